This is an optimization exercise on Yosys and OpenROAD, whose aim is small area and a short achievable clock period, not a production implementation.
RTL that was checked went through simulation tests only; none was proved equivalent to the original.
Runs are listed by start time; runs that overlapped did not see each other's results, and the first one shown may already differ from the original design.
Not every run is shown, and edits may drop behaviour that the tests do not exercise.
No functional check of the RTL was part of runs 7 to 10.
Power and IR drop assume default switching activity.

<file path="flow/config.mk">
export PLATFORM = sky130hd
export DESIGN_NAME = alu_top
export DESIGN_NICKNAME = alu_top
export VERILOG_FILES = /design/flow/design.v
export SDC_FILE = /design/flow/constraint.sdc
export NUM_CORES = 4
export LEC_CHECK = 0
export CAP_MARGIN = 20
export CORE_MARGIN = 2
export CORE_UTILIZATION = 40
export SLEW_MARGIN = 20
</file>
<file path="flow/constraint.sdc">
create_clock -name core_clock -period 25.0 [get_ports {clk}]
set_input_delay 5.0000 -clock core_clock [delete_from_list [all_inputs] [get_ports {clk}]]
set_output_delay 5.0000 -clock core_clock [all_outputs]
set_load 0.01 [all_outputs]
</file>
<file path="flow/design.v">
module alu_top (
    input             clk,
    input      [7:0]  a,
    input      [7:0]  b,
    input      [3:0]  command,
    input             en,
    output reg [15:0] out
);
    reg  [7:0]  a_q, b_q;
    reg  [3:0]  command_q;
    reg         en_q;
    wire [15:0] alu_out;
    always @(posedge clk) begin
        a_q       <= a;
        b_q       <= b;
        command_q <= command;
        en_q      <= en;
        out       <= alu_out;
    end
    alu u_alu (.a(a_q), .b(b_q), .command(command_q), .en(en_q), .out(alu_out));
endmodule

module alu (
	input [7:0]a,b, 
	input [3:0]command,
	input en,
	output reg [15:0] out
);
parameter 	 
    ADD  = 4'b0000,  
	INC  = 4'b0001,  
	SUB  = 4'b0010,  
	DEC  = 4'b0011,  
	MUL  = 4'b0100,  
	DIV  = 4'b0101,  
	SHL  = 4'b0110,  
	SHR  = 4'b0111,  
	AND  = 4'b1000,  
	OR   = 4'b1001,  
	INV  = 4'b1010,  
	NAND = 4'b1011,  
	NOR  = 4'b1100,  
	XOR  = 4'b1101,  
	XNOR = 4'b1110,  
	BUF  = 4'b1111;  
always @(*) begin
	if (en) begin
		case (command)
		ADD	: out= a+b;
		INC	: out= a+1;
		SUB	: out= b-a;
		DEC	: out= a-1;
		MUL	: out= a*b;
		DIV	: out= (b == 8'd0) ? 16'd0 : a/b;
		SHL	: out= a<<1;
		SHR	: out= a>>1;
		AND	: out= a&b;
		OR	: out= a|b;
		INV	: out= ~(a&b);
		NAND: out= ~(a|b);
		NOR	: out= ~(a^b);
		XOR	: out= a^b;
		XNOR: out= ~(a^b);
		BUF	: out= a;
	endcase
	end
	else begin
		out=16'd0;
	end
end
endmodule
</file>
<file path="flow/run.sh">
#!/bin/bash
# synth_recipe.tcl (not shown) runs the flow's synth.tcl, then flattens the netlist and writes it again
# the make line also repeats each setting of config.mk as NAME=value (left out here)
make -C /OpenROAD-flow-scripts/flow DESIGN_CONFIG=/design/flow/config.mk WORK_HOME=/design/flow/orfs CLKGATE_MAP_FILE= SYNTH_SCRIPT=/design/flow/synth_recipe.tcl finish
</file>
==> results.yml, run 1 <==
finish:
  nets: 1605
  seq_area_um2: 741
  drive_above_1_share_pct: 14.4
  final_common_cell: "ha_1"
  final_cells: 1697
  fin_util_pct: 47.5
  fill_cells: 2427
  area_growth_pct: 17.1
  multiInputGateArea_um2: 8910
  diodes: 0
  final_cell_mix: "165 x ha_1, 141 x nor2_1, 115 x nand2_1"
timing:
  hold_violations: 0
  hold_slack_ns: 0.639
  worst_pin_slew_ns: 0.980
  fmax_mhz: 42.1
  clock_skew_ns: 0.0146
  finalSetupViolCount: 0
  relSlewSlack_pct: 34.3
  setup_tns_ns: 0
  drv_slew: 0
  finalCritPeriodShare_pct: 95.1
  final.min_clock_period_ns: 23.77
place:
  port_buffers: 37
  hpwl_um: 22900
  gp_congestion: 0.911
  placed_cells: 1668
grt:
  antenna_found_initial: 0
  grt-ovfl-total: 0
  grt_max_degree: 47
  grt_use_total_pct: 23.1
  grt_pass1_vias: 9098
  grt_pass1_wl_um: 48000
job:
  cap_viol_max_count: 0
synth:
  yosysWarnings: 2
  synth-edff-count: 0
  netlist_area_um2: 9820
  synth-seq-cells: 37
  async_flop_share_pct: 0
  synthTopCellsByArea: "ha_1 22%, fa_1 7.7%, dfxtp_1 7.5%"
  synthCells: 1293
  synth_top_cell_area_share_pct: 22.0
  ys_seq_area_share_pct: 7.54
  synth-main-ff-cell: "dfxtp_1"
  synth_area_leader_cell: "ha_1"
  post_synth_num_cell_types: 87
  synth_area_per_cell_um2: 7.59
critical_path:
  end_kind: "flip-flop"
  critPathLaunchType: "flip-flop"
  crit_arrival_ns: 23.95
  crit_top_cell: "o21a_1"
  path_class: "flip-flop to flip-flop"
  crit_buf_inv: 6
  path_max_fanout: 9
  required_ns: 25.17
  slowest_delay_ns: 0.44
  critPathTopFamily: "compound AO/OA/AOI/OAI gates"
  cpMaxStageDelayCell: "o41a_1"
clocking:
  cts_max_level: 2
  cts_tree: "yes"
  cts_buffers: 5
  clk_latency_ns: 0.31
  cts_root_buf: "clkbuf_16"
  clkSinkCount: 37
  clockBufferDepth: 2
  cts.clk_slew.worst_paths_ns: 0.07
  postCtsHoldBufs: 0
die:
  die_w_um: 161
  ioPinCount: 38
  start_util_pct: 40.6
  row_count: 57
  design.core.area_um2: 24200
  die_h_um: 161
  die_area_um2: 25800
routing:
  routed_wl_um: 30600
  via_per_inst: 5.72
  drtPass1Iterations: 8
  num_vias: 9706
  wire_per_inst_um: 18.0
  drc_errors: 0
  ant_nets: 0
  drt-initial-drc-count: 728
power:
  total_leakage_power_uw: 0.00529
  vdd_drop_max_uv: 218
  power_uw: 1680
  p_per_area_nw_per_um2: 146
hold_path:
  hold_class: "flip-flop to flip-flop"
outcome:
  outcome: "finished clean"
==> final cells by class <==
type | instances | area share (%)
clock inverter | 3 | 0.381
multi-input combinational | 1122 | 77.5
sequential | 37 | 6.44
clock buffer | 5 | 1.09
tap | 324 | 3.53
inverter | 100 | 3.27
timing repair buffer | 106 | 7.76
==> per-layer routing <==
layer / vias up / track usage (%) / share of wire (%)
met5: - / 0 / 0
met4: 0 / 5.94 / 2.5
met3: 49 / 2.66 / 4.5
met2: 248 / 37.5 / 45
met1: 4575 / 32.6 / 48
li1: 4834 / - / -
==> what timing repair did <==
action | in CTS | in global routing
gates resized for setup | 3 | 71
pin swaps | 0 | 39
cloned | 0 | 1
endpoints found under the setup margin | 1 | 2
setup buffers | 1 | 19
==> power by group <==
| group | switching, uW | internal (uW) | leakage, uW |
|---|---|---|---|
| clock | 31.7 | 47.4 | 0.0000842 |
| combinational | 818 | 714 | 0.00489 |
| sequential | 5.92 | 64.2 | 0.000310 |
| total | 856 | 826 | 0.00529 |
==> sequential cells by signal, summed over array words and instances, names as in the netlist <==
register,cells
command_q,4
b_q,8
en_q,1
out,16
a_q,8
==> final timing paths <==
| check | start | cells past startpoint | end | slack, ns |
|---|---|---|---|---|
| hold reg to reg | en_q$_DFF_P_ | 1 | out[6]$_SDFF_PN0_ | 0.64 |
| setup / recovery | b_q[0]$_DFF_P_ | 123 | out[0]$_SDFF_PN0_ | 1.23 |
| setup reg to reg | b_q[0]$_DFF_P_ | 123 | out[0]$_SDFF_PN0_ | 1.23 |
| hold / removal | en_q$_DFF_P_ | 1 | out[6]$_SDFF_PN0_ | 0.64 |
==> metrics by stage <==
stage                     setup slack (ns)  instance area, um2
after floorplan                     0.0961                9850
after global placement               0.159               10800
after detailed placement            -0.335               10800
after CTS                           0.0168               11000
after global routing                -0.316               11500
final                                 1.23               11500
==> worst reg2reg max path: cells and delay by family, from the launching register on <==
family | cells | cell delay [ns]
AOI/OAI and AO/OA | 67 | 12.25
DFF | 1 | 0.34
buffers and inverters | 6 | 0.88
and+or+nand+nor | 29 | 4.03
muxes | 8 | 2.24
adders and majority gates | 13 | 3.89
==> synth_stat cells, types with 7 or more instances <==
cell      count
mux2i_1      14
o22ai_1       9
nand3_1      18
or2_2         8
o21ai_0      55
ha_1        173
o21a_1       38
or3_1        13
mux2_2       25
clkbuf_1     28
nand2b_1      9
xor2_1       26
o21bai_1     12
xnor2_1      52
nand2_1     117
a221oi_1     10
o31ai_1      17
nor2_1      149
nor3_1       52
o221ai_1      7
inv_1        96
nor2b_1      12
a211oi_1      9
a21o_1       22
a21oi_1      96
dfxtp_1      37
fa_1         38
a31oi_1      14
o211ai_1     13
==> logic make-up after synthesis <==
kind of cell	count (synthesis)	share of synthesized area (%)
AOI/OAI and AO/OA	364	25.5
xor gates and xnor gates	78	6.96
adders and majority gates	211	29.8
buffers and inverters	142	5.75
DFF	37	7.54
muxes	43	4.94
other	1	0.0382
and+or+nand+nor	417	19.5
==> inputs of run 2 (changes only) <==
==> flow/design.v (replaced) <==
module alu_top (
    input             clk,
    input      [7:0]  a,
    input      [7:0]  b,
    input      [3:0]  command,
    input             en,
    output reg [15:0] out
);
    reg  [7:0]  a_q, b_q;
    reg  [3:0]  command_q;
    reg         en_q;
    wire [15:0] alu_out;
    always @(posedge clk) begin
        a_q       <= a;
        b_q       <= b;
        command_q <= command;
        en_q      <= en;
        out       <= alu_out;
    end
    alu u_alu (.a(a_q), .b(b_q), .command(command_q), .en(en_q), .out(alu_out));
endmodule

module alu (
	input [7:0] a, b,
	input [3:0] command,
	input en,
	output [15:0] out
);
wire T0 = (command[2:0] == 3'd2) | (command[2:0] == 3'd3) | (command[2:0] == 3'd4) | (command[2:0] == 3'd6);
wire T1 = (command[2:0] == 3'd1) | (command[2:0] == 3'd2) | (command[2:0] == 3'd5);
wire T2 = (command[2:0] == 3'd1) | (command[2:0] == 3'd2) | (command[2:0] == 3'd5) | (command[2:0] == 3'd7);
wire T3 = (command[2:0] == 3'd0) | (command[2:0] == 3'd1) | (command[2:0] == 3'd4) | (command[2:0] == 3'd6) | (command[2:0] == 3'd7);
wire [7:0] r_log;
assign r_log[0] = a[0] ? (b[0] ? T3 : T2) : (b[0] ? T1 : T0);
assign r_log[1] = a[1] ? (b[1] ? T3 : T2) : (b[1] ? T1 : T0);
assign r_log[2] = a[2] ? (b[2] ? T3 : T2) : (b[2] ? T1 : T0);
assign r_log[3] = a[3] ? (b[3] ? T3 : T2) : (b[3] ? T1 : T0);
assign r_log[4] = a[4] ? (b[4] ? T3 : T2) : (b[4] ? T1 : T0);
assign r_log[5] = a[5] ? (b[5] ? T3 : T2) : (b[5] ? T1 : T0);
assign r_log[6] = a[6] ? (b[6] ? T3 : T2) : (b[6] ? T1 : T0);
assign r_log[7] = a[7] ? (b[7] ? T3 : T2) : (b[7] ? T1 : T0);
wire log_hi = (command[2:0] == 3'd2) | (command[2:0] == 3'd3) | (command[2:0] == 3'd4) | (command[2:0] == 3'd6);
wire [7:0] x = a ^ {8{command[1] & ~command[0]}};
wire [7:0] y = (b & {8{~command[0]}}) | {8{command[1] & command[0]}};
wire [8:0] s = x + y + (command[1] ^ command[0]);
wire [15:0] r_arith = {{7{command[1] & ~s[8]}}, s[8] ^ command[1], s[7:0]};
wire pp0_0 = a[0] & b[0];
wire pp0_1 = a[0] & b[1];
wire pp0_2 = a[0] & b[2];
wire pp0_3 = a[0] & b[3];
wire pp0_4 = a[0] & b[4];
wire pp0_5 = a[0] & b[5];
wire pp0_6 = a[0] & b[6];
wire pp0_7 = a[0] & b[7];
wire pp1_0 = a[1] & b[0];
wire pp1_1 = a[1] & b[1];
wire pp1_2 = a[1] & b[2];
wire pp1_3 = a[1] & b[3];
wire pp1_4 = a[1] & b[4];
wire pp1_5 = a[1] & b[5];
wire pp1_6 = a[1] & b[6];
wire pp1_7 = a[1] & b[7];
wire pp2_0 = a[2] & b[0];
wire pp2_1 = a[2] & b[1];
wire pp2_2 = a[2] & b[2];
wire pp2_3 = a[2] & b[3];
wire pp2_4 = a[2] & b[4];
wire pp2_5 = a[2] & b[5];
wire pp2_6 = a[2] & b[6];
wire pp2_7 = a[2] & b[7];
wire pp3_0 = a[3] & b[0];
wire pp3_1 = a[3] & b[1];
wire pp3_2 = a[3] & b[2];
wire pp3_3 = a[3] & b[3];
wire pp3_4 = a[3] & b[4];
wire pp3_5 = a[3] & b[5];
wire pp3_6 = a[3] & b[6];
wire pp3_7 = a[3] & b[7];
wire pp4_0 = a[4] & b[0];
wire pp4_1 = a[4] & b[1];
wire pp4_2 = a[4] & b[2];
wire pp4_3 = a[4] & b[3];
wire pp4_4 = a[4] & b[4];
wire pp4_5 = a[4] & b[5];
wire pp4_6 = a[4] & b[6];
wire pp4_7 = a[4] & b[7];
wire pp5_0 = a[5] & b[0];
wire pp5_1 = a[5] & b[1];
wire pp5_2 = a[5] & b[2];
wire pp5_3 = a[5] & b[3];
wire pp5_4 = a[5] & b[4];
wire pp5_5 = a[5] & b[5];
wire pp5_6 = a[5] & b[6];
wire pp5_7 = a[5] & b[7];
wire pp6_0 = a[6] & b[0];
wire pp6_1 = a[6] & b[1];
wire pp6_2 = a[6] & b[2];
wire pp6_3 = a[6] & b[3];
wire pp6_4 = a[6] & b[4];
wire pp6_5 = a[6] & b[5];
wire pp6_6 = a[6] & b[6];
wire pp6_7 = a[6] & b[7];
wire pp7_0 = a[7] & b[0];
wire pp7_1 = a[7] & b[1];
wire pp7_2 = a[7] & b[2];
wire pp7_3 = a[7] & b[3];
wire pp7_4 = a[7] & b[4];
wire pp7_5 = a[7] & b[5];
wire pp7_6 = a[7] & b[6];
wire pp7_7 = a[7] & b[7];
wire hs1 = pp0_6 ^ pp1_5;
wire hc2 = pp0_6 & pp1_5;
wire fs3 = pp0_7 ^ pp1_6 ^ pp2_5;
wire fc4 = (pp0_7 & pp1_6) | (pp0_7 & pp2_5) | (pp1_6 & pp2_5);
wire hs5 = pp3_4 ^ pp4_3;
wire hc6 = pp3_4 & pp4_3;
wire fs7 = pp1_7 ^ pp2_6 ^ pp3_5;
wire fc8 = (pp1_7 & pp2_6) | (pp1_7 & pp3_5) | (pp2_6 & pp3_5);
wire hs9 = pp4_4 ^ pp5_3;
wire hc10 = pp4_4 & pp5_3;
wire fs11 = pp2_7 ^ pp3_6 ^ pp4_5;
wire fc12 = (pp2_7 & pp3_6) | (pp2_7 & pp4_5) | (pp3_6 & pp4_5);
wire hs13 = pp0_4 ^ pp1_3;
wire hc14 = pp0_4 & pp1_3;
wire fs15 = pp0_5 ^ pp1_4 ^ pp2_3;
wire fc16 = (pp0_5 & pp1_4) | (pp0_5 & pp2_3) | (pp1_4 & pp2_3);
wire hs17 = pp3_2 ^ pp4_1;
wire hc18 = pp3_2 & pp4_1;
wire fs19 = hs1 ^ pp2_4 ^ pp3_3;
wire fc20 = (hs1 & pp2_4) | (hs1 & pp3_3) | (pp2_4 & pp3_3);
wire fs21 = pp4_2 ^ pp5_1 ^ pp6_0;
wire fc22 = (pp4_2 & pp5_1) | (pp4_2 & pp6_0) | (pp5_1 & pp6_0);
wire fs23 = fs3 ^ hs5 ^ pp5_2;
wire fc24 = (fs3 & hs5) | (fs3 & pp5_2) | (hs5 & pp5_2);
wire fs25 = pp6_1 ^ pp7_0 ^ hc2;
wire fc26 = (pp6_1 & pp7_0) | (pp6_1 & hc2) | (pp7_0 & hc2);
wire fs27 = fs7 ^ hs9 ^ pp6_2;
wire fc28 = (fs7 & hs9) | (fs7 & pp6_2) | (hs9 & pp6_2);
wire fs29 = pp7_1 ^ fc4 ^ hc6;
wire fc30 = (pp7_1 & fc4) | (pp7_1 & hc6) | (fc4 & hc6);
wire fs31 = fs11 ^ pp5_4 ^ pp6_3;
wire fc32 = (fs11 & pp5_4) | (fs11 & pp6_3) | (pp5_4 & pp6_3);
wire fs33 = pp7_2 ^ fc8 ^ hc10;
wire fc34 = (pp7_2 & fc8) | (pp7_2 & hc10) | (fc8 & hc10);
wire fs35 = pp3_7 ^ pp4_6 ^ pp5_5;
wire fc36 = (pp3_7 & pp4_6) | (pp3_7 & pp5_5) | (pp4_6 & pp5_5);
wire fs37 = pp6_4 ^ pp7_3 ^ fc12;
wire fc38 = (pp6_4 & pp7_3) | (pp6_4 & fc12) | (pp7_3 & fc12);
wire fs39 = pp4_7 ^ pp5_6 ^ pp6_5;
wire fc40 = (pp4_7 & pp5_6) | (pp4_7 & pp6_5) | (pp5_6 & pp6_5);
wire hs41 = pp0_3 ^ pp1_2;
wire hc42 = pp0_3 & pp1_2;
wire fs43 = hs13 ^ pp2_2 ^ pp3_1;
wire fc44 = (hs13 & pp2_2) | (hs13 & pp3_1) | (pp2_2 & pp3_1);
wire fs45 = fs15 ^ hs17 ^ pp5_0;
wire fc46 = (fs15 & hs17) | (fs15 & pp5_0) | (hs17 & pp5_0);
wire fs47 = fs19 ^ fs21 ^ fc16;
wire fc48 = (fs19 & fs21) | (fs19 & fc16) | (fs21 & fc16);
wire fs49 = fs23 ^ fs25 ^ fc20;
wire fc50 = (fs23 & fs25) | (fs23 & fc20) | (fs25 & fc20);
wire fs51 = fs27 ^ fs29 ^ fc24;
wire fc52 = (fs27 & fs29) | (fs27 & fc24) | (fs29 & fc24);
wire fs53 = fs31 ^ fs33 ^ fc28;
wire fc54 = (fs31 & fs33) | (fs31 & fc28) | (fs33 & fc28);
wire fs55 = fs35 ^ fs37 ^ fc32;
wire fc56 = (fs35 & fs37) | (fs35 & fc32) | (fs37 & fc32);
wire fs57 = fs39 ^ pp7_4 ^ fc36;
wire fc58 = (fs39 & pp7_4) | (fs39 & fc36) | (pp7_4 & fc36);
wire fs59 = pp5_7 ^ pp6_6 ^ pp7_5;
wire fc60 = (pp5_7 & pp6_6) | (pp5_7 & pp7_5) | (pp6_6 & pp7_5);
wire hs61 = pp0_2 ^ pp1_1;
wire hc62 = pp0_2 & pp1_1;
wire fs63 = hs41 ^ pp2_1 ^ pp3_0;
wire fc64 = (hs41 & pp2_1) | (hs41 & pp3_0) | (pp2_1 & pp3_0);
wire fs65 = fs43 ^ pp4_0 ^ hc42;
wire fc66 = (fs43 & pp4_0) | (fs43 & hc42) | (pp4_0 & hc42);
wire fs67 = fs45 ^ hc14 ^ fc44;
wire fc68 = (fs45 & hc14) | (fs45 & fc44) | (hc14 & fc44);
wire fs69 = fs47 ^ hc18 ^ fc46;
wire fc70 = (fs47 & hc18) | (fs47 & fc46) | (hc18 & fc46);
wire fs71 = fs49 ^ fc22 ^ fc48;
wire fc72 = (fs49 & fc22) | (fs49 & fc48) | (fc22 & fc48);
wire fs73 = fs51 ^ fc26 ^ fc50;
wire fc74 = (fs51 & fc26) | (fs51 & fc50) | (fc26 & fc50);
wire fs75 = fs53 ^ fc30 ^ fc52;
wire fc76 = (fs53 & fc30) | (fs53 & fc52) | (fc30 & fc52);
wire fs77 = fs55 ^ fc34 ^ fc54;
wire fc78 = (fs55 & fc34) | (fs55 & fc54) | (fc34 & fc54);
wire fs79 = fs57 ^ fc38 ^ fc56;
wire fc80 = (fs57 & fc38) | (fs57 & fc56) | (fc38 & fc56);
wire fs81 = fs59 ^ fc40 ^ fc58;
wire fc82 = (fs59 & fc40) | (fs59 & fc58) | (fc40 & fc58);
wire fs83 = pp6_7 ^ pp7_6 ^ fc60;
wire fc84 = (pp6_7 & pp7_6) | (pp6_7 & fc60) | (pp7_6 & fc60);
wire [15:0] m_x = {1'b0, pp7_7, fs83, fs81, fs79, fs77, fs75, fs73, fs71, fs69, fs67, fs65, fs63, hs61, pp0_1, pp0_0};
wire [15:0] m_y = {1'b0, fc84, fc82, fc80, fc78, fc76, fc74, fc72, fc70, fc68, fc66, fc64, hc62, pp2_0, pp1_0, 1'b0};
wire [15:0] r_mul = m_x + m_y;
wire bnz = |b;
wire e85 = a[6] ~^ b[0];
wire e86 = a[7] ~^ b[1];
wire E87 = e86 & e85;
wire V88 = e86 ? a[6] : a[7];
wire ge89 = E87 | V88;
wire d90 = ~e85;
wire d91 = e86 ^ (e85 | a[6]);
wire c92 = ge89 & (b <= 8'd3);
wire e93 = ~a[6];
wire e94 = a[7] ~^ b[0];
wire E95 = e94 & e93;
wire V96 = e94 ? a[6] : a[7];
wire ge97 = E95 | V96;
wire d98 = ~e93;
wire d99 = e94 ^ (e93 | a[6]);
wire c100 = ge97 & (b <= 8'd1);
wire [10:0] b3 = 3 * {3'b0, b};
wire e101 = a[6] ~^ b3[0];
wire e102 = a[7] ~^ b3[1];
wire E103 = e102 & e101;
wire V104 = e102 ? a[6] : a[7];
wire ge105 = E103 | V104;
wire d106 = ~e101;
wire d107 = e102 ^ (e101 | a[6]);
wire c108 = ge105 & (b <= 8'd1);
wire q7 = c100;
wire q6 = (c100 ? c108 : c92);
wire s109 = ~c92;
wire s110 = c92 & ~c100;
wire s111 = c100 & ~c108;
wire s112 = c108;
wire r113 = (s109 & a[6]) | (s110 & d90) | (s111 & d98) | (s112 & d106);
wire r114 = (s109 & a[7]) | (s110 & d91) | (s111 & d99) | (s112 & d107);
wire e115 = a[4] ~^ b[0];
wire e116 = a[5] ~^ b[1];
wire e117 = r113 ~^ b[2];
wire e118 = r114 ~^ b[3];
wire E119 = e116 & e115;
wire V120 = e116 ? a[4] : a[5];
wire E121 = e118 & e117;
wire V122 = e118 ? r113 : r114;
wire E123 = e117 & E119;
wire V124 = e117 ? V120 : r113;
wire E125 = E121 & E119;
wire V126 = E121 ? V120 : V122;
wire ge127 = E125 | V126;
wire d128 = ~e115;
wire d129 = e116 ^ (e115 | a[4]);
wire d130 = e117 ^ (E119 | V120);
wire d131 = e118 ^ (E123 | V124);
wire c132 = ge127 & (b <= 8'd15);
wire e133 = ~a[4];
wire e134 = a[5] ~^ b[0];
wire e135 = r113 ~^ b[1];
wire e136 = r114 ~^ b[2];
wire E137 = e134 & e133;
wire V138 = e134 ? a[4] : a[5];
wire E139 = e136 & e135;
wire V140 = e136 ? r113 : r114;
wire E141 = e135 & E137;
wire V142 = e135 ? V138 : r113;
wire E143 = E139 & E137;
wire V144 = E139 ? V138 : V140;
wire ge145 = E143 | V144;
wire d146 = ~e133;
wire d147 = e134 ^ (e133 | a[4]);
wire d148 = e135 ^ (E137 | V138);
wire d149 = e136 ^ (E141 | V142);
wire c150 = ge145 & (b <= 8'd7);
wire e151 = a[4] ~^ b3[0];
wire e152 = a[5] ~^ b3[1];
wire e153 = r113 ~^ b3[2];
wire e154 = r114 ~^ b3[3];
wire E155 = e152 & e151;
wire V156 = e152 ? a[4] : a[5];
wire E157 = e154 & e153;
wire V158 = e154 ? r113 : r114;
wire E159 = e153 & E155;
wire V160 = e153 ? V156 : r113;
wire E161 = E157 & E155;
wire V162 = E157 ? V156 : V158;
wire ge163 = E161 | V162;
wire d164 = ~e151;
wire d165 = e152 ^ (e151 | a[4]);
wire d166 = e153 ^ (E155 | V156);
wire d167 = e154 ^ (E159 | V160);
wire c168 = ge163 & (b <= 8'd5);
wire q5 = c150;
wire q4 = (c150 ? c168 : c132);
wire s169 = ~c132;
wire s170 = c132 & ~c150;
wire s171 = c150 & ~c168;
wire s172 = c168;
wire r173 = (s169 & a[4]) | (s170 & d128) | (s171 & d146) | (s172 & d164);
wire r174 = (s169 & a[5]) | (s170 & d129) | (s171 & d147) | (s172 & d165);
wire r175 = (s169 & r113) | (s170 & d130) | (s171 & d148) | (s172 & d166);
wire r176 = (s169 & r114) | (s170 & d131) | (s171 & d149) | (s172 & d167);
wire e177 = a[2] ~^ b[0];
wire e178 = a[3] ~^ b[1];
wire e179 = r173 ~^ b[2];
wire e180 = r174 ~^ b[3];
wire e181 = r175 ~^ b[4];
wire e182 = r176 ~^ b[5];
wire E183 = e178 & e177;
wire V184 = e178 ? a[2] : a[3];
wire E185 = e180 & e179;
wire V186 = e180 ? r173 : r174;
wire E187 = e182 & e181;
wire V188 = e182 ? r175 : r176;
wire E189 = e179 & E183;
wire V190 = e179 ? V184 : r173;
wire E191 = E185 & E183;
wire V192 = E185 ? V184 : V186;
wire E193 = e181 & E191;
wire V194 = e181 ? V192 : r175;
wire E195 = E187 & E191;
wire V196 = E187 ? V192 : V188;
wire ge197 = E195 | V196;
wire d198 = ~e177;
wire d199 = e178 ^ (e177 | a[2]);
wire d200 = e179 ^ (E183 | V184);
wire d201 = e180 ^ (E189 | V190);
wire d202 = e181 ^ (E191 | V192);
wire d203 = e182 ^ (E193 | V194);
wire c204 = ge197 & (b <= 8'd63);
wire e205 = ~a[2];
wire e206 = a[3] ~^ b[0];
wire e207 = r173 ~^ b[1];
wire e208 = r174 ~^ b[2];
wire e209 = r175 ~^ b[3];
wire e210 = r176 ~^ b[4];
wire E211 = e206 & e205;
wire V212 = e206 ? a[2] : a[3];
wire E213 = e208 & e207;
wire V214 = e208 ? r173 : r174;
wire E215 = e210 & e209;
wire V216 = e210 ? r175 : r176;
wire E217 = e207 & E211;
wire V218 = e207 ? V212 : r173;
wire E219 = E213 & E211;
wire V220 = E213 ? V212 : V214;
wire E221 = e209 & E219;
wire V222 = e209 ? V220 : r175;
wire E223 = E215 & E219;
wire V224 = E215 ? V220 : V216;
wire ge225 = E223 | V224;
wire d226 = ~e205;
wire d227 = e206 ^ (e205 | a[2]);
wire d228 = e207 ^ (E211 | V212);
wire d229 = e208 ^ (E217 | V218);
wire d230 = e209 ^ (E219 | V220);
wire d231 = e210 ^ (E221 | V222);
wire c232 = ge225 & (b <= 8'd31);
wire e233 = a[2] ~^ b3[0];
wire e234 = a[3] ~^ b3[1];
wire e235 = r173 ~^ b3[2];
wire e236 = r174 ~^ b3[3];
wire e237 = r175 ~^ b3[4];
wire e238 = r176 ~^ b3[5];
wire E239 = e234 & e233;
wire V240 = e234 ? a[2] : a[3];
wire E241 = e236 & e235;
wire V242 = e236 ? r173 : r174;
wire E243 = e238 & e237;
wire V244 = e238 ? r175 : r176;
wire E245 = e235 & E239;
wire V246 = e235 ? V240 : r173;
wire E247 = E241 & E239;
wire V248 = E241 ? V240 : V242;
wire E249 = e237 & E247;
wire V250 = e237 ? V248 : r175;
wire E251 = E243 & E247;
wire V252 = E243 ? V248 : V244;
wire ge253 = E251 | V252;
wire d254 = ~e233;
wire d255 = e234 ^ (e233 | a[2]);
wire d256 = e235 ^ (E239 | V240);
wire d257 = e236 ^ (E245 | V246);
wire d258 = e237 ^ (E247 | V248);
wire d259 = e238 ^ (E249 | V250);
wire c260 = ge253 & (b <= 8'd21);
wire q3 = c232;
wire q2 = (c232 ? c260 : c204);
wire s261 = ~c204;
wire s262 = c204 & ~c232;
wire s263 = c232 & ~c260;
wire s264 = c260;
wire r265 = (s261 & a[2]) | (s262 & d198) | (s263 & d226) | (s264 & d254);
wire r266 = (s261 & a[3]) | (s262 & d199) | (s263 & d227) | (s264 & d255);
wire r267 = (s261 & r173) | (s262 & d200) | (s263 & d228) | (s264 & d256);
wire r268 = (s261 & r174) | (s262 & d201) | (s263 & d229) | (s264 & d257);
wire r269 = (s261 & r175) | (s262 & d202) | (s263 & d230) | (s264 & d258);
wire r270 = (s261 & r176) | (s262 & d203) | (s263 & d231) | (s264 & d259);
wire e271 = a[0] ~^ b[0];
wire e272 = a[1] ~^ b[1];
wire e273 = r265 ~^ b[2];
wire e274 = r266 ~^ b[3];
wire e275 = r267 ~^ b[4];
wire e276 = r268 ~^ b[5];
wire e277 = r269 ~^ b[6];
wire e278 = r270 ~^ b[7];
wire E279 = e272 & e271;
wire V280 = e272 ? a[0] : a[1];
wire E281 = e274 & e273;
wire V282 = e274 ? r265 : r266;
wire E283 = e276 & e275;
wire V284 = e276 ? r267 : r268;
wire E285 = e278 & e277;
wire V286 = e278 ? r269 : r270;
wire E287 = e273 & E279;
wire V288 = e273 ? V280 : r265;
wire E289 = E281 & E279;
wire V290 = E281 ? V280 : V282;
wire E291 = e277 & E283;
wire V292 = e277 ? V284 : r269;
wire E293 = E285 & E283;
wire V294 = E285 ? V284 : V286;
wire E295 = e275 & E289;
wire V296 = e275 ? V290 : r267;
wire E297 = E283 & E289;
wire V298 = E283 ? V290 : V284;
wire E299 = E291 & E289;
wire V300 = E291 ? V290 : V292;
wire E301 = E293 & E289;
wire V302 = E293 ? V290 : V294;
wire ge303 = E301 | V302;
wire c304 = ge303;
wire e305 = ~a[0];
wire e306 = a[1] ~^ b[0];
wire e307 = r265 ~^ b[1];
wire e308 = r266 ~^ b[2];
wire e309 = r267 ~^ b[3];
wire e310 = r268 ~^ b[4];
wire e311 = r269 ~^ b[5];
wire e312 = r270 ~^ b[6];
wire E313 = e306 & e305;
wire V314 = e306 ? a[0] : a[1];
wire E315 = e308 & e307;
wire V316 = e308 ? r265 : r266;
wire E317 = e310 & e309;
wire V318 = e310 ? r267 : r268;
wire E319 = e312 & e311;
wire V320 = e312 ? r269 : r270;
wire E321 = e307 & E313;
wire V322 = e307 ? V314 : r265;
wire E323 = E315 & E313;
wire V324 = E315 ? V314 : V316;
wire E325 = e311 & E317;
wire V326 = e311 ? V318 : r269;
wire E327 = E319 & E317;
wire V328 = E319 ? V318 : V320;
wire E329 = e309 & E323;
wire V330 = e309 ? V324 : r267;
wire E331 = E317 & E323;
wire V332 = E317 ? V324 : V318;
wire E333 = E325 & E323;
wire V334 = E325 ? V324 : V326;
wire E335 = E327 & E323;
wire V336 = E327 ? V324 : V328;
wire ge337 = E335 | V336;
wire c338 = ge337 & (b <= 8'd127);
wire e339 = a[0] ~^ b3[0];
wire e340 = a[1] ~^ b3[1];
wire e341 = r265 ~^ b3[2];
wire e342 = r266 ~^ b3[3];
wire e343 = r267 ~^ b3[4];
wire e344 = r268 ~^ b3[5];
wire e345 = r269 ~^ b3[6];
wire e346 = r270 ~^ b3[7];
wire E347 = e340 & e339;
wire V348 = e340 ? a[0] : a[1];
wire E349 = e342 & e341;
wire V350 = e342 ? r265 : r266;
wire E351 = e344 & e343;
wire V352 = e344 ? r267 : r268;
wire E353 = e346 & e345;
wire V354 = e346 ? r269 : r270;
wire E355 = e341 & E347;
wire V356 = e341 ? V348 : r265;
wire E357 = E349 & E347;
wire V358 = E349 ? V348 : V350;
wire E359 = e345 & E351;
wire V360 = e345 ? V352 : r269;
wire E361 = E353 & E351;
wire V362 = E353 ? V352 : V354;
wire E363 = e343 & E357;
wire V364 = e343 ? V358 : r267;
wire E365 = E351 & E357;
wire V366 = E351 ? V358 : V352;
wire E367 = E359 & E357;
wire V368 = E359 ? V358 : V360;
wire E369 = E361 & E357;
wire V370 = E361 ? V358 : V362;
wire ge371 = E369 | V370;
wire c372 = ge371 & (b <= 8'd85);
wire q1 = c338;
wire q0 = (c338 ? c372 : c304);
wire [15:0] r_div = {8'd0, {q7,q6,q5,q4,q3,q2,q1,q0} & {8{bnz}}};
reg [15:0] o;
always @(*) begin
	case (command)
	4'd0, 4'd1, 4'd2, 4'd3: o = r_arith;
	4'd4: o = r_mul;
	4'd5: o = r_div;
	4'd6: o = {7'd0, a, 1'b0};
	4'd7: o = {9'd0, a[7:1]};
	default: o = {{8{log_hi}}, r_log};
	endcase
end
assign out = en ? o : 16'd0;
endmodule
==> results.yml, run 2 <==
die:
  ioPinCount: 38
  row_count: 46
  design.core.area_um2: 15900
  start_util_pct: 40.8
  die_h_um: 131
  die_w_um: 131
  die_area_um2: 17200
critical_path:
  r2r_slack_ns: 17.86
  crit_arrival_ns: 7.36
  crit_path_end: "out[1]$_SDFF_PN0_"
  reg2reg_depth: 21
  r2r_end: "out[1]$_SDFF_PN0_"
  critPathLaunchType: "flip-flop"
  path_class: "flip-flop to flip-flop"
  r2r_start: "b_q[1]$_DFF_P_"
  setup.worst_path.start: "b_q[1]$_DFF_P_"
  required_ns: 25.22
  path_max_fanout: 14
  end_kind: "flip-flop"
finish:
  final_cell_mix: "78 x inv_1, 68 x nor2_1, 63 x ha_1"
  largest_reg_flops: 16
  area_growth_pct: 10.4
  final_common_cell: "inv_1"
  regMostFlops: "out"
  fin_util_pct: 45.1
  drive_above_1_share_pct: 7.64
  diodes: 0
  nets: 935
  reg.largest.list: "out (16), a_q (8), b_q (8)"
synth:
  ys_seq_area_share_pct: 11.4
  netlist_area_um2: 6480
  yosysWarnings: 2
  synth_top_cell_area_share_pct: 12.2
  post_synth_num_cell_types: 90
  synth.most_common_cell: "inv_1"
  synth_area_leader_cell: "ha_1"
  synthCells: 800
  async_flop_share_pct: 0
  ys_top_cells_by_count: "78 x inv_1, 68 x nor2_1, 63 x ha_1"
  synth-edff-count: 0
  synth_area_per_cell_um2: 8.10
  synth-main-ff-cell: "dfxtp_1"
  synth-seq-cells: 37
  synthTopCellsByArea: "ha_1 12%, fa_1 12%, dfxtp_1 11%"
timing:
  finalCritPeriodShare_pct: 28.6
  rsz0062_at_grt: "false"
  relSlewSlack_pct: 21.4
  setup_tns_ns: 0
  final.min_clock_period_ns: 7.14
  fmax_mhz: 140
  finalSetupViolCount: 0
  hold_slack_ns: 0.496
  drv_slew: 0
  worst_pin_slew_ns: 1.16
  clock_skew_ns: 0.0110
  hold_violations: 0
power:
  combPwrFrac_pct: 64.0
  swShare_pct: 45.6
  total_leakage_power_uw: 0.00295
  p_clk_share_pct: 17.5
  p_switching_uw: 172
  p_per_area_nw_per_um2: 52.8
  intPower_uw: 206
  vdd_drop_max_uv: 28.8
  seqPwrFrac_pct: 18.5
clocking:
  clkSinkCount: 37
  cts.clk_slew.worst_paths_ns: 0.06
  cts_max_level: 2
  postCtsHoldBufs: 0
  cts_setup_buffers: 0
  cts_tree: "yes"
  cts_buffers: 5
  clk_latency_ns: 0.31
  clockBufferDepth: 2
  cts_resized: 0
  cts_root_buf: "clkbuf_16"
hold_path:
  min_path_cells: 2
  hold_class: "flip-flop to flip-flop"
routing:
  routed_wl_um: 20000
  drtPass1Iterations: 5
  ant_nets: 0
  via_per_inst: 5.83
  num_vias: 5997
  drc_errors: 0
  wire_per_inst_um: 19.4
  drt-initial-drc-count: 583
grt:
  grt-ovfl-total: 0
  grt_pass1_wl_um: 31900
  grt_max_degree: 26
  grt_use_total_pct: 23.4
  grt_pass1_vias: 5909
  antenna_found_initial: 0
job:
  cap_viol_max_count: 0
place:
  hpwl_um: 15300
  port_buffers: 37
  gp_congestion: 0.983
outcome:
  outcome: "finished clean"
==> run 2: area by class of cell <==
class,instances,area (um2)
inverter,85,319
multi-input combinational,640,5280
tap,216,270
timing repair buffer,42,408
fill,1620,8730
clock inverter,3,17.5
sequential,37,741
clock buffer,5,125
==> run 2: per-layer routing <==
metal  part of all wire [%]  track usage, %  vias up  wire [um]
met5                      0               0        -          0
met4                    4.1            11.4        0        826
met3                    6.7            4.09       58       1340
met2                     44            36.8      228       8860
met1                     45            30.9     2863       8940
li1                       -               -     2848          -
==> run 2: critical path: stages, from the launching register on <==
cell       delay (ns)
dfxtp_1          0.68
clkinv_1         0.54
ha_1             0.62
inv_1            0.15
a211oi_2         0.24
o31ai_4          0.11
a221oi_4         0.49
nor2_1           0.10
o31ai_2          0.69
o21a_2           0.32
o22ai_1          0.19
o221a_2          0.40
o311ai_4         0.34
and2_1           0.29
a2bb2oi_1        0.11
o311a_2          0.20
maj3_2           0.32
maj3_2           0.31
maj3_2           0.31
nor3_2           0.29
a21oi_1          0.11
a211oi_1         0.24
==> run 2: stage by stage <==
stage          cells  total power, uW  worst slack [ns]  area (um2)
2_1_floorplan    800              255             18.97        6480
3_3_place_gp    1020              309             17.84        7000
3_5_place_dp    1020              309             17.65        7000
4_1_cts         1028              377             17.65        7140
5_1_grt         1028              411             17.35        7160
6_report        1028              378             17.86        7160
==> run 2: kinds of logic after synthesis <==
| family | Yosys count | share of synthesized area, % |
|---|---|---|
| AO/OA/AOI/OAI | 235 | 26.9 |
| XOR/XNOR | 67 | 9.05 |
| adder cells (fa/ha/maj) | 120 | 27.1 |
| buffers and inverters | 123 | 7.43 |
| flip-flops | 37 | 11.4 |
| multiplexers | 12 | 2.86 |
| AND/OR/NAND/NOR | 206 | 15.3 |
==> run 2: worst min-delay path by stage <==
stage | startpoint | endpoint | slack, ns
detailed placement | en_q$_DFF_P_ | out[2]$_SDFF_PN0_ | 0.48
floorplan | en_q$_DFF_P_ | out[2]$_SDFF_PN0_ | 0.44
global route | en_q$_DFF_P_ | out[2]$_SDFF_PN0_ | 0.53
CTS | en_q$_DFF_P_ | out[2]$_SDFF_PN0_ | 0.50
global placement | en_q$_DFF_P_ | out[2]$_SDFF_PN0_ | 0.48
finish | en_q$_DFF_P_ | out[2]$_SDFF_PN0_ | 0.50
==> run 2: power groups by stage <==
| stage | clock [uW] | combinational, uW | sequential, uW |
|---|---|---|---|
| after detailed placement | 0 | 238 | 71.0 |
| after floorplan | 0 | 186 | 69.1 |
| after global placement | 0 | 238 | 70.9 |
| after global routing | 70.1 | 270 | 70.6 |
| final | 66.2 | 242 | 69.8 |
| after CTS | 67.5 | 240 | 69.7 |
==> inputs of run 3 (changes only) <==
==> flow/design.v (replaced) <==
module alu_top (
    input             clk,
    input      [7:0]  a,
    input      [7:0]  b,
    input      [3:0]  command,
    input             en,
    output reg [15:0] out
);
    reg  [7:0]  a_q, b_q;
    reg  [3:0]  command_q;
    reg         en_q;
    wire [15:0] alu_out;
    always @(posedge clk) begin
        a_q       <= a;
        b_q       <= b;
        command_q <= command;
        en_q      <= en;
        out       <= alu_out;
    end
    alu u_alu (.a(a_q), .b(b_q), .command(command_q), .en(en_q), .out(alu_out));
endmodule

module alu (
	input [7:0] a, b,
	input [3:0] command,
	input en,
	output [15:0] out
);
wire T0 = (command[2:0] == 3'd2) | (command[2:0] == 3'd3) | (command[2:0] == 3'd4) | (command[2:0] == 3'd6);
wire T1 = (command[2:0] == 3'd1) | (command[2:0] == 3'd2) | (command[2:0] == 3'd5);
wire T2 = (command[2:0] == 3'd1) | (command[2:0] == 3'd2) | (command[2:0] == 3'd5) | (command[2:0] == 3'd7);
wire T3 = (command[2:0] == 3'd0) | (command[2:0] == 3'd1) | (command[2:0] == 3'd4) | (command[2:0] == 3'd6) | (command[2:0] == 3'd7);
wire [7:0] r_log;
assign r_log[0] = a[0] ? (b[0] ? T3 : T2) : (b[0] ? T1 : T0);
assign r_log[1] = a[1] ? (b[1] ? T3 : T2) : (b[1] ? T1 : T0);
assign r_log[2] = a[2] ? (b[2] ? T3 : T2) : (b[2] ? T1 : T0);
assign r_log[3] = a[3] ? (b[3] ? T3 : T2) : (b[3] ? T1 : T0);
assign r_log[4] = a[4] ? (b[4] ? T3 : T2) : (b[4] ? T1 : T0);
assign r_log[5] = a[5] ? (b[5] ? T3 : T2) : (b[5] ? T1 : T0);
assign r_log[6] = a[6] ? (b[6] ? T3 : T2) : (b[6] ? T1 : T0);
assign r_log[7] = a[7] ? (b[7] ? T3 : T2) : (b[7] ? T1 : T0);
wire log_hi = (command[2:0] == 3'd2) | (command[2:0] == 3'd3) | (command[2:0] == 3'd4) | (command[2:0] == 3'd6);
wire [7:0] x = a ^ {8{command[1] & ~command[0]}};
wire [7:0] y = (b & {8{~command[0]}}) | {8{command[1] & command[0]}};
wire [8:0] s = x + y + (command[1] ^ command[0]);
wire [15:0] r_arith = {{7{command[1] & ~s[8]}}, s[8] ^ command[1], s[7:0]};
wire pp0_0 = a[0] & b[0];
wire pp0_1 = a[0] & b[1];
wire pp0_2 = a[0] & b[2];
wire pp0_3 = a[0] & b[3];
wire pp0_4 = a[0] & b[4];
wire pp0_5 = a[0] & b[5];
wire pp0_6 = a[0] & b[6];
wire pp0_7 = a[0] & b[7];
wire pp1_0 = a[1] & b[0];
wire pp1_1 = a[1] & b[1];
wire pp1_2 = a[1] & b[2];
wire pp1_3 = a[1] & b[3];
wire pp1_4 = a[1] & b[4];
wire pp1_5 = a[1] & b[5];
wire pp1_6 = a[1] & b[6];
wire pp1_7 = a[1] & b[7];
wire pp2_0 = a[2] & b[0];
wire pp2_1 = a[2] & b[1];
wire pp2_2 = a[2] & b[2];
wire pp2_3 = a[2] & b[3];
wire pp2_4 = a[2] & b[4];
wire pp2_5 = a[2] & b[5];
wire pp2_6 = a[2] & b[6];
wire pp2_7 = a[2] & b[7];
wire pp3_0 = a[3] & b[0];
wire pp3_1 = a[3] & b[1];
wire pp3_2 = a[3] & b[2];
wire pp3_3 = a[3] & b[3];
wire pp3_4 = a[3] & b[4];
wire pp3_5 = a[3] & b[5];
wire pp3_6 = a[3] & b[6];
wire pp3_7 = a[3] & b[7];
wire pp4_0 = a[4] & b[0];
wire pp4_1 = a[4] & b[1];
wire pp4_2 = a[4] & b[2];
wire pp4_3 = a[4] & b[3];
wire pp4_4 = a[4] & b[4];
wire pp4_5 = a[4] & b[5];
wire pp4_6 = a[4] & b[6];
wire pp4_7 = a[4] & b[7];
wire pp5_0 = a[5] & b[0];
wire pp5_1 = a[5] & b[1];
wire pp5_2 = a[5] & b[2];
wire pp5_3 = a[5] & b[3];
wire pp5_4 = a[5] & b[4];
wire pp5_5 = a[5] & b[5];
wire pp5_6 = a[5] & b[6];
wire pp5_7 = a[5] & b[7];
wire pp6_0 = a[6] & b[0];
wire pp6_1 = a[6] & b[1];
wire pp6_2 = a[6] & b[2];
wire pp6_3 = a[6] & b[3];
wire pp6_4 = a[6] & b[4];
wire pp6_5 = a[6] & b[5];
wire pp6_6 = a[6] & b[6];
wire pp6_7 = a[6] & b[7];
wire pp7_0 = a[7] & b[0];
wire pp7_1 = a[7] & b[1];
wire pp7_2 = a[7] & b[2];
wire pp7_3 = a[7] & b[3];
wire pp7_4 = a[7] & b[4];
wire pp7_5 = a[7] & b[5];
wire pp7_6 = a[7] & b[6];
wire pp7_7 = a[7] & b[7];
wire hs1 = pp0_6 ^ pp1_5;
wire hc2 = pp0_6 & pp1_5;
wire fs3 = pp0_7 ^ pp1_6 ^ pp2_5;
wire fc4 = (pp0_7 & pp1_6) | (pp0_7 & pp2_5) | (pp1_6 & pp2_5);
wire hs5 = pp3_4 ^ pp4_3;
wire hc6 = pp3_4 & pp4_3;
wire fs7 = pp1_7 ^ pp2_6 ^ pp3_5;
wire fc8 = (pp1_7 & pp2_6) | (pp1_7 & pp3_5) | (pp2_6 & pp3_5);
wire hs9 = pp4_4 ^ pp5_3;
wire hc10 = pp4_4 & pp5_3;
wire fs11 = pp2_7 ^ pp3_6 ^ pp4_5;
wire fc12 = (pp2_7 & pp3_6) | (pp2_7 & pp4_5) | (pp3_6 & pp4_5);
wire hs13 = pp0_4 ^ pp1_3;
wire hc14 = pp0_4 & pp1_3;
wire fs15 = pp0_5 ^ pp1_4 ^ pp2_3;
wire fc16 = (pp0_5 & pp1_4) | (pp0_5 & pp2_3) | (pp1_4 & pp2_3);
wire hs17 = pp3_2 ^ pp4_1;
wire hc18 = pp3_2 & pp4_1;
wire fs19 = hs1 ^ pp2_4 ^ pp3_3;
wire fc20 = (hs1 & pp2_4) | (hs1 & pp3_3) | (pp2_4 & pp3_3);
wire fs21 = pp4_2 ^ pp5_1 ^ pp6_0;
wire fc22 = (pp4_2 & pp5_1) | (pp4_2 & pp6_0) | (pp5_1 & pp6_0);
wire fs23 = fs3 ^ hs5 ^ pp5_2;
wire fc24 = (fs3 & hs5) | (fs3 & pp5_2) | (hs5 & pp5_2);
wire fs25 = pp6_1 ^ pp7_0 ^ hc2;
wire fc26 = (pp6_1 & pp7_0) | (pp6_1 & hc2) | (pp7_0 & hc2);
wire fs27 = fs7 ^ hs9 ^ pp6_2;
wire fc28 = (fs7 & hs9) | (fs7 & pp6_2) | (hs9 & pp6_2);
wire fs29 = pp7_1 ^ fc4 ^ hc6;
wire fc30 = (pp7_1 & fc4) | (pp7_1 & hc6) | (fc4 & hc6);
wire fs31 = fs11 ^ pp5_4 ^ pp6_3;
wire fc32 = (fs11 & pp5_4) | (fs11 & pp6_3) | (pp5_4 & pp6_3);
wire fs33 = pp7_2 ^ fc8 ^ hc10;
wire fc34 = (pp7_2 & fc8) | (pp7_2 & hc10) | (fc8 & hc10);
wire fs35 = pp3_7 ^ pp4_6 ^ pp5_5;
wire fc36 = (pp3_7 & pp4_6) | (pp3_7 & pp5_5) | (pp4_6 & pp5_5);
wire fs37 = pp6_4 ^ pp7_3 ^ fc12;
wire fc38 = (pp6_4 & pp7_3) | (pp6_4 & fc12) | (pp7_3 & fc12);
wire fs39 = pp4_7 ^ pp5_6 ^ pp6_5;
wire fc40 = (pp4_7 & pp5_6) | (pp4_7 & pp6_5) | (pp5_6 & pp6_5);
wire hs41 = pp0_3 ^ pp1_2;
wire hc42 = pp0_3 & pp1_2;
wire fs43 = hs13 ^ pp2_2 ^ pp3_1;
wire fc44 = (hs13 & pp2_2) | (hs13 & pp3_1) | (pp2_2 & pp3_1);
wire fs45 = fs15 ^ hs17 ^ pp5_0;
wire fc46 = (fs15 & hs17) | (fs15 & pp5_0) | (hs17 & pp5_0);
wire fs47 = fs19 ^ fs21 ^ fc16;
wire fc48 = (fs19 & fs21) | (fs19 & fc16) | (fs21 & fc16);
wire fs49 = fs23 ^ fs25 ^ fc20;
wire fc50 = (fs23 & fs25) | (fs23 & fc20) | (fs25 & fc20);
wire fs51 = fs27 ^ fs29 ^ fc24;
wire fc52 = (fs27 & fs29) | (fs27 & fc24) | (fs29 & fc24);
wire fs53 = fs31 ^ fs33 ^ fc28;
wire fc54 = (fs31 & fs33) | (fs31 & fc28) | (fs33 & fc28);
wire fs55 = fs35 ^ fs37 ^ fc32;
wire fc56 = (fs35 & fs37) | (fs35 & fc32) | (fs37 & fc32);
wire fs57 = fs39 ^ pp7_4 ^ fc36;
wire fc58 = (fs39 & pp7_4) | (fs39 & fc36) | (pp7_4 & fc36);
wire fs59 = pp5_7 ^ pp6_6 ^ pp7_5;
wire fc60 = (pp5_7 & pp6_6) | (pp5_7 & pp7_5) | (pp6_6 & pp7_5);
wire hs61 = pp0_2 ^ pp1_1;
wire hc62 = pp0_2 & pp1_1;
wire fs63 = hs41 ^ pp2_1 ^ pp3_0;
wire fc64 = (hs41 & pp2_1) | (hs41 & pp3_0) | (pp2_1 & pp3_0);
wire fs65 = fs43 ^ pp4_0 ^ hc42;
wire fc66 = (fs43 & pp4_0) | (fs43 & hc42) | (pp4_0 & hc42);
wire fs67 = fs45 ^ hc14 ^ fc44;
wire fc68 = (fs45 & hc14) | (fs45 & fc44) | (hc14 & fc44);
wire fs69 = fs47 ^ hc18 ^ fc46;
wire fc70 = (fs47 & hc18) | (fs47 & fc46) | (hc18 & fc46);
wire fs71 = fs49 ^ fc22 ^ fc48;
wire fc72 = (fs49 & fc22) | (fs49 & fc48) | (fc22 & fc48);
wire fs73 = fs51 ^ fc26 ^ fc50;
wire fc74 = (fs51 & fc26) | (fs51 & fc50) | (fc26 & fc50);
wire fs75 = fs53 ^ fc30 ^ fc52;
wire fc76 = (fs53 & fc30) | (fs53 & fc52) | (fc30 & fc52);
wire fs77 = fs55 ^ fc34 ^ fc54;
wire fc78 = (fs55 & fc34) | (fs55 & fc54) | (fc34 & fc54);
wire fs79 = fs57 ^ fc38 ^ fc56;
wire fc80 = (fs57 & fc38) | (fs57 & fc56) | (fc38 & fc56);
wire fs81 = fs59 ^ fc40 ^ fc58;
wire fc82 = (fs59 & fc40) | (fs59 & fc58) | (fc40 & fc58);
wire fs83 = pp6_7 ^ pp7_6 ^ fc60;
wire fc84 = (pp6_7 & pp7_6) | (pp6_7 & fc60) | (pp7_6 & fc60);
wire [15:0] m_x = {1'b0, pp7_7, fs83, fs81, fs79, fs77, fs75, fs73, fs71, fs69, fs67, fs65, fs63, hs61, pp0_1, pp0_0};
wire [15:0] m_y = {1'b0, fc84, fc82, fc80, fc78, fc76, fc74, fc72, fc70, fc68, fc66, fc64, hc62, pp2_0, pp1_0, 1'b0};
wire p85 = pp0_1 ^ pp1_0;
wire p86 = hs61 ^ pp2_0;
wire p87 = fs63 ^ hc62;
wire p88 = fs65 ^ fc64;
wire p89 = fs67 ^ fc66;
wire p90 = fs69 ^ fc68;
wire p91 = fs71 ^ fc70;
wire p92 = fs73 ^ fc72;
wire p93 = fs75 ^ fc74;
wire p94 = fs77 ^ fc76;
wire p95 = fs79 ^ fc78;
wire p96 = fs81 ^ fc80;
wire p97 = fs83 ^ fc82;
wire p98 = pp7_7 ^ fc84;
wire E99 = p86 & p85;
wire V100 = p86 ? pp0_1 : hs61;
wire E101 = p88 & p87;
wire V102 = p88 ? fs63 : fs65;
wire E103 = p90 & p89;
wire V104 = p90 ? fs67 : fs69;
wire E105 = p92 & p91;
wire V106 = p92 ? fs71 : fs73;
wire E107 = p94 & p93;
wire V108 = p94 ? fs75 : fs77;
wire E109 = p96 & p95;
wire V110 = p96 ? fs79 : fs81;
wire E111 = p98 & p97;
wire V112 = p98 ? fs83 : pp7_7;
wire E113 = p87 & E99;
wire V114 = p87 ? V100 : fs63;
wire E115 = E101 & E99;
wire V116 = E101 ? V100 : V102;
wire E117 = p91 & E103;
wire V118 = p91 ? V104 : fs71;
wire E119 = E105 & E103;
wire V120 = E105 ? V104 : V106;
wire E121 = p95 & E107;
wire V122 = p95 ? V108 : fs79;
wire E123 = E109 & E107;
wire V124 = E109 ? V108 : V110;
wire E125 = 1'b0 & E111;
wire V126 = 1'b0 ? V112 : 1'b0;
wire E127 = p89 & E115;
wire V128 = p89 ? V116 : fs67;
wire E129 = E103 & E115;
wire V130 = E103 ? V116 : V104;
wire E131 = E117 & E115;
wire V132 = E117 ? V116 : V118;
wire E133 = E119 & E115;
wire V134 = E119 ? V116 : V120;
wire E135 = p97 & E123;
wire V136 = p97 ? V124 : fs83;
wire E137 = E111 & E123;
wire V138 = E111 ? V124 : V112;
wire E139 = E125 & E123;
wire V140 = E125 ? V124 : V126;
wire E141 = p93 & E133;
wire V142 = p93 ? V134 : fs75;
wire E143 = E107 & E133;
wire V144 = E107 ? V134 : V108;
wire E145 = E121 & E133;
wire V146 = E121 ? V134 : V122;
wire E147 = E123 & E133;
wire V148 = E123 ? V134 : V124;
wire E149 = E135 & E133;
wire V150 = E135 ? V134 : V136;
wire E151 = E137 & E133;
wire V152 = E137 ? V134 : V138;
wire E153 = E139 & E133;
wire V154 = E139 ? V134 : V140;
wire sm155 = p85;
wire sm156 = p86 ^ (~p85 & pp0_1);
wire sm157 = p87 ^ (~E99 & V100);
wire sm158 = p88 ^ (~E113 & V114);
wire sm159 = p89 ^ (~E115 & V116);
wire sm160 = p90 ^ (~E127 & V128);
wire sm161 = p91 ^ (~E129 & V130);
wire sm162 = p92 ^ (~E131 & V132);
wire sm163 = p93 ^ (~E133 & V134);
wire sm164 = p94 ^ (~E141 & V142);
wire sm165 = p95 ^ (~E143 & V144);
wire sm166 = p96 ^ (~E145 & V146);
wire sm167 = p97 ^ (~E147 & V148);
wire sm168 = p98 ^ (~E149 & V150);
wire sm169 = 1'b0 ^ (~E151 & V152);
wire [15:0] r_mul = {sm169, sm168, sm167, sm166, sm165, sm164, sm163, sm162, sm161, sm160, sm159, sm158, sm157, sm156, sm155, pp0_0};
wire bnz = |b;
wire e170 = a[7] ~^ b[0];
wire ge171 = e170 | a[7];
wire d172 = ~e170;
wire c173 = ge171 & (b <= 8'd1);
wire q7 = c173;
wire s174 = ~c173;
wire s175 = c173;
wire r176 = (s174 & a[7]) | (s175 & d172);
wire e177 = a[6] ~^ b[0];
wire e178 = r176 ~^ b[1];
wire E179 = e178 & e177;
wire V180 = e178 ? a[6] : r176;
wire ge181 = E179 | V180;
wire d182 = ~e177;
wire d183 = e178 ^ (e177 | a[6]);
wire c184 = ge181 & (b <= 8'd3);
wire q6 = c184;
wire s185 = ~c184;
wire s186 = c184;
wire r187 = (s185 & a[6]) | (s186 & d182);
wire r188 = (s185 & r176) | (s186 & d183);
wire e189 = a[5] ~^ b[0];
wire e190 = r187 ~^ b[1];
wire e191 = r188 ~^ b[2];
wire E192 = e190 & e189;
wire V193 = e190 ? a[5] : r187;
wire E194 = e191 & E192;
wire V195 = e191 ? V193 : r188;
wire ge196 = E194 | V195;
wire d197 = ~e189;
wire d198 = e190 ^ (e189 | a[5]);
wire d199 = e191 ^ (E192 | V193);
wire c200 = ge196 & (b <= 8'd7);
wire q5 = c200;
wire s201 = ~c200;
wire s202 = c200;
wire r203 = (s201 & a[5]) | (s202 & d197);
wire r204 = (s201 & r187) | (s202 & d198);
wire r205 = (s201 & r188) | (s202 & d199);
wire e206 = a[4] ~^ b[0];
wire e207 = r203 ~^ b[1];
wire e208 = r204 ~^ b[2];
wire e209 = r205 ~^ b[3];
wire E210 = e207 & e206;
wire V211 = e207 ? a[4] : r203;
wire E212 = e208 & E210;
wire V213 = e208 ? V211 : r204;
wire E214 = e209 & E212;
wire V215 = e209 ? V213 : r205;
wire ge216 = E214 | V215;
wire d217 = ~e206;
wire d218 = e207 ^ (e206 | a[4]);
wire d219 = e208 ^ (E210 | V211);
wire d220 = e209 ^ (E212 | V213);
wire c221 = ge216 & (b <= 8'd15);
wire q4 = c221;
wire s222 = ~c221;
wire s223 = c221;
wire r224 = (s222 & a[4]) | (s223 & d217);
wire r225 = (s222 & r203) | (s223 & d218);
wire r226 = (s222 & r204) | (s223 & d219);
wire r227 = (s222 & r205) | (s223 & d220);
wire e228 = a[3] ~^ b[0];
wire e229 = r224 ~^ b[1];
wire e230 = r225 ~^ b[2];
wire e231 = r226 ~^ b[3];
wire e232 = r227 ~^ b[4];
wire E233 = e229 & e228;
wire V234 = e229 ? a[3] : r224;
wire E235 = e230 & E233;
wire V236 = e230 ? V234 : r225;
wire E237 = e231 & E235;
wire V238 = e231 ? V236 : r226;
wire E239 = e232 & E237;
wire V240 = e232 ? V238 : r227;
wire ge241 = E239 | V240;
wire d242 = ~e228;
wire d243 = e229 ^ (e228 | a[3]);
wire d244 = e230 ^ (E233 | V234);
wire d245 = e231 ^ (E235 | V236);
wire d246 = e232 ^ (E237 | V238);
wire c247 = ge241 & (b <= 8'd31);
wire q3 = c247;
wire s248 = ~c247;
wire s249 = c247;
wire r250 = (s248 & a[3]) | (s249 & d242);
wire r251 = (s248 & r224) | (s249 & d243);
wire r252 = (s248 & r225) | (s249 & d244);
wire r253 = (s248 & r226) | (s249 & d245);
wire r254 = (s248 & r227) | (s249 & d246);
wire e255 = a[2] ~^ b[0];
wire e256 = r250 ~^ b[1];
wire e257 = r251 ~^ b[2];
wire e258 = r252 ~^ b[3];
wire e259 = r253 ~^ b[4];
wire e260 = r254 ~^ b[5];
wire E261 = e256 & e255;
wire V262 = e256 ? a[2] : r250;
wire E263 = e257 & E261;
wire V264 = e257 ? V262 : r251;
wire E265 = e258 & E263;
wire V266 = e258 ? V264 : r252;
wire E267 = e259 & E265;
wire V268 = e259 ? V266 : r253;
wire E269 = e260 & E267;
wire V270 = e260 ? V268 : r254;
wire ge271 = E269 | V270;
wire d272 = ~e255;
wire d273 = e256 ^ (e255 | a[2]);
wire d274 = e257 ^ (E261 | V262);
wire d275 = e258 ^ (E263 | V264);
wire d276 = e259 ^ (E265 | V266);
wire d277 = e260 ^ (E267 | V268);
wire c278 = ge271 & (b <= 8'd63);
wire q2 = c278;
wire s279 = ~c278;
wire s280 = c278;
wire r281 = (s279 & a[2]) | (s280 & d272);
wire r282 = (s279 & r250) | (s280 & d273);
wire r283 = (s279 & r251) | (s280 & d274);
wire r284 = (s279 & r252) | (s280 & d275);
wire r285 = (s279 & r253) | (s280 & d276);
wire r286 = (s279 & r254) | (s280 & d277);
wire e287 = a[1] ~^ b[0];
wire e288 = r281 ~^ b[1];
wire e289 = r282 ~^ b[2];
wire e290 = r283 ~^ b[3];
wire e291 = r284 ~^ b[4];
wire e292 = r285 ~^ b[5];
wire e293 = r286 ~^ b[6];
wire E294 = e288 & e287;
wire V295 = e288 ? a[1] : r281;
wire E296 = e289 & E294;
wire V297 = e289 ? V295 : r282;
wire E298 = e290 & E296;
wire V299 = e290 ? V297 : r283;
wire E300 = e291 & E298;
wire V301 = e291 ? V299 : r284;
wire E302 = e292 & E300;
wire V303 = e292 ? V301 : r285;
wire E304 = e293 & E302;
wire V305 = e293 ? V303 : r286;
wire ge306 = E304 | V305;
wire d307 = ~e287;
wire d308 = e288 ^ (e287 | a[1]);
wire d309 = e289 ^ (E294 | V295);
wire d310 = e290 ^ (E296 | V297);
wire d311 = e291 ^ (E298 | V299);
wire d312 = e292 ^ (E300 | V301);
wire d313 = e293 ^ (E302 | V303);
wire c314 = ge306 & (b <= 8'd127);
wire q1 = c314;
wire s315 = ~c314;
wire s316 = c314;
wire r317 = (s315 & a[1]) | (s316 & d307);
wire r318 = (s315 & r281) | (s316 & d308);
wire r319 = (s315 & r282) | (s316 & d309);
wire r320 = (s315 & r283) | (s316 & d310);
wire r321 = (s315 & r284) | (s316 & d311);
wire r322 = (s315 & r285) | (s316 & d312);
wire r323 = (s315 & r286) | (s316 & d313);
wire e324 = a[0] ~^ b[0];
wire e325 = r317 ~^ b[1];
wire e326 = r318 ~^ b[2];
wire e327 = r319 ~^ b[3];
wire e328 = r320 ~^ b[4];
wire e329 = r321 ~^ b[5];
wire e330 = r322 ~^ b[6];
wire e331 = r323 ~^ b[7];
wire E332 = e325 & e324;
wire V333 = e325 ? a[0] : r317;
wire E334 = e326 & E332;
wire V335 = e326 ? V333 : r318;
wire E336 = e327 & E334;
wire V337 = e327 ? V335 : r319;
wire E338 = e328 & E336;
wire V339 = e328 ? V337 : r320;
wire E340 = e329 & E338;
wire V341 = e329 ? V339 : r321;
wire E342 = e330 & E340;
wire V343 = e330 ? V341 : r322;
wire E344 = e331 & E342;
wire V345 = e331 ? V343 : r323;
wire ge346 = E344 | V345;
wire c347 = ge346;
wire q0 = c347;
wire [15:0] r_div = {8'd0, {q7,q6,q5,q4,q3,q2,q1,q0} & {8{bnz}}};
reg [15:0] o;
always @(*) begin
	case (command)
	4'd0, 4'd1, 4'd2, 4'd3: o = r_arith;
	4'd4: o = r_mul;
	4'd5: o = r_div;
	4'd6: o = {7'd0, a, 1'b0};
	4'd7: o = {9'd0, a[7:1]};
	default: o = {{8{log_hi}}, r_log};
	endcase
end
assign out = en ? o : 16'd0;
endmodule
==> flow/flow/run.sh (new file) <==
#!/bin/bash
# The standard layout, with repair_timing aiming for more setup slack than the clock needs,
# so that it shortens the longest paths. Each tool's output goes to ORFS's logs under orfs/logs.
set -euo pipefail
bash standard.sh SETUP_SLACK_MARGIN=19.2 finish > make_finish.log 2>&1
==> flow/standard.sh (new file) <==
#!/bin/bash
# synth_recipe.tcl (not shown) runs the flow's synth.tcl, then flattens the netlist and writes it again
# the make line also repeats each setting of config.mk as NAME=value (left out here)
make -C /OpenROAD-flow-scripts/flow DESIGN_CONFIG=/design/flow/config.mk WORK_HOME=/design/flow/orfs CLKGATE_MAP_FILE= SYNTH_SCRIPT=/design/flow/synth_recipe.tcl "${@:-finish}"
--- a/flow/config.mk
+++ b/flow/config.mk
@@ -5,6 +5,7 @@
 export SDC_FILE = /design/flow/constraint.sdc
 export NUM_CORES = 4
 export LEC_CHECK = 0
+export ABC_AREA = 1
 export CAP_MARGIN = 20
 export CORE_MARGIN = 2
 export CORE_UTILIZATION = 40
removed: flow/run.sh
==> results.yml, run 3 <==
power:
  p_clk_share_pct: 23.5
  total_leakage_power_uw: 0.00403
  intPower_uw: 204
  p_per_area_nw_per_um2: 49.4
  vdd_drop_max_uv: 40.3
  combPwrFrac_pct: 58.0
  swShare_pct: 44.8
  p_switching_uw: 166
  seqPwrFrac_pct: 18.4
critical_path:
  crit_top_cell: "buf_4"
  path_max_fanout: 3
  r2r_end: "out[7]$_SDFF_PN0_"
  end_kind: "flip-flop"
  path_class: "flip-flop to flip-flop"
  critPathLaunchType: "flip-flop"
  r2r_slack_ns: 18.46
  required_ns: 25.25
  r2r_start: "b_q[3]$_DFF_P_"
  cpMaxStageDelayCell: "dfxtp_2"
  slowest_delay_ns: 0.33
  crit_arrival_ns: 6.79
  reg2reg_depth: 49
die:
  die_h_um: 120
  die_area_um2: 14500
  die_w_um: 120
  ioPinCount: 38
  row_count: 42
  start_util_pct: 41.0
  design.core.area_um2: 13200
timing:
  fin_ws_ns: 18.46
  drv_slew: 0
  final.min_clock_period_ns: 6.54
  hold_violations: 0
  finalSetupViolCount: 0
  relSlewSlack_pct: 47.4
  setup_tns_ns: 0
  clock_skew_ns: 0.00523
  hold_slack_ns: 0.566
  finalCritPeriodShare_pct: 26.1
  fmax_mhz: 153
  rsz0062_at_grt: "true"
  worst_pin_slew_ns: 0.788
hold_path:
  hold_class: "flip-flop to flip-flop"
  hold_end: "out[8]$_SDFF_PN0_"
  min_path_cells: 2
  min_from: "en_q$_DFF_P_"
outcome:
  outcome: "finished clean"
finish:
  final_cell_mix: "182 x nand2_1, 169 x inv_1, 95 x buf_4"
  diodes: 0
  drive_above_1_share_pct: 28.0
  nets: 1089
  final_common_cell: "nand2_1"
  area_growth_pct: 38.1
  reg.largest.list: "out (16), a_q (8), b_q (8)"
  largest_reg_flops: 16
  regMostFlops: "out"
clocking:
  cts_max_level: 2
  clockBufferDepth: 2
  cts_buffers: 5
  cts.clk_slew.worst_paths_ns: 0.06
  cts_root_buf: "clkbuf_16"
  clk_latency_ns: 0.31
  cts_tree: "yes"
  clkSinkCount: 37
  postCtsHoldBufs: 0
synth:
  synth.most_common_cell: "nand2_1"
  synth_area_leader_cell: "nand2_1"
  synth_top_cell_area_share_pct: 15.9
  ys_top_cells_by_count: "230 x nand2_1, 174 x inv_1, 69 x nor2_1"
  synthCells: 869
  synthTopCellsByArea: "nand2_1 16%, dfxtp_1 14%, fa_1 14%"
  async_flop_share_pct: 0
  yosysWarnings: 2
  synth-main-ff-cell: "dfxtp_1"
  netlist_area_um2: 5430
  synth_area_per_cell_um2: 6.24
  synth-seq-cells: 37
  ys_seq_area_share_pct: 13.7
  synth-edff-count: 0
  post_synth_num_cell_types: 45
grt:
  grt_max_degree: 20
  antenna_found_initial: 0
  grt_pass1_wl_um: 31000
  grt-ovfl-total: 0
  grt_use_total_pct: 27.3
  grt_pass1_vias: 6035
routing:
  drt-initial-drc-count: 526
  wire_per_inst_um: 17.2
  via_per_inst: 5.36
  num_vias: 6277
  routed_wl_um: 20200
  drtPass1Iterations: 6
  drc_errors: 0
  ant_nets: 0
place:
  port_buffers: 37
  place_ws_ns: 18.16
  gp_congestion: 0.953
  hpwl_um: 12000
job:
  cap_viol_max_count: 0
run 3: cell types whose count changed in the layout (fill, tap and decap cells not counted), moves of 14 or more:
cell / delta
and2_1: -20
buf_2: +16
buf_4: +90
clkdlybuf4s50_1: -16
ha_1: -28
inv_1: +91
nand2_1: +134
nand2_2: +44
nand2_4: +26
nand3_1: +24
nand3_2: +18
nand3_4: +14
xnor2_1: -40
run 3: what timing repair did:
action,4_1_cts,5_1_grt
gates resized for setup,170,65
setup buffers,85,16
gates cloned,0,0
endpoints found under the setup margin,18,3
pin swaps,47,61
run 3: layout make-up:
cell class / count / area [um2]
Fill cell: 1267 / 5750
Multi-Input combinational cell: 620 / 4430
Timing Repair Buffer: 143 / 1150
Sequential cell: 37 / 769
Inverter: 188 / 728
Tap cell: 176 / 220
Clock buffer: 5 / 125
Clock inverter: 3 / 68.8
run 3: kinds of logic after synthesis:
logic type      count (synthesis)  synth area share, %
xor+xnor                       20                 3.23
buf+inv                       212                 15.1
simple gates                  404                 32.7
flops                          37                 13.7
compound gates                124                 13.6
fa+ha+maj                      72                 21.7
run 3: how the worst max path moves through the flow:
| stage | start | to | slack [ns] | cells past startpoint |
|---|---|---|---|---|
| detailed placement | b_q[2]$_DFF_P_ | out[0]$_SDFF_PN0_ | 18.16 | 67 |
| CTS | b_q[0]$_DFF_P_ | out[0]$_SDFF_PN0_ | 19.16 | 64 |
| finish | b_q[3]$_DFF_P_ | out[7]$_SDFF_PN0_ | 18.46 | 49 |
| global route | b_q[3]$_DFF_P_ | out[0]$_SDFF_PN0_ | 18.21 | 73 |
| floorplan | b_q[0]$_DFF_P_ | out[0]$_SDFF_PN0_ | 19.53 | 68 |
| global placement | b_q[2]$_DFF_P_ | out[0]$_SDFF_PN0_ | 18.39 | 69 |
run 3: critical path: cells and delay by family, from the launching register on:
family	cells	cell delay, ns
flip-flops	1	0.33
AND/OR/NAND/NOR	3	0.39
buffers and inverters	44	5.39
AO/OA/AOI/OAI	2	0.34
run 3: metrics by stage:
stage	utilization (%)	std cells	power, uW	cell area (um2)
floorplan	-	869	212	5430
global placement	44.9	1063	255	5940
finish	56.6	1172	370	7490
CTS	53.5	1156	359	7080
detailed placement	44.9	1063	255	5940
global route	56.6	1172	405	7490
run 3: routing by layer:
| layer | vias to the layer above | wire (um) | track usage, % |
|---|---|---|---|
| li1 | 2959 | - | - |
| met1 | 2872 | 7660 | 32.9 |
| met2 | 324 | 9460 | 45.7 |
| met3 | 122 | 1720 | 5.24 |
| met4 | 0 | 1330 | 15.3 |
| met5 | - | 0 | 0 |
run 3: power by group through the flow:
stage               clock, uW  sequential, uW  combinational [uW]
floorplan                   0            68.9                 143
global placement            0            71.5                 184
detailed placement          0            71.5                 184
CTS                      87.6            68.1                 203
global route             91.3            68.7                 245
finish                   87.2            68.2                 215
==> inputs of run 4 (changes only) <==
==> flow/run.sh (new file) <==
#!/bin/bash
# synth_recipe.tcl (not shown) runs the flow's synth.tcl, then flattens the netlist and writes it again
# the make line also repeats each setting of config.mk as NAME=value (left out here)
make -C /OpenROAD-flow-scripts/flow DESIGN_CONFIG=/design/flow/config.mk WORK_HOME=/design/flow/orfs CLKGATE_MAP_FILE= SYNTH_SCRIPT=/design/flow/synth_recipe.tcl finish
removed: flow/flow/run.sh
removed: flow/standard.sh
==> results.yml, run 4 <==
power:
  intPower_uw: 191
  p_per_area_nw_per_um2: 55.6
  total_leakage_power_uw: 0.00343
  p_switching_uw: 150
  seqPwrFrac_pct: 20.6
  vdd_drop_max_uv: 40.3
  p_clk_share_pct: 25.4
  swShare_pct: 43.9
  combPwrFrac_pct: 54.0
clocking:
  clk_latency_ns: 0.30
  cts_setup_buffers: 0
  clkSinkCount: 37
  cts_resized: 0
  clockBufferDepth: 2
  cts_max_level: 2
  cts.clk_slew.worst_paths_ns: 0.06
  cts_tree: "yes"
  cts_root_buf: "clkbuf_16"
  postCtsHoldBufs: 0
  cts_buffers: 5
critical_path:
  critPathTopFamily: "simple AND/OR/NAND/NOR gates"
  crit_top_cell: "nand2_1"
  required_ns: 25.18
  r2r_slack_ns: 18.03
  path_max_fanout: 15
  cpMaxStageDelayCell: "dfxtp_1"
  path_class: "flip-flop to flip-flop"
  end_kind: "flip-flop"
  slowest_delay_ns: 0.81
  crit_arrival_ns: 7.15
  critPathLaunchType: "flip-flop"
  crit_buf_inv: 3
timing:
  relSlewSlack_pct: 44.4
  finalSetupViolCount: 0
  finalCritPeriodShare_pct: 27.9
  final.min_clock_period_ns: 6.97
  drv_slew: 0
  setup_tns_ns: 0
  rsz0062_at_grt: "false"
  worst_pin_slew_ns: 0.833
  clock_skew_ns: 0.00765
  hold_violations: 0
  fin_ws_ns: 18.03
  fmax_mhz: 143
hold_path:
  hold_class: "flip-flop to flip-flop"
synth:
  yosysWarnings: 2
  async_flop_share_pct: 0
  synthTopCellsByArea: "nand2_1 16%, dfxtp_1 14%, fa_1 14%"
  netlist_area_um2: 5430
  synth.most_common_cell: "nand2_1"
  ys_top_cells_by_count: "230 x nand2_1, 174 x inv_1, 69 x nor2_1"
  ys_seq_area_share_pct: 13.7
  synth-edff-count: 0
  synth_top_cell_area_share_pct: 15.9
  synth-seq-cells: 37
  synthCells: 869
  synth_area_per_cell_um2: 6.24
  synth_area_leader_cell: "nand2_1"
  post_synth_num_cell_types: 45
  synth-main-ff-cell: "dfxtp_1"
finish:
  diodes: 0
  nets: 988
  fill_cells: 1445
  final_common_cell: "nand2_1"
  reg.largest.list: "out (16), a_q (8), b_q (8)"
  drive_above_1_share_pct: 7.26
  area_growth_pct: 13.1
  multiInputGateArea_um2: 3860
  final_cell_mix: "230 x nand2_1, 174 x inv_1, 69 x nor2_1"
  regMostFlops: "out"
  seq_area_um2: 741
  final_area_um2: 6140
  largest_reg_flops: 16
  final_cells: 1071
place:
  hpwl_um: 12000
  place_area_um2: 5940
  place_ws_ns: 18.16
  gp_congestion: 0.953
  placed_cells: 1063
  port_buffers: 37
outcome:
  outcome: "finished clean"
die:
  row_count: 42
  die_h_um: 120
  design.core.area_um2: 13200
  die_w_um: 120
  die_area_um2: 14500
  ioPinCount: 38
  start_util_pct: 41.0
grt:
  grt-ovfl-total: 0
  grt_use_total_pct: 23.1
  grt_pass1_vias: 5235
  grt_pass1_wl_um: 26200
  grt_max_degree: 20
  antenna_found_initial: 0
routing:
  drtPass1Iterations: 5
  drt-initial-drc-count: 292
  ant_nets: 0
  drc_errors: 0
  wire_per_inst_um: 14.7
  via_per_inst: 4.99
  routed_wl_um: 15800
  num_vias: 5344
job:
  cap_viol_max_count: 0
[run 4: cell types whose count changed in the layout (fill, tap and decap cells not counted), moves of 8 or more]
cell / before / now
nand3_2: 18 / 6
buf_6: 8 / 0
nand2_2: 44 / 18
nand2_1: 182 / 230
clkdlybuf4s50_1: 21 / 37
nand2_4: 26 / 5
buf_4: 95 / 5
buf_2: 16 / 0
nand3_4: 14 / 1
nand3_1: 29 / 54
dfxtp_1: 28 / 37
[run 4: cell families after synthesis]
kind of cell,count (synthesis),share of synthesized area [%]
AO/OA/AOI/OAI,124,13.6
AND/OR/NAND/NOR,404,32.7
buffers and inverters,212,15.1
XOR/XNOR,20,3.23
adder cells (fa/ha/maj),72,21.7
flip-flops,37,13.7
[run 4: worst reg2reg max path: cells and delay by family, from the launching register on]
| family | cells | cell delay [ns] |
|---|---|---|
| AND/OR/NAND/NOR | 61 | 5.15 |
| flip-flops | 1 | 0.81 |
| buffers and inverters | 3 | 0.49 |
| AO/OA/AOI/OAI | 3 | 0.36 |
[run 4: final timing paths]
| kind | start | endpoint | cells past startpoint |
|---|---|---|---|
| worst max-delay path | b_q[2]$_DFF_P_ | out[0]$_SDFF_PN0_ | 67 |
| worst min-delay path | en_q$_DFF_P_ | out[8]$_SDFF_PN0_ | 2 |
| worst max register to register | b_q[2]$_DFF_P_ | out[0]$_SDFF_PN0_ | 67 |
| worst min register to register | en_q$_DFF_P_ | out[8]$_SDFF_PN0_ | 2 |
[run 4: metrics by stage]
stage	hold slack (ns)	power, uW	util, %
3_5_place_dp	0.543	255	44.9
3_3_place_gp	0.544	255	44.9
5_1_grt	0.598	376	46.3
6_report	0.551	341	46.3
2_1_floorplan	0.456	212	-
4_1_cts	0.547	343	46.3
[run 4: metal layers]
metal  part of all wire [%]  global-route usage (%)
met5                      0                       0
met4                    3.0                    9.01
met3                    4.2                    2.97
met2                     48                    40.0
met1                     45                    29.0
[run 4: area by class of cell]
| cell class | count | area share (%) |
|---|---|---|
| multi-input combinational | 620 | 63.0 |
| sequential | 37 | 12.1 |
| inverter | 188 | 11.5 |
| timing repair buffer | 42 | 6.65 |
| tap | 176 | 3.59 |
| clock buffer | 5 | 2.04 |
| clock inverter | 3 | 1.12 |
[run 4: power by group through the flow]
stage	combinational [uW]	clock [uW]	sequential, uW
global route	215	91.1	70.8
global placement	184	0	71.5
floorplan	143	0	68.9
finish	184	86.5	70.2
detailed placement	184	0	71.5
CTS	186	87.6	70.3
==> inputs of run 5 (changes only) <==
--- a/flow/config.mk
+++ b/flow/config.mk
@@ -5,8 +5,8 @@
 export SDC_FILE = /design/flow/constraint.sdc
 export NUM_CORES = 4
 export LEC_CHECK = 0
-export ABC_AREA = 1
 export CAP_MARGIN = 20
 export CORE_MARGIN = 2
 export CORE_UTILIZATION = 40
+export GPL_TIMING_DRIVEN = 0
 export SLEW_MARGIN = 20
==> results.yml, run 5 <==
outcome:
  outcome: "finished clean"
timing:
  finalCritPeriodShare_pct: 38.2
  hold_violations: 0
  setup_tns_ns: 0
  final.min_clock_period_ns: 9.55
  rsz0062_at_grt: "false"
  fmax_mhz: 105
  finalSetupViolCount: 0
  worst_pin_slew_ns: 0.834
  fin_ws_ns: 15.45
  relSlewSlack_pct: 44.3
  clock_skew_ns: 0.00632
  drv_slew: 0
clocking:
  cts_setup_buffers: 0
  cts.clk_slew.worst_paths_ns: 0.06
  clkSinkCount: 37
  postCtsHoldBufs: 0
  cts_root_buf: "clkbuf_16"
  clockBufferDepth: 2
  clk_latency_ns: 0.30
  cts_max_level: 2
  cts_tree: "yes"
  cts_resized: 0
  cts_buffers: 5
synth:
  synth-main-ff-cell: "dfxtp_1"
  synth_area_leader_cell: "dfxtp_1"
  synth-seq-cells: 37
  synth_area_per_cell_um2: 8.24
  ys_top_cells_by_count: "81 x nor2_1, 54 x inv_1, 52 x nand2_1"
  async_flop_share_pct: 0
  synthTopCellsByArea: "dfxtp_1 13%, fa_1 13%, ha_1 7.6%"
  synth-edff-count: 0
  synthCells: 697
  ys_seq_area_share_pct: 12.9
  netlist_area_um2: 5740
  synth_top_cell_area_share_pct: 12.9
  synth.most_common_cell: "nor2_1"
  yosysWarnings: 2
  post_synth_num_cell_types: 87
critical_path:
  required_ns: 25.20
  critPathTopFamily: "compound AO/OA/AOI/OAI gates"
  crit_arrival_ns: 9.75
  cp.depth: 28
  r2r_slack_ns: 15.45
  path_max_fanout: 10
  setup.worst_path.start: "a_q[6]$_DFF_P_"
  slowest_delay_ns: 0.61
  end_kind: "flip-flop"
  r2r_start: "a_q[6]$_DFF_P_"
  critPathLaunchType: "flip-flop"
  reg2reg_depth: 28
  crit_buf_inv: 3
  crit_top_cell: "maj3_2"
  r2r_end: "out[0]$_SDFF_PN0_"
  path_class: "flip-flop to flip-flop"
  cpMaxStageDelayCell: "xnor2_1"
finish:
  final_common_cell: "nor2_1"
  nets: 835
  largest_reg_flops: 16
  fin_util_pct: 46.9
  regMostFlops: "out"
  diodes: 0
  drive_above_1_share_pct: 8.49
  area_growth_pct: 13.8
  reg.largest.list: "out (16), a_q (8), b_q (8)"
  final_cell_mix: "81 x nor2_1, 54 x inv_1, 52 x nand2_1"
  final_area_um2: 6530
grt:
  grt_use_total_pct: 23.5
  grt_pass1_wl_um: 27500
  antenna_found_initial: 0
  grt_pass1_vias: 5357
  grt-ovfl-total: 0
  grt_max_degree: 19
die:
  die_w_um: 124
  die_h_um: 124
  row_count: 43
  die_area_um2: 15300
  ioPinCount: 38
  design.core.area_um2: 13900
  start_util_pct: 41.2
place:
  hpwl_um: 13400
  gp_congestion: 0.944
  place_ws_ns: 15.61
  place_area_um2: 6340
  port_buffers: 37
routing:
  wire_per_inst_um: 18.5
  via_per_inst: 5.86
  num_vias: 5400
  drtPass1Iterations: 5
  routed_wl_um: 17000
  drt-initial-drc-count: 424
  ant_nets: 0
  drc_errors: 0
power:
  p_per_area_nw_per_um2: 52.7
  total_leakage_power_uw: 0.00256
  vdd_drop_max_uv: 33.5
hold_path:
  hold_end: "out[14]$_SDFF_PN0_"
  min_from: "en_q$_DFF_P_"
  min_path_cells: 1
  hold_class: "flip-flop to flip-flop"
job:
  cap_viol_max_count: 0
-- run 5: changes by cell type in the layout (fill, tap and decap cells not counted), moves of 17 or more --
cell,change
a21oi_1,-21
and2_1,+22
clkbuf_1,+27
inv_1,-120
nand2_1,-178
nand2_2,-17
nand3_1,-46
xnor2_1,+37
-- run 5: area by class of cell --
| cell class | count | area [um2] |
|---|---|---|
| timing repair buffer | 37 | 370 |
| fill | 1350 | 7400 |
| tap | 180 | 225 |
| buffer | 35 | 145 |
| sequential | 37 | 741 |
| clock inverter | 3 | 68.8 |
| multi-input combinational | 567 | 4640 |
| clock buffer | 5 | 125 |
| inverter | 58 | 218 |
-- run 5: routing by layer --
layer	GRT usage [%]	up-vias	part of all wire (%)
li1	-	2529	-
met1	28.9	2602	42
met2	40.2	232	49
met3	5.40	37	7.6
met4	8.24	0	2.2
met5	0	-	0
-- run 5: worst max-delay path by stage --
stage	end	slack [ns]
CTS	out[0]$_SDFF_PN0_	15.57
global placement	out[0]$_SDFF_PN0_	15.72
global route	out[0]$_SDFF_PN0_	15.03
floorplan	out[0]$_SDFF_PN0_	17.11
detailed placement	out[0]$_SDFF_PN0_	15.61
finish	out[0]$_SDFF_PN0_	15.45
-- run 5: where the power goes --
group          internal (uW)  leakage (uW)  switching [uW]
registers               63.9      0.000310            3.53
logic                   86.4       0.00216             104
clock network           57.6     0.0000944            29.4
total                    208       0.00256             136
-- run 5: logic make-up (layout without fill, tap and decap cells) --
kind of cell / count (synthesis) / in the layout / synth area share [%]
compound gates: 178 / 178 / 23.6
xor+xnor: 64 / 64 / 9.89
fa+ha+maj: 87 / 87 / 23.2
buf+inv: 93 / 138 / 6.32
flops: 37 / 37 / 12.9
mux: 21 / 21 / 5.75
simple gates: 217 / 217 / 18.3
-- run 5: stage by stage --
| step | cells | hold WS, ns | power, uW |
|---|---|---|---|
| after floorplan | 697 | 0.475 | 215 |
| after global placement | 914 | 0.569 | 253 |
| after detailed placement | 914 | 0.569 | 257 |
| after CTS | 922 | 0.577 | 346 |
| after global routing | 922 | 0.594 | 371 |
| final | 922 | 0.578 | 344 |
==> inputs of run 6 (changes only) <==
--- a/flow/config.mk
+++ b/flow/config.mk
@@ -5,6 +5,7 @@
 export SDC_FILE = /design/flow/constraint.sdc
 export NUM_CORES = 4
 export LEC_CHECK = 0
+export ABC_AREA = 1
 export CAP_MARGIN = 20
 export CORE_MARGIN = 2
 export CORE_UTILIZATION = 40
==> results.yml, run 6 <==
clocking:
  cts_max_level: 2
  postCtsHoldBufs: 0
  cts.clk_slew.worst_paths_ns: 0.06
  cts_tree: "yes"
  cts_root_buf: "clkbuf_16"
  cts_setup_buffers: 0
  clkSinkCount: 37
  cts_resized: 0
  cts_buffers: 5
  clk_latency_ns: 0.30
  clockBufferDepth: 2
synth:
  synthCells: 869
  synthTopCellsByArea: "nand2_1 16%, dfxtp_1 14%, fa_1 14%"
  post_synth_num_cell_types: 45
  ys_seq_area_share_pct: 13.7
  synth_top_cell_area_share_pct: 15.9
  synth.most_common_cell: "nand2_1"
  netlist_area_um2: 5430
  synth-seq-cells: 37
  async_flop_share_pct: 0
  synth_area_per_cell_um2: 6.24
  synth-edff-count: 0
  synth_area_leader_cell: "nand2_1"
  synth-main-ff-cell: "dfxtp_1"
  ys_top_cells_by_count: "230 x nand2_1, 174 x inv_1, 69 x nor2_1"
  yosysWarnings: 2
die:
  design.core.area_um2: 13200
  die_w_um: 120
  ioPinCount: 38
  die_h_um: 120
  start_util_pct: 41.0
  row_count: 42
  die_area_um2: 14500
critical_path:
  path_class: "flip-flop to flip-flop"
  r2r_start: "b_q[0]$_DFF_P_"
  r2r_end: "out[0]$_SDFF_PN0_"
  r2r_slack_ns: 18.18
  crit_top_cell: "nand2_1"
  end_kind: "flip-flop"
  reg2reg_depth: 66
  crit_arrival_ns: 6.99
  cpMaxStageDelayCell: "dfxtp_1"
  required_ns: 25.17
  slowest_delay_ns: 0.87
  path_max_fanout: 18
  critPathLaunchType: "flip-flop"
routing:
  drt-initial-drc-count: 318
  routed_wl_um: 15500
  drtPass1Iterations: 5
  wire_per_inst_um: 14.2
  num_vias: 5346
  drc_errors: 0
  via_per_inst: 4.90
  ant_nets: 0
outcome:
  outcome: "finished clean"
grt:
  antenna_found_initial: 0
  grt_max_degree: 19
  grt_use_total_pct: 22.4
  grt_busiest_layer: "met2"
  gr-usage-met1_pct: 29.1
  met2_usage_pct: 37.6
  grt_util_met3_pct: 2.92
  grt_pass1_vias: 4983
  grt-ovfl-total: 0
  grt_pass1_wl_um: 25100
finish:
  drive_above_1_share_pct: 7.33
  largest_reg_flops: 16
  diodes: 0
  final_common_cell: "nand2_1"
  final_cells: 1090
  nets: 1007
  final_cell_mix: "230 x nand2_1, 174 x inv_1, 69 x nor2_1"
  area_growth_pct: 14.4
  reg.largest.list: "out (16), a_q (8), b_q (8)"
  regMostFlops: "out"
hold_path:
  min_path_cells: 2
  hold_end: "out[8]$_SDFF_PN0_"
  hold_class: "flip-flop to flip-flop"
  min_from: "en_q$_DFF_P_"
timing:
  worst_pin_slew_ns: 0.851
  clock_skew_ns: 0.00541
  rsz0062_at_grt: "false"
  final.min_clock_period_ns: 6.82
  fmax_mhz: 147
  finalSetupViolCount: 0
  finalCritPeriodShare_pct: 27.3
  drv_slew: 0
  relSlewSlack_pct: 43.2
  hold_violations: 0
  setup_tns_ns: 0
place:
  gp_congestion: 0.971
  port_buffers: 37
  placed_cells: 1082
  hpwl_um: 12400
power:
  total_leakage_power_uw: 0.00345
  vdd_drop_max_uv: 49.4
  p_per_area_nw_per_um2: 54.7
job:
  cap_viol_max_count: 0
==> run 6: cell count changes after synthesis, moves of 14 or more <==
cell,change
nand2_1,+178
inv_1,+120
nand3_1,+46
xnor2_1,-37
and2_1,-22
a21oi_1,+21
nand2_2,+17
clkbuf_1,-14
==> run 6: routing by layer <==
layer  vias up  wire length [um]  share of wire [%]
li1       2776                 -                  -
met1      2406              6950                 45
met2       136              7220                 47
met3        28               779                5.0
met4         0               509                3.3
met5         -                 0                  0
==> run 6: worst max path at each step <==
stage                    from                end  slack [ns]  cells after the start
2_1_floorplan  b_q[0]$_DFF_P_  out[0]$_SDFF_PN0_       19.53                     68
3_3_place_gp   b_q[0]$_DFF_P_  out[0]$_SDFF_PN0_       18.29                     69
3_5_place_dp   b_q[0]$_DFF_P_  out[0]$_SDFF_PN0_       18.24                     64
4_1_cts        b_q[0]$_DFF_P_  out[0]$_SDFF_PN0_       18.22                     66
5_1_grt        b_q[0]$_DFF_P_  out[0]$_SDFF_PN0_       17.41                     67
6_report       b_q[0]$_DFF_P_  out[0]$_SDFF_PN0_       18.18                     66
==> run 6: stage by stage <==
step / area, um2 / utilization (%) / total power [uW] / worst slack, ns / hold slack, ns
2_1_floorplan: 5430 / - / 212 / 19.53 / 0.456
3_3_place_gp: 6020 / 45.4 / 255 / 18.29 / 0.547
3_5_place_dp: 6020 / 45.4 / 256 / 18.24 / 0.550
4_1_cts: 6210 / 46.9 / 343 / 18.22 / 0.561
5_1_grt: 6210 / 46.9 / 376 / 17.41 / 0.617
6_report: 6210 / 46.9 / 339 / 18.18 / 0.572
==> run 6: cell families after synthesis <==
kind of cell,Yosys count,share of synthesized area (%)
AND/OR/NAND/NOR,404,32.7
buffers and inverters,212,15.1
AO/OA/AOI/OAI,124,13.6
adder cells (fa/ha/maj),72,21.7
flip-flops,37,13.7
XOR/XNOR,20,3.23
==> run 6: layout make-up <==
class / instances / area, um2
repair buffers: 37 / 370
well taps: 176 / 220
clock buffers: 5 / 125
plain buffers: 24 / 111
clock inverters: 3 / 65.1
multi-input cells: 620 / 3860
fillers: 1467 / 7040
inverters: 188 / 708
flip-flops and latches: 37 / 741
==> run 6: power by group <==
| group | internal (uW) | switching, uW |
|---|---|---|
| Clock | 57.0 | 27.5 |
| Combinational | 70.5 | 117 |
| Sequential | 63.6 | 3.89 |
==> run 6: worst max-delay path: cells and delay by family, from the launching register on <==
kind	cells	cell delay [ns]
AOI/OAI and AO/OA	3	0.37
adders and majority gates	1	0.27
buffers and inverters	6	0.42
DFF	1	0.87
and+or+nand+nor	56	4.73
==> inputs of run 7 (changes only) <==
==> flow/design.v (replaced) <==
module alu_top (
    input             clk,
    input      [7:0]  a,
    input      [7:0]  b,
    input      [3:0]  command,
    input             en,
    output reg [15:0] out
);
    reg  [7:0]  a_q, b_q;
    reg  [3:0]  command_q;
    reg         en_q;
    wire [15:0] alu_out;
    always @(posedge clk) begin
        a_q       <= a;
        b_q       <= b;
        command_q <= command;
        en_q      <= en;
        out       <= alu_out;
    end
    alu u_alu (.a(a_q), .b(b_q), .command(command_q), .en(en_q), .out(alu_out));
endmodule

module alu (
	input [7:0] a, b,
	input [3:0] command,
	input en,
	output [15:0] out
);
wire T0 = (command[2:0] == 3'd2) | (command[2:0] == 3'd3) | (command[2:0] == 3'd4) | (command[2:0] == 3'd6);
wire T1 = (command[2:0] == 3'd1) | (command[2:0] == 3'd2) | (command[2:0] == 3'd5);
wire T2 = (command[2:0] == 3'd1) | (command[2:0] == 3'd2) | (command[2:0] == 3'd5) | (command[2:0] == 3'd7);
wire T3 = (command[2:0] == 3'd0) | (command[2:0] == 3'd1) | (command[2:0] == 3'd4) | (command[2:0] == 3'd6) | (command[2:0] == 3'd7);
wire [7:0] r_log;
assign r_log[0] = a[0] ? (b[0] ? T3 : T2) : (b[0] ? T1 : T0);
assign r_log[1] = a[1] ? (b[1] ? T3 : T2) : (b[1] ? T1 : T0);
assign r_log[2] = a[2] ? (b[2] ? T3 : T2) : (b[2] ? T1 : T0);
assign r_log[3] = a[3] ? (b[3] ? T3 : T2) : (b[3] ? T1 : T0);
assign r_log[4] = a[4] ? (b[4] ? T3 : T2) : (b[4] ? T1 : T0);
assign r_log[5] = a[5] ? (b[5] ? T3 : T2) : (b[5] ? T1 : T0);
assign r_log[6] = a[6] ? (b[6] ? T3 : T2) : (b[6] ? T1 : T0);
assign r_log[7] = a[7] ? (b[7] ? T3 : T2) : (b[7] ? T1 : T0);
wire log_hi = (command[2:0] == 3'd2) | (command[2:0] == 3'd3) | (command[2:0] == 3'd4) | (command[2:0] == 3'd6);
wire [7:0] x = a ^ {8{command[1] & ~command[0]}};
wire [7:0] y = (b & {8{~command[0]}}) | {8{command[1] & command[0]}};
wire [8:0] s = x + y + (command[1] ^ command[0]);
wire [15:0] r_arith = {{7{command[1] & ~s[8]}}, s[8] ^ command[1], s[7:0]};
wire pp0_0 = a[0] & b[0];
wire pp0_1 = a[0] & b[1];
wire pp0_2 = a[0] & b[2];
wire pp0_3 = a[0] & b[3];
wire pp0_4 = a[0] & b[4];
wire pp0_5 = a[0] & b[5];
wire pp0_6 = a[0] & b[6];
wire pp0_7 = a[0] & b[7];
wire pp1_0 = a[1] & b[0];
wire pp1_1 = a[1] & b[1];
wire pp1_2 = a[1] & b[2];
wire pp1_3 = a[1] & b[3];
wire pp1_4 = a[1] & b[4];
wire pp1_5 = a[1] & b[5];
wire pp1_6 = a[1] & b[6];
wire pp1_7 = a[1] & b[7];
wire pp2_0 = a[2] & b[0];
wire pp2_1 = a[2] & b[1];
wire pp2_2 = a[2] & b[2];
wire pp2_3 = a[2] & b[3];
wire pp2_4 = a[2] & b[4];
wire pp2_5 = a[2] & b[5];
wire pp2_6 = a[2] & b[6];
wire pp2_7 = a[2] & b[7];
wire pp3_0 = a[3] & b[0];
wire pp3_1 = a[3] & b[1];
wire pp3_2 = a[3] & b[2];
wire pp3_3 = a[3] & b[3];
wire pp3_4 = a[3] & b[4];
wire pp3_5 = a[3] & b[5];
wire pp3_6 = a[3] & b[6];
wire pp3_7 = a[3] & b[7];
wire pp4_0 = a[4] & b[0];
wire pp4_1 = a[4] & b[1];
wire pp4_2 = a[4] & b[2];
wire pp4_3 = a[4] & b[3];
wire pp4_4 = a[4] & b[4];
wire pp4_5 = a[4] & b[5];
wire pp4_6 = a[4] & b[6];
wire pp4_7 = a[4] & b[7];
wire pp5_0 = a[5] & b[0];
wire pp5_1 = a[5] & b[1];
wire pp5_2 = a[5] & b[2];
wire pp5_3 = a[5] & b[3];
wire pp5_4 = a[5] & b[4];
wire pp5_5 = a[5] & b[5];
wire pp5_6 = a[5] & b[6];
wire pp5_7 = a[5] & b[7];
wire pp6_0 = a[6] & b[0];
wire pp6_1 = a[6] & b[1];
wire pp6_2 = a[6] & b[2];
wire pp6_3 = a[6] & b[3];
wire pp6_4 = a[6] & b[4];
wire pp6_5 = a[6] & b[5];
wire pp6_6 = a[6] & b[6];
wire pp6_7 = a[6] & b[7];
wire pp7_0 = a[7] & b[0];
wire pp7_1 = a[7] & b[1];
wire pp7_2 = a[7] & b[2];
wire pp7_3 = a[7] & b[3];
wire pp7_4 = a[7] & b[4];
wire pp7_5 = a[7] & b[5];
wire pp7_6 = a[7] & b[6];
wire pp7_7 = a[7] & b[7];
wire hs1 = pp0_6 ^ pp1_5;
wire hc2 = pp0_6 & pp1_5;
wire fs3 = pp0_7 ^ pp1_6 ^ pp2_5;
wire fc4 = (pp0_7 & pp1_6) | (pp0_7 & pp2_5) | (pp1_6 & pp2_5);
wire hs5 = pp3_4 ^ pp4_3;
wire hc6 = pp3_4 & pp4_3;
wire fs7 = pp1_7 ^ pp2_6 ^ pp3_5;
wire fc8 = (pp1_7 & pp2_6) | (pp1_7 & pp3_5) | (pp2_6 & pp3_5);
wire hs9 = pp4_4 ^ pp5_3;
wire hc10 = pp4_4 & pp5_3;
wire fs11 = pp2_7 ^ pp3_6 ^ pp4_5;
wire fc12 = (pp2_7 & pp3_6) | (pp2_7 & pp4_5) | (pp3_6 & pp4_5);
wire hs13 = pp0_4 ^ pp1_3;
wire hc14 = pp0_4 & pp1_3;
wire fs15 = pp0_5 ^ pp1_4 ^ pp2_3;
wire fc16 = (pp0_5 & pp1_4) | (pp0_5 & pp2_3) | (pp1_4 & pp2_3);
wire hs17 = pp3_2 ^ pp4_1;
wire hc18 = pp3_2 & pp4_1;
wire fs19 = hs1 ^ pp2_4 ^ pp3_3;
wire fc20 = (hs1 & pp2_4) | (hs1 & pp3_3) | (pp2_4 & pp3_3);
wire fs21 = pp4_2 ^ pp5_1 ^ pp6_0;
wire fc22 = (pp4_2 & pp5_1) | (pp4_2 & pp6_0) | (pp5_1 & pp6_0);
wire fs23 = fs3 ^ hs5 ^ pp5_2;
wire fc24 = (fs3 & hs5) | (fs3 & pp5_2) | (hs5 & pp5_2);
wire fs25 = pp6_1 ^ pp7_0 ^ hc2;
wire fc26 = (pp6_1 & pp7_0) | (pp6_1 & hc2) | (pp7_0 & hc2);
wire fs27 = fs7 ^ hs9 ^ pp6_2;
wire fc28 = (fs7 & hs9) | (fs7 & pp6_2) | (hs9 & pp6_2);
wire fs29 = pp7_1 ^ fc4 ^ hc6;
wire fc30 = (pp7_1 & fc4) | (pp7_1 & hc6) | (fc4 & hc6);
wire fs31 = fs11 ^ pp5_4 ^ pp6_3;
wire fc32 = (fs11 & pp5_4) | (fs11 & pp6_3) | (pp5_4 & pp6_3);
wire fs33 = pp7_2 ^ fc8 ^ hc10;
wire fc34 = (pp7_2 & fc8) | (pp7_2 & hc10) | (fc8 & hc10);
wire fs35 = pp3_7 ^ pp4_6 ^ pp5_5;
wire fc36 = (pp3_7 & pp4_6) | (pp3_7 & pp5_5) | (pp4_6 & pp5_5);
wire fs37 = pp6_4 ^ pp7_3 ^ fc12;
wire fc38 = (pp6_4 & pp7_3) | (pp6_4 & fc12) | (pp7_3 & fc12);
wire fs39 = pp4_7 ^ pp5_6 ^ pp6_5;
wire fc40 = (pp4_7 & pp5_6) | (pp4_7 & pp6_5) | (pp5_6 & pp6_5);
wire hs41 = pp0_3 ^ pp1_2;
wire hc42 = pp0_3 & pp1_2;
wire fs43 = hs13 ^ pp2_2 ^ pp3_1;
wire fc44 = (hs13 & pp2_2) | (hs13 & pp3_1) | (pp2_2 & pp3_1);
wire fs45 = fs15 ^ hs17 ^ pp5_0;
wire fc46 = (fs15 & hs17) | (fs15 & pp5_0) | (hs17 & pp5_0);
wire fs47 = fs19 ^ fs21 ^ fc16;
wire fc48 = (fs19 & fs21) | (fs19 & fc16) | (fs21 & fc16);
wire fs49 = fs23 ^ fs25 ^ fc20;
wire fc50 = (fs23 & fs25) | (fs23 & fc20) | (fs25 & fc20);
wire fs51 = fs27 ^ fs29 ^ fc24;
wire fc52 = (fs27 & fs29) | (fs27 & fc24) | (fs29 & fc24);
wire fs53 = fs31 ^ fs33 ^ fc28;
wire fc54 = (fs31 & fs33) | (fs31 & fc28) | (fs33 & fc28);
wire fs55 = fs35 ^ fs37 ^ fc32;
wire fc56 = (fs35 & fs37) | (fs35 & fc32) | (fs37 & fc32);
wire fs57 = fs39 ^ pp7_4 ^ fc36;
wire fc58 = (fs39 & pp7_4) | (fs39 & fc36) | (pp7_4 & fc36);
wire fs59 = pp5_7 ^ pp6_6 ^ pp7_5;
wire fc60 = (pp5_7 & pp6_6) | (pp5_7 & pp7_5) | (pp6_6 & pp7_5);
wire hs61 = pp0_2 ^ pp1_1;
wire hc62 = pp0_2 & pp1_1;
wire fs63 = hs41 ^ pp2_1 ^ pp3_0;
wire fc64 = (hs41 & pp2_1) | (hs41 & pp3_0) | (pp2_1 & pp3_0);
wire fs65 = fs43 ^ pp4_0 ^ hc42;
wire fc66 = (fs43 & pp4_0) | (fs43 & hc42) | (pp4_0 & hc42);
wire fs67 = fs45 ^ hc14 ^ fc44;
wire fc68 = (fs45 & hc14) | (fs45 & fc44) | (hc14 & fc44);
wire fs69 = fs47 ^ hc18 ^ fc46;
wire fc70 = (fs47 & hc18) | (fs47 & fc46) | (hc18 & fc46);
wire fs71 = fs49 ^ fc22 ^ fc48;
wire fc72 = (fs49 & fc22) | (fs49 & fc48) | (fc22 & fc48);
wire fs73 = fs51 ^ fc26 ^ fc50;
wire fc74 = (fs51 & fc26) | (fs51 & fc50) | (fc26 & fc50);
wire fs75 = fs53 ^ fc30 ^ fc52;
wire fc76 = (fs53 & fc30) | (fs53 & fc52) | (fc30 & fc52);
wire fs77 = fs55 ^ fc34 ^ fc54;
wire fc78 = (fs55 & fc34) | (fs55 & fc54) | (fc34 & fc54);
wire fs79 = fs57 ^ fc38 ^ fc56;
wire fc80 = (fs57 & fc38) | (fs57 & fc56) | (fc38 & fc56);
wire fs81 = fs59 ^ fc40 ^ fc58;
wire fc82 = (fs59 & fc40) | (fs59 & fc58) | (fc40 & fc58);
wire fs83 = pp6_7 ^ pp7_6 ^ fc60;
wire fc84 = (pp6_7 & pp7_6) | (pp6_7 & fc60) | (pp7_6 & fc60);
wire [15:0] m_x = {1'b0, pp7_7, fs83, fs81, fs79, fs77, fs75, fs73, fs71, fs69, fs67, fs65, fs63, hs61, pp0_1, pp0_0};
wire [15:0] m_y = {1'b0, fc84, fc82, fc80, fc78, fc76, fc74, fc72, fc70, fc68, fc66, fc64, hc62, pp2_0, pp1_0, 1'b0};
wire p85 = pp0_1 ^ pp1_0;
wire p86 = hs61 ^ pp2_0;
wire p87 = fs63 ^ hc62;
wire p88 = fs65 ^ fc64;
wire p89 = fs67 ^ fc66;
wire p90 = fs69 ^ fc68;
wire p91 = fs71 ^ fc70;
wire p92 = fs73 ^ fc72;
wire p93 = fs75 ^ fc74;
wire p94 = fs77 ^ fc76;
wire p95 = fs79 ^ fc78;
wire p96 = fs81 ^ fc80;
wire p97 = fs83 ^ fc82;
wire p98 = pp7_7 ^ fc84;
wire E99 = p86 & p85;
wire V100 = p86 ? pp0_1 : hs61;
wire E101 = p87 & E99;
wire V102 = p87 ? V100 : fs63;
wire E103 = p88 & E101;
wire V104 = p88 ? V102 : fs65;
wire E105 = p89 & E103;
wire V106 = p89 ? V104 : fs67;
wire E107 = p90 & E105;
wire V108 = p90 ? V106 : fs69;
wire E109 = p91 & E107;
wire V110 = p91 ? V108 : fs71;
wire E111 = p92 & E109;
wire V112 = p92 ? V110 : fs73;
wire E113 = p93 & E111;
wire V114 = p93 ? V112 : fs75;
wire E115 = p94 & E113;
wire V116 = p94 ? V114 : fs77;
wire E117 = p95 & E115;
wire V118 = p95 ? V116 : fs79;
wire E119 = p96 & E117;
wire V120 = p96 ? V118 : fs81;
wire E121 = p97 & E119;
wire V122 = p97 ? V120 : fs83;
wire E123 = p98 & E121;
wire V124 = p98 ? V122 : pp7_7;
wire E125 = 1'b0 & E123;
wire V126 = 1'b0 ? V124 : 1'b0;
wire sm127 = p85;
wire sm128 = p86 ^ (~p85 & pp0_1);
wire sm129 = p87 ^ (~E99 & V100);
wire sm130 = p88 ^ (~E101 & V102);
wire sm131 = p89 ^ (~E103 & V104);
wire sm132 = p90 ^ (~E105 & V106);
wire sm133 = p91 ^ (~E107 & V108);
wire sm134 = p92 ^ (~E109 & V110);
wire sm135 = p93 ^ (~E111 & V112);
wire sm136 = p94 ^ (~E113 & V114);
wire sm137 = p95 ^ (~E115 & V116);
wire sm138 = p96 ^ (~E117 & V118);
wire sm139 = p97 ^ (~E119 & V120);
wire sm140 = p98 ^ (~E121 & V122);
wire sm141 = 1'b0 ^ (~E123 & V124);
wire [15:0] r_mul = {sm141, sm140, sm139, sm138, sm137, sm136, sm135, sm134, sm133, sm132, sm131, sm130, sm129, sm128, sm127, pp0_0};
wire bnz = |b;
wire e142 = a[7] ~^ b[0];
wire ge143 = e142 | a[7];
wire d144 = ~e142;
wire c145 = ge143 & (b <= 8'd1);
wire q7 = c145;
wire s146 = ~c145;
wire s147 = c145;
wire r148 = (s146 & a[7]) | (s147 & d144);
wire e149 = a[6] ~^ b[0];
wire e150 = r148 ~^ b[1];
wire E151 = e150 & e149;
wire V152 = e150 ? a[6] : r148;
wire ge153 = E151 | V152;
wire d154 = ~e149;
wire d155 = e150 ^ (e149 | a[6]);
wire c156 = ge153 & (b <= 8'd3);
wire q6 = c156;
wire s157 = ~c156;
wire s158 = c156;
wire r159 = (s157 & a[6]) | (s158 & d154);
wire r160 = (s157 & r148) | (s158 & d155);
wire e161 = a[5] ~^ b[0];
wire e162 = r159 ~^ b[1];
wire e163 = r160 ~^ b[2];
wire E164 = e162 & e161;
wire V165 = e162 ? a[5] : r159;
wire E166 = e163 & E164;
wire V167 = e163 ? V165 : r160;
wire ge168 = E166 | V167;
wire d169 = ~e161;
wire d170 = e162 ^ (e161 | a[5]);
wire d171 = e163 ^ (E164 | V165);
wire c172 = ge168 & (b <= 8'd7);
wire q5 = c172;
wire s173 = ~c172;
wire s174 = c172;
wire r175 = (s173 & a[5]) | (s174 & d169);
wire r176 = (s173 & r159) | (s174 & d170);
wire r177 = (s173 & r160) | (s174 & d171);
wire e178 = a[4] ~^ b[0];
wire e179 = r175 ~^ b[1];
wire e180 = r176 ~^ b[2];
wire e181 = r177 ~^ b[3];
wire E182 = e179 & e178;
wire V183 = e179 ? a[4] : r175;
wire E184 = e180 & E182;
wire V185 = e180 ? V183 : r176;
wire E186 = e181 & E184;
wire V187 = e181 ? V185 : r177;
wire ge188 = E186 | V187;
wire d189 = ~e178;
wire d190 = e179 ^ (e178 | a[4]);
wire d191 = e180 ^ (E182 | V183);
wire d192 = e181 ^ (E184 | V185);
wire c193 = ge188 & (b <= 8'd15);
wire q4 = c193;
wire s194 = ~c193;
wire s195 = c193;
wire r196 = (s194 & a[4]) | (s195 & d189);
wire r197 = (s194 & r175) | (s195 & d190);
wire r198 = (s194 & r176) | (s195 & d191);
wire r199 = (s194 & r177) | (s195 & d192);
wire e200 = a[3] ~^ b[0];
wire e201 = r196 ~^ b[1];
wire e202 = r197 ~^ b[2];
wire e203 = r198 ~^ b[3];
wire e204 = r199 ~^ b[4];
wire E205 = e201 & e200;
wire V206 = e201 ? a[3] : r196;
wire E207 = e202 & E205;
wire V208 = e202 ? V206 : r197;
wire E209 = e203 & E207;
wire V210 = e203 ? V208 : r198;
wire E211 = e204 & E209;
wire V212 = e204 ? V210 : r199;
wire ge213 = E211 | V212;
wire d214 = ~e200;
wire d215 = e201 ^ (e200 | a[3]);
wire d216 = e202 ^ (E205 | V206);
wire d217 = e203 ^ (E207 | V208);
wire d218 = e204 ^ (E209 | V210);
wire c219 = ge213 & (b <= 8'd31);
wire q3 = c219;
wire s220 = ~c219;
wire s221 = c219;
wire r222 = (s220 & a[3]) | (s221 & d214);
wire r223 = (s220 & r196) | (s221 & d215);
wire r224 = (s220 & r197) | (s221 & d216);
wire r225 = (s220 & r198) | (s221 & d217);
wire r226 = (s220 & r199) | (s221 & d218);
wire e227 = a[2] ~^ b[0];
wire e228 = r222 ~^ b[1];
wire e229 = r223 ~^ b[2];
wire e230 = r224 ~^ b[3];
wire e231 = r225 ~^ b[4];
wire e232 = r226 ~^ b[5];
wire E233 = e228 & e227;
wire V234 = e228 ? a[2] : r222;
wire E235 = e229 & E233;
wire V236 = e229 ? V234 : r223;
wire E237 = e230 & E235;
wire V238 = e230 ? V236 : r224;
wire E239 = e231 & E237;
wire V240 = e231 ? V238 : r225;
wire E241 = e232 & E239;
wire V242 = e232 ? V240 : r226;
wire ge243 = E241 | V242;
wire d244 = ~e227;
wire d245 = e228 ^ (e227 | a[2]);
wire d246 = e229 ^ (E233 | V234);
wire d247 = e230 ^ (E235 | V236);
wire d248 = e231 ^ (E237 | V238);
wire d249 = e232 ^ (E239 | V240);
wire c250 = ge243 & (b <= 8'd63);
wire q2 = c250;
wire s251 = ~c250;
wire s252 = c250;
wire r253 = (s251 & a[2]) | (s252 & d244);
wire r254 = (s251 & r222) | (s252 & d245);
wire r255 = (s251 & r223) | (s252 & d246);
wire r256 = (s251 & r224) | (s252 & d247);
wire r257 = (s251 & r225) | (s252 & d248);
wire r258 = (s251 & r226) | (s252 & d249);
wire e259 = a[1] ~^ b[0];
wire e260 = r253 ~^ b[1];
wire e261 = r254 ~^ b[2];
wire e262 = r255 ~^ b[3];
wire e263 = r256 ~^ b[4];
wire e264 = r257 ~^ b[5];
wire e265 = r258 ~^ b[6];
wire E266 = e260 & e259;
wire V267 = e260 ? a[1] : r253;
wire E268 = e261 & E266;
wire V269 = e261 ? V267 : r254;
wire E270 = e262 & E268;
wire V271 = e262 ? V269 : r255;
wire E272 = e263 & E270;
wire V273 = e263 ? V271 : r256;
wire E274 = e264 & E272;
wire V275 = e264 ? V273 : r257;
wire E276 = e265 & E274;
wire V277 = e265 ? V275 : r258;
wire ge278 = E276 | V277;
wire d279 = ~e259;
wire d280 = e260 ^ (e259 | a[1]);
wire d281 = e261 ^ (E266 | V267);
wire d282 = e262 ^ (E268 | V269);
wire d283 = e263 ^ (E270 | V271);
wire d284 = e264 ^ (E272 | V273);
wire d285 = e265 ^ (E274 | V275);
wire c286 = ge278 & (b <= 8'd127);
wire q1 = c286;
wire s287 = ~c286;
wire s288 = c286;
wire r289 = (s287 & a[1]) | (s288 & d279);
wire r290 = (s287 & r253) | (s288 & d280);
wire r291 = (s287 & r254) | (s288 & d281);
wire r292 = (s287 & r255) | (s288 & d282);
wire r293 = (s287 & r256) | (s288 & d283);
wire r294 = (s287 & r257) | (s288 & d284);
wire r295 = (s287 & r258) | (s288 & d285);
wire e296 = a[0] ~^ b[0];
wire e297 = r289 ~^ b[1];
wire e298 = r290 ~^ b[2];
wire e299 = r291 ~^ b[3];
wire e300 = r292 ~^ b[4];
wire e301 = r293 ~^ b[5];
wire e302 = r294 ~^ b[6];
wire e303 = r295 ~^ b[7];
wire E304 = e297 & e296;
wire V305 = e297 ? a[0] : r289;
wire E306 = e298 & E304;
wire V307 = e298 ? V305 : r290;
wire E308 = e299 & E306;
wire V309 = e299 ? V307 : r291;
wire E310 = e300 & E308;
wire V311 = e300 ? V309 : r292;
wire E312 = e301 & E310;
wire V313 = e301 ? V311 : r293;
wire E314 = e302 & E312;
wire V315 = e302 ? V313 : r294;
wire E316 = e303 & E314;
wire V317 = e303 ? V315 : r295;
wire ge318 = E316 | V317;
wire c319 = ge318;
wire q0 = c319;
wire [15:0] r_div = {8'd0, {q7,q6,q5,q4,q3,q2,q1,q0} & {8{bnz}}};
reg [15:0] o;
always @(*) begin
	case (command)
	4'd0, 4'd1, 4'd2, 4'd3: o = r_arith;
	4'd4: o = r_mul;
	4'd5: o = r_div;
	4'd6: o = {7'd0, a, 1'b0};
	4'd7: o = {9'd0, a[7:1]};
	default: o = {{8{log_hi}}, r_log};
	endcase
end
assign out = en ? o : 16'd0;
endmodule
==> flow/flow/run.sh (new file) <==
#!/bin/bash
# Standard layout with two changes:
#  - synthesis without full/half-adder cell extraction (ADDER_MAP_FILE empty), so ABC maps all logic;
#  - after the placement resize step, flip-flops with large fanout get the x4 drive.
# make's output goes to make_*.log here; ORFS writes each tool's log under orfs/logs/.
set -euo pipefail
here=$(pwd)
export UPSIZE_FLOP_FANOUT=${UPSIZE_FLOP_FANOUT:-8}
bash standard.sh ADDER_MAP_FILE= synth > make_synth.log 2>&1
bash standard.sh ADDER_MAP_FILE= POST_RESIZE_TCL=$here/flow/upsize_flops.tcl finish > make_finish.log 2>&1
==> flow/flow/upsize_flops.tcl (new file) <==
# Flip-flops whose output drives many pins get a stronger drive (same function, same name).
set n 0
foreach inst [get_cells *] {
  set ref [get_property $inst ref_name]
  if {$ref ne "sky130_fd_sc_hd__dfxtp_1"} { continue }
  set q [get_pins -of_objects $inst -filter "direction == output"]
  set loads [llength [get_pins -of_objects [get_nets -of_objects $q] -filter "direction == input"]]
  if {$loads >= $::env(UPSIZE_FLOP_FANOUT)} {
    replace_cell $inst sky130_fd_sc_hd__dfxtp_4
    incr n
  }
}
puts "upsize_flops: $n flip-flops resized"
==> flow/standard.sh (new file) <==
#!/bin/bash
# synth_recipe.tcl (not shown) runs the flow's synth.tcl, then flattens the netlist and writes it again
# the make line also repeats each setting of config.mk as NAME=value (left out here)
make -C /OpenROAD-flow-scripts/flow DESIGN_CONFIG=/design/flow/config.mk WORK_HOME=/design/flow/orfs CLKGATE_MAP_FILE= SYNTH_SCRIPT=/design/flow/synth_recipe.tcl "${@:-finish}"
removed: flow/run.sh
==> results.yml, run 7 <==
outcome:
  outcome: "finished clean"
timing:
  hold_violations: 0
  final.min_clock_period_ns: 6.46
  worst_pin_slew_ns: 0.806
  drv_slew: 0
  finalSetupViolCount: 0
  setup_tns_ns: 0
  rsz0062_at_grt: "false"
  fmax_mhz: 155
  clock_skew_ns: 0.0146
  relSlewSlack_pct: 44.9
  finalCritPeriodShare_pct: 25.8
place:
  port_buffers: 37
  placed_cells: 1173
  hpwl_um: 13300
  gp_congestion: 0.956
power:
  vdd_drop_max_uv: 32.1
  intPower_uw: 164
  combPwrFrac_pct: 56.5
  p_switching_uw: 140
  total_leakage_power_uw: 0.00309
  p_clk_share_pct: 21.6
  p_per_area_nw_per_um2: 50.7
  seqPwrFrac_pct: 21.8
  swShare_pct: 46.1
hold_path:
  hold_end: "out[8]$_SDFF_PN0_"
  hold_class: "flip-flop to flip-flop"
  min_from: "en_q$_DFF_P_"
  min_path_cells: 2
finish:
  final_cells: 1181
  regMostFlops: "out"
  seq_area_um2: 741
  reg.largest.list: "out (16), a_q (8), b_q (8)"
  drive_above_1_share_pct: 9.12
  final_cell_mix: "318 x nand2_1, 114 x inv_1, 88 x nor2_1"
  diodes: 0
  final_common_cell: "nand2_1"
  nets: 1030
  multiInputGateArea_um2: 3930
  largest_reg_flops: 16
  area_growth_pct: 13.9
  fill_cells: 1477
synth:
  post_synth_num_cell_types: 44
  ys_seq_area_share_pct: 14.1
  synthCells: 964
  ys_top_cells_by_count: "318 x nand2_1, 114 x inv_1, 88 x nor2_1"
  synthTopCellsByArea: "nand2_1 23%, dfxtp_1 14%, xor2_1 8.3%"
  synth_area_leader_cell: "nand2_1"
  yosysWarnings: 2
  netlist_area_um2: 5270
  synth_top_cell_area_share_pct: 22.7
  synth-seq-cells: 37
  synth_area_per_cell_um2: 5.46
  async_flop_share_pct: 0
  synth-edff-count: 0
  synth-main-ff-cell: "dfxtp_1"
  synth.most_common_cell: "nand2_1"
job:
  cap_viol_max_count: 0
routing:
  routed_wl_um: 16900
  drc_errors: 0
  drt-initial-drc-count: 501
  via_per_inst: 5.14
  num_vias: 6067
  drtPass1Iterations: 6
  wire_per_inst_um: 14.3
  ant_nets: 0
critical_path:
  required_ns: 25.24
  critPathTopFamily: "simple AND/OR/NAND/NOR gates"
  crit_top_cell: "nand2_1"
  cpMaxStageDelayCell: "dfxtp_1"
  path_class: "flip-flop to flip-flop"
  reg2reg_depth: 68
  end_kind: "flip-flop"
  r2r_slack_ns: 18.54
  crit_buf_inv: 9
  setup.worst_path.start: "b_q[4]$_DFF_P_"
  r2r_start: "b_q[4]$_DFF_P_"
  path_max_fanout: 9
  crit_arrival_ns: 6.69
  critPathLaunchType: "flip-flop"
  slowest_delay_ns: 0.54
  r2r_end: "out[0]$_SDFF_PN0_"
clocking:
  cts.clk_slew.worst_paths_ns: 0.07
  clkSinkCount: 37
  clk_latency_ns: 0.30
  cts_setup_buffers: 0
  cts_resized: 0
  cts_max_level: 2
  postCtsHoldBufs: 0
  cts_tree: "yes"
  cts_buffers: 5
  clockBufferDepth: 2
  cts_root_buf: "clkbuf_16"
die:
  start_util_pct: 41.4
  die_area_um2: 14100
  ioPinCount: 38
  design.core.area_um2: 12700
  die_h_um: 119
  row_count: 41
  die_w_um: 119
grt:
  grt_use_total_pct: 24.7
  grt_pass1_vias: 5549
  grt-ovfl-total: 0
  grt_max_degree: 14
  antenna_found_initial: 0
  grt_pass1_wl_um: 28000
==> run 7: how the worst max path moves through the flow <==
stage,endpoint,slack (ns),depth (start not counted)
finish,out[0]$_SDFF_PN0_,18.54,68
global route,out[0]$_SDFF_PN0_,17.77,66
CTS,out[0]$_SDFF_PN0_,18.54,68
detailed placement,out[0]$_SDFF_PN0_,18.57,68
global placement,out[0]$_SDFF_PN0_,18.58,68
floorplan,out[0],19.67,0
==> run 7: area by class of cell <==
class	instances	share of cell area, %
Buffer	28	1.92
Clock buffer	5	2.09
Clock inverter	3	0.375
Inverter	129	8.07
Multi-Input combinational cell	770	65.5
Sequential cell	37	12.3
Tap cell	172	3.59
Timing Repair Buffer	37	6.17
==> run 7: through the flow <==
step	instance area, um2	utilization [%]	power (uW)	hold WS, ns	worst slack [ns]
finish	6000	47.2	304	0.516	18.54
global route	6000	47.2	334	0.545	17.77
CTS	6000	47.2	305	0.525	18.54
detailed placement	5850	46.0	238	0.514	18.57
global placement	5850	46.0	237	0.500	18.58
floorplan	5270	-	198	0.434	19.67
==> run 7: power by group through the flow <==
stage	clock, uW	combinational [uW]	sequential, uW
finish	65.7	172	66.4
global route	70.1	197	66.9
CTS	67.9	171	66.3
detailed placement	0	170	67.6
global placement	0	169	67.6
floorplan	0	130	68.0
==> run 7: worst reg2reg max path, delay by kind of cell, from the launching register on <==
kind | cells | cell delay (ns)
simple gates | 57 | 4.77
buf+inv | 9 | 0.74
flops | 1 | 0.54
compound gates | 2 | 0.35
==> run 7: routing by layer <==
layer | GRT usage (%) | up-vias | part of all wire (%)
li1 | - | 3151 | -
met1 | 33.6 | 2664 | 46
met3 | 5.16 | 35 | 8.0
met4 | 6.77 | 0 | 2.5
met2 | 39.4 | 217 | 44
met5 | 0 | - | 0
==> run 7: logic make-up after synthesis <==
logic type | after synthesis | share of synthesized area, %
AND/OR/NAND/NOR | 546 | 46.6
XOR/XNOR | 67 | 11.1
AO/OA/AOI/OAI | 157 | 16.8
buffers and inverters | 157 | 11.4
flip-flops | 37 | 14.1
==> inputs of run 8 (changes only) <==
--- a/flow/design.v
+++ b/flow/design.v
@@ -210,235 +210,326 @@
 wire p98 = pp7_7 ^ fc84;
 wire E99 = p86 & p85;
 wire V100 = p86 ? pp0_1 : hs61;
-wire E101 = p87 & E99;
-wire V102 = p87 ? V100 : fs63;
-wire E103 = p88 & E101;
-wire V104 = p88 ? V102 : fs65;
-wire E105 = p89 & E103;
-wire V106 = p89 ? V104 : fs67;
-wire E107 = p90 & E105;
-wire V108 = p90 ? V106 : fs69;
-wire E109 = p91 & E107;
-wire V110 = p91 ? V108 : fs71;
-wire E111 = p92 & E109;
-wire V112 = p92 ? V110 : fs73;
-wire E113 = p93 & E111;
-wire V114 = p93 ? V112 : fs75;
-wire E115 = p94 & E113;
-wire V116 = p94 ? V114 : fs77;
-wire E117 = p95 & E115;
-wire V118 = p95 ? V116 : fs79;
-wire E119 = p96 & E117;
-wire V120 = p96 ? V118 : fs81;
-wire E121 = p97 & E119;
-wire V122 = p97 ? V120 : fs83;
-wire E123 = p98 & E121;
-wire V124 = p98 ? V122 : pp7_7;
-wire E125 = 1'b0 & E123;
-wire V126 = 1'b0 ? V124 : 1'b0;
-wire sm127 = p85;
-wire sm128 = p86 ^ (~p85 & pp0_1);
-wire sm129 = p87 ^ (~E99 & V100);
-wire sm130 = p88 ^ (~E101 & V102);
-wire sm131 = p89 ^ (~E103 & V104);
-wire sm132 = p90 ^ (~E105 & V106);
-wire sm133 = p91 ^ (~E107 & V108);
-wire sm134 = p92 ^ (~E109 & V110);
-wire sm135 = p93 ^ (~E111 & V112);
-wire sm136 = p94 ^ (~E113 & V114);
-wire sm137 = p95 ^ (~E115 & V116);
-wire sm138 = p96 ^ (~E117 & V118);
-wire sm139 = p97 ^ (~E119 & V120);
-wire sm140 = p98 ^ (~E121 & V122);
-wire sm141 = 1'b0 ^ (~E123 & V124);
-wire [15:0] r_mul = {sm141, sm140, sm139, sm138, sm137, sm136, sm135, sm134, sm133, sm132, sm131, sm130, sm129, sm128, sm127, pp0_0};
+wire E101 = p88 & p87;
+wire V102 = p88 ? fs63 : fs65;
+wire E103 = p90 & p89;
+wire V104 = p90 ? fs67 : fs69;
+wire E105 = p92 & p91;
+wire V106 = p92 ? fs71 : fs73;
+wire E107 = p94 & p93;
+wire V108 = p94 ? fs75 : fs77;
+wire E109 = p96 & p95;
+wire V110 = p96 ? fs79 : fs81;
+wire E111 = p98 & p97;
+wire V112 = p98 ? fs83 : pp7_7;
+wire E113 = p87 & E99;
+wire V114 = p87 ? V100 : fs63;
+wire E115 = E101 & E99;
+wire V116 = E101 ? V100 : V102;
+wire E117 = p91 & E103;
+wire V118 = p91 ? V104 : fs71;
+wire E119 = E105 & E103;
+wire V120 = E105 ? V104 : V106;
+wire E121 = p95 & E107;
+wire V122 = p95 ? V108 : fs79;
+wire E123 = E109 & E107;
+wire V124 = E109 ? V108 : V110;
+wire E125 = 1'b0 & E111;
+wire V126 = 1'b0 ? V112 : 1'b0;
+wire E127 = p89 & E115;
+wire V128 = p89 ? V116 : fs67;
+wire E129 = E103 & E115;
+wire V130 = E103 ? V116 : V104;
+wire E131 = E117 & E115;
+wire V132 = E117 ? V116 : V118;
+wire E133 = E119 & E115;
+wire V134 = E119 ? V116 : V120;
+wire E135 = p97 & E123;
+wire V136 = p97 ? V124 : fs83;
+wire E137 = E111 & E123;
+wire V138 = E111 ? V124 : V112;
+wire E139 = E125 & E123;
+wire V140 = E125 ? V124 : V126;
+wire E141 = p93 & E133;
+wire V142 = p93 ? V134 : fs75;
+wire E143 = E107 & E133;
+wire V144 = E107 ? V134 : V108;
+wire E145 = E121 & E133;
+wire V146 = E121 ? V134 : V122;
+wire E147 = E123 & E133;
+wire V148 = E123 ? V134 : V124;
+wire E149 = E135 & E133;
+wire V150 = E135 ? V134 : V136;
+wire E151 = E137 & E133;
+wire V152 = E137 ? V134 : V138;
+wire E153 = E139 & E133;
+wire V154 = E139 ? V134 : V140;
+wire sm155 = p85;
+wire sm156 = p86 ^ (~p85 & pp0_1);
+wire sm157 = p87 ^ (~E99 & V100);
+wire sm158 = p88 ^ (~E113 & V114);
+wire sm159 = p89 ^ (~E115 & V116);
+wire sm160 = p90 ^ (~E127 & V128);
+wire sm161 = p91 ^ (~E129 & V130);
+wire sm162 = p92 ^ (~E131 & V132);
+wire sm163 = p93 ^ (~E133 & V134);
+wire sm164 = p94 ^ (~E141 & V142);
+wire sm165 = p95 ^ (~E143 & V144);
+wire sm166 = p96 ^ (~E145 & V146);
+wire sm167 = p97 ^ (~E147 & V148);
+wire sm168 = p98 ^ (~E149 & V150);
+wire sm169 = 1'b0 ^ (~E151 & V152);
+wire [15:0] r_mul = {sm169, sm168, sm167, sm166, sm165, sm164, sm163, sm162, sm161, sm160, sm159, sm158, sm157, sm156, sm155, pp0_0};
 wire bnz = |b;
-wire e142 = a[7] ~^ b[0];
-wire ge143 = e142 | a[7];
-wire d144 = ~e142;
-wire c145 = ge143 & (b <= 8'd1);
-wire q7 = c145;
-wire s146 = ~c145;
-wire s147 = c145;
-wire r148 = (s146 & a[7]) | (s147 & d144);
-wire e149 = a[6] ~^ b[0];
-wire e150 = r148 ~^ b[1];
-wire E151 = e150 & e149;
-wire V152 = e150 ? a[6] : r148;
-wire ge153 = E151 | V152;
-wire d154 = ~e149;
-wire d155 = e150 ^ (e149 | a[6]);
-wire c156 = ge153 & (b <= 8'd3);
-wire q6 = c156;
-wire s157 = ~c156;
-wire s158 = c156;
-wire r159 = (s157 & a[6]) | (s158 & d154);
-wire r160 = (s157 & r148) | (s158 & d155);
-wire e161 = a[5] ~^ b[0];
-wire e162 = r159 ~^ b[1];
-wire e163 = r160 ~^ b[2];
-wire E164 = e162 & e161;
-wire V165 = e162 ? a[5] : r159;
-wire E166 = e163 & E164;
-wire V167 = e163 ? V165 : r160;
-wire ge168 = E166 | V167;
-wire d169 = ~e161;
-wire d170 = e162 ^ (e161 | a[5]);
-wire d171 = e163 ^ (E164 | V165);
-wire c172 = ge168 & (b <= 8'd7);
-wire q5 = c172;
-wire s173 = ~c172;
-wire s174 = c172;
-wire r175 = (s173 & a[5]) | (s174 & d169);
-wire r176 = (s173 & r159) | (s174 & d170);
-wire r177 = (s173 & r160) | (s174 & d171);
-wire e178 = a[4] ~^ b[0];
-wire e179 = r175 ~^ b[1];
-wire e180 = r176 ~^ b[2];
-wire e181 = r177 ~^ b[3];
-wire E182 = e179 & e178;
-wire V183 = e179 ? a[4] : r175;
-wire E184 = e180 & E182;
-wire V185 = e180 ? V183 : r176;
-wire E186 = e181 & E184;
-wire V187 = e181 ? V185 : r177;
-wire ge188 = E186 | V187;
-wire d189 = ~e178;
-wire d190 = e179 ^ (e178 | a[4]);
-wire d191 = e180 ^ (E182 | V183);
-wire d192 = e181 ^ (E184 | V185);
-wire c193 = ge188 & (b <= 8'd15);
-wire q4 = c193;
-wire s194 = ~c193;
-wire s195 = c193;
-wire r196 = (s194 & a[4]) | (s195 & d189);
-wire r197 = (s194 & r175) | (s195 & d190);
-wire r198 = (s194 & r176) | (s195 & d191);
-wire r199 = (s194 & r177) | (s195 & d192);
-wire e200 = a[3] ~^ b[0];
-wire e201 = r196 ~^ b[1];
-wire e202 = r197 ~^ b[2];
-wire e203 = r198 ~^ b[3];
-wire e204 = r199 ~^ b[4];
-wire E205 = e201 & e200;
-wire V206 = e201 ? a[3] : r196;
-wire E207 = e202 & E205;
-wire V208 = e202 ? V206 : r197;
-wire E209 = e203 & E207;
-wire V210 = e203 ? V208 : r198;
-wire E211 = e204 & E209;
-wire V212 = e204 ? V210 : r199;
-wire ge213 = E211 | V212;
-wire d214 = ~e200;
-wire d215 = e201 ^ (e200 | a[3]);
-wire d216 = e202 ^ (E205 | V206);
-wire d217 = e203 ^ (E207 | V208);
-wire d218 = e204 ^ (E209 | V210);
-wire c219 = ge213 & (b <= 8'd31);
-wire q3 = c219;
-wire s220 = ~c219;
-wire s221 = c219;
-wire r222 = (s220 & a[3]) | (s221 & d214);
-wire r223 = (s220 & r196) | (s221 & d215);
-wire r224 = (s220 & r197) | (s221 & d216);
-wire r225 = (s220 & r198) | (s221 & d217);
-wire r226 = (s220 & r199) | (s221 & d218);
-wire e227 = a[2] ~^ b[0];
-wire e228 = r222 ~^ b[1];
-wire e229 = r223 ~^ b[2];
-wire e230 = r224 ~^ b[3];
-wire e231 = r225 ~^ b[4];
-wire e232 = r226 ~^ b[5];
-wire E233 = e228 & e227;
-wire V234 = e228 ? a[2] : r222;
-wire E235 = e229 & E233;
-wire V236 = e229 ? V234 : r223;
-wire E237 = e230 & E235;
-wire V238 = e230 ? V236 : r224;
-wire E239 = e231 & E237;
-wire V240 = e231 ? V238 : r225;
-wire E241 = e232 & E239;
-wire V242 = e232 ? V240 : r226;
-wire ge243 = E241 | V242;
-wire d244 = ~e227;
-wire d245 = e228 ^ (e227 | a[2]);
-wire d246 = e229 ^ (E233 | V234);
-wire d247 = e230 ^ (E235 | V236);
-wire d248 = e231 ^ (E237 | V238);
-wire d249 = e232 ^ (E239 | V240);
-wire c250 = ge243 & (b <= 8'd63);
-wire q2 = c250;
-wire s251 = ~c250;
-wire s252 = c250;
-wire r253 = (s251 & a[2]) | (s252 & d244);
-wire r254 = (s251 & r222) | (s252 & d245);
-wire r255 = (s251 & r223) | (s252 & d246);
-wire r256 = (s251 & r224) | (s252 & d247);
-wire r257 = (s251 & r225) | (s252 & d248);
-wire r258 = (s251 & r226) | (s252 & d249);
-wire e259 = a[1] ~^ b[0];
-wire e260 = r253 ~^ b[1];
-wire e261 = r254 ~^ b[2];
-wire e262 = r255 ~^ b[3];
-wire e263 = r256 ~^ b[4];
-wire e264 = r257 ~^ b[5];
-wire e265 = r258 ~^ b[6];
-wire E266 = e260 & e259;
-wire V267 = e260 ? a[1] : r253;
-wire E268 = e261 & E266;
-wire V269 = e261 ? V267 : r254;
-wire E270 = e262 & E268;
-wire V271 = e262 ? V269 : r255;
-wire E272 = e263 & E270;
-wire V273 = e263 ? V271 : r256;
-wire E274 = e264 & E272;
-wire V275 = e264 ? V273 : r257;
-wire E276 = e265 & E274;
-wire V277 = e265 ? V275 : r258;
-wire ge278 = E276 | V277;
-wire d279 = ~e259;
-wire d280 = e260 ^ (e259 | a[1]);
-wire d281 = e261 ^ (E266 | V267);
-wire d282 = e262 ^ (E268 | V269);
-wire d283 = e263 ^ (E270 | V271);
-wire d284 = e264 ^ (E272 | V273);
-wire d285 = e265 ^ (E274 | V275);
-wire c286 = ge278 & (b <= 8'd127);
-wire q1 = c286;
-wire s287 = ~c286;
-wire s288 = c286;
-wire r289 = (s287 & a[1]) | (s288 & d279);
-wire r290 = (s287 & r253) | (s288 & d280);
-wire r291 = (s287 & r254) | (s288 & d281);
-wire r292 = (s287 & r255) | (s288 & d282);
-wire r293 = (s287 & r256) | (s288 & d283);
-wire r294 = (s287 & r257) | (s288 & d284);
-wire r295 = (s287 & r258) | (s288 & d285);
-wire e296 = a[0] ~^ b[0];
-wire e297 = r289 ~^ b[1];
-wire e298 = r290 ~^ b[2];
-wire e299 = r291 ~^ b[3];
-wire e300 = r292 ~^ b[4];
-wire e301 = r293 ~^ b[5];
-wire e302 = r294 ~^ b[6];
-wire e303 = r295 ~^ b[7];
-wire E304 = e297 & e296;
-wire V305 = e297 ? a[0] : r289;
-wire E306 = e298 & E304;
-wire V307 = e298 ? V305 : r290;
-wire E308 = e299 & E306;
-wire V309 = e299 ? V307 : r291;
-wire E310 = e300 & E308;
-wire V311 = e300 ? V309 : r292;
-wire E312 = e301 & E310;
-wire V313 = e301 ? V311 : r293;
-wire E314 = e302 & E312;
-wire V315 = e302 ? V313 : r294;
-wire E316 = e303 & E314;
-wire V317 = e303 ? V315 : r295;
-wire ge318 = E316 | V317;
-wire c319 = ge318;
-wire q0 = c319;
+wire e170 = a[6] ~^ b[0];
+wire e171 = a[7] ~^ b[1];
+wire E172 = e171 & e170;
+wire V173 = e171 ? a[6] : a[7];
+wire ge174 = E172 | V173;
+wire d175 = ~e170;
+wire d176 = e171 ^ (e170 | a[6]);
+wire c177 = ge174 & (b <= 8'd3);
+wire e178 = ~a[6];
+wire e179 = a[7] ~^ b[0];
+wire E180 = e179 & e178;
+wire V181 = e179 ? a[6] : a[7];
+wire ge182 = E180 | V181;
+wire d183 = ~e178;
+wire d184 = e179 ^ (e178 | a[6]);
+wire c185 = ge182 & (b <= 8'd1);
+wire [10:0] b3 = 3 * {3'b0, b};
+wire e186 = a[6] ~^ b3[0];
+wire e187 = a[7] ~^ b3[1];
+wire E188 = e187 & e186;
+wire V189 = e187 ? a[6] : a[7];
+wire ge190 = E188 | V189;
+wire d191 = ~e186;
+wire d192 = e187 ^ (e186 | a[6]);
+wire c193 = ge190 & (b <= 8'd1);
+wire q7 = c185;
+wire q6 = (c185 ? c193 : c177);
+wire s194 = ~c177;
+wire s195 = c177 & ~c185;
+wire s196 = c185 & ~c193;
+wire s197 = c193;
+wire r198 = (s194 & a[6]) | (s195 & d175) | (s196 & d183) | (s197 & d191);
+wire r199 = (s194 & a[7]) | (s195 & d176) | (s196 & d184) | (s197 & d192);
+wire e200 = a[4] ~^ b[0];
+wire e201 = a[5] ~^ b[1];
+wire e202 = r198 ~^ b[2];
+wire e203 = r199 ~^ b[3];
+wire E204 = e201 & e200;
+wire V205 = e201 ? a[4] : a[5];
+wire E206 = e202 & E204;
+wire V207 = e202 ? V205 : r198;
+wire E208 = e203 & E206;
+wire V209 = e203 ? V207 : r199;
+wire ge210 = E208 | V209;
+wire d211 = ~e200;
+wire d212 = e201 ^ (e200 | a[4]);
+wire d213 = e202 ^ (E204 | V205);
+wire d214 = e203 ^ (E206 | V207);
+wire c215 = ge210 & (b <= 8'd15);
+wire e216 = ~a[4];
+wire e217 = a[5] ~^ b[0];
+wire e218 = r198 ~^ b[1];
+wire e219 = r199 ~^ b[2];
+wire E220 = e217 & e216;
+wire V221 = e217 ? a[4] : a[5];
+wire E222 = e218 & E220;
+wire V223 = e218 ? V221 : r198;
+wire E224 = e219 & E222;
+wire V225 = e219 ? V223 : r199;
+wire ge226 = E224 | V225;
+wire d227 = ~e216;
+wire d228 = e217 ^ (e216 | a[4]);
+wire d229 = e218 ^ (E220 | V221);
+wire d230 = e219 ^ (E222 | V223);
+wire c231 = ge226 & (b <= 8'd7);
+wire e232 = a[4] ~^ b3[0];
+wire e233 = a[5] ~^ b3[1];
+wire e234 = r198 ~^ b3[2];
+wire e235 = r199 ~^ b3[3];
+wire E236 = e233 & e232;
+wire V237 = e233 ? a[4] : a[5];
+wire E238 = e234 & E236;
+wire V239 = e234 ? V237 : r198;
+wire E240 = e235 & E238;
+wire V241 = e235 ? V239 : r199;
+wire ge242 = E240 | V241;
+wire d243 = ~e232;
+wire d244 = e233 ^ (e232 | a[4]);
+wire d245 = e234 ^ (E236 | V237);
+wire d246 = e235 ^ (E238 | V239);
+wire c247 = ge242 & (b <= 8'd5);
+wire q5 = c231;
+wire q4 = (c231 ? c247 : c215);
+wire s248 = ~c215;
+wire s249 = c215 & ~c231;
+wire s250 = c231 & ~c247;
+wire s251 = c247;
+wire r252 = (s248 & a[4]) | (s249 & d211) | (s250 & d227) | (s251 & d243);
+wire r253 = (s248 & a[5]) | (s249 & d212) | (s250 & d228) | (s251 & d244);
+wire r254 = (s248 & r198) | (s249 & d213) | (s250 & d229) | (s251 & d245);
+wire r255 = (s248 & r199) | (s249 & d214) | (s250 & d230) | (s251 & d246);
+wire e256 = a[2] ~^ b[0];
+wire e257 = a[3] ~^ b[1];
+wire e258 = r252 ~^ b[2];
+wire e259 = r253 ~^ b[3];
+wire e260 = r254 ~^ b[4];
+wire e261 = r255 ~^ b[5];
+wire E262 = e257 & e256;
+wire V263 = e257 ? a[2] : a[3];
+wire E264 = e258 & E262;
+wire V265 = e258 ? V263 : r252;
+wire E266 = e259 & E264;
+wire V267 = e259 ? V265 : r253;
+wire E268 = e260 & E266;
+wire V269 = e260 ? V267 : r254;
+wire E270 = e261 & E268;
+wire V271 = e261 ? V269 : r255;
+wire ge272 = E270 | V271;
+wire d273 = ~e256;
+wire d274 = e257 ^ (e256 | a[2]);
+wire d275 = e258 ^ (E262 | V263);
+wire d276 = e259 ^ (E264 | V265);
+wire d277 = e260 ^ (E266 | V267);
+wire d278 = e261 ^ (E268 | V269);
+wire c279 = ge272 & (b <= 8'd63);
+wire e280 = ~a[2];
+wire e281 = a[3] ~^ b[0];
+wire e282 = r252 ~^ b[1];
+wire e283 = r253 ~^ b[2];
+wire e284 = r254 ~^ b[3];
+wire e285 = r255 ~^ b[4];
+wire E286 = e281 & e280;
+wire V287 = e281 ? a[2] : a[3];
+wire E288 = e282 & E286;
+wire V289 = e282 ? V287 : r252;
+wire E290 = e283 & E288;
+wire V291 = e283 ? V289 : r253;
+wire E292 = e284 & E290;
+wire V293 = e284 ? V291 : r254;
+wire E294 = e285 & E292;
+wire V295 = e285 ? V293 : r255;
+wire ge296 = E294 | V295;
+wire d297 = ~e280;
+wire d298 = e281 ^ (e280 | a[2]);
+wire d299 = e282 ^ (E286 | V287);
+wire d300 = e283 ^ (E288 | V289);
+wire d301 = e284 ^ (E290 | V291);
+wire d302 = e285 ^ (E292 | V293);
+wire c303 = ge296 & (b <= 8'd31);
+wire e304 = a[2] ~^ b3[0];
+wire e305 = a[3] ~^ b3[1];
+wire e306 = r252 ~^ b3[2];
+wire e307 = r253 ~^ b3[3];
+wire e308 = r254 ~^ b3[4];
+wire e309 = r255 ~^ b3[5];
+wire E310 = e305 & e304;
+wire V311 = e305 ? a[2] : a[3];
+wire E312 = e306 & E310;
+wire V313 = e306 ? V311 : r252;
+wire E314 = e307 & E312;
+wire V315 = e307 ? V313 : r253;
+wire E316 = e308 & E314;
+wire V317 = e308 ? V315 : r254;
+wire E318 = e309 & E316;
+wire V319 = e309 ? V317 : r255;
+wire ge320 = E318 | V319;
+wire d321 = ~e304;
+wire d322 = e305 ^ (e304 | a[2]);
+wire d323 = e306 ^ (E310 | V311);
+wire d324 = e307 ^ (E312 | V313);
+wire d325 = e308 ^ (E314 | V315);
+wire d326 = e309 ^ (E316 | V317);
+wire c327 = ge320 & (b <= 8'd21);
+wire q3 = c303;
+wire q2 = (c303 ? c327 : c279);
+wire s328 = ~c279;
+wire s329 = c279 & ~c303;
+wire s330 = c303 & ~c327;
+wire s331 = c327;
+wire r332 = (s328 & a[2]) | (s329 & d273) | (s330 & d297) | (s331 & d321);
+wire r333 = (s328 & a[3]) | (s329 & d274) | (s330 & d298) | (s331 & d322);
+wire r334 = (s328 & r252) | (s329 & d275) | (s330 & d299) | (s331 & d323);
+wire r335 = (s328 & r253) | (s329 & d276) | (s330 & d300) | (s331 & d324);
+wire r336 = (s328 & r254) | (s329 & d277) | (s330 & d301) | (s331 & d325);
+wire r337 = (s328 & r255) | (s329 & d278) | (s330 & d302) | (s331 & d326);
+wire e338 = a[0] ~^ b[0];
+wire e339 = a[1] ~^ b[1];
+wire e340 = r332 ~^ b[2];
+wire e341 = r333 ~^ b[3];
+wire e342 = r334 ~^ b[4];
+wire e343 = r335 ~^ b[5];
+wire e344 = r336 ~^ b[6];
+wire e345 = r337 ~^ b[7];
+wire E346 = e339 & e338;
+wire V347 = e339 ? a[0] : a[1];
+wire E348 = e340 & E346;
+wire V349 = e340 ? V347 : r332;
+wire E350 = e341 & E348;
+wire V351 = e341 ? V349 : r333;
+wire E352 = e342 & E350;
+wire V353 = e342 ? V351 : r334;
+wire E354 = e343 & E352;
+wire V355 = e343 ? V353 : r335;
+wire E356 = e344 & E354;
+wire V357 = e344 ? V355 : r336;
+wire E358 = e345 & E356;
+wire V359 = e345 ? V357 : r337;
+wire ge360 = E358 | V359;
+wire c361 = ge360;
+wire e362 = ~a[0];
+wire e363 = a[1] ~^ b[0];
+wire e364 = r332 ~^ b[1];
+wire e365 = r333 ~^ b[2];
+wire e366 = r334 ~^ b[3];
+wire e367 = r335 ~^ b[4];
+wire e368 = r336 ~^ b[5];
+wire e369 = r337 ~^ b[6];
+wire E370 = e363 & e362;
+wire V371 = e363 ? a[0] : a[1];
+wire E372 = e364 & E370;
+wire V373 = e364 ? V371 : r332;
+wire E374 = e365 & E372;
+wire V375 = e365 ? V373 : r333;
+wire E376 = e366 & E374;
+wire V377 = e366 ? V375 : r334;
+wire E378 = e367 & E376;
+wire V379 = e367 ? V377 : r335;
+wire E380 = e368 & E378;
+wire V381 = e368 ? V379 : r336;
+wire E382 = e369 & E380;
+wire V383 = e369 ? V381 : r337;
+wire ge384 = E382 | V383;
+wire c385 = ge384 & (b <= 8'd127);
+wire e386 = a[0] ~^ b3[0];
+wire e387 = a[1] ~^ b3[1];
+wire e388 = r332 ~^ b3[2];
+wire e389 = r333 ~^ b3[3];
+wire e390 = r334 ~^ b3[4];
+wire e391 = r335 ~^ b3[5];
+wire e392 = r336 ~^ b3[6];
+wire e393 = r337 ~^ b3[7];
+wire E394 = e387 & e386;
+wire V395 = e387 ? a[0] : a[1];
+wire E396 = e388 & E394;
+wire V397 = e388 ? V395 : r332;
+wire E398 = e389 & E396;
+wire V399 = e389 ? V397 : r333;
+wire E400 = e390 & E398;
+wire V401 = e390 ? V399 : r334;
+wire E402 = e391 & E400;
+wire V403 = e391 ? V401 : r335;
+wire E404 = e392 & E402;
+wire V405 = e392 ? V403 : r336;
+wire E406 = e393 & E404;
+wire V407 = e393 ? V405 : r337;
+wire ge408 = E406 | V407;
+wire c409 = ge408 & (b <= 8'd85);
+wire q1 = c385;
+wire q0 = (c385 ? c409 : c361);
 wire [15:0] r_div = {8'd0, {q7,q6,q5,q4,q3,q2,q1,q0} & {8{bnz}}};
 reg [15:0] o;
 always @(*) begin
==> results.yml, run 8 <==
outcome:
  outcome: "finished clean"
clocking:
  clkSinkCount: 37
  cts_tree: "yes"
  postCtsHoldBufs: 0
  cts_setup_buffers: 0
  clk_latency_ns: 0.30
  cts_max_level: 2
  cts_resized: 0
  cts.clk_slew.worst_paths_ns: 0.06
  clockBufferDepth: 2
  cts_root_buf: "clkbuf_16"
  cts_buffers: 5
timing:
  relSlewSlack_pct: 48.9
  drv_slew: 0
  worst_pin_slew_ns: 0.759
  rsz0062_at_grt: "false"
  clock_skew_ns: 0.00972
  setup_tns_ns: 0
  fin_ws_ns: 18.85
  hold_violations: 0
  finalSetupViolCount: 0
  final.min_clock_period_ns: 6.15
  finalCritPeriodShare_pct: 24.6
  fmax_mhz: 163
grt:
  grt_use_total_pct: 25.8
  gr-usage-met1_pct: 34.3
  grt_pass1_wl_um: 30600
  antenna_found_initial: 0
  met2_usage_pct: 42.0
  grt_busiest_layer: "met2"
  grt-ovfl-total: 0
  grt_util_met3_pct: 3.62
  grt_max_degree: 13
  grt_pass1_vias: 6229
finish:
  multiInputGateArea_um2: 4250
  drive_above_1_share_pct: 9.65
  regMostFlops: "out"
  area_growth_pct: 12.8
  fill_cells: 1547
  final_common_cell: "nand2_1"
  final_cell_mix: "359 x nand2_1, 141 x inv_1, 105 x nor2_1"
  seq_area_um2: 741
  largest_reg_flops: 16
  reg.largest.list: "out (16), a_q (8), b_q (8)"
  nets: 1130
  diodes: 0
die:
  row_count: 43
  design.core.area_um2: 14000
  ioPinCount: 38
  start_util_pct: 41.3
  die_h_um: 124
  die_area_um2: 15400
  die_w_um: 124
synth:
  synthCells: 1064
  ys_top_cells_by_count: "359 x nand2_1, 141 x inv_1, 105 x nor2_1"
  synth_area_per_cell_um2: 5.43
  yosysWarnings: 2
  post_synth_num_cell_types: 56
  synth_area_leader_cell: "nand2_1"
  ys_seq_area_share_pct: 12.8
  synthTopCellsByArea: "nand2_1 23%, dfxtp_1 13%, inv_1 9.2%"
  synth.most_common_cell: "nand2_1"
  synth-seq-cells: 37
  synth_top_cell_area_share_pct: 23.3
  synth-edff-count: 0
  async_flop_share_pct: 0
  synth-main-ff-cell: "dfxtp_1"
  netlist_area_um2: 5770
critical_path:
  crit_chain: "clkdlybuf4s50_1"
  slowest_delay_ns: 0.53
  end_kind: "output pin"
  cpMaxStageDelayCell: "clkdlybuf4s50_1"
  path_class: "flip-flop to output pin"
  critPathLaunchType: "flip-flop"
  critPathTopFamily: "buffers and inverters"
  path_max_fanout: 1
  crit_arrival_ns: 1.15
  required_ns: 20.00
  crit_buf_inv: 1
place:
  gp_congestion: 0.928
  place_ws_ns: 19.17
  hpwl_um: 14900
  port_buffers: 37
power:
  p_per_area_nw_per_um2: 45.8
  vdd_drop_max_uv: 27.5
  total_leakage_power_uw: 0.00341
routing:
  drc_errors: 0
  via_per_inst: 5.16
  ant_nets: 0
  num_vias: 6651
  routed_wl_um: 18700
  wire_per_inst_um: 14.5
  drt-initial-drc-count: 458
  drtPass1Iterations: 5
job:
  cap_viol_max_count: 0
hold_path:
  hold_class: "flip-flop to flip-flop"
[run 8: routing by layer]
layer | wire [um] | vias up
li1 | - | 3475
met1 | 8400 | 2918
met2 | 8440 | 220
met3 | 1400 | 38
met4 | 497 | 0
met5 | 0 | -
[run 8: kinds of logic after synthesis]
group	Yosys count	synth area share [%]
flip-flops	37	12.8
XOR/XNOR	59	8.95
AND/OR/NAND/NOR	591	45.2
buffers and inverters	186	13.5
AO/OA/AOI/OAI	191	19.5
[run 8: cell type report]
type,count,share of cell area (%)
tap,180,3.46
inverter,158,9.11
buffer,28,2.86
multi-input combinational,841,65.3
clock inverter,3,0.269
timing repair buffer,37,5.69
sequential,37,11.4
clock buffer,5,1.92
[run 8: stage by stage]
stage | std cells | power, uW | util (%) | cell area [um2] | hold slack, ns
after floorplan | 1064 | 196 | - | 5770 | 0.454
after global placement | 1281 | 233 | 45.5 | 6370 | 0.498
after detailed placement | 1281 | 234 | 45.5 | 6370 | 0.491
after CTS | 1289 | 300 | 46.6 | 6510 | 0.499
after global routing | 1289 | 329 | 46.6 | 6510 | 0.524
final | 1289 | 298 | 46.6 | 6510 | 0.502
[run 8: worst reg2reg max path: cells and delay by family (launching register included)]
kind	cells	cell delay, ns
and+or+nand+nor	23	2.46
buffers and inverters	3	0.30
AOI/OAI and AO/OA	5	0.91
DFF	1	0.30
[run 8: worst paths after layout]
path | start | slack (ns) | to | cells after the start
worst max-delay path | out[6]$_SDFF_PN0_ | 18.85 | out[6] | 1
worst min-delay path | en_q$_DFF_P_ | 0.50 | out[0]$_SDFF_PN0_ | 2
worst max register to register | b_q[7]$_DFF_P_ | 20.89 | out[0]$_SDFF_PN0_ | 31
worst min register to register | en_q$_DFF_P_ | 0.50 | out[0]$_SDFF_PN0_ | 2
[run 8: power by group]
part,switching [uW],internal [uW]
clock network,28.0,36.6
logic,108,59.8
registers,2.65,63.3
total,138,160
==> inputs of run 9 (changes only) <==
==> flow/flow/run.sh (replaced) <==
#!/bin/bash
# Standard layout with these changes:
#  - synthesis without full/half-adder cell extraction (ADDER_MAP_FILE empty), so ABC maps all logic;
#  - port buffers chosen in flow/ports.tcl instead of the default (DONT_BUFFER_PORTS=1 stops the
#    flow's own call; ports.tcl runs just before it, at the start of global placement);
#  - after the placement resize step, flip-flops with large fanout get the x4 drive.
# make's output goes to make_*.log here; ORFS writes each tool's log under orfs/logs/.
set -euo pipefail
here=$(pwd)
export UPSIZE_FLOP_FANOUT=${UPSIZE_FLOP_FANOUT:-8}
bash standard.sh ADDER_MAP_FILE= synth > make_synth.log 2>&1
bash standard.sh ADDER_MAP_FILE= DONT_BUFFER_PORTS=1 PRE_GLOBAL_PLACE_TCL=$here/flow/ports.tcl \
  POST_RESIZE_TCL=$here/flow/upsize_flops.tcl finish > make_finish.log 2>&1
==> flow/flow/ports.tcl (new file) <==
# Port buffers: the smallest buffer on inputs (they have most of the cycle to spare) and a
# faster one on outputs. Every input and output port still gets its own buffer.
buffer_ports -inputs -buffer_cell sky130_fd_sc_hd__buf_1
buffer_ports -outputs -buffer_cell sky130_fd_sc_hd__buf_2
==> results.yml, run 9 <==
routing:
  drc_errors: 0
  drtPass1Iterations: 5
  num_vias: 6664
  wire_per_inst_um: 14.4
  via_per_inst: 5.17
  drt-initial-drc-count: 487
  routed_wl_um: 18600
  ant_nets: 0
synth:
  synthTopCellsByArea: "nand2_1 23%, dfxtp_1 13%, inv_1 9.2%"
  synth_top_cell_area_share_pct: 23.3
  async_flop_share_pct: 0
  yosysWarnings: 2
  ys_top_cells_by_count: "359 x nand2_1, 141 x inv_1, 105 x nor2_1"
  post_synth_num_cell_types: 56
  synth_area_leader_cell: "nand2_1"
  netlist_area_um2: 5770
  synthCells: 1064
  synth.most_common_cell: "nand2_1"
  synth_area_per_cell_um2: 5.43
  synth-seq-cells: 37
  synth-main-ff-cell: "dfxtp_1"
  ys_seq_area_share_pct: 12.8
  synth-edff-count: 0
timing:
  relSlewSlack_pct: 45.0
  finalSetupViolCount: 0
  setup_tns_ns: 0
  rsz0062_at_grt: "false"
  final.min_clock_period_ns: 5.72
  clock_skew_ns: 0.00502
  fmax_mhz: 175
  finalCritPeriodShare_pct: 22.9
  worst_pin_slew_ns: 0.819
  hold_slack_ns: 0.509
  hold_violations: 0
  drv_slew: 0
clocking:
  cts_tree: "yes"
  clkSinkCount: 37
  cts.clk_slew.worst_paths_ns: 0.06
  postCtsHoldBufs: 0
  cts_resized: 0
  clockBufferDepth: 2
  cts_max_level: 2
  cts_root_buf: "clkbuf_16"
  clk_latency_ns: 0.30
  cts_setup_buffers: 0
  cts_buffers: 5
grt:
  grt_busiest_layer: "met2"
  antenna_found_initial: 0
  grt_pass1_vias: 6023
  grt-ovfl-total: 0
  grt_use_total_pct: 25.2
  grt_pass1_wl_um: 29800
  grt_util_met3_pct: 3.11
  gr-usage-met1_pct: 33.1
  grt_max_degree: 14
  met2_usage_pct: 42.7
finish:
  largest_reg_flops: 16
  diodes: 0
  nets: 1130
  regMostFlops: "out"
  drive_above_1_share_pct: 11.1
  final_common_cell: "nand2_1"
  area_growth_pct: 10.0
  final_cell_mix: "359 x nand2_1, 141 x inv_1, 105 x nor2_1"
  reg.largest.list: "out (16), a_q (8), b_q (8)"
  final_area_um2: 6350
  fill_cells: 1583
critical_path:
  setup.worst_path.start: "out[6]$_SDFF_PN0_"
  end_kind: "output pin"
  r2r_start: "a_q[7]$_DFF_P_"
  crit_arrival_ns: 0.72
  required_ns: 20.00
  crit_buf_inv: 1
  path_max_fanout: 1
  slowest_delay_ns: 0.31
  critPathTopFamily: "flip-flops"
  crit_chain: "buf_2"
  r2r_slack_ns: 20.80
  critPathLaunchType: "flip-flop"
  cpMaxStageDelayCell: "dfxtp_1"
  path_class: "flip-flop to output pin"
die:
  die_h_um: 124
  die_w_um: 124
  design.core.area_um2: 14000
  row_count: 43
  die_area_um2: 15400
  ioPinCount: 38
  start_util_pct: 41.3
power:
  p_per_area_nw_per_um2: 49.4
  total_leakage_power_uw: 0.00340
  vdd_drop_max_uv: 39.5
place:
  place_area_um2: 6160
  hpwl_um: 14800
  gp_congestion: 0.938
  port_buffers: 37
job:
  cap_viol_max_count: 0
hold_path:
  hold_class: "flip-flop to flip-flop"
  min_from: "en_q$_DFF_P_"
outcome:
  outcome: "finished clean"
[run 9: layer usage]
metal  up-vias  routed length, um  share of wire [%]
met4         0                454                2.4
met1      2929               8210                 44
met2       238               8650                 47
li1       3468                  -                  -
met3        29               1270                6.8
met5         -                  0                  0
[run 9: worst paths after layout]
kind,end,cells past startpoint
setup / recovery,out[6],1
setup reg to reg,out[0]$_SDFF_PN0_,33
hold reg to reg,out[0]$_SDFF_PN0_,2
hold / removal,out[0]$_SDFF_PN0_,2
[run 9: metrics by stage]
step	util, %	total power [uW]	cells	worst slack, ns
6_report	45.4	314	1289	19.28
3_3_place_gp	44.0	228	1281	19.58
3_5_place_dp	44.0	229	1281	19.59
4_1_cts	45.4	315	1289	19.26
2_1_floorplan	-	196	1064	19.67
5_1_grt	45.4	343	1289	19.22
[run 9: area by class of cell]
class                      instances  area (um2)  share of cell area (%)
multi-input combinational        841        4250                    67.0
inverter                         158         593                    9.34
clock inverter                     3        68.8                    1.08
clock buffer                       5         125                    1.97
buffer                            28         186                    2.93
timing repair buffer              37         159                    2.50
tap                              180         225                    3.55
sequential                        37         741                    11.7
[run 9: tightest hold or removal path, delay by kind of cell, from the launching register on]
| family | cells | cell delay [ns] |
|---|---|---|
| flops | 1 | 0.35 |
| compound gates | 2 | 0.12 |
[run 9: kinds of logic after synthesis]
logic type,Yosys count,synth area share (%)
xor gates and xnor gates,59,8.95
DFF,37,12.8
buffers and inverters,186,13.5
and+or+nand+nor,591,45.2
AOI/OAI and AO/OA,191,19.5
[run 9: power by group]
group	total, uW	internal [uW]	switching [uW]
clock	84.9	57.5	27.3
combinational	163	55.3	108
sequential	65.9	63.3	2.62
total	314	176	138
==> inputs of run 10 (changes only) <==
==> flow/design.v: back to that of run 7 <==
==> results.yml, run 10 <==
die:
  die_h_um: 119
  die_w_um: 119
  ioPinCount: 38
  row_count: 41
  start_util_pct: 41.4
  design.core.area_um2: 12700
  die_area_um2: 14100
critical_path:
  r2r_slack_ns: 18.56
  r2r_end: "out[0]$_SDFF_PN0_"
  end_kind: "flip-flop"
  crit_top_cell: "nand2_1"
  setup.worst_path.start: "b_q[4]$_DFF_P_"
  r2r_start: "b_q[4]$_DFF_P_"
  slowest_delay_ns: 0.42
  cpMaxStageDelayCell: "dfxtp_1"
  crit_arrival_ns: 6.68
  critPathLaunchType: "flip-flop"
  crit_path_end: "out[0]$_SDFF_PN0_"
  path_max_fanout: 9
  required_ns: 25.24
  reg2reg_depth: 67
  path_class: "flip-flop to flip-flop"
synth:
  yosysWarnings: 2
  synth_area_per_cell_um2: 5.46
  netlist_area_um2: 5270
  synth.most_common_cell: "nand2_1"
  synth_area_leader_cell: "nand2_1"
  synth_top_cell_area_share_pct: 22.7
  synthCells: 964
  synthTopCellsByArea: "nand2_1 23%, dfxtp_1 14%, xor2_1 8.3%"
  synth-main-ff-cell: "dfxtp_1"
  async_flop_share_pct: 0
  post_synth_num_cell_types: 44
  ys_seq_area_share_pct: 14.1
  synth-seq-cells: 37
  ys_top_cells_by_count: "318 x nand2_1, 114 x inv_1, 88 x nor2_1"
  synth-edff-count: 0
grt:
  grt-ovfl-total: 0
  grt_pass1_vias: 5385
  antenna_found_initial: 0
  grt_pass1_wl_um: 27100
  grt_use_total_pct: 24.1
  grt_max_degree: 14
power:
  combPwrFrac_pct: 55.7
  swShare_pct: 46.9
  vdd_drop_max_uv: 40.0
  p_clk_share_pct: 22.2
  total_leakage_power_uw: 0.00306
  p_per_area_nw_per_um2: 51.8
  intPower_uw: 159
  p_switching_uw: 141
  seqPwrFrac_pct: 22.1
finish:
  diodes: 0
  fill_cells: 1466
  nets: 1030
  largest_reg_flops: 16
  reg.largest.list: "out (16), a_q (8), b_q (8)"
  final_common_cell: "nand2_1"
  drive_above_1_share_pct: 10.7
  final_cell_mix: "318 x nand2_1, 114 x inv_1, 88 x nor2_1"
  area_growth_pct: 9.90
  final_area_um2: 5790
  regMostFlops: "out"
  multiInputGateArea_um2: 3930
  seq_area_um2: 741
hold_path:
  hold_class: "flip-flop to flip-flop"
  min_path_cells: 2
clocking:
  clockBufferDepth: 2
  cts_setup_buffers: 0
  cts.clk_slew.worst_paths_ns: 0.07
  cts_buffers: 5
  postCtsHoldBufs: 0
  cts_resized: 0
  cts_root_buf: "clkbuf_16"
  clkSinkCount: 37
  cts_max_level: 2
  clk_latency_ns: 0.31
  cts_tree: "yes"
job:
  cap_viol_max_count: 0
routing:
  ant_nets: 0
  met2WireLength_um: 7310
  drtPass1Iterations: 5
  drt-met1-wl_um: 7700
  wl_met3_um: 1320
  routed_wl_um: 16800
  drc_errors: 0
  dr.max_layer_used: "met4"
  drt-initial-drc-count: 483
  wire_per_inst_um: 14.3
  num_vias: 6023
  via_per_inst: 5.10
timing:
  fmax_mhz: 155
  finalSetupViolCount: 0
  hold_slack_ns: 0.513
  drv_slew: 0
  clock_skew_ns: 0.0111
  relSlewSlack_pct: 43.3
  rsz0062_at_grt: "false"
  finalCritPeriodShare_pct: 25.8
  setup_tns_ns: 0
  worst_pin_slew_ns: 0.828
  final.min_clock_period_ns: 6.44
  hold_violations: 0
place:
  place_area_um2: 5640
  port_buffers: 37
  gp_congestion: 0.953
  hpwl_um: 13000
outcome:
  outcome: "finished clean"
run 10: cell count changes after synthesis, moves of 8 or more:
cell      delta
clkbuf_1    +14
o21ai_1      -8
inv_1       -27
nand3_1     +16
o21ai_0     -11
nand2_1     -41
nor2_1      -17
run 10: final cells by class:
type | count | share of cell area [%]
Timing Repair Buffer | 37 | 2.74
Inverter | 129 | 8.36
Tap cell | 172 | 3.72
Clock inverter | 3 | 0.389
Multi-Input combinational cell | 770 | 67.8
Clock buffer | 5 | 2.16
Sequential cell | 37 | 12.8
Buffer | 28 | 1.99
run 10: metrics by stage:
stage	std cells	total power, uW	worst slack, ns	utilization [%]
after floorplan	964	198	19.67	-
after detailed placement	1173	233	18.59	44.3
after global routing	1181	326	17.66	45.5
after CTS	1181	301	18.57	45.5
final	1181	300	18.56	45.5
after global placement	1173	231	18.59	44.3
run 10: how the worst min path moves through the flow:
stage                 start                 to
6_report       en_q$_DFF_P_  out[8]$_SDFF_PN0_
5_1_grt        en_q$_DFF_P_  out[8]$_SDFF_PN0_
4_1_cts        en_q$_DFF_P_  out[8]$_SDFF_PN0_
3_5_place_dp   en_q$_DFF_P_  out[8]$_SDFF_PN0_
3_3_place_gp   en_q$_DFF_P_  out[8]$_SDFF_PN0_
2_1_floorplan  en_q$_DFF_P_  out[8]$_SDFF_PN0_
run 10: worst max-delay path: cells and delay by family (launching register included):
kind                   cells  cell delay, ns
and+or+nand+nor           59            5.16
buffers and inverters      7            0.59
DFF                        1            0.42
AOI/OAI and AO/OA          1            0.18
run 10: logic make-up after synthesis:
group           after synthesis  share of synthesized area, %
compound gates              157                          16.8
flops                        37                          14.1
buf+inv                     157                          11.4
xor+xnor                     67                          11.1
simple gates                546                          46.6
run 10: power groups by stage:
| stage | clock network, uW | registers, uW | logic (uW) |
|---|---|---|---|
| final | 66.7 | 66.2 | 167 |
| after global routing | 70.4 | 66.7 | 189 |
| after CTS | 68.5 | 66.2 | 166 |
| after detailed placement | 0 | 67.5 | 165 |
| after global placement | 0 | 67.5 | 164 |
| after floorplan | 0 | 68.0 | 130 |
run 10: routing by layer:
layer  vias to the layer above  global-route usage, %
met5                         -                      0
li1                       3153                      -
met2                       207                   37.8
met1                      2614                   31.7
met3                        49                   5.98
met4                         0                   9.23
==> inputs of run 11 (changes only) <==
--- a/flow/design.v
+++ b/flow/design.v
@@ -376,69 +376,81 @@
 wire r256 = (s251 & r224) | (s252 & d247);
 wire r257 = (s251 & r225) | (s252 & d248);
 wire r258 = (s251 & r226) | (s252 & d249);
-wire e259 = a[1] ~^ b[0];
-wire e260 = r253 ~^ b[1];
-wire e261 = r254 ~^ b[2];
-wire e262 = r255 ~^ b[3];
-wire e263 = r256 ~^ b[4];
-wire e264 = r257 ~^ b[5];
-wire e265 = r258 ~^ b[6];
-wire E266 = e260 & e259;
-wire V267 = e260 ? a[1] : r253;
-wire E268 = e261 & E266;
-wire V269 = e261 ? V267 : r254;
-wire E270 = e262 & E268;
-wire V271 = e262 ? V269 : r255;
-wire E272 = e263 & E270;
-wire V273 = e263 ? V271 : r256;
-wire E274 = e264 & E272;
-wire V275 = e264 ? V273 : r257;
-wire E276 = e265 & E274;
-wire V277 = e265 ? V275 : r258;
-wire ge278 = E276 | V277;
-wire d279 = ~e259;
-wire d280 = e260 ^ (e259 | a[1]);
-wire d281 = e261 ^ (E266 | V267);
-wire d282 = e262 ^ (E268 | V269);
-wire d283 = e263 ^ (E270 | V271);
-wire d284 = e264 ^ (E272 | V273);
-wire d285 = e265 ^ (E274 | V275);
-wire c286 = ge278 & (b <= 8'd127);
-wire q1 = c286;
-wire s287 = ~c286;
-wire s288 = c286;
-wire r289 = (s287 & a[1]) | (s288 & d279);
-wire r290 = (s287 & r253) | (s288 & d280);
-wire r291 = (s287 & r254) | (s288 & d281);
-wire r292 = (s287 & r255) | (s288 & d282);
-wire r293 = (s287 & r256) | (s288 & d283);
-wire r294 = (s287 & r257) | (s288 & d284);
-wire r295 = (s287 & r258) | (s288 & d285);
-wire e296 = a[0] ~^ b[0];
-wire e297 = r289 ~^ b[1];
-wire e298 = r290 ~^ b[2];
-wire e299 = r291 ~^ b[3];
-wire e300 = r292 ~^ b[4];
-wire e301 = r293 ~^ b[5];
-wire e302 = r294 ~^ b[6];
-wire e303 = r295 ~^ b[7];
-wire E304 = e297 & e296;
-wire V305 = e297 ? a[0] : r289;
-wire E306 = e298 & E304;
-wire V307 = e298 ? V305 : r290;
-wire E308 = e299 & E306;
-wire V309 = e299 ? V307 : r291;
-wire E310 = e300 & E308;
-wire V311 = e300 ? V309 : r292;
-wire E312 = e301 & E310;
-wire V313 = e301 ? V311 : r293;
-wire E314 = e302 & E312;
-wire V315 = e302 ? V313 : r294;
-wire E316 = e303 & E314;
-wire V317 = e303 ? V315 : r295;
-wire ge318 = E316 | V317;
-wire c319 = ge318;
-wire q0 = c319;
+wire e259 = a[0] ~^ b[0];
+wire e260 = a[1] ~^ b[1];
+wire e261 = r253 ~^ b[2];
+wire e262 = r254 ~^ b[3];
+wire e263 = r255 ~^ b[4];
+wire e264 = r256 ~^ b[5];
+wire e265 = r257 ~^ b[6];
+wire e266 = r258 ~^ b[7];
+wire E267 = e260 & e259;
+wire V268 = e260 ? a[0] : a[1];
+wire E269 = e261 & E267;
+wire V270 = e261 ? V268 : r253;
+wire E271 = e262 & E269;
+wire V272 = e262 ? V270 : r254;
+wire E273 = e263 & E271;
+wire V274 = e263 ? V272 : r255;
+wire E275 = e264 & E273;
+wire V276 = e264 ? V274 : r256;
+wire E277 = e265 & E275;
+wire V278 = e265 ? V276 : r257;
+wire E279 = e266 & E277;
+wire V280 = e266 ? V278 : r258;
+wire ge281 = E279 | V280;
+wire c282 = ge281;
+wire e283 = ~a[0];
+wire e284 = a[1] ~^ b[0];
+wire e285 = r253 ~^ b[1];
+wire e286 = r254 ~^ b[2];
+wire e287 = r255 ~^ b[3];
+wire e288 = r256 ~^ b[4];
+wire e289 = r257 ~^ b[5];
+wire e290 = r258 ~^ b[6];
+wire E291 = e284 & e283;
+wire V292 = e284 ? a[0] : a[1];
+wire E293 = e285 & E291;
+wire V294 = e285 ? V292 : r253;
+wire E295 = e286 & E293;
+wire V296 = e286 ? V294 : r254;
+wire E297 = e287 & E295;
+wire V298 = e287 ? V296 : r255;
+wire E299 = e288 & E297;
+wire V300 = e288 ? V298 : r256;
+wire E301 = e289 & E299;
+wire V302 = e289 ? V300 : r257;
+wire E303 = e290 & E301;
+wire V304 = e290 ? V302 : r258;
+wire ge305 = E303 | V304;
+wire c306 = ge305 & (b <= 8'd127);
+wire [10:0] b3 = 3 * {3'b0, b};
+wire e307 = a[0] ~^ b3[0];
+wire e308 = a[1] ~^ b3[1];
+wire e309 = r253 ~^ b3[2];
+wire e310 = r254 ~^ b3[3];
+wire e311 = r255 ~^ b3[4];
+wire e312 = r256 ~^ b3[5];
+wire e313 = r257 ~^ b3[6];
+wire e314 = r258 ~^ b3[7];
+wire E315 = e308 & e307;
+wire V316 = e308 ? a[0] : a[1];
+wire E317 = e309 & E315;
+wire V318 = e309 ? V316 : r253;
+wire E319 = e310 & E317;
+wire V320 = e310 ? V318 : r254;
+wire E321 = e311 & E319;
+wire V322 = e311 ? V320 : r255;
+wire E323 = e312 & E321;
+wire V324 = e312 ? V322 : r256;
+wire E325 = e313 & E323;
+wire V326 = e313 ? V324 : r257;
+wire E327 = e314 & E325;
+wire V328 = e314 ? V326 : r258;
+wire ge329 = E327 | V328;
+wire c330 = ge329 & (b <= 8'd85);
+wire q1 = c306;
+wire q0 = (c306 ? c330 : c282);
 wire [15:0] r_div = {8'd0, {q7,q6,q5,q4,q3,q2,q1,q0} & {8{bnz}}};
 reg [15:0] o;
 always @(*) begin
--- a/flow/config.mk
+++ b/flow/config.mk
@@ -8,6 +8,6 @@
 export ABC_AREA = 1
 export CAP_MARGIN = 20
 export CORE_MARGIN = 2
-export CORE_UTILIZATION = 40
+export CORE_UTILIZATION = 65
 export GPL_TIMING_DRIVEN = 0
 export SLEW_MARGIN = 20
==> results.yml, run 11 <==
synth:
  yosysWarnings: 2
  post_synth_num_cell_types: 54
  synthTopCellsByArea: "nand2_1 20%, dfxtp_1 14%, inv_1 8.8%"
  synth-edff-count: 0
  async_flop_share_pct: 0
  netlist_area_um2: 5370
  ys_seq_area_share_pct: 13.8
  synth-seq-cells: 37
  synthCells: 972
  ys_top_cells_by_count: "293 x nand2_1, 126 x inv_1, 97 x nor2_1"
  synth.most_common_cell: "nand2_1"
  synth_area_leader_cell: "nand2_1"
  synth_area_per_cell_um2: 5.52
  synth-main-ff-cell: "dfxtp_1"
  synth_top_cell_area_share_pct: 20.5
routing:
  num_vias: 6333
  via_per_inst: 5.64
  drt-initial-drc-count: 467
  drc_errors: 0
  drtPass1Iterations: 6
  ant_nets: 0
  routed_wl_um: 16400
  wire_per_inst_um: 14.7
grt:
  grt_pass1_wl_um: 26800
  met2_usage_pct: 65.9
  gr-usage-met1_pct: 45.0
  grt_busiest_layer: "met2"
  antenna_found_initial: 0
  grt_use_total_pct: 38.2
  grt_max_degree: 13
  grt_pass1_vias: 5778
  grt-ovfl-total: 0
  grt_util_met3_pct: 8.06
timing:
  fmax_mhz: 174
  hold_violations: 0
  finalSetupViolCount: 0
  rsz0062_at_grt: "false"
  hold_slack_ns: 0.568
  setup_tns_ns: 0
  worst_pin_slew_ns: 0.936
  clock_skew_ns: 0.0157
  relSlewSlack_pct: 37.4
  drv_slew: 0
  final.min_clock_period_ns: 5.75
  finalCritPeriodShare_pct: 23.0
finish:
  final_common_cell: "nand2_1"
  final_area_um2: 5750
  largest_reg_flops: 16
  diodes: 0
  reg.largest.list: "out (16), a_q (8), b_q (8)"
  nets: 1038
  final_cell_mix: "293 x nand2_1, 126 x inv_1, 97 x nor2_1"
  regMostFlops: "out"
  area_growth_pct: 7.11
  drive_above_1_share_pct: 10.0
  fin_util_pct: 71.0
critical_path:
  required_ns: 20.00
  crit_chain: "buf_2"
  slowest_delay_ns: 0.32
  crit_buf_inv: 1
  path_class: "flip-flop to output pin"
  critPathTopFamily: "flip-flops"
  cpMaxStageDelayCell: "dfxtp_1"
  critPathLaunchType: "flip-flop"
  crit_arrival_ns: 0.75
  end_kind: "output pin"
  path_max_fanout: 1
clocking:
  postCtsHoldBufs: 0
  cts_root_buf: "clkbuf_8"
  cts_tree: "yes"
  cts_max_level: 2
  cts_resized: 0
  cts.clk_slew.worst_paths_ns: 0.10
  clockBufferDepth: 2
  cts_setup_buffers: 0
  clk_latency_ns: 0.32
  clkSinkCount: 37
  cts_buffers: 5
die:
  start_util_pct: 66.3
  die_w_um: 94.9
  row_count: 33
  die_area_um2: 9000
  design.core.area_um2: 8090
  ioPinCount: 38
  die_h_um: 94.9
power:
  total_leakage_power_uw: 0.00303
  p_per_area_nw_per_um2: 48.6
  vdd_drop_max_uv: 31.5
job:
  cap_viol_max_count: 0
place:
  port_buffers: 37
  hpwl_um: 12800
  place_area_um2: 5660
  gp_congestion: 1.01
hold_path:
  hold_class: "flip-flop to flip-flop"
outcome:
  outcome: "finished clean"
## run 11: cell count changes in the layout (fill, tap and decap cells not counted), sizes merged, moves of 5 or more
cell     previous run  this run
inv               129       138
or2                13         8
a21oi              53        61
nor2               91       103
xnor2              17        23
nand2             352       315
buf                45        52
a31oi               8         2
o2111ai             2         7
clkbuf             25        20
## run 11: kinds of logic after synthesis
family | Yosys count | share of synthesized area [%]
xor gates and xnor gates | 72 | 11.7
DFF | 37 | 13.8
AOI/OAI and AO/OA | 175 | 19.0
buffers and inverters | 169 | 12.3
and+or+nand+nor | 516 | 42.6
adders and majority gates | 3 | 0.583
## run 11: power breakdown
group	total (uW)	internal, uW	switching, uW	leakage [uW]
sequential	65.9	63.2	2.71	0.000310
combinational	167	58.8	109	0.00267
clock	46.0	19.3	26.6	0.0000439
total	279	141	138	0.00303
## run 11: routing by layer
layer | share of wire (%) | wire, um
met2 | 46 | 7490
met5 | 0 | 0
met3 | 8.3 | 1370
met4 | 4.9 | 812
met1 | 41 | 6770
## run 11: area by class of cell
cell class,instances,area [um2]
Multi-Input combinational cell,766,3970
Inverter,139,522
Timing Repair Buffer,37,159
Tap cell,105,131
Fill cell,830,2340
Sequential cell,37,741
Clock buffer,5,68.8
Clock inverter,3,17.5
Buffer,30,140
## run 11: final timing paths
kind	cells after the start	start	endpoint	slack, ns
hold reg to reg	2	en_q$_DFF_P_	out[8]$_SDFF_PN0_	0.57
setup reg to reg	39	b_q[7]$_DFF_P_	out[0]$_SDFF_PN0_	19.72
hold / removal	2	en_q$_DFF_P_	out[8]$_SDFF_PN0_	0.57
setup / recovery	1	out[7]$_SDFF_PN0_	out[7]	19.25
## run 11: per-stage QoR
step,total power [uW],setup WS (ns),cells
global placement,229,19.59,1114
global route,303,19.21,1122
floorplan,195,19.67,972
CTS,278,19.25,1122
finish,279,19.25,1122
detailed placement,233,19.58,1114
==> inputs of run 12 (changes only) <==
--- a/flow/config.mk
+++ b/flow/config.mk
@@ -8,6 +8,6 @@
 export ABC_AREA = 1
 export CAP_MARGIN = 20
 export CORE_MARGIN = 2
-export CORE_UTILIZATION = 65
+export CORE_UTILIZATION = 40
 export GPL_TIMING_DRIVEN = 0
 export SLEW_MARGIN = 20
==> results.yml, run 12 <==
outcome:
  outcome: "finished clean"
finish:
  nets: 1038
  diodes: 0
  fill_cells: 1473
  fin_util_pct: 45.1
  area_growth_pct: 10.8
  regMostFlops: "out"
  reg.largest.list: "out (16), a_q (8), b_q (8)"
  largest_reg_flops: 16
  final_common_cell: "nand2_1"
  drive_above_1_share_pct: 10.0
  final_area_um2: 5950
  final_cell_mix: "293 x nand2_1, 126 x inv_1, 97 x nor2_1"
clocking:
  cts_setup_buffers: 0
  clockBufferDepth: 2
  clkSinkCount: 37
  cts_resized: 0
  cts_tree: "yes"
  cts_buffers: 5
  clk_latency_ns: 0.30
  postCtsHoldBufs: 0
  cts_max_level: 2
  cts.clk_slew.worst_paths_ns: 0.06
  cts_root_buf: "clkbuf_16"
place:
  place_area_um2: 5750
  gp_congestion: 0.968
  port_buffers: 37
  hpwl_um: 13700
synth:
  post_synth_num_cell_types: 54
  synth-edff-count: 0
  synth_area_per_cell_um2: 5.52
  ys_seq_area_share_pct: 13.8
  synth.most_common_cell: "nand2_1"
  netlist_area_um2: 5370
  synthTopCellsByArea: "nand2_1 20%, dfxtp_1 14%, inv_1 8.8%"
  yosysWarnings: 2
  synth_top_cell_area_share_pct: 20.5
  async_flop_share_pct: 0
  synthCells: 972
  synth_area_leader_cell: "nand2_1"
  ys_top_cells_by_count: "293 x nand2_1, 126 x inv_1, 97 x nor2_1"
  synth-main-ff-cell: "dfxtp_1"
  synth-seq-cells: 37
critical_path:
  path_class: "flip-flop to output pin"
  crit_buf_inv: 1
  crit_chain: "buf_2"
  path_max_fanout: 1
  required_ns: 20.00
  crit_arrival_ns: 0.72
  cpMaxStageDelayCell: "dfxtp_1"
  reg2reg_depth: 39
  r2r_slack_ns: 19.71
  critPathLaunchType: "flip-flop"
  r2r_start: "b_q[7]$_DFF_P_"
  end_kind: "output pin"
  r2r_end: "out[0]$_SDFF_PN0_"
  critPathTopFamily: "flip-flops"
  slowest_delay_ns: 0.31
timing:
  setup_tns_ns: 0
  hold_violations: 0
  clock_skew_ns: 0.00626
  fmax_mhz: 175
  finalCritPeriodShare_pct: 22.9
  hold_slack_ns: 0.563
  rsz0062_at_grt: "false"
  worst_pin_slew_ns: 0.924
  final.min_clock_period_ns: 5.72
  drv_slew: 0
  relSlewSlack_pct: 38.2
  finalSetupViolCount: 0
die:
  start_util_pct: 40.7
  die_h_um: 120
  die_area_um2: 14400
  die_w_um: 120
  ioPinCount: 38
  design.core.area_um2: 13200
  row_count: 42
routing:
  ant_nets: 0
  drt-initial-drc-count: 433
  drc_errors: 0
  num_vias: 6195
  via_per_inst: 5.19
  wire_per_inst_um: 14.6
  routed_wl_um: 17500
  drtPass1Iterations: 5
grt:
  grt_pass1_vias: 5837
  antenna_found_initial: 0
  grt_max_degree: 14
  grt-ovfl-total: 0
  grt_pass1_wl_um: 28800
  grt_use_total_pct: 25.2
hold_path:
  min_path_cells: 2
  hold_class: "flip-flop to flip-flop"
  hold_end: "out[8]$_SDFF_PN0_"
  min_from: "en_q$_DFF_P_"
power:
  p_per_area_nw_per_um2: 53.5
  total_leakage_power_uw: 0.00308
  vdd_drop_max_uv: 33.4
job:
  cap_viol_max_count: 0
## run 12: changes by cell type in the layout (fill, tap and decap cells not counted), sizes merged
cell,before,now
bufinv,0,2
clkinv,3,1
clkinvlp,1,0
inv,138,139
## run 12: worst max path at each step
stage	from	to	slack, ns	depth (start not counted)
floorplan	out[0]$_SDFF_PN0_	out[0]	19.67	0
global placement	out[7]$_SDFF_PN0_	out[7]	19.59	1
detailed placement	out[4]$_SDFF_PN0_	out[4]	19.58	1
CTS	out[4]$_SDFF_PN0_	out[4]	19.26	1
global route	b_q[1]$_DFF_P_	out[0]$_SDFF_PN0_	19.19	45
finish	out[4]$_SDFF_PN0_	out[4]	19.28	1
## run 12: layout make-up
| type | instances | area, um2 | area share [%] |
|---|---|---|---|
| inverters | 139 | 522 | 8.78 |
| clock buffers | 5 | 125 | 2.10 |
| clock inverters | 3 | 68.8 | 1.16 |
| flip-flops and latches | 37 | 741 | 12.5 |
| repair buffers | 37 | 159 | 2.67 |
| multi-input cells | 766 | 3970 | 66.8 |
| plain buffers | 30 | 140 | 2.36 |
| well taps | 176 | 220 | 3.70 |
## run 12: cells by family (layout without fill, tap and decap cells)
logic type / after synthesis / after routing / synth area share (%)
AOI/OAI and AO/OA: 175 / 175 / 19.0
xor gates and xnor gates: 72 / 72 / 11.7
adders and majority gates: 3 / 3 / 0.583
buffers and inverters: 169 / 214 / 12.3
DFF: 37 / 37 / 13.8
and+or+nand+nor: 516 / 516 / 42.6
## run 12: metrics by stage
step	cells	worst slack [ns]	total power [uW]
after detailed placement	1185	19.58	233
after floorplan	972	19.67	195
final	1193	19.28	318
after global routing	1193	19.19	344
after CTS	1193	19.26	319
after global placement	1185	19.59	231
## run 12: power breakdown
| part | internal, uW | switching (uW) | total, uW |
|---|---|---|---|
| logic | 58.8 | 107 | 166 |
| registers | 63.3 | 2.71 | 66.0 |
| clock network | 57.6 | 27.9 | 85.5 |
| total | 180 | 138 | 318 |
## run 12: per-layer routing
layer	GRT usage (%)	up-vias	wire, um
met1	32.6	2756	7950
li1	-	3210	-
met4	10.1	0	557
met3	3.37	40	951
met5	0	-	0
met2	42.3	189	8000
==> inputs of run 13 (changes only) <==
==> flow/flow/run.sh (replaced) <==
#!/bin/bash
# Standard layout with these changes:
#  - synthesis: no full/half-adder cell extraction (ADDER_MAP_FILE empty), so ABC maps all logic,
#    and ABC's area script is flow/abc_area.script (a copy of ORFS's scripts folder with that
#    one file replaced is used for the synthesis step only);
#  - port buffers chosen in flow/ports.tcl instead of the default (DONT_BUFFER_PORTS=1 stops the
#    flow's own call; ports.tcl runs just before it, at the start of global placement);
#  - after the placement resize step, flip-flops with large fanout get the x4 drive;
#  - clock tree: one level of buffers, no dummy loads.
# make's output goes to make_*.log here; ORFS writes each tool's log under orfs/logs/.
set -euo pipefail
here=$(pwd)
export UPSIZE_FLOP_FANOUT=${UPSIZE_FLOP_FANOUT:-8}
rm -rf "$here/synth_scripts"
cp -r "$FLOW_HOME/scripts" "$here/synth_scripts"
cp "$here/flow/abc_area.script" "$here/synth_scripts/abc_area.script"
bash standard.sh ADDER_MAP_FILE= SCRIPTS_DIR="$here/synth_scripts" synth > make_synth.log 2>&1
CTS="-root_buf sky130_fd_sc_hd__clkbuf_16 -buf_list sky130_fd_sc_hd__clkbuf_16 -sink_clustering_enable -sink_clustering_size 60 -sink_clustering_max_diameter 1000 -dont_use_dummy_load -repair_clock_nets"
bash standard.sh ADDER_MAP_FILE= DONT_BUFFER_PORTS=1 PRE_GLOBAL_PLACE_TCL="$here/flow/ports.tcl" \
  POST_RESIZE_TCL="$here/flow/upsize_flops.tcl" "CTS_ARGS=$CTS" finish > make_finish.log 2>&1
==> flow/flow/abc_area.script (new file) <==
strash
dc2
balance
rewrite
refactor
balance
rewrite
rewrite -z
balance
refactor -z
rewrite -z
balance
dch
map -B 0.9
strash
dch
map -B 0.9
topo
stime -c
buffer -c
upsize -c
dnsize -c
==> results.yml, run 13 <==
synth:
  synth-seq-cells: 37
  synth-edff-count: 0
  synth_top_cell_area_share_pct: 22.9
  synth_area_leader_cell: "nand2_1"
  synth.most_common_cell: "nand2_1"
  async_flop_share_pct: 0
  synthCells: 928
  netlist_area_um2: 5090
  synthTopCellsByArea: "nand2_1 23%, dfxtp_1 15%, inv_1 7.5%"
  ys_seq_area_share_pct: 14.6
  yosysWarnings: 2
  post_synth_num_cell_types: 47
  ys_top_cells_by_count: "311 x nand2_1, 102 x inv_1, 65 x nor2_1"
  synth_area_per_cell_um2: 5.48
  synth-main-ff-cell: "dfxtp_1"
power:
  seqPwrFrac_pct: 24.1
  p_per_area_nw_per_um2: 49.2
  p_clk_share_pct: 21.5
  total_leakage_power_uw: 0.00285
  combPwrFrac_pct: 54.4
  swShare_pct: 44.7
  p_switching_uw: 123
  power_uw: 275
  vdd_drop_max_uv: 28.4
  intPower_uw: 152
routing:
  routed_wl_um: 16600
  wire_per_inst_um: 14.6
  drc_errors: 0
  drt-initial-drc-count: 518
  drtPass1Iterations: 5
  via_per_inst: 5.24
  ant_nets: 0
  num_vias: 5984
finish:
  diodes: 0
  reg.largest.list: "out (16), a_q (8), b_q (8)"
  final_cell_mix: "311 x nand2_1, 102 x inv_1, 65 x nor2_1"
  regMostFlops: "out"
  final_cells: 1142
  drive_above_1_share_pct: 10.3
  multiInputGateArea_um2: 3810
  nets: 994
  largest_reg_flops: 16
  area_growth_pct: 9.81
  final_common_cell: "nand2_1"
  seq_area_um2: 741
  fin_util_pct: 44.6
  fill_cells: 1454
  final_area_um2: 5590
grt:
  grt-ovfl-total: 0
  grt_use_total_pct: 25.5
  grt_pass1_wl_um: 26700
  grt_max_degree: 12
  antenna_found_initial: 0
  grt_pass1_vias: 5343
critical_path:
  critPathTopFamily: "flip-flops"
  required_ns: 20.00
  crit_chain: "buf_2"
  path_class: "flip-flop to output pin"
  critPathLaunchType: "flip-flop"
  crit_arrival_ns: 0.71
  end_kind: "output pin"
  r2r_slack_ns: 19.38
  crit_buf_inv: 1
  slowest_delay_ns: 0.29
  path_max_fanout: 1
  cpMaxStageDelayCell: "dfxtp_1"
die:
  design.core.area_um2: 12500
  die_w_um: 117
  start_util_pct: 40.6
  ioPinCount: 38
  die_area_um2: 13600
  die_h_um: 117
  row_count: 41
place:
  hpwl_um: 13000
  placed_cells: 1137
  port_buffers: 37
  place_area_um2: 5460
  gp_congestion: 1.01
clocking:
  cts_max_level: 2
  clockBufferDepth: 2
  cts.clk_slew.worst_paths_ns: 0.06
  clkSinkCount: 37
  postCtsHoldBufs: 0
  cts_root_buf: "clkbuf_16"
  cts_resized: 0
  clk_latency_ns: 0.29
  cts_setup_buffers: 0
  cts_tree: "yes"
  cts_buffers: 5
timing:
  relSlewSlack_pct: 34.3
  finalCritPeriodShare_pct: 22.8
  finalSetupViolCount: 0
  fmax_mhz: 175
  hold_violations: 0
  worst_pin_slew_ns: 0.981
  rsz0062_at_grt: "false"
  clock_skew_ns: 0.0134
  drv_slew: 0
  final.min_clock_period_ns: 5.71
  setup_tns_ns: 0
hold_path:
  hold_class: "flip-flop to flip-flop"
outcome:
  outcome: "finished clean"
job:
  cap_viol_max_count: 0
run 13: cell count changes in the layout (fill, tap and decap cells not counted), moves of 3 or more:
cell       before  now
nor2_1         97   65
nor3_1          4   11
nand2_2        15   23
nand3_2        12    4
inv_2          12    9
inv_1         126  102
nand2_1       293  311
o2111ai_1       6    0
nand2_4         6    2
xor2_1         49   43
or2_2           6   24
a31oi_1         2    7
a21oi_1        60   52
run 13: path summary, 6_finish.rpt:
check,start,to,cells after the start
worst max-delay path,out[1]$_SDFF_PN0_,out[1],1
worst min-delay path,en_q$_DFF_P_,out[13]$_SDFF_PN0_,1
worst max register to register,b_q[3]$_DFF_P_,out[0]$_SDFF_PN0_,51
worst min register to register,en_q$_DFF_P_,out[13]$_SDFF_PN0_,1
run 13: layout make-up:
type,count,share of cell area [%]
Multi-Input combinational cell,752,68.2
Sequential cell,37,13.3
Inverter,111,7.46
Tap cell,172,3.85
Timing Repair Buffer,37,2.84
Clock buffer,5,2.24
Buffer,28,2.19
run 13: metal layers:
layer / vias to the layer above / track usage [%] / share of wire [%]
li1: 3074 / - / -
met3: 33 / 4.02 / 8.6
met4: 0 / 9.18 / 3.1
met1: 2644 / 34.9 / 45
met2: 233 / 40.5 / 43
met5: - / 0 / 0
run 13: power groups by stage:
stage	clock, uW	sequential [uW]	combinational [uW]
floorplan	0	67.8	117
global placement	0	67.4	146
detailed placement	0	67.4	147
CTS	61.2	66.1	148
global route	63.4	66.7	170
finish	59.2	66.2	149
run 13: cells by family after synthesis:
logic type | synth area share [%]
AND/OR/NAND/NOR | 44.4
adder cells (fa/ha/maj) | 0.197
buffers and inverters | 10.6
flip-flops | 14.6
XOR/XNOR | 11.0
AO/OA/AOI/OAI | 19.2
run 13: through the flow:
stage / setup slack [ns] / hold WS (ns)
2_1_floorplan: 19.67 / 0.446
3_5_place_dp: 19.48 / 0.545
6_report: 19.29 / 0.581
5_1_grt: 18.75 / 0.580
4_1_cts: 19.28 / 0.566
3_3_place_gp: 19.57 / 0.555
==> inputs of run 14 (changes only) <==
--- a/flow/flow/run.sh
+++ b/flow/flow/run.sh
@@ -15,6 +15,6 @@
 cp -r "$FLOW_HOME/scripts" "$here/synth_scripts"
 cp "$here/flow/abc_area.script" "$here/synth_scripts/abc_area.script"
 bash standard.sh ADDER_MAP_FILE= SCRIPTS_DIR="$here/synth_scripts" synth > make_synth.log 2>&1
-CTS="-root_buf sky130_fd_sc_hd__clkbuf_16 -buf_list sky130_fd_sc_hd__clkbuf_16 -sink_clustering_enable -sink_clustering_size 60 -sink_clustering_max_diameter 1000 -dont_use_dummy_load -repair_clock_nets"
+CTS="-root_buf sky130_fd_sc_hd__clkbuf_8 -buf_list sky130_fd_sc_hd__clkbuf_8 -sink_clustering_enable -sink_clustering_size 60 -sink_clustering_max_diameter 1000 -dont_use_dummy_load -repair_clock_nets"
 bash standard.sh ADDER_MAP_FILE= DONT_BUFFER_PORTS=1 PRE_GLOBAL_PLACE_TCL="$here/flow/ports.tcl" \
   POST_RESIZE_TCL="$here/flow/upsize_flops.tcl" "CTS_ARGS=$CTS" finish > make_finish.log 2>&1
--- a/flow/config.mk
+++ b/flow/config.mk
@@ -8,6 +8,6 @@
 export ABC_AREA = 1
 export CAP_MARGIN = 20
 export CORE_MARGIN = 2
-export CORE_UTILIZATION = 40
+export CORE_UTILIZATION = 60
 export GPL_TIMING_DRIVEN = 0
 export SLEW_MARGIN = 20
==> results.yml, run 14 <==
clocking:
  cts_setup_buffers: 0
  cts_root_buf: "clkbuf_8"
  cts.clk_slew.worst_paths_ns: 0.08
  clockBufferDepth: 2
  cts_max_level: 2
  postCtsHoldBufs: 0
  clkSinkCount: 37
  cts_tree: "yes"
  cts_buffers: 5
  clk_latency_ns: 0.30
  cts_resized: 0
critical_path:
  cpMaxStageDelayCell: "dfxtp_1"
  crit_chain: "buf_2"
  required_ns: 20.00
  slowest_delay_ns: 0.32
  end_kind: "output pin"
  crit_arrival_ns: 0.73
  critPathLaunchType: "flip-flop"
  path_class: "flip-flop to output pin"
  critPathTopFamily: "flip-flops"
  crit_buf_inv: 1
  path_max_fanout: 1
die:
  die_w_um: 96.1
  start_util_pct: 61.9
  design.core.area_um2: 8220
  die_area_um2: 9230
  row_count: 33
  die_h_um: 96.1
  ioPinCount: 38
synth:
  netlist_area_um2: 5090
  synth.most_common_cell: "nand2_1"
  synthTopCellsByArea: "nand2_1 23%, dfxtp_1 15%, inv_1 7.5%"
  synth_area_leader_cell: "nand2_1"
  synth-edff-count: 0
  synth_area_per_cell_um2: 5.48
  ys_seq_area_share_pct: 14.6
  ys_top_cells_by_count: "311 x nand2_1, 102 x inv_1, 65 x nor2_1"
  synth-seq-cells: 37
  synth-main-ff-cell: "dfxtp_1"
  synthCells: 928
  yosysWarnings: 2
  async_flop_share_pct: 0
  synth_top_cell_area_share_pct: 22.9
  post_synth_num_cell_types: 47
finish:
  diodes: 0
  drive_above_1_share_pct: 10.3
  final_common_cell: "nand2_1"
  regMostFlops: "out"
  fin_util_pct: 66.3
  area_growth_pct: 7.06
  final_cell_mix: "311 x nand2_1, 102 x inv_1, 65 x nor2_1"
  fill_cells: 848
  reg.largest.list: "out (16), a_q (8), b_q (8)"
  nets: 994
  final_cells: 1075
  largest_reg_flops: 16
place:
  hpwl_um: 12900
  placed_cells: 1070
  port_buffers: 37
  gp_congestion: 1.02
timing:
  drv_slew: 0
  clock_skew_ns: 0.00902
  final.min_clock_period_ns: 5.73
  relSlewSlack_pct: 30.4
  fmax_mhz: 174
  setup_tns_ns: 0
  worst_pin_slew_ns: 1.04
  finalSetupViolCount: 0
  hold_violations: 0
  rsz0062_at_grt: "false"
  finalCritPeriodShare_pct: 22.9
power:
  p_per_area_nw_per_um2: 47.6
  vdd_drop_max_uv: 25.1
  total_leakage_power_uw: 0.00283
grt:
  antenna_found_initial: 0
  grt_use_total_pct: 36.9
  grt-ovfl-total: 0
  grt_pass1_wl_um: 26400
  grt_pass1_vias: 5636
  grt_max_degree: 12
routing:
  ant_nets: 0
  drt-initial-drc-count: 754
  wire_per_inst_um: 15.6
  drtPass1Iterations: 8
  num_vias: 6351
  routed_wl_um: 16700
  drc_errors: 0
  via_per_inst: 5.91
outcome:
  outcome: "finished clean"
hold_path:
  hold_class: "flip-flop to flip-flop"
job:
  cap_viol_max_count: 0
[run 14: cell counts after synthesis]
Identical to the previous run, type by type.
[run 14: where the power goes]
| group | switching, uW | leakage (uW) | internal, uW |
|---|---|---|---|
| clock network | 23.2 | 0.0000359 | 18.1 |
| logic | 98.5 | 0.00248 | 53.6 |
| registers | 2.98 | 0.000310 | 63.1 |
| total | 125 | 0.00283 | 135 |
[run 14: cells by family after synthesis]
group                    synth area share, %
AND/OR/NAND/NOR                         44.4
AO/OA/AOI/OAI                           19.2
buffers and inverters                   10.6
XOR/XNOR                                11.0
flip-flops                              14.6
adder cells (fa/ha/maj)                0.197
[run 14: cell type report]
| type | instances | area, um2 | share of cell area, % |
|---|---|---|---|
| multi-input cells | 752 | 3810 | 69.9 |
| flip-flops and latches | 37 | 741 | 13.6 |
| inverters | 111 | 417 | 7.65 |
| repair buffers | 37 | 159 | 2.92 |
| well taps | 105 | 131 | 2.41 |
| plain buffers | 28 | 123 | 2.25 |
| clock buffers | 5 | 68.8 | 1.26 |
[run 14: through the flow]
stage	hold WS, ns	total power [uW]	cell area, um2	worst slack, ns
2_1_floorplan	0.446	185	5090	19.67
3_3_place_gp	0.547	210	5380	19.60
3_5_place_dp	0.551	215	5380	19.55
4_1_cts	0.575	256	5450	19.26
5_1_grt	0.597	280	5450	18.88
6_report	0.585	259	5450	19.27
[run 14: path summary, 6_finish.rpt]
path,start,endpoint,slack [ns],cells past startpoint
worst max-delay path,out[13]$_SDFF_PN0_,out[13],19.27,1
worst min register to register,en_q$_DFF_P_,out[13]$_SDFF_PN0_,0.59,1
worst min-delay path,en_q$_DFF_P_,out[13]$_SDFF_PN0_,0.59,1
worst max register to register,b_q[0]$_DFF_P_,out[0]$_SDFF_PN0_,19.37,54
[run 14: layer usage]
layer | wire length, um | up-vias | global-route usage (%)
li1 | - | 3070 | -
met1 | 6600 | 2810 | 46.8
met2 | 7420 | 393 | 59.9
met3 | 1960 | 78 | 7.83
met4 | 746 | 0 | 16.8
met5 | 0 | - | 0
==> inputs of run 15 (changes only) <==
--- a/flow/design.v
+++ b/flow/design.v
@@ -26,24 +26,46 @@
 	input en,
 	output [15:0] out
 );
-wire T0 = (command[2:0] == 3'd2) | (command[2:0] == 3'd3) | (command[2:0] == 3'd4) | (command[2:0] == 3'd6);
-wire T1 = (command[2:0] == 3'd1) | (command[2:0] == 3'd2) | (command[2:0] == 3'd5);
-wire T2 = (command[2:0] == 3'd1) | (command[2:0] == 3'd2) | (command[2:0] == 3'd5) | (command[2:0] == 3'd7);
-wire T3 = (command[2:0] == 3'd0) | (command[2:0] == 3'd1) | (command[2:0] == 3'd4) | (command[2:0] == 3'd6) | (command[2:0] == 3'd7);
-wire [7:0] r_log;
-assign r_log[0] = a[0] ? (b[0] ? T3 : T2) : (b[0] ? T1 : T0);
-assign r_log[1] = a[1] ? (b[1] ? T3 : T2) : (b[1] ? T1 : T0);
-assign r_log[2] = a[2] ? (b[2] ? T3 : T2) : (b[2] ? T1 : T0);
-assign r_log[3] = a[3] ? (b[3] ? T3 : T2) : (b[3] ? T1 : T0);
-assign r_log[4] = a[4] ? (b[4] ? T3 : T2) : (b[4] ? T1 : T0);
-assign r_log[5] = a[5] ? (b[5] ? T3 : T2) : (b[5] ? T1 : T0);
-assign r_log[6] = a[6] ? (b[6] ? T3 : T2) : (b[6] ? T1 : T0);
-assign r_log[7] = a[7] ? (b[7] ? T3 : T2) : (b[7] ? T1 : T0);
-wire log_hi = (command[2:0] == 3'd2) | (command[2:0] == 3'd3) | (command[2:0] == 3'd4) | (command[2:0] == 3'd6);
-wire [7:0] x = a ^ {8{command[1] & ~command[0]}};
-wire [7:0] y = (b & {8{~command[0]}}) | {8{command[1] & command[0]}};
-wire [8:0] s = x + y + (command[1] ^ command[0]);
-wire [15:0] r_arith = {{7{command[1] & ~s[8]}}, s[8] ^ command[1], s[7:0]};
+wire P0 = (command == 4'd2) | (command == 4'd3) | (command == 4'd10) | (command == 4'd11) | (command == 4'd12) | (command == 4'd14);
+wire P1 = (command == 4'd0) | (command == 4'd3) | (command == 4'd9) | (command == 4'd10) | (command == 4'd13);
+wire P2 = (command == 4'd0) | (command == 4'd1) | (command == 4'd9) | (command == 4'd10) | (command == 4'd13) | (command == 4'd15);
+wire P3 = (command == 4'd1) | (command == 4'd2) | (command == 4'd8) | (command == 4'd9) | (command == 4'd12) | (command == 4'd14) | (command == 4'd15);
+wire G0 = 1'b0;
+wire G1 = (command == 4'd2);
+wire G2 = (command == 4'd3) | (command == 4'd6);
+wire G3 = (command == 4'd0) | (command == 4'd3) | (command == 4'd6);
+wire cin = (command == 4'd1) | (command == 4'd2);
+wire [7:0] up, ug;
+wire [8:0] uc;
+assign uc[0] = cin;
+assign up[0] = a[0] ? (b[0] ? P3 : P2) : (b[0] ? P1 : P0);
+assign ug[0] = a[0] ? (b[0] ? G3 : G2) : (b[0] ? G1 : G0);
+assign uc[1] = ug[0] | (up[0] & uc[0]);
+assign up[1] = a[1] ? (b[1] ? P3 : P2) : (b[1] ? P1 : P0);
+assign ug[1] = a[1] ? (b[1] ? G3 : G2) : (b[1] ? G1 : G0);
+assign uc[2] = ug[1] | (up[1] & uc[1]);
+assign up[2] = a[2] ? (b[2] ? P3 : P2) : (b[2] ? P1 : P0);
+assign ug[2] = a[2] ? (b[2] ? G3 : G2) : (b[2] ? G1 : G0);
+assign uc[3] = ug[2] | (up[2] & uc[2]);
+assign up[3] = a[3] ? (b[3] ? P3 : P2) : (b[3] ? P1 : P0);
+assign ug[3] = a[3] ? (b[3] ? G3 : G2) : (b[3] ? G1 : G0);
+assign uc[4] = ug[3] | (up[3] & uc[3]);
+assign up[4] = a[4] ? (b[4] ? P3 : P2) : (b[4] ? P1 : P0);
+assign ug[4] = a[4] ? (b[4] ? G3 : G2) : (b[4] ? G1 : G0);
+assign uc[5] = ug[4] | (up[4] & uc[4]);
+assign up[5] = a[5] ? (b[5] ? P3 : P2) : (b[5] ? P1 : P0);
+assign ug[5] = a[5] ? (b[5] ? G3 : G2) : (b[5] ? G1 : G0);
+assign uc[6] = ug[5] | (up[5] & uc[5]);
+assign up[6] = a[6] ? (b[6] ? P3 : P2) : (b[6] ? P1 : P0);
+assign ug[6] = a[6] ? (b[6] ? G3 : G2) : (b[6] ? G1 : G0);
+assign uc[7] = ug[6] | (up[6] & uc[6]);
+assign up[7] = a[7] ? (b[7] ? P3 : P2) : (b[7] ? P1 : P0);
+assign ug[7] = a[7] ? (b[7] ? G3 : G2) : (b[7] ? G1 : G0);
+assign uc[8] = ug[7] | (up[7] & uc[7]);
+wire u_sub = command[3:1] == 3'b001;
+wire u_c8 = (command == 4'd0) | (command == 4'd1) | (command == 4'd6);
+wire u_hi = u_sub ? ~uc[8] : ((command == 4'd10) | (command == 4'd11) | (command == 4'd12) | (command == 4'd14));
+wire [15:0] r_unit = {{7{u_hi}}, u_c8 ? uc[8] : u_hi, up ^ uc[7:0]};
 wire pp0_0 = a[0] & b[0];
 wire pp0_1 = a[0] & b[1];
 wire pp0_2 = a[0] & b[2];
@@ -455,12 +477,10 @@
 reg [15:0] o;
 always @(*) begin
 	case (command)
-	4'd0, 4'd1, 4'd2, 4'd3: o = r_arith;
 	4'd4: o = r_mul;
 	4'd5: o = r_div;
-	4'd6: o = {7'd0, a, 1'b0};
 	4'd7: o = {9'd0, a[7:1]};
-	default: o = {{8{log_hi}}, r_log};
+	default: o = r_unit;
 	endcase
 end
 assign out = en ? o : 16'd0;
==> flow/flow/run.sh (replaced) <==
#!/bin/bash
# Standard layout with these changes:
#  - synthesis: no full/half-adder cell extraction (ADDER_MAP_FILE empty), so ABC maps all logic,
#    and ABC's area script is flow/abc_area.script (a copy of ORFS's scripts folder with that
#    one file replaced is used for the synthesis step only);
#  - port buffers chosen in flow/ports.tcl instead of the default (DONT_BUFFER_PORTS=1 stops the
#    flow's own call; ports.tcl runs just before it, at the start of global placement);
#  - after the placement resize step, flip-flops with large fanout get the x4 drive, and gates
#    on paths slower than TARGET_NS are sized up (flow/post_resize.tcl);
#  - clock tree: one level of buffers, no dummy loads.
# make's output goes to make_*.log here; ORFS writes each tool's log under orfs/logs/.
set -euo pipefail
here=$(pwd)
export UPSIZE_FLOP_FANOUT=${UPSIZE_FLOP_FANOUT:-8}
# setup slack that the post-placement sizing aims for: the clock period less TARGET_NS
TARGET_NS=5.5
export REPAIR_SETUP_MARGIN=$(python3 -c "print(round($FLOW_PERIOD_NS - $TARGET_NS, 3))")
rm -rf "$here/synth_scripts"
cp -r "$FLOW_HOME/scripts" "$here/synth_scripts"
cp "$here/flow/abc_area.script" "$here/synth_scripts/abc_area.script"
bash standard.sh ADDER_MAP_FILE= SCRIPTS_DIR="$here/synth_scripts" synth > make_synth.log 2>&1
CTS="-root_buf sky130_fd_sc_hd__clkbuf_16 -buf_list sky130_fd_sc_hd__clkbuf_16 -sink_clustering_enable -sink_clustering_size 60 -sink_clustering_max_diameter 1000 -dont_use_dummy_load -repair_clock_nets"
bash standard.sh ADDER_MAP_FILE= DONT_BUFFER_PORTS=1 PRE_GLOBAL_PLACE_TCL="$here/flow/ports.tcl" \
  POST_RESIZE_TCL="$here/flow/post_resize.tcl" "CTS_ARGS=$CTS" finish > make_finish.log 2>&1
==> flow/flow/post_resize.tcl (new file) <==
# After the placement resize step: stronger flip-flops on large fanouts, then (when
# REPAIR_SETUP_MARGIN is set) gate sizing and swaps, no new buffers, on paths with less setup
# slack than that margin.
source [file join [file dirname [info script]] upsize_flops.tcl]
if { [info exists ::env(REPAIR_SETUP_MARGIN)] && $::env(REPAIR_SETUP_MARGIN) ne "" } {
  estimate_parasitics -placement
  repair_timing -setup -setup_margin $::env(REPAIR_SETUP_MARGIN) -sequence "sizeup,swap" -skip_last_gasp
  report_worst_slack -max
}
--- a/flow/config.mk
+++ b/flow/config.mk
@@ -8,6 +8,6 @@
 export ABC_AREA = 1
 export CAP_MARGIN = 20
 export CORE_MARGIN = 2
-export CORE_UTILIZATION = 60
+export CORE_UTILIZATION = 40
 export GPL_TIMING_DRIVEN = 0
 export SLEW_MARGIN = 20
==> results.yml, run 15 <==
outcome:
  outcome: "finished clean"
critical_path:
  critPathTopFamily: "flip-flops"
  slowest_delay_ns: 0.31
  crit_chain: "buf_2"
  crit_arrival_ns: 0.73
  crit_buf_inv: 1
  path_max_fanout: 1
  cpMaxStageDelayCell: "dfxtp_1"
  path_class: "flip-flop to output pin"
  required_ns: 20.00
  r2r_slack_ns: 19.66
  end_kind: "output pin"
  critPathLaunchType: "flip-flop"
timing:
  hold_slack_ns: 0.713
  finalCritPeriodShare_pct: 22.9
  rsz0062_at_grt: "false"
  fmax_mhz: 174
  drv_slew: 0
  clock_skew_ns: 0.00807
  relSlewSlack_pct: 31.7
  hold_violations: 0
  final.min_clock_period_ns: 5.73
  worst_pin_slew_ns: 1.02
  finalSetupViolCount: 0
  setup_tns_ns: 0
finish:
  largest_reg_flops: 16
  drive_above_1_share_pct: 9.55
  fin_util_pct: 44.9
  nets: 977
  regMostFlops: "out"
  diodes: 0
  final_common_cell: "nand2_1"
  area_growth_pct: 9.51
  reg.largest.list: "out (16), a_q (8), b_q (8)"
  final_cell_mix: "320 x nand2_1, 98 x inv_1, 74 x o21ai_0"
  final_area_um2: 5390
clocking:
  cts_setup_buffers: 0
  clk_latency_ns: 0.30
  cts_resized: 0
  clockBufferDepth: 2
  postCtsHoldBufs: 0
  cts_tree: "yes"
  cts_root_buf: "clkbuf_16"
  cts_max_level: 2
  cts.clk_slew.worst_paths_ns: 0.06
  cts_buffers: 5
  clkSinkCount: 37
synth:
  ys_top_cells_by_count: "320 x nand2_1, 98 x inv_1, 74 x o21ai_0"
  synth-main-ff-cell: "dfxtp_1"
  async_flop_share_pct: 0
  synth_top_cell_area_share_pct: 24.4
  synthCells: 911
  synth-seq-cells: 37
  ys_seq_area_share_pct: 15.0
  post_synth_num_cell_types: 43
  netlist_area_um2: 4920
  synth-edff-count: 0
  synthTopCellsByArea: "nand2_1 24%, dfxtp_1 15%, o21ai_0 7.5%"
  yosysWarnings: 2
  synth_area_leader_cell: "nand2_1"
  synth.most_common_cell: "nand2_1"
  synth_area_per_cell_um2: 5.40
place:
  hpwl_um: 12500
  place_area_um2: 5270
  gp_congestion: 0.935
  port_buffers: 37
routing:
  drt-initial-drc-count: 560
  ant_nets: 0
  drtPass1Iterations: 6
  drc_errors: 0
  via_per_inst: 5.28
  routed_wl_um: 16000
  num_vias: 5807
  wire_per_inst_um: 14.6
grt:
  grt-ovfl-total: 0
  grt_pass1_wl_um: 26100
  grt_pass1_vias: 5177
  grt_max_degree: 12
  antenna_found_initial: 0
  grt_use_total_pct: 25.1
die:
  start_util_pct: 41.0
  die_h_um: 115
  die_area_um2: 13200
  die_w_um: 115
  design.core.area_um2: 12000
  row_count: 40
  ioPinCount: 38
power:
  p_switching_uw: 123
  p_clk_share_pct: 22.4
  total_leakage_power_uw: 0.00278
  combPwrFrac_pct: 53.4
  vdd_drop_max_uv: 24.6
  power_uw: 272
  seqPwrFrac_pct: 24.3
  intPower_uw: 149
  p_per_area_nw_per_um2: 50.5
  swShare_pct: 45.2
hold_path:
  hold_class: "flip-flop to flip-flop"
job:
  cap_viol_max_count: 0
-- run 15: area by class of cell --
class / count / area, um2
Inverter: 106 / 400
Clock buffer: 5 / 125
Tap cell: 147 / 184
Buffer: 26 / 124
Sequential cell: 37 / 741
Multi-Input combinational cell: 742 / 3660
Timing Repair Buffer: 37 / 159
Fill cell: 1325 / 6620
-- run 15: final timing paths --
path / from / endpoint / depth (start not counted)
worst min register to register: en_q$_DFF_P_ / out[0]$_SDFF_PN0_ / 3
worst max register to register: b_q[6]$_DFF_P_ / out[0]$_SDFF_PN0_ / 50
worst min-delay path: en_q$_DFF_P_ / out[0]$_SDFF_PN0_ / 3
worst max-delay path: out[14]$_SDFF_PN0_ / out[14] / 1
-- run 15: worst min-delay path: stages, from the launching register on --
cell and delay [ns]:
dfxtp_1 0.29, clkbuf_1 0.21, nand2_1 0.12, a21oi_1 0.04
-- run 15: cell families (layout without fill, tap and decap cells) --
logic type	Yosys count	count (layout)	share of synthesized area (%)
multiplexers	1	1	0.229
buffers and inverters	132	174	10.7
flip-flops	37	37	15.0
AND/OR/NAND/NOR	509	509	44.1
XOR/XNOR	53	53	9.43
AO/OA/AOI/OAI	179	179	20.5
-- run 15: routing by layer --
| metal | part of all wire [%] | vias up | global-route usage, % |
|---|---|---|---|
| met5 | 0 | - | 0 |
| met4 | 2.3 | 0 | 8.03 |
| met3 | 6.9 | 28 | 4.48 |
| met2 | 45 | 214 | 40.7 |
| met1 | 46 | 2538 | 33.8 |
| li1 | - | 3027 | - |
-- run 15: through the flow --
stage	worst slack, ns	std cells
after CTS	19.26	1100
after detailed placement	19.59	1095
final	19.27	1100
after global placement	19.58	1095
after floorplan	19.67	911
after global routing	18.90	1100
-- run 15: power by group through the flow --
stage | Sequential [uW] | Combinational (uW) | Clock (uW)
after floorplan | 68.4 | 111 | 0
after global placement | 67.3 | 142 | 0
after detailed placement | 67.3 | 143 | 0
after CTS | 66.0 | 144 | 62.9
after global routing | 66.5 | 166 | 64.3
final | 66.0 | 145 | 60.8
==> inputs of run 16 (changes only) <==
==> flow/flow/run.sh (replaced) <==
#!/bin/bash
# Standard layout with these changes:
#  - synthesis: no full/half-adder cell extraction (ADDER_MAP_FILE empty), so ABC maps all logic,
#    and ABC's area script is flow/abc_area.script (a copy of ORFS's scripts folder with that
#    one file replaced is used for the synthesis step only);
#  - port buffers chosen in flow/ports.tcl instead of the default (DONT_BUFFER_PORTS=1 stops the
#    flow's own call; ports.tcl runs just before it, at the start of global placement);
#  - after the placement resize step, flip-flops with large fanout get the x4 drive;
#  - clock tree: one level of buffers, no dummy loads.
# make's output goes to make_*.log here; ORFS writes each tool's log under orfs/logs/.
set -euo pipefail
here=$(pwd)
export UPSIZE_FLOP_FANOUT=${UPSIZE_FLOP_FANOUT:-8}
rm -rf "$here/synth_scripts"
cp -r "$FLOW_HOME/scripts" "$here/synth_scripts"
cp "$here/flow/abc_area.script" "$here/synth_scripts/abc_area.script"
bash standard.sh ADDER_MAP_FILE= SCRIPTS_DIR="$here/synth_scripts" synth > make_synth.log 2>&1
CTS="-root_buf sky130_fd_sc_hd__clkbuf_16 -buf_list sky130_fd_sc_hd__clkbuf_16 -sink_clustering_enable -sink_clustering_size 60 -sink_clustering_max_diameter 1000 -dont_use_dummy_load -repair_clock_nets"
bash standard.sh ADDER_MAP_FILE= DONT_BUFFER_PORTS=1 PRE_GLOBAL_PLACE_TCL="$here/flow/ports.tcl" \
  POST_RESIZE_TCL="$here/flow/upsize_flops.tcl" "CTS_ARGS=$CTS" finish > make_finish.log 2>&1
removed: flow/flow/post_resize.tcl
==> results.yml, run 16 <==
power:
  p_switching_uw: 123
  intPower_uw: 149
  vdd_drop_max_uv: 24.6
  total_leakage_power_uw: 0.00278
  p_clk_share_pct: 22.4
  combPwrFrac_pct: 53.4
  seqPwrFrac_pct: 24.3
  p_per_area_nw_per_um2: 50.5
  swShare_pct: 45.2
timing:
  drv_slew: 0
  clock_skew_ns: 0.00807
  relSlewSlack_pct: 31.7
  final.min_clock_period_ns: 5.73
  finalSetupViolCount: 0
  finalCritPeriodShare_pct: 22.9
  hold_slack_ns: 0.713
  fmax_mhz: 174
  hold_violations: 0
  setup_tns_ns: 0
  rsz0062_at_grt: "false"
  worst_pin_slew_ns: 1.02
grt:
  grt_pass1_wl_um: 26100
  grt_use_total_pct: 25.1
  antenna_found_initial: 0
  grt-ovfl-total: 0
  grt_pass1_vias: 5177
  grt_max_degree: 12
finish:
  seq_area_um2: 741
  final_cell_mix: "320 x nand2_1, 98 x inv_1, 74 x o21ai_0"
  multiInputGateArea_um2: 3660
  regMostFlops: "out"
  nets: 977
  diodes: 0
  fill_cells: 1325
  final_cells: 1100
  area_growth_pct: 9.51
  reg.largest.list: "out (16), a_q (8), b_q (8)"
  drive_above_1_share_pct: 9.55
  largest_reg_flops: 16
  fin_util_pct: 44.9
  final_common_cell: "nand2_1"
synth:
  synth-edff-count: 0
  synth_area_leader_cell: "nand2_1"
  ys_seq_area_share_pct: 15.0
  synth.most_common_cell: "nand2_1"
  synthTopCellsByArea: "nand2_1 24%, dfxtp_1 15%, o21ai_0 7.5%"
  synthCells: 911
  netlist_area_um2: 4920
  yosysWarnings: 2
  synth-main-ff-cell: "dfxtp_1"
  ys_top_cells_by_count: "320 x nand2_1, 98 x inv_1, 74 x o21ai_0"
  async_flop_share_pct: 0
  synth_area_per_cell_um2: 5.40
  synth-seq-cells: 37
  synth_top_cell_area_share_pct: 24.4
  post_synth_num_cell_types: 43
die:
  die_h_um: 115
  die_w_um: 115
  start_util_pct: 41.0
  design.core.area_um2: 12000
  die_area_um2: 13200
  ioPinCount: 38
  row_count: 40
routing:
  drc_errors: 0
  ant_nets: 0
  num_vias: 5807
  wire_per_inst_um: 14.6
  via_per_inst: 5.28
  routed_wl_um: 16000
  drtPass1Iterations: 6
  drt-initial-drc-count: 560
critical_path:
  crit_chain: "buf_2"
  required_ns: 20.00
  slowest_delay_ns: 0.31
  cp.depth: 1
  crit_arrival_ns: 0.73
  reg2reg_depth: 50
  path_max_fanout: 1
  critPathLaunchType: "flip-flop"
  path_class: "flip-flop to output pin"
  end_kind: "output pin"
  crit_buf_inv: 1
  cpMaxStageDelayCell: "dfxtp_1"
  critPathTopFamily: "flip-flops"
job:
  cap_viol_max_count: 0
place:
  hpwl_um: 12500
  port_buffers: 37
  placed_cells: 1095
  gp_congestion: 0.935
clocking:
  cts_root_buf: "clkbuf_16"
  clkSinkCount: 37
  clk_latency_ns: 0.30
  postCtsHoldBufs: 0
  cts.clk_slew.worst_paths_ns: 0.06
  clockBufferDepth: 2
  cts_resized: 0
  cts_setup_buffers: 0
  cts_buffers: 5
  cts_tree: "yes"
  cts_max_level: 2
hold_path:
  hold_class: "flip-flop to flip-flop"
  min_path_cells: 3
outcome:
  outcome: "finished clean"
## run 16: cell counts after synthesis
Identical to the previous run, type by type.
## run 16: worst register-to-register path, delay by kind of cell (launching register included)
family / cells / cell delay, ns
simple gates: 42 / 4.07
buf+inv: 4 / 0.26
flops: 1 / 0.33
compound gates: 4 / 0.58
## run 16: final timing paths
check                                        start                end  slack (ns)
worst max register to register      b_q[6]$_DFF_P_  out[0]$_SDFF_PN0_       19.66
worst min register to register        en_q$_DFF_P_  out[0]$_SDFF_PN0_        0.71
worst max-delay path            out[14]$_SDFF_PN0_            out[14]       19.27
worst min-delay path                  en_q$_DFF_P_  out[0]$_SDFF_PN0_        0.71
## run 16: cells by family after synthesis
family                 count (synthesis)  share of synthesized area [%]
AND/OR/NAND/NOR                      509                           44.1
XOR/XNOR                              53                           9.43
flip-flops                            37                           15.0
AO/OA/AOI/OAI                        179                           20.5
multiplexers                           1                          0.229
buffers and inverters                132                           10.7
## run 16: power groups by stage
| stage | Sequential (uW) | Clock (uW) | Combinational, uW |
|---|---|---|---|
| 2_1_floorplan | 68.4 | 0 | 111 |
| 3_3_place_gp | 67.3 | 0 | 142 |
| 3_5_place_dp | 67.3 | 0 | 143 |
| 4_1_cts | 66.0 | 62.9 | 144 |
| 5_1_grt | 66.5 | 64.3 | 166 |
| 6_report | 66.0 | 60.8 | 145 |
## run 16: cell type report
type	count	area share (%)
plain buffers	26	2.30
clock buffers	5	2.32
inverters	106	7.43
multi-input cells	742	67.9
flip-flops and latches	37	13.7
well taps	147	3.41
repair buffers	37	2.95
## run 16: through the flow
step | cell area, um2 | power, uW | setup slack, ns
final | 5390 | 272 | 19.27
after global routing | 5390 | 296 | 18.90
after CTS | 5390 | 273 | 19.26
after detailed placement | 5270 | 210 | 19.59
after global placement | 5270 | 210 | 19.58
after floorplan | 4920 | 179 | 19.67
## run 16: metal layers
metal / GRT usage, % / vias up / share of wire (%)
met2: 40.7 / 214 / 45
li1: - / 3027 / -
met4: 8.03 / 0 / 2.3
met1: 33.8 / 2538 / 46
met5: 0 / - / 0
met3: 4.48 / 28 / 6.9
==> inputs of run 17 (changes only) <==
==> flow/flow/run.sh (replaced) <==
#!/bin/bash
# Standard layout with these changes:
#  - synthesis: no full/half-adder cell extraction (ADDER_MAP_FILE empty), so ABC maps all logic,
#    and ABC's area script is flow/abc_area.script (a copy of ORFS's scripts folder with that
#    one file replaced is used for the synthesis step only);
#  - port buffers chosen in flow/ports.tcl instead of the default (DONT_BUFFER_PORTS=1 stops the
#    flow's own call; ports.tcl runs just before it, at the start of global placement);
#  - after the placement resize step, flip-flops with large fanout get the x4 drive, and gates
#    on paths slower than TARGET_NS are sized up (flow/post_resize.tcl);
#  - clock tree: one level of buffers, no dummy loads.
# make's output goes to make_*.log here; ORFS writes each tool's log under orfs/logs/.
set -euo pipefail
here=$(pwd)
export UPSIZE_FLOP_FANOUT=${UPSIZE_FLOP_FANOUT:-8}
# setup slack that the post-placement sizing aims for: the clock period less TARGET_NS
TARGET_NS=5.1
export REPAIR_SETUP_MARGIN=$(python3 -c "print(round($FLOW_PERIOD_NS - $TARGET_NS, 3))")
rm -rf "$here/synth_scripts"
cp -r "$FLOW_HOME/scripts" "$here/synth_scripts"
cp "$here/flow/abc_area.script" "$here/synth_scripts/abc_area.script"
bash standard.sh ADDER_MAP_FILE= SCRIPTS_DIR="$here/synth_scripts" synth > make_synth.log 2>&1
CTS="-root_buf sky130_fd_sc_hd__clkbuf_16 -buf_list sky130_fd_sc_hd__clkbuf_16 -sink_clustering_enable -sink_clustering_size 60 -sink_clustering_max_diameter 1000 -dont_use_dummy_load -repair_clock_nets"
bash standard.sh ADDER_MAP_FILE= DONT_BUFFER_PORTS=1 PRE_GLOBAL_PLACE_TCL="$here/flow/ports.tcl" \
  POST_RESIZE_TCL="$here/flow/post_resize.tcl" "CTS_ARGS=$CTS" finish > make_finish.log 2>&1
==> flow/flow/post_resize.tcl (new file) <==
# After the placement resize step: stronger flip-flops on large fanouts, then (when
# REPAIR_SETUP_MARGIN is set) gate sizing and swaps, no new buffers, on paths with less setup
# slack than that margin.
source [file join [file dirname [info script]] upsize_flops.tcl]
if { [info exists ::env(REPAIR_SETUP_MARGIN)] && $::env(REPAIR_SETUP_MARGIN) ne "" } {
  estimate_parasitics -placement
  repair_timing -setup -setup_margin $::env(REPAIR_SETUP_MARGIN) -sequence "sizeup,swap" -skip_last_gasp
  report_worst_slack -max
}
==> results.yml, run 17 <==
finish:
  regMostFlops: "out"
  reg.largest.list: "out (16), a_q (8), b_q (8)"
  drive_above_1_share_pct: 9.97
  final_common_cell: "nand2_1"
  fill_cells: 1343
  area_growth_pct: 10.1
  largest_reg_flops: 16
  diodes: 0
  nets: 977
  final_cell_mix: "319 x nand2_1, 98 x inv_1, 73 x o21ai_0"
  final_area_um2: 5420
synth:
  synth_top_cell_area_share_pct: 24.4
  post_synth_num_cell_types: 43
  synthTopCellsByArea: "nand2_1 24%, dfxtp_1 15%, o21ai_0 7.5%"
  async_flop_share_pct: 0
  synth_area_per_cell_um2: 5.40
  synth_area_leader_cell: "nand2_1"
  synth-main-ff-cell: "dfxtp_1"
  ys_top_cells_by_count: "320 x nand2_1, 98 x inv_1, 74 x o21ai_0"
  synth-edff-count: 0
  synth-seq-cells: 37
  synth.most_common_cell: "nand2_1"
  synthCells: 911
  ys_seq_area_share_pct: 15.0
  yosysWarnings: 2
  netlist_area_um2: 4920
timing:
  relSlewSlack_pct: 29.9
  worst_pin_slew_ns: 1.04
  finalSetupViolCount: 0
  finalCritPeriodShare_pct: 22.9
  fin_ws_ns: 19.27
  final.min_clock_period_ns: 5.73
  rsz0062_at_grt: "false"
  fmax_mhz: 175
  setup_tns_ns: 0
  hold_violations: 0
  clock_skew_ns: 0.0111
  drv_slew: 0
critical_path:
  required_ns: 20.00
  crit_buf_inv: 1
  path_max_fanout: 1
  r2r_slack_ns: 19.77
  r2r_end: "out[0]$_SDFF_PN0_"
  path_class: "flip-flop to output pin"
  cpMaxStageDelayCell: "dfxtp_1"
  slowest_delay_ns: 0.31
  crit_arrival_ns: 0.73
  end_kind: "output pin"
  crit_chain: "buf_2"
  critPathTopFamily: "flip-flops"
  reg2reg_depth: 53
  r2r_start: "a_q[7]$_DFF_P_"
  critPathLaunchType: "flip-flop"
place:
  hpwl_um: 12600
  gp_congestion: 0.935
  port_buffers: 37
  place_ws_ns: 19.58
  place_area_um2: 5300
die:
  row_count: 40
  ioPinCount: 38
  start_util_pct: 41.0
  die_h_um: 115
  die_w_um: 115
  design.core.area_um2: 12000
  die_area_um2: 13200
grt:
  grt_use_total_pct: 25.4
  grt_pass1_wl_um: 26300
  grt_pass1_vias: 5237
  grt_max_degree: 14
  grt-ovfl-total: 0
  antenna_found_initial: 0
clocking:
  cts_buffers: 5
  cts_setup_buffers: 0
  cts_root_buf: "clkbuf_16"
  clkSinkCount: 37
  cts_resized: 0
  cts_max_level: 2
  clockBufferDepth: 2
  postCtsHoldBufs: 0
  cts_tree: "yes"
  cts.clk_slew.worst_paths_ns: 0.06
  clk_latency_ns: 0.30
routing:
  ant_nets: 0
  drtPass1Iterations: 6
  drt-initial-drc-count: 461
  wire_per_inst_um: 14.6
  via_per_inst: 5.36
  num_vias: 5891
  drc_errors: 0
  routed_wl_um: 16000
outcome:
  outcome: "finished clean"
job:
  cap_viol_max_count: 0
hold_path:
  min_from: "en_q$_DFF_P_"
  hold_class: "flip-flop to flip-flop"
  hold_end: "out[0]$_SDFF_PN0_"
  min_path_cells: 3
power:
  vdd_drop_max_uv: 46.8
  total_leakage_power_uw: 0.00278
  p_per_area_nw_per_um2: 50.0
==> run 17: kinds of logic after synthesis <==
logic type	Yosys count	synth area share [%]
multiplexers	1	0.229
flip-flops	37	15.0
XOR/XNOR	53	9.43
AO/OA/AOI/OAI	179	20.5
AND/OR/NAND/NOR	509	44.1
buffers and inverters	132	10.7
==> run 17: cell type report <==
cell class	count	area, um2	share of cell area, %
Multi-Input combinational cell	742	3680	67.8
Timing Repair Buffer	37	165	3.05
Tap cell	147	184	3.39
Sequential cell	37	743	13.7
Clock buffer	5	125	2.31
Inverter	106	403	7.43
Buffer	26	124	2.29
==> run 17: per-layer routing <==
layer	GRT usage (%)	share of wire [%]	vias to the layer above
met2	39.8	44	210
met1	34.1	45	2604
met5	0	0	-
li1	-	-	3030
met3	5.69	7.8	47
met4	9.24	3.3	0
==> run 17: per-stage QoR <==
step                util (%)  hold WS (ns)  instances  power, uW
floorplan                  -         0.582        911        179
global placement        43.8         0.705       1095        210
detailed placement      44.1         0.689       1095        212
CTS                     45.1         0.698       1100        271
global route            45.1         0.736       1100        296
finish                  45.1         0.699       1100        271
==> run 17: where the power goes <==
group | leakage (uW) | internal (uW) | switching (uW)
clock | 0.0000616 | 35.2 | 23.0
combinational | 0.00241 | 50.4 | 96.3
sequential | 0.000310 | 63.8 | 2.50
total | 0.00278 | 149 | 122
==> run 17: worst max-delay path by stage <==
stage	startpoint	to	slack (ns)	cells past startpoint
finish	out[7]$_SDFF_PN0_	out[7]	19.27	1
global route	b_q[4]$_DFF_P_	out[0]$_SDFF_PN0_	19.10	52
CTS	out[7]$_SDFF_PN0_	out[7]	19.26	1
detailed placement	out[7]$_SDFF_PN0_	out[7]	19.58	1
global placement	out[14]$_SDFF_PN0_	out[14]	19.58	1
floorplan	out[0]$_SDFF_PN0_	out[0]	19.67	0
==> inputs of run 18 (changes only) <==
--- a/flow/flow/abc_area.script
+++ b/flow/flow/abc_area.script
@@ -17,6 +17,4 @@
 map -B 0.9
 topo
 stime -c
-buffer -c
-upsize -c
 dnsize -c
==> results.yml, run 18 <==
outcome:
  outcome: "finished clean"
power:
  combPwrFrac_pct: 51.1
  total_leakage_power_uw: 0.00240
  seqPwrFrac_pct: 26.9
  swShare_pct: 44.8
  p_per_area_nw_per_um2: 49.7
  p_clk_share_pct: 22.0
  p_switching_uw: 120
  intPower_uw: 148
  vdd_drop_max_uv: 40.1
routing:
  drc_errors: 0
  drt-initial-drc-count: 510
  ant_nets: 0
  via_per_inst: 5.29
  wire_per_inst_um: 14.2
  routed_wl_um: 15200
  drtPass1Iterations: 8
  num_vias: 5661
synth:
  post_synth_num_cell_types: 28
  synth-simple-area-share_pct: 44.3
  synth_fa_ha_area_share_pct: 0
  synth-edff-count: 0
  synth-main-ff-cell: "dfxtp_1"
  synthCells: 885
  netlist_area_um2: 4690
  async_flop_share_pct: 0
  ys_seq_area_share_pct: 15.8
  synth_xor_area_share_pct: 9.90
  synth-compound-area-share_pct: 21.2
  synth-seq-cells: 37
  synth_top_cell_area_share_pct: 27.0
  ys_top_cells_by_count: "337 x nand2_1, 106 x clkinv_1, 81 x o21ai_0"
  synth_top_family_by_area: "simple AND/OR/NAND/NOR gates"
  synth_area_leader_cell: "nand2_1"
  synthTopCellsByArea: "nand2_1 27%, dfxtp_1 16%, o21ai_0 8.6%"
  yosysWarnings: 2
  synth.most_common_cell: "nand2_1"
  synth_mux_area_share_pct: 0.240
  synth_area_per_cell_um2: 5.30
clocking:
  cts_setup_buffers: 0
  cts_resized: 0
  clk_latency_ns: 0.29
  cts_tree: "yes"
  postCtsHoldBufs: 0
  clockBufferDepth: 2
  cts_buffers: 5
  cts.clk_slew.worst_paths_ns: 0.05
  cts_max_level: 2
  clkSinkCount: 37
  cts_root_buf: "clkbuf_16"
finish:
  final_common_cell: "nand2_1"
  final_cell_mix: "317 x nand2_1, 100 x clkinv_1, 74 x o21ai_0"
  seq_area_um2: 805
  nets: 951
  multiInputGateArea_um2: 3710
  drive_above_1_share_pct: 11.4
  area_growth_pct: 15.1
  largest_reg_flops: 16
  regMostFlops: "out"
  fill_cells: 1281
  reg.largest.list: "out (16), a_q (8), b_q (8)"
  diodes: 0
critical_path:
  critPathLaunchType: "flip-flop"
  end_kind: "output pin"
  path_max_fanout: 1
  crit_arrival_ns: 0.73
  crit_buf_inv: 1
  critPathTopFamily: "flip-flops"
  slowest_delay_ns: 0.31
  required_ns: 20.00
  crit_chain: "buf_2"
  cpMaxStageDelayCell: "dfxtp_1"
  path_class: "flip-flop to output pin"
grt:
  grt_pass1_vias: 5114
  grt-ovfl-total: 0
  antenna_found_initial: 0
  grt_pass1_wl_um: 24800
  grt_max_degree: 22
  grt_use_total_pct: 24.5
timing:
  final.min_clock_period_ns: 5.73
  clock_skew_ns: 0.00976
  finalSetupViolCount: 0
  relSlewSlack_pct: 38.2
  finalCritPeriodShare_pct: 22.9
  hold_violations: 0
  rsz0062_at_grt: "false"
  drv_slew: 0
  setup_tns_ns: 0
  fmax_mhz: 175
  worst_pin_slew_ns: 0.917
  hold_slack_ns: 0.533
die:
  row_count: 39
  ioPinCount: 38
  die_w_um: 112
  design.core.area_um2: 11400
  start_util_pct: 41.1
  die_h_um: 112
  die_area_um2: 12600
place:
  port_buffers: 37
  gp_congestion: 0.948
  hpwl_um: 11400
hold_path:
  hold_class: "flip-flop to flip-flop"
job:
  cap_viol_max_count: 0
[run 18: cell types whose count changed after synthesis, sizes merged]
| cell | change |
|---|---|
| buf | -13 |
| clkbuf | -13 |
| inv | -103 |
| clkinv | +103 |
[run 18: final timing paths]
path	end	depth (start not counted)	from	slack (ns)
setup / recovery	out[4]	1	out[4]$_SDFF_PN0_	19.27
hold / removal	out[2]$_SDFF_PN0_	2	en_q$_DFF_P_	0.53
setup reg to reg	out[1]$_SDFF_PN0_	45	b_q[0]$_DFF_P_	19.48
hold reg to reg	out[2]$_SDFF_PN0_	2	en_q$_DFF_P_	0.53
[run 18: cell families (layout without fill, tap and decap cells)]
kind of cell | count (synthesis) | count (layout)
DFF | 37 | 37
AOI/OAI and AO/OA | 179 | 179
xor gates and xnor gates | 53 | 53
and+or+nand+nor | 509 | 509
muxes | 1 | 1
buffers and inverters | 106 | 148
[run 18: power by group through the flow]
stage                     Clock (uW)  Combinational (uW)  Sequential, uW
after floorplan                    0                 104            71.3
after global placement             0                 130            73.3
after detailed placement           0                 136            72.8
after CTS                       60.6                 136            71.6
after global routing            62.1                 157            72.5
final                           59.0                 137            72.0
[run 18: through the flow]
step           instances  setup WS [ns]  instance area, um2  power (uW)  util, %
2_1_floorplan        885          19.67                4690         176        -
3_3_place_gp        1065          17.60                5030         203     44.0
3_5_place_dp        1065          19.58                5270         208     46.1
4_1_cts             1070          19.26                5390         269     47.2
5_1_grt             1070          18.80                5390         292     47.2
6_report            1070          19.27                5390         268     47.2
[run 18: cell type report]
class / instances / share of cell area [%]
clock buffers: 5 / 2.32
multi-input cells: 742 / 68.8
repair buffers: 37 / 2.95
well taps: 143 / 3.32
flip-flops and latches: 37 / 14.9
inverters: 106 / 7.65
[run 18: layer usage]
layer	up-vias	share of wire, %	track usage [%]
li1	2996	-	-
met1	2399	45	32.6
met2	218	42	37.7
met3	48	8.3	5.89
met4	0	4.1	11.0
met5	-	0	0

-- re-timing with driven ports --
In the flow no input, the clock included, has a driving cell. The finished layouts below were timed again as built, in two steps.
Step 1 (the two cells are an assumption about what drives the block):
set clk [get_ports {clk}]
set_driving_cell -lib_cell sky130_fd_sc_hd__clkbuf_16 $clk
set_driving_cell -lib_cell sky130_fd_sc_hd__buf_2 [delete_from_list [all_inputs] $clk]
Step 2 adds t to the input delays and takes it off the output delays; t is the mean of the earliest and latest rising clock arrival at the registers after step 1. Input paths then give back, and output paths get back, about the clock's delay inside the block.
Three values: ideal ports, drivers, drivers and shift; two values: the first two.
run	t, ns	setup slack, ns	hold WS [ns]	worst slew at a driven data input, ns	cell pins on the clock port's net
run 1	0.346	1.227 / 1.227 / 1.227	0.639 / 0.639 / 0.639	0.04	1
run 2	0.346	17.860 / 17.860 / 17.860	0.496 / 0.496 / 0.496	0.03	1
run 3	0.347	18.463 / 18.463 / 18.463	0.566 / 0.566 / 0.566	0.03	1
run 4	0.340	18.026 / 18.026 / 18.026	0.551 / 0.551 / 0.551	0.03	1
run 5	0.340	15.449 / 15.449 / 15.449	0.578 / 0.578 / 0.578	0.04	1
run 6	0.330	18.184 / 18.184 / 18.184	0.572 / 0.572 / 0.572	0.04	1
run 7	0.337	18.544 / 18.544 / 18.544	0.516 / 0.516 / 0.516	0.04	1
run 8	0.339	18.854 / 18.815 / 19.154	0.502 / 0.502 / 0.502	0.03	1
run 9	0.336	19.275 / 19.233 / 19.568	0.509 / 0.509 / 0.509	0.03	1
run 10	0.341	18.559 / 18.559 / 18.559	0.513 / 0.513 / 0.513	0.03	1
run 11	0.342	19.252 / 19.218 / 19.560	0.568 / 0.568 / 0.568	0.03	1
run 12	0.336	19.278 / 19.237 / 19.573	0.563 / 0.563 / 0.563	0.03	1
run 13	0.325	19.292 / 19.251 / 19.376	0.581 / 0.581 / 0.581	0.03	1
run 14	0.324	19.268 / 19.235 / 19.370	0.585 / 0.585 / 0.585	0.03	1
run 15	0.333	19.268 / 19.227 / 19.560	0.713 / 0.713 / 0.713	0.03	1
run 16	0.333	19.268 / 19.227 / 19.560	0.713 / 0.713 / 0.713	0.03	1
run 17	0.334	19.275 / 19.232 / 19.566	0.699 / 0.699 / 0.699	0.03	1
run 18	0.328	19.274 / 19.235 / 19.483	0.533 / 0.533 / 0.533	0.03	1
After both steps every run listed still meets setup and hold.
